What follows belongs to an exercise in optimizing a design on an open flow for small area; a production flow would make more cautious choices.
RTL that was checked went through simulation tests only; none was proved equivalent to the original.
Runs are listed by start time; runs that overlapped did not see each other's results, and the first one shown may already differ from the original design.
Not every run is shown, and edits may drop behaviour that the tests do not exercise.
Function not checked in runs 3 to 5: the RTL went through the layout flow alone.
Power figures rest on the tool's default switching activity, not on a simulated workload. The flow treats the clock pin as an ideal source, which a real chip does not have.

## config.mk

```make
export PLATFORM = sky130hd
export DESIGN_NAME = ia_loader_top
export DESIGN_NICKNAME = ia_loader_top
export VERILOG_FILES = /design/flow/design.v
export SDC_FILE = /design/flow/constraint.sdc
export NUM_CORES = 4
export LEC_CHECK = 0
export CAP_MARGIN = 20
export CELL_PAD_IN_SITES_DETAIL_PLACEMENT = 2
export CELL_PAD_IN_SITES_GLOBAL_PLACEMENT = 2
export CORE_MARGIN = 2
export CORE_UTILIZATION = 25
export PLACE_DENSITY = 0.45
export SLEW_MARGIN = 20
```

## constraint.sdc

```tcl
create_clock -name core_clock -period 12.0 [get_ports {clk}]
set_input_delay 2.4000 -clock core_clock [delete_from_list [all_inputs] [get_ports {clk}]]
set_output_delay 2.4000 -clock core_clock [all_outputs]
set_load 0.01 [all_outputs]
```

## design.v

```verilog
module ia_loader #(
    parameter int unsigned DATA_WIDTH = 16,
    parameter int unsigned SIZE = 16,
    parameter int unsigned BUS_WIDTH = 32,
    parameter int unsigned REG_WIDTH = 32
) (
    input  logic                        clk,
    input  logic                        rst_n,
    input  logic                        init_cfg,
    output logic                        load_ia_req,
    input  logic                        load_ia_granted,
    input  logic                        send_ia_trigger,
    input  logic [REG_WIDTH-1:0]        k,
    input  logic [REG_WIDTH-1:0]        n,
    input  logic [REG_WIDTH-1:0]        m,
    input  logic signed [REG_WIDTH-1:0] lhs_zp,
    input  logic [REG_WIDTH-1:0]        lhs_row_stride_b,
    input  logic [REG_WIDTH-1:0]        lhs_base,
    input  logic                        use_16bits,
    output logic                        icb_cmd_valid,
    input  logic                        icb_cmd_ready,
    output logic                        icb_cmd_read,
    output logic [REG_WIDTH-1:0]        icb_cmd_addr,
    output logic [3:0]                  icb_cmd_len,
    input  logic                        icb_rsp_valid,
    output logic                        icb_rsp_ready,
    input  logic [BUS_WIDTH-1:0]        icb_rsp_rdata,
    input  logic                        icb_rsp_err,
    output logic                        ia_sending_done,
    output logic                        ia_row_valid,
    output logic                        ia_is_init_data,
    output logic                        ia_calc_done,
    output logic [SIZE-1:0][DATA_WIDTH-1:0] ia_out,
    output logic                        ia_data_valid
);
    localparam logic [1:0] IDLE = 2'b00, INIT = 2'b11, LOAD = 2'b01, SEND = 2'b10;
    logic [1:0] state;
    logic [15:0] cfg_zp;
    logic [31:0] cfg_stride;
    logic        cfg_16;
    logic [5:0]  k_hi, n_hi, m_hi;    
    logic [3:0]  k_lo;                
    logic [3:1]  n_lo;                
    logic [5:0]  tc, tr, lp;
    logic [31:0] row_base;
    logic [4:0]  rd_row;
    logic [31:0] cmd_addr;
    logic [2:0]  bc;
    logic [3:0]  rc;
    logic [4:0]  idx;
    wire [9:0] km1 = k[9:0] - 10'd1;
    wire [9:0] nm1 = n[9:0] - 10'd1;
    wire [9:0] mm1 = m[9:0] - 10'd1;
    wire last_col  = (tc == n_hi);
    wire last_row  = (tr == k_hi);
    wire last_loop = (lp == m_hi);
    wire last_tile = last_col & last_loop & last_row;
    wire [3:0] rows_m1  = last_row ? k_lo : 4'd15;
    wire [2:0] beats_m1 = cfg_16 ? (last_col ? n_lo[3:1] : 3'd7)
                                 : (last_col ? {1'b0, n_lo[3:2]} : 3'd3);
    wire cmd_hs = icb_cmd_valid & icb_cmd_ready;
    wire rsp_hs = icb_rsp_valid & icb_rsp_ready & (state == LOAD);
    wire beat_last = (bc == beats_m1);
    wire row_last  = (rc == rows_m1);
    wire all_issued = (rd_row == {1'b0, rows_m1} + 5'd1);
    always_ff @(posedge clk or negedge rst_n) begin
        if (!rst_n) begin
            state <= IDLE;
        end else begin
            case (state)
                IDLE: if (init_cfg) state <= INIT;
                INIT: if (load_ia_granted) state <= LOAD;
                LOAD: if (ia_data_valid) state <= SEND;
                default: begin
                    if (ia_sending_done && last_tile) state <= IDLE;
                    else if (load_ia_granted) state <= LOAD;
                end
            endcase
        end
    end
    always_ff @(posedge clk) begin
        if (state == IDLE && init_cfg) begin
            cfg_zp     <= lhs_zp[15:0];
            cfg_stride <= lhs_row_stride_b;
            cfg_16     <= use_16bits;
            k_hi       <= km1[9:4];
            k_lo       <= km1[3:0];
            n_hi       <= nm1[9:4];
            n_lo       <= nm1[3:1];
            m_hi       <= mm1[9:4];
        end
    end
    always_ff @(posedge clk) begin
        if (state == IDLE && init_cfg) begin
            tc <= '0;
            tr <= '0;
            lp <= '0;
            row_base <= lhs_base;
        end else if (state == SEND && ia_sending_done) begin
            if (last_col) begin
                tc <= '0;
                if (last_loop) begin
                    lp <= '0;
                    tr <= tr + 6'd1;
                    row_base <= row_base + {cfg_stride[27:0], 4'b0};
                end else begin
                    lp <= lp + 6'd1;
                end
            end else begin
                tc <= tc + 6'd1;
            end
        end
    end
    always_ff @(posedge clk or negedge rst_n) begin
        if (!rst_n)
            load_ia_req <= 1'b0;
        else if (load_ia_granted)
            load_ia_req <= 1'b0;
        else if (state == INIT || (state == SEND && ia_sending_done && !last_tile))
            load_ia_req <= 1'b1;
    end
    wire [31:0] tile_addr = row_base + (cfg_16 ? {21'b0, tc, 5'b0} : {22'b0, tc, 4'b0});
    always_ff @(posedge clk or negedge rst_n) begin
        if (!rst_n) begin
            rd_row <= '0;
            icb_cmd_valid <= 1'b0;
        end else if (state == LOAD) begin
            if (!all_issued) begin
                if (!icb_cmd_valid || icb_cmd_ready) begin
                    icb_cmd_valid <= 1'b1;
                    rd_row <= rd_row + 5'd1;
                end
            end else begin
                icb_cmd_valid <= 1'b0;
            end
        end else begin
            rd_row <= '0;
            icb_cmd_valid <= 1'b0;
        end
    end
    always_ff @(posedge clk) begin
        if (state == LOAD && !all_issued && (!icb_cmd_valid || icb_cmd_ready))
            cmd_addr <= (rd_row == 5'd0) ? tile_addr : cmd_addr + cfg_stride;
    end
    assign icb_cmd_addr = cmd_addr;
    assign icb_cmd_read = icb_cmd_valid;
    assign icb_cmd_len  = {1'b0, beats_m1};
    always_ff @(posedge clk or negedge rst_n) begin
        if (!rst_n) begin
            icb_rsp_ready <= 1'b0;
            bc <= '0;
            rc <= '0;
        end else begin
            icb_rsp_ready <= (state == LOAD);
            if (state != LOAD) begin
                bc <= '0;
                rc <= '0;
            end else if (rsp_hs) begin
                if (beat_last) begin
                    bc <= '0;
                    rc <= row_last ? 4'd0 : rc + 4'd1;
                end else begin
                    bc <= bc + 3'd1;
                end
            end
        end
    end
    always_ff @(posedge clk or negedge rst_n) begin
        if (!rst_n)
            ia_data_valid <= 1'b0;
        else if (state == LOAD) begin
            if (rsp_hs && beat_last && row_last)
                ia_data_valid <= 1'b1;
        end else if (state == SEND) begin
            if (send_ia_trigger || idx != 5'd0)
                ia_data_valid <= 1'b0;
        end else
            ia_data_valid <= 1'b0;
    end
    always_ff @(posedge clk or negedge rst_n) begin
        if (!rst_n) begin
            idx <= '0;
            ia_sending_done <= 1'b0;
        end else if (state == SEND) begin
            if (send_ia_trigger || idx != 5'd0) begin
                if (idx == {1'b0, rows_m1} + 5'd1) begin
                    ia_sending_done <= 1'b1;
                    idx <= '0;
                end else begin
                    idx <= idx + 5'd1;
                    ia_sending_done <= 1'b0;
                end
            end else begin
                ia_sending_done <= 1'b0;
            end
        end else begin
            idx <= '0;
            ia_sending_done <= 1'b0;
        end
    end
    assign ia_row_valid    = (idx != 5'd0);
    assign ia_is_init_data = (tc == 6'd0);
    assign ia_calc_done    = last_col & last_loop;
    wire [3:0] gap = 4'd15 - rows_m1;
    logic [1:0] align;
    logic [5:0] psel;
    always_comb begin
        case (gap)
            4'd0:  begin align = 2'd0; psel = 6'b000001; end
            4'd1:  begin align = 2'd1; psel = 6'b000001; end
            4'd2:  begin align = 2'd2; psel = 6'b000001; end
            4'd3:  begin align = 2'd0; psel = 6'b000010; end
            4'd4:  begin align = 2'd1; psel = 6'b000010; end
            4'd5:  begin align = 2'd2; psel = 6'b000010; end
            4'd6:  begin align = 2'd0; psel = 6'b000100; end
            4'd7:  begin align = 2'd1; psel = 6'b000100; end
            4'd8:  begin align = 2'd2; psel = 6'b000100; end
            4'd9:  begin align = 2'd0; psel = 6'b001000; end
            4'd10: begin align = 2'd1; psel = 6'b001000; end
            4'd11: begin align = 2'd2; psel = 6'b001000; end
            4'd12: begin align = 2'd0; psel = 6'b010000; end
            4'd13: begin align = 2'd1; psel = 6'b010000; end
            4'd14: begin align = 2'd2; psel = 6'b010000; end
            default: begin align = 2'd0; psel = 6'b100000; end
        endcase
    end
    wire shift = (rsp_hs && bc == 3'd0 && rc != 4'd0)
               || (state == LOAD && ia_data_valid && align != 2'd0)
               || (state == SEND && icb_rsp_ready && align == 2'd2)
               || (state == SEND && idx != 5'd0);
    wire [15:0] lane0 = (cfg_16 ? icb_rsp_rdata[15:0]  : {{8{icb_rsp_rdata[7]}},  icb_rsp_rdata[7:0]})   + cfg_zp;
    wire [15:0] lane1 = (cfg_16 ? icb_rsp_rdata[31:16] : {{8{icb_rsp_rdata[15]}}, icb_rsp_rdata[15:8]})  + cfg_zp;
    wire [15:0] lane2 = {{8{icb_rsp_rdata[23]}}, icb_rsp_rdata[23:16]} + cfg_zp;
    wire [15:0] lane3 = {{8{icb_rsp_rdata[31]}}, icb_rsp_rdata[31:24]} + cfg_zp;
    wire [15:0] wd [4];
    assign wd[0] = lane0;
    assign wd[1] = lane1;
    assign wd[2] = cfg_16 ? lane0 : lane2;
    assign wd[3] = cfg_16 ? lane1 : lane3;
    logic [15:0] fifo [16][16];    
    always_ff @(posedge clk) begin
        if (shift) begin
            for (int p = 0; p < 15; p++)
                for (int c = 0; c < 16; c++)
                    fifo[p][c] <= fifo[p+1][c];
        end
    end
    always_ff @(posedge clk) begin
        for (int c = 0; c < 16; c++) begin
            if (rsp_hs && (cfg_16 ? (bc == 3'(c >> 1)) : (bc[1:0] == 2'(c >> 2))))
                fifo[15][c] <= wd[c % 4];
        end
    end
    generate
        for (genvar c = 0; c < 16; c++) begin : gen_out
            assign ia_out[c] = ({16{psel[0]}} & fifo[0][c])
                             | ({16{psel[1]}} & fifo[3][c])
                             | ({16{psel[2]}} & fifo[6][c])
                             | ({16{psel[3]}} & fifo[9][c])
                             | ({16{psel[4]}} & fifo[12][c])
                             | ({16{psel[5]}} & fifo[15][c]);
        end
    endgenerate
endmodule
module ia_loader_top (
    input  wire         clk,
    input  wire         rst_n,
    input  wire         init_cfg,
    output wire         load_ia_req,
    input  wire         load_ia_granted,
    input  wire         send_ia_trigger,
    input  wire [31:0]  k,
    input  wire [31:0]  n,
    input  wire [31:0]  m,
    input  wire [31:0]  lhs_zp,
    input  wire [31:0]  lhs_row_stride_b,
    input  wire [31:0]  lhs_base,
    input  wire         use_16bits,
    output wire         icb_cmd_valid,
    input  wire         icb_cmd_ready,
    output wire         icb_cmd_read,
    output wire [31:0]  icb_cmd_addr,
    output wire [3:0]   icb_cmd_len,
    input  wire         icb_rsp_valid,
    output wire         icb_rsp_ready,
    input  wire [31:0]  icb_rsp_rdata,
    input  wire         icb_rsp_err,
    output wire         ia_sending_done,
    output wire         ia_row_valid,
    output wire         ia_is_init_data,
    output wire         ia_calc_done,
    output wire [255:0] ia_out_flat,
    output wire         ia_data_valid
);
    ia_loader #(
        .DATA_WIDTH(16),
        .SIZE(16),
        .BUS_WIDTH(32),
        .REG_WIDTH(32)
    ) u_ia_loader (
        .clk              (clk),
        .rst_n            (rst_n),
        .init_cfg         (init_cfg),
        .load_ia_req      (load_ia_req),
        .load_ia_granted  (load_ia_granted),
        .send_ia_trigger  (send_ia_trigger),
        .k                (k),
        .n                (n),
        .m                (m),
        .lhs_zp           (lhs_zp),
        .lhs_row_stride_b (lhs_row_stride_b),
        .lhs_base         (lhs_base),
        .use_16bits       (use_16bits),
        .icb_cmd_valid    (icb_cmd_valid),
        .icb_cmd_ready    (icb_cmd_ready),
        .icb_cmd_read     (icb_cmd_read),
        .icb_cmd_addr     (icb_cmd_addr),
        .icb_cmd_len      (icb_cmd_len),
        .icb_rsp_valid    (icb_rsp_valid),
        .icb_rsp_ready    (icb_rsp_ready),
        .icb_rsp_rdata    (icb_rsp_rdata),
        .icb_rsp_err      (icb_rsp_err),
        .ia_sending_done  (ia_sending_done),
        .ia_row_valid     (ia_row_valid),
        .ia_is_init_data  (ia_is_init_data),
        .ia_calc_done     (ia_calc_done),
        .ia_out           (ia_out_flat),
        .ia_data_valid    (ia_data_valid)
    );
endmodule
```

## run.sh

```bash
#!/bin/bash
# synth_recipe.tcl (not shown) runs the flow's synth.tcl, then flattens the netlist and writes it again
# the make line also repeats each setting of config.mk as NAME=value (left out here)
make -C /OpenROAD-flow-scripts/flow DESIGN_CONFIG=/design/flow/config.mk WORK_HOME=/design/flow/orfs CLKGATE_MAP_FILE= SYNTH_SCRIPT=/design/flow/synth_recipe.tcl finish
```

==> impl_results.md, run 1 <==
* Status: no timing/DRC/antenna violations
* Crit path time final at 8.286 ns
* Reg2reg start: u_ia_loader.cfg_16$_DFFE_PP_
* Internal cell power at 0.02676 W
* Slowest CP cell: buf_4
* Row count at 279
* Max H-tree Level at 5
* Setup TNS at 0 ns
* Tot GR Track Use at 12.84%
* Worst Path Required at 9.60 ns
* Reg-to-Reg End: u_ia_loader.fifo[243][15]$_DFFE_PP_
* Final Setup Violations at 0
* Routed vias at 68550
* Startpoint types: flop
* Clock buffer depth at 4
* Syn avg cell area at 20.99 sq um
* P_leak at 54.33 nW
* Layout cells sized above 1 at 10.43%
* Fin. max-slew vios at 0
* Maximum number of pins on one net before global-route repair at 214
* Leading area contributor after synthesis: edfxtp_1
* Area share of the largest cell type after synthesis at 87.56%
* Maximum VDD drop at 0.0001387 V
* CTS Buf Count at 467
* Crit path cell chain: xnor2_1 -> nand2_1 -> or2_1 -> nor2_1 -> inv_1 -> ha_1 -> mux2i_1 -> nor2_4 -> buf_4 -> buf_4 -> a222oi_1 -> nand3_1 -> clkdlybuf4s50_1
* Clock skew at 0.1287 ns
* Reg2Reg Depth at 11
* Total gr overflow at 0
* Die W at 766.1 um
* Relative slew slack at 22.43%
* Syn Nets at 7308
* Clock transition at the registers of the reported paths at 0.06 ns
* Synth cell types at 85
* Area contributors post-synth: edfxtp_1 (88%), a222oi_1 (1.8%), a22oi_1 (1.3%), ha_1 (1.3%), nand2_1 (1.1%)
* Post-Syn Area at 145200 sq um
* Hold Path End: u_ia_loader.fifo[98][0]$_DFFE_PP_
* Worst hold start: u_ia_loader.fifo[114][0]$_DFFE_PP_
* Sink Count at 4276
* Max-Cap Viols at 0
* Final nets at 8134
* Initial antenna violation count at 86
* CP peak stage delay at 0.78 ns
* Met1 GRT Util at 17.46%
* WHS Path Cells at 0
* Post_cts resized at 0
* Switching Power at 0.008963 W
* Most frequent cell on the critical path: buf_4
* GP Congestion at 0.7534
* Post-synth ARST share at 0.5613%
* Drt total wl at 388.1 mm
* Dpl hpwl at 228.2 mm
* Min-delay worst type: reg2reg
* Skew-Pair Late Insertion Delay at 1.03 ns
* Synth Register Bits at 4276
* GRT Max-Usage Layer: met2
* Post-CTS Setup Inserts at 0
* Buffers & Inverters on Critical Path at 4
* Drt drc at 0
* Antenna-violating nets left at 0
* WP data arrival at 5.89 ns
* Number of buffers added on ports at 449
* Worst-path fanout max at 40
* Synth-to-Final Area Change at 20.57%
* Ys flop type: edfxtp_1
* First-pass GRT wire length at 558.7 mm
* Grt met2 use at 20.74%
* Power per cell area at 204.1 nW/um^2
* Upper clock frequency limit at 120.7 MHz
* Ports at 534
* Power Total at 0.03573 W
* Sw Share at 25.09%
* Worst reg-to-reg setup slack at 7.04 ns
* CORE AREA at 578100 sq um
* Synth Instances at 6919
* Worst Setup End Kind: output port
* Wire per inst at 24.47 um
* Post-synth EDFFs at 4234
* Worst-Margin Slew at 1.158 ns
* Clock Power Share at 39.1%
* Final period utilization at 69.05%
* CTS tree: built
* Drt via density at 4.321
* Final count of hold timing violations at 0
* Top Family by Delay on Critical Path: buffers and inverters
* 1st-iter DRT viols at 6664
* RSZ-0062 raised after global routing: no
* Pre-antenna DRT Iters at 6
* Combinational Power Share at 9.9%
* YS warnings at 2
* Initial cell density of the core at 25.12%
* Sequential fraction of the synthesis area at 88.22%
* Critical path depth in cells at 13
* Flop pwr share at 50.9%
* WS Path Type: reg2out
* Die area at 586900 sq um
* Number of hold buffers added after cts at 0
* Root Driver: clkbuf_16
* Vias in the first global route at 73893
* Met3 usage in global routing at 2.789%
* DIE HEIGHT at 766.1 um
-- sequential cells by signal, summed over array words and instances (netlist names), 6 cells and up --
| name | cells |
|---|---|
| u_ia_loader.row_base | 32 |
| u_ia_loader.tc | 6 |
| u_ia_loader.fifo | 4096 |
| u_ia_loader.tr | 6 |
| u_ia_loader.cmd_addr | 32 |
| u_ia_loader.n_hi | 6 |
| u_ia_loader.lp | 6 |
| u_ia_loader.cfg_stride | 32 |
| u_ia_loader.cfg_zp | 16 |
| u_ia_loader.m_hi | 6 |
| u_ia_loader.k_hi | 6 |
-- metrics by stage --
stage                     area, sq um  hold WS, ns  util [%]  worst slack (ns)  cells
after floorplan                145200       0.4003         -            -17.77   6919
after global placement         160000       0.4002     27.69             4.548  14997
after detailed placement       160100       0.4051     27.70             4.541  15000
after CTS                      174900       0.3379     30.26             3.433  15837
after global routing           175000       0.3524     30.28             3.290  15847
final                          175100       0.3464     30.29             3.714  15865
-- area by class of cell --
cell class | instances | area (sq um)
Tap cell | 7727 | 9668
Sequential cell | 4276 | 128100
Clock inverter | 249 | 2609
Fill cell | 58191 | 403000
Clock buffer | 588 | 12190
Antenna cell | 25 | 62.56
Inverter | 75 | 286.5
Multi-Input combinational cell | 2352 | 16310
Timing Repair Buffer | 573 | 5853
-- power groups by stage --
stage	logic, W	clock network, W	registers (W)
6_report	0.00355	0.0140	0.0182
5_1_grt	0.00393	0.0151	0.0183
2_1_floorplan	0.00181	0	0.0194
3_3_place_gp	0.00361	0	0.0184
4_1_cts	0.00373	0.0146	0.0182
3_5_place_dp	0.00371	0	0.0185
-- cell usage after synthesis (all sizes together) (17+ instances only) --
library cell	count
a21o	37
a21oi	136
a222oi	257
a22oi	261
and3	27
buf	57
clkbuf	159
dfrtp	24
dfxtp	18
edfxtp	4234
ha	149
inv	75
mux2	19
nand2	429
nand2b	22
nand3	298
nand4	17
nor2	139
nor3	34
o21ai	99
xnor2	94
xor2	103
-- layer usage --
layer,vias up,share of wire (%)
met1,36744,45
met2,1505,47
met3,574,5.2
li1,29701,-
met4,26,2.6
met5,-,0.045
-- kinds of logic (layout without fill, tap and decap cells) --
group,Yosys count,count (layout),synth area share [%]
other,1,26,0.002582
buffers and inverters,291,1485,0.7996
AOI/OAI and AO/OA,918,918,4.862
xor gates and xnor gates,197,197,1.188
and+or+nand+nor,1045,1045,3.290
DFF,4276,4276,88.22
adders and majority gates,156,156,1.380
muxes,35,35,0.2576
-- how the worst max path moves through the flow --
| stage | startpoint | end | slack, ns |
|---|---|---|---|
| 6_report | u_ia_loader.k_hi[3]$_DFFE_PP_ | ia_out_flat[206] | 3.71 |
| 3_5_place_dp | u_ia_loader.k_hi[3]$_DFFE_PP_ | ia_out_flat[206] | 4.54 |
| 5_1_grt | u_ia_loader.tr[3]$_SDFFE_PP0P_ | ia_out_flat[206] | 3.29 |
| 2_1_floorplan | icb_rsp_valid | u_ia_loader.fifo[0][0]$_DFFE_PP_ | -17.77 |
| 3_3_place_gp | u_ia_loader.k_hi[1]$_DFFE_PP_ | ia_out_flat[86] | 4.55 |
| 4_1_cts | u_ia_loader.k_hi[1]$_DFFE_PP_ | ia_out_flat[83] | 3.43 |
-- placed cells by master (no fill, tap or decap), drive strengths merged, types with 94 or more instances in the layout --
cell,netlist,layout
a21oi,136,136
a222oi,257,257
a22oi,261,261
buf,57,124
clkbuf,159,588
clkdlybuf4s50,0,449
clkinv,0,203
edfxtp,4234,4234
ha,149,149
nand2,429,429
nand3,298,298
nor2,139,139
o21ai,99,99
xnor2,94,94
xor2,103,103
==> run 2, diff against run 1 <==
--- a/config.mk
+++ b/config.mk
@@ -9,6 +9,6 @@
 export CELL_PAD_IN_SITES_DETAIL_PLACEMENT = 2
 export CELL_PAD_IN_SITES_GLOBAL_PLACEMENT = 2
 export CORE_MARGIN = 2
-export CORE_UTILIZATION = 25
-export PLACE_DENSITY = 0.45
+export CORE_UTILIZATION = 60
+export PLACE_DENSITY = 0.7
 export SLEW_MARGIN = 20
==> impl_results.md, run 2 <==
* Ys flop type: edfxtp_1
* Synth Register Bits at 4276
* Syn Nets at 7308
* YS warnings at 2
* Synth cell types at 85
* Stop err: [ERROR DPL-0033] detailed placement checks failed during check placement.
* Most frequent cell after synthesis: edfxtp_1
* Number of buffers added on ports at 449
* Sequential fraction of the synthesis area at 88.22%
* Initial cell density of the core at 60.37%
* GP Congestion at 0.8073
* Row count at 180
* Syn avg cell area at 20.99 sq um
* Leading area contributor after synthesis: edfxtp_1
* Die W at 496.0 um
* Ports at 534
* Synth Instances at 6919
* Post-synth EDFFs at 4234
* Status: did not finish
* Post-Syn Area at 145200 sq um
* Dpl hpwl at 396.3 mm
* Post-synth top cells: edfxtp_1 (4234), nand2_1 (429), nand3_1 (298), a22oi_1 (261), a222oi_1 (257)
* Area share of the largest cell type after synthesis at 87.56%
* Post-synth ARST share at 0.5613%
* Area contributors post-synth: edfxtp_1 (88%), a222oi_1 (1.8%), a22oi_1 (1.3%), ha_1 (1.3%), nand2_1 (1.1%)
* DIE HEIGHT at 496.0 um
* Failed at: detailed placement (3_5_place_dp)
## run 2: through the flow
stage | instance area (sq um) | total power (W) | setup slack, ns | hold slack (ns) | cells
after global placement | 154000 | 0.02158 | 4.467 | 0.4003 | 10430
after floorplan | 145200 | 0.02122 | -17.77 | 0.4003 | 6919
## run 2: cell families after synthesis
family | Yosys count | synth area share (%)
DFF | 4276 | 88.22
and+or+nand+nor | 1045 | 3.290
AOI/OAI and AO/OA | 918 | 4.862
buffers and inverters | 291 | 0.7996
xor gates and xnor gates | 197 | 1.188
adders and majority gates | 156 | 1.380
muxes | 35 | 0.2576
other | 1 | 0.002582
## run 2: how the worst min path moves through the flow
stage / startpoint / endpoint / slack [ns] / cells past startpoint
after floorplan: u_ia_loader.fifo[16][0]$_DFFE_PP_ / u_ia_loader.fifo[0][0]$_DFFE_PP_ / 0.40 / 0
after global placement: u_ia_loader.fifo[30][3]$_DFFE_PP_ / u_ia_loader.fifo[14][3]$_DFFE_PP_ / 0.40 / 0
## run 2: power by group through the flow
stage	logic, W	registers [W]	clock network, W
floorplan	0.00181	0.0194	0
global placement	0.00319	0.0184	0
==> run 3, diff against run 2 <==
--- a/design.v
+++ b/design.v
@@ -201,33 +201,69 @@
     assign ia_row_valid    = (idx != 5'd0);
     assign ia_is_init_data = (tc == 6'd0);
     assign ia_calc_done    = last_col & last_loop;
-    wire [3:0] gap = 4'd15 - rows_m1;
-    logic [1:0] align;
-    logic [5:0] psel;
+    logic [1:0] b1;
+    logic [2:0] b2;
     always_comb begin
-        case (gap)
-            4'd0:  begin align = 2'd0; psel = 6'b000001; end
-            4'd1:  begin align = 2'd1; psel = 6'b000001; end
-            4'd2:  begin align = 2'd2; psel = 6'b000001; end
-            4'd3:  begin align = 2'd0; psel = 6'b000010; end
-            4'd4:  begin align = 2'd1; psel = 6'b000010; end
-            4'd5:  begin align = 2'd2; psel = 6'b000010; end
-            4'd6:  begin align = 2'd0; psel = 6'b000100; end
-            4'd7:  begin align = 2'd1; psel = 6'b000100; end
-            4'd8:  begin align = 2'd2; psel = 6'b000100; end
-            4'd9:  begin align = 2'd0; psel = 6'b001000; end
-            4'd10: begin align = 2'd1; psel = 6'b001000; end
-            4'd11: begin align = 2'd2; psel = 6'b001000; end
-            4'd12: begin align = 2'd0; psel = 6'b010000; end
-            4'd13: begin align = 2'd1; psel = 6'b010000; end
-            4'd14: begin align = 2'd2; psel = 6'b010000; end
-            default: begin align = 2'd0; psel = 6'b100000; end
+        case (rows_m1)
+            4'd0:  begin b1 = 2'd1; b2 = 3'd1; end
+            4'd1:  begin b1 = 2'd2; b2 = 3'd2; end
+            4'd2:  begin b1 = 2'd0; b2 = 3'd3; end
+            4'd3:  begin b1 = 2'd0; b2 = 3'd4; end
+            4'd4:  begin b1 = 2'd0; b2 = 3'd5; end
+            4'd5:  begin b1 = 2'd1; b2 = 3'd6; end
+            4'd6:  begin b1 = 2'd0; b2 = 3'd0; end
+            4'd7:  begin b1 = 2'd0; b2 = 3'd0; end
+            4'd8:  begin b1 = 2'd0; b2 = 3'd0; end
+            4'd9:  begin b1 = 2'd0; b2 = 3'd1; end
+            4'd10: begin b1 = 2'd0; b2 = 3'd2; end
+            4'd11: begin b1 = 2'd0; b2 = 3'd3; end
+            4'd12: begin b1 = 2'd0; b2 = 3'd4; end
+            4'd13: begin b1 = 2'd0; b2 = 3'd5; end
+            4'd14: begin b1 = 2'd1; b2 = 3'd6; end
+            default: begin b1 = 2'd2; b2 = 3'd7; end
         endcase
     end
-    wire shift = (rsp_hs && bc == 3'd0 && rc != 4'd0)
-               || (state == LOAD && ia_data_valid && align != 2'd0)
-               || (state == SEND && icb_rsp_ready && align == 2'd2)
-               || (state == SEND && idx != 5'd0);
+    wire wA = ({2'b0, rc} < {4'b0, b1});
+    wire wB = !wA && ({1'b0, rc} < {2'b0, b2});
+    wire wC = !wA && !wB;
+    wire first_beat = rsp_hs && bc == 3'd0;
+    wire pushA = first_beat && wA && rc != 4'd0;
+    wire pushB = first_beat && wB && rc != {2'b0, b1};
+    wire pushC = first_beat && wC && rc != {1'b0, b2};
+    wire sending = (idx != 5'd0);
+    wire loaded = ia_data_valid || sending;
+    wire doneA = loaded || (state == LOAD && !wA);
+    wire doneB = loaded || (state == LOAD && wC);
+    wire doneC = loaded;
+    wire [4:0] idx_d = (state == SEND && (send_ia_trigger || idx != 5'd0) && idx != {1'b0, rows_m1} + 5'd1)
+                       ? idx + 5'd1 : 5'd0;
+    logic sA, sB, sC;
+    always_ff @(posedge clk) begin
+        sA <= (idx_d <= {3'b0, b1});
+        sB <= (idx_d > {3'b0, b1}) && (idx_d <= {2'b0, b2});
+        sC <= (idx_d > {2'b0, b2});
+    end
+    logic [0:0] cntA;
+    logic [2:0] cntB;
+    logic [3:0] cntC;
+    wire alA = doneA && cntA != 1'd0;
+    wire alB = doneB && cntB != 3'd0;
+    wire alC = doneC && cntC != 4'd0;
+    wire tile_start = state == INIT || (state == SEND && ia_sending_done);
+    always_ff @(posedge clk) begin
+        if (tile_start) begin
+            cntA <= 1'd1;
+            cntB <= 3'd4;
+            cntC <= 4'd8;
+        end else begin
+            if (pushA || alA) cntA <= cntA - 1'd1;
+            if (pushB || alB) cntB <= cntB - 3'd1;
+            if (pushC || alC) cntC <= cntC - 4'd1;
+        end
+    end
+    wire shA = pushA || alA || (sending && sA);
+    wire shB = pushB || alB || (sending && sB);
+    wire shC = pushC || alC || (sending && sC);
     wire [15:0] lane0 = (cfg_16 ? icb_rsp_rdata[15:0]  : {{8{icb_rsp_rdata[7]}},  icb_rsp_rdata[7:0]})   + cfg_zp;
     wire [15:0] lane1 = (cfg_16 ? icb_rsp_rdata[31:16] : {{8{icb_rsp_rdata[15]}}, icb_rsp_rdata[15:8]})  + cfg_zp;
     wire [15:0] lane2 = {{8{icb_rsp_rdata[23]}}, icb_rsp_rdata[23:16]} + cfg_zp;
@@ -237,28 +273,30 @@
     assign wd[1] = lane1;
     assign wd[2] = cfg_16 ? lane0 : lane2;
     assign wd[3] = cfg_16 ? lane1 : lane3;
-    logic [15:0] fifo [16][16];    
+    logic [15:0] col_we;
+    always_comb
+        for (int c = 0; c < 16; c++)
+            col_we[c] = rsp_hs && (cfg_16 ? (bc == 3'(c >> 1)) : (bc[1:0] == 2'(c >> 2)));
+    logic [15:0] segA [2][16];
+    logic [15:0] segB [5][16];
+    logic [15:0] segC [9][16];
     always_ff @(posedge clk) begin
-        if (shift) begin
-            for (int p = 0; p < 15; p++)
-                for (int c = 0; c < 16; c++)
-                    fifo[p][c] <= fifo[p+1][c];
-        end
+        if (shA) for (int p = 0; p < 1; p++) for (int c = 0; c < 16; c++) segA[p][c] <= segA[p+1][c];
+        if (shB) for (int p = 0; p < 4; p++) for (int c = 0; c < 16; c++) segB[p][c] <= segB[p+1][c];
+        if (shC) for (int p = 0; p < 8; p++) for (int c = 0; c < 16; c++) segC[p][c] <= segC[p+1][c];
     end
     always_ff @(posedge clk) begin
         for (int c = 0; c < 16; c++) begin
-            if (rsp_hs && (cfg_16 ? (bc == 3'(c >> 1)) : (bc[1:0] == 2'(c >> 2))))
-                fifo[15][c] <= wd[c % 4];
+            if (col_we[c] && wA) segA[1][c] <= ~wd[c % 4];
+            if (col_we[c] && wB) segB[4][c] <= ~wd[c % 4];
+            if (col_we[c] && wC) segC[8][c] <= ~wd[c % 4];
         end
     end
     generate
         for (genvar c = 0; c < 16; c++) begin : gen_out
-            assign ia_out[c] = ({16{psel[0]}} & fifo[0][c])
-                             | ({16{psel[1]}} & fifo[3][c])
-                             | ({16{psel[2]}} & fifo[6][c])
-                             | ({16{psel[3]}} & fifo[9][c])
-                             | ({16{psel[4]}} & fifo[12][c])
-                             | ({16{psel[5]}} & fifo[15][c]);
+            assign ia_out[c] = ~(({16{sA}} & segA[0][c])
+                               | ({16{sB}} & segB[0][c])
+                               | ({16{sC}} & segC[0][c]));
         end
     endgenerate
 endmodule
--- a/config.mk
+++ b/config.mk
@@ -9,6 +9,8 @@
 export CELL_PAD_IN_SITES_DETAIL_PLACEMENT = 2
 export CELL_PAD_IN_SITES_GLOBAL_PLACEMENT = 2
 export CORE_MARGIN = 2
-export CORE_UTILIZATION = 60
-export PLACE_DENSITY = 0.7
+export CORE_UTILIZATION = 25
+export CTS_CLUSTER_DIAMETER = 80
+export CTS_CLUSTER_SIZE = 30
+export PLACE_DENSITY = 0.45
 export SLEW_MARGIN = 20
==> impl_results.md, run 3 <==
* Status: no timing/DRC/antenna violations
* Fin. max-slew vios at 0
* Final count of hold timing violations at 0
* Worst Setup End Kind: flop
* Post_cts resized at 0
* Max-Cap Viols at 0
* YS warnings at 4
* Drt via density at 4.130
* Final nets at 7261
* Slack of the critical path at 4.824 ns
* Row count at 276
* Skew-Pair Late Insertion Delay at 1.02 ns
* Leading area contributor after synthesis: edfxtp_1
* Layout cells sized above 1 at 10.00%
* CTS Buf Count at 242
* Clock skew at 0.1062 ns
* Sink Count at 4287
* RSZ-0062 raised after global routing: no
* Final Core Density at 29.41%
* 1st-iter DRT viols at 5419
* Initial cell density of the core at 25.06%
* Sequential fraction of the synthesis area at 90.76%
* Synth Instances at 6154
* Top Registers: u_ia_loader.segC x2304, u_ia_loader.segB x1280, u_ia_loader.segA x512
* Syn Nets at 6555
* Initial antenna violation count at 87
* Final period utilization at 59.80%
* Maximum number of pins on one net before global-route repair at 181
* Synth cell types at 84
* Final Setup Violations at 0
* WP data arrival at 7.81 ns
* Reg2reg start: u_ia_loader.tr[1]$_SDFFE_PP0P_
* Root Driver: clkbuf_16
* Synth Register Bits at 4287
* Most common cell after layout, fill and taps aside: edfxtp_1
* Post-synth top cells: edfxtp_1 (4234), a222oi_1 (256), nand2_1 (190), ha_1 (161), nor2_1 (154)
* Top reg by flops: u_ia_loader.segC
* Number of buffers added on ports at 449
* Total gr overflow at 0
* Routed vias at 60250
* Number of hold buffers added after cts at 0
* Max H-tree Level at 4
* Post-Syn Area at 141400 sq um
* CTS tree: built
* CP startpoint: u_ia_loader.tr[1]$_SDFFE_PP0P_
* Power per cell area at 233.8 nW/um^2
* Post-synth EDFFs at 4234
* Most frequent cells in the layout: edfxtp_1 (4234), clkdlybuf4s50_1 (449), a222oi_1 (256)
* Clock transition at the registers of the reported paths at 0.10 ns
* Crit path time final at 7.176 ns
* Relative slew slack at 17.70%
* Die area at 571600 sq um
* Maximum VDD drop at 0.0001689 V
* Ports at 534
* Worst hold start: u_ia_loader.segC[68][0]$_DFFE_PP_
* Startpoint types: flop
* Wire per inst at 25.39 um
* Upper clock frequency limit at 139.4 MHz
* Drt drc at 0
* Post-synth ARST share at 0.5598%
* Drt total wl at 370.4 mm
* CORE AREA at 564300 sq um
* Antenna-violating nets left at 0
* Power Total at 0.03880 W
* Synth-to-Final Area Change at 17.40%
* Dpl hpwl at 224.3 mm
* Clock buffer depth at 4
* Post-CTS Setup Inserts at 0
* Tot GR Track Use at 12.58%
* Worst-Margin Slew at 1.235 ns
* Most frequent cell after synthesis: edfxtp_1
* Min-delay worst type: reg2reg
* WS Path Type: reg2reg
* P_leak at 51.32 nW
* Largest register FFs at 2304
* Worst-path fanout max at 166
* Pre-antenna DRT Iters at 10
* First-pass GRT wire length at 512.6 mm
* GP Congestion at 0.7592
* Area share of the largest cell type after synthesis at 89.93%
* Syn avg cell area at 22.97 sq um
* Die W at 756.0 um
* Placement Setup Slack at 4.500 ns
* Vias in the first global route at 65790
* Worst Path Required at 12.63 ns
* Area contributors post-synth: edfxtp_1 (90%), a222oi_1 (1.8%), ha_1 (1.4%), xnor2_1 (0.66%), xor2_1 (0.55%)
* Setup TNS at 0 ns
* DIE HEIGHT at 756.0 um
* Ys flop type: edfxtp_1
run 3: per-stage QoR:
stage	hold slack (ns)	std cells	cell area [sq um]
6_report	0.3346	14587	166000
5_1_grt	0.3353	14570	165900
4_1_cts	0.3195	14565	165900
3_5_place_dp	0.4051	14121	156800
3_3_place_gp	0.4000	14111	156700
2_1_floorplan	0.4003	6154	141400
run 3: final timing paths:
kind | end | slack [ns] | depth (start not counted)
max in group asynchronous | u_ia_loader.rd_row[4]$_DFFE_PN0P_ | 9.84 | 2
setup / recovery | u_ia_loader.segC[23][4]$_DFFE_PP_ | 4.82 | 15
hold / removal | u_ia_loader.segC[52][0]$_DFFE_PP_ | 0.33 | 0
min in group asynchronous | u_ia_loader.idx[2]$_DFFE_PN0P_ | 1.81 | 2
setup reg to reg | u_ia_loader.segC[23][4]$_DFFE_PP_ | 4.82 | 15
hold reg to reg | u_ia_loader.segC[52][0]$_DFFE_PP_ | 0.33 | 0
run 3: per-layer routing:
metal / up-vias / wire length [um] / global-route usage [%]
met5: - / 241 / 0
met4: 40 / 9248 / 3.053
met3: 410 / 23900 / 2.991
met2: 1273 / 179700 / 21.36
met1: 32151 / 157300 / 16.21
li1: 26376 / - / -
run 3: area by class of cell:
cell class	instances	area, sq um
fillers	57181	398300
flip-flops and latches	4287	128300
multi-input cells	1659	12850
well taps	7506	9392
clock buffers	254	6121
repair buffers	598	5946
clock inverters	190	3004
inverters	72	272.8
diodes	21	52.55
run 3: report_power, final:
group / internal [W] / switching (W) / total, W
registers: 0.0208 / 0.000892 / 0.0217
logic: 0.00205 / 0.00504 / 0.00709
clock network: 0.00438 / 0.00568 / 0.0101
total: 0.0272 / 0.0116 / 0.0388
run 3: kinds of logic (layout without fill, tap and decap cells):
group / Yosys count / count (layout) / share of synthesized area (%)
DFF: 4287 / 4287 / 90.76
AOI/OAI and AO/OA: 691 / 691 / 3.774
and+or+nand+nor: 572 / 572 / 1.917
buffers and inverters: 208 / 1114 / 0.5708
xor gates and xnor gates: 196 / 196 / 1.214
adders and majority gates: 168 / 168 / 1.524
muxes: 31 / 31 / 0.2345
other: 1 / 22 / 0.002652
run 3: worst max-delay path: stages (launching register included):
cell and delay [ns]:
dfxtp_1 0.46, xnor2_1 0.15, nand4_1 0.23, nor2_1 0.47, nand2_1 0.18, ha_1 0.22, mux2i_1 0.28, ha_1 0.22
inv_1 0.07, o21ai_4 0.68, nand2_1 0.81, inv_1 0.27, a32oi_1 0.35, nand2_8 0.67, buf_4 0.83, buf_12 0.64
==> run 4, diff against run 3 <==
==> config.mk (replaced) <==
export PLATFORM = sky130hd
export DESIGN_NAME = ia_loader_top
export DESIGN_NICKNAME = ia_loader_top
export VERILOG_FILES = /design/flow/design.v
export SDC_FILE = /design/flow/constraint.sdc
export NUM_CORES = 4
export LEC_CHECK = 0
export CAP_MARGIN = 20
export CELL_PAD_IN_SITES_DETAIL_PLACEMENT = 1
export CELL_PAD_IN_SITES_GLOBAL_PLACEMENT = 1
export CORE_MARGIN = 2
export CORE_UTILIZATION = 45
export CTS_CLUSTER_DIAMETER = 60
export CTS_CLUSTER_SIZE = 30
export PLACE_DENSITY = 0.6
export SLEW_MARGIN = 20
==> impl_results.md, run 4 <==
* CTS tree: built
* Synth Register Bits at 4287
* Total gr overflow at 0
* Pre-antenna DRT Iters at 10
* Clock transition at the registers of the reported paths at 0.10 ns
* Power per cell area at 237.0 nW/um^2
* WHS Path Cells at 0
* Synth Instances at 6154
* Final Setup Violations at 0
* Area contributors post-synth: edfxtp_1 (90%), a222oi_1 (1.8%), ha_1 (1.4%), xnor2_1 (0.66%), xor2_1 (0.55%)
* Post-synth ARST share at 0.5598%
* Synth-to-Final Area Change at 14.63%
* WS Path Type: reg2out
* Final nets at 7271
* Top Registers: u_ia_loader.segC x2304, u_ia_loader.segB x1280, u_ia_loader.segA x512
* P_leak at 51.54 nW
* Most frequent cells in the layout: edfxtp_1 (4234), clkdlybuf4s50_1 (448), clkbuf_16 (277)
* Most frequent cell after synthesis: edfxtp_1
* Final instance area at 162100 sq um
* Antenna-violating nets left at 0
* Maximum number of pins on one net before global-route repair at 183
* Initial antenna violation count at 57
* Worst Path Required at 9.60 ns
* Skew-Pair Late Insertion Delay at 0.92 ns
* Row count at 205
* 1st-iter DRT viols at 6232
* Sequential fraction of the synthesis area at 90.76%
* DIE HEIGHT at 564.5 um
* Drt drc at 0
* Post-CTS Setup Inserts at 0
* Syn Nets at 6555
* Top reg by flops: u_ia_loader.segC
* WP data arrival at 4.44 ns
* Initial cell density of the core at 45.29%
* Max H-tree Level at 5
* Tot GR Track Use at 18.28%
* Dpl hpwl at 174.5 mm
* Reg2reg start: u_ia_loader.tr[0]$_SDFFE_PP0P_
* Number of hold buffers added after cts at 0
* Clock buffer depth at 4
* Final period utilization at 57.04%
* Worst-Margin Slew at 1.264 ns
* Hold Path End: u_ia_loader.segC[0][12]$_DFFE_PP_
* Root Driver: clkbuf_16
* Worst-path fanout max at 56
* Drt via density at 5.284
* Clock skew at 0.05262 ns
* Relative slew slack at 15.73%
* Drt total wl at 296.2 mm
* Final count of hold timing violations at 0
* Post-Syn Area at 141400 sq um
* Leading area contributor after synthesis: edfxtp_1
* Number of buffers added on ports at 449
* RSZ-0062 raised after global routing: no
* First-pass GRT wire length at 421.5 mm
* Largest register FFs at 2304
* Sink Count at 4287
* Upper clock frequency limit at 146.1 MHz
* Max-Cap Viols at 0
* Wire per inst at 26.36 um
* Routed vias at 59383
* Crit path time final at 6.845 ns
* Min-delay worst type: reg2reg
* Reg2Reg Depth at 16
* Min Hold Slack at 0.3892 ns
* Post-synth EDFFs at 4234
* Placement Setup Slack at 4.465 ns
* GP Congestion at 0.8020
* Worst Setup End Kind: output port
* Maximum VDD drop at 0.0001832 V
* Worst hold start: u_ia_loader.segC[16][12]$_DFFE_PP_
* Fin. max-slew vios at 0
* CORE AREA at 312200 sq um
* Die area at 318700 sq um
* Synth cell types at 84
* Power Total at 0.03841 W
* Vias in the first global route at 61371
* Syn avg cell area at 22.97 sq um
* Die W at 564.5 um
* Post-synth top cells: edfxtp_1 (4234), a222oi_1 (256), nand2_1 (190), ha_1 (161), nor2_1 (154)
* Ys flop type: edfxtp_1
* Reg-to-Reg End: u_ia_loader.segC[16][12]$_DFFE_PP_
* Placed cell areas at 152200 sq um
* Most common cell after layout, fill and taps aside: edfxtp_1
* Layout cells sized above 1 at 10.28%
* Worst reg-to-reg setup slack at 5.24 ns
* Status: no timing/DRC/antenna violations
* YS warnings at 4
* Ports at 534
* Area share of the largest cell type after synthesis at 89.93%
* Post_cts resized at 0
* Startpoint types: flop
* CTS Buf Count at 270
* Slack of the critical path at 5.155 ns
[run 4: how the worst max path moves through the flow]
stage,cells past startpoint,from,slack [ns],endpoint
after global routing,16,u_ia_loader.tr[0]$_SDFFE_PP0P_,4.58,u_ia_loader.segC[116][12]$_DFFE_PP_
after global placement,13,icb_rsp_rdata[8],4.61,u_ia_loader.segA[31][14]$_DFFE_PP_
after detailed placement,13,icb_rsp_rdata[8],4.47,u_ia_loader.segA[19][14]$_DFFE_PP_
after floorplan,12,u_ia_loader.tr[0]$_SDFFE_PP0P_,-3.26,u_ia_loader.segA[0][0]$_DFFE_PP_
after CTS,4,u_ia_loader.sA$_DFF_P_,5.02,ia_out_flat[86]
final,4,u_ia_loader.sA$_DFF_P_,5.16,ia_out_flat[86]
[run 4: metrics by stage]
stage               util (%)  setup TNS, ns  cells
floorplan                  -        -834.40   6154
global placement       48.74              0  10728
detailed placement     48.75              0  10736
CTS                    51.89              0  11228
global route           51.92              0  11235
finish                 51.92              0  11239
[run 4: critical path, cell delays in order (launching register included)]
cell and delay [ns]:
dfxtp_4 1.02, buf_4 0.70, buf_4 0.67, a222oi_1 0.46, clkdlybuf4s50_1 0.60
[run 4: area by class of cell]
cell class	count	area [sq um]
fillers	26914	150100
flip-flops and latches	4287	128300
multi-input cells	1659	12800
clock buffers	284	6968
repair buffers	580	5648
well taps	4140	5180
clock inverters	208	2848
inverters	72	272.8
diodes	9	22.52
[run 4: cell families after synthesis]
group                      count (synthesis)  share of synthesized area (%)
buffers and inverters                    208                         0.5708
AOI/OAI and AO/OA                        691                          3.774
muxes                                     31                         0.2345
xor gates and xnor gates                 196                          1.214
and+or+nand+nor                          572                          1.917
DFF                                     4287                          90.76
adders and majority gates                168                          1.524
other                                      1                       0.002652
[run 4: routing by layer]
| metal | vias to the layer above | part of all wire, % | track usage [%] | wire length [um] |
|---|---|---|---|---|
| met5 | - | 0.046 | 0 | 136 |
| met3 | 415 | 4.9 | 2.657 | 14430 |
| met1 | 30962 | 43 | 24.70 | 126400 |
| met2 | 1564 | 50 | 31.08 | 147300 |
| li1 | 26422 | - | - | - |
| met4 | 20 | 2.7 | 5.034 | 7994 |
[run 4: report_power, final]
| part | total [W] | switching (W) | internal (W) | leakage, nW |
|---|---|---|---|---|
| logic | 0.00655 | 0.00459 | 0.00197 | 7.69 |
| registers | 0.0216 | 0.000802 | 0.0208 | 39.1 |
| clock network | 0.0103 | 0.00543 | 0.00487 | 4.70 |
==> run 5, diff against run 4 <==
--- a/design.v
+++ b/design.v
@@ -38,21 +38,23 @@
     logic [15:0] cfg_zp;
     logic [31:0] cfg_stride;
     logic        cfg_16;
-    logic [5:0]  k_hi, n_hi, m_hi;    
+    logic [5:0]  n_hi, m_hi;          
     logic [3:0]  k_lo;                
     logic [3:1]  n_lo;                
-    logic [5:0]  tc, tr, lp;
+    logic [5:0]  tc, lp;
+    logic [5:0]  tr_left;             
     logic [31:0] row_base;
-    logic [4:0]  rd_row;
+    logic [3:0]  rd_row;
+    logic        issued;
     logic [31:0] cmd_addr;
     logic [2:0]  bc;
     logic [3:0]  rc;
-    logic [4:0]  idx;
+    logic [3:0]  sr;
     wire [9:0] km1 = k[9:0] - 10'd1;
     wire [9:0] nm1 = n[9:0] - 10'd1;
     wire [9:0] mm1 = m[9:0] - 10'd1;
     wire last_col  = (tc == n_hi);
-    wire last_row  = (tr == k_hi);
+    wire last_row  = (tr_left == 6'd0);
     wire last_loop = (lp == m_hi);
     wire last_tile = last_col & last_loop & last_row;
     wire [3:0] rows_m1  = last_row ? k_lo : 4'd15;
@@ -62,7 +64,6 @@
     wire rsp_hs = icb_rsp_valid & icb_rsp_ready & (state == LOAD);
     wire beat_last = (bc == beats_m1);
     wire row_last  = (rc == rows_m1);
-    wire all_issued = (rd_row == {1'b0, rows_m1} + 5'd1);
     always_ff @(posedge clk or negedge rst_n) begin
         if (!rst_n) begin
             state <= IDLE;
@@ -83,7 +84,6 @@
             cfg_zp     <= lhs_zp[15:0];
             cfg_stride <= lhs_row_stride_b;
             cfg_16     <= use_16bits;
-            k_hi       <= km1[9:4];
             k_lo       <= km1[3:0];
             n_hi       <= nm1[9:4];
             n_lo       <= nm1[3:1];
@@ -93,7 +93,7 @@
     always_ff @(posedge clk) begin
         if (state == IDLE && init_cfg) begin
             tc <= '0;
-            tr <= '0;
+            tr_left <= km1[9:4];
             lp <= '0;
             row_base <= lhs_base;
         end else if (state == SEND && ia_sending_done) begin
@@ -101,8 +101,8 @@
                 tc <= '0;
                 if (last_loop) begin
                     lp <= '0;
-                    tr <= tr + 6'd1;
-                    row_base <= row_base + {cfg_stride[27:0], 4'b0};
+                    tr_left <= tr_left - 6'd1;
+                    row_base <= asum;
                 end else begin
                     lp <= lp + 6'd1;
                 end
@@ -119,39 +119,62 @@
         else if (state == INIT || (state == SEND && ia_sending_done && !last_tile))
             load_ia_req <= 1'b1;
     end
-    wire [31:0] tile_addr = row_base + (cfg_16 ? {21'b0, tc, 5'b0} : {22'b0, tc, 4'b0});
+    wire first_cmd = (state != LOAD) || (rd_row == 4'd0);
+    wire [31:0] aa = first_cmd ? row_base : cmd_addr;
+    wire [31:0] ab = (state != LOAD) ? {cfg_stride[27:0], 4'b0}
+                   : (rd_row != 4'd0) ? cfg_stride
+                   : (cfg_16 ? {21'b0, tc, 5'b0} : {22'b0, tc, 4'b0});
+    logic [31:0] asum;
+    logic [16:0] cl;
+    logic [15:0] h0, h1;
+    logic [16:0] c0, c1;
+    always_comb begin
+        cl[0] = 1'b0;
+        c0[0] = 1'b0;
+        c1[0] = 1'b1;
+        for (int i = 0; i < 16; i++) begin
+            asum[i] = aa[i] ^ ab[i] ^ cl[i];
+            cl[i+1] = (aa[i] & ab[i]) | (cl[i] & (aa[i] ^ ab[i]));
+            h0[i] = aa[i+16] ^ ab[i+16] ^ c0[i];
+            c0[i+1] = (aa[i+16] & ab[i+16]) | (c0[i] & (aa[i+16] ^ ab[i+16]));
+            h1[i] = aa[i+16] ^ ab[i+16] ^ c1[i];
+            c1[i+1] = (aa[i+16] & ab[i+16]) | (c1[i] & (aa[i+16] ^ ab[i+16]));
+        end
+        asum[31:16] = cl[16] ? h1 : h0;
+    end
+    wire issue = state == LOAD && !issued && (!icb_cmd_valid || icb_cmd_ready);
     always_ff @(posedge clk or negedge rst_n) begin
-        if (!rst_n) begin
-            rd_row <= '0;
+        if (!rst_n)
             icb_cmd_valid <= 1'b0;
-        end else if (state == LOAD) begin
-            if (!all_issued) begin
-                if (!icb_cmd_valid || icb_cmd_ready) begin
-                    icb_cmd_valid <= 1'b1;
-                    rd_row <= rd_row + 5'd1;
-                end
-            end else begin
-                icb_cmd_valid <= 1'b0;
-            end
-        end else begin
-            rd_row <= '0;
+        else if (state == LOAD)
+            icb_cmd_valid <= !issued;
+        else
             icb_cmd_valid <= 1'b0;
+    end
+    always_ff @(posedge clk) begin
+        if (state != LOAD) begin
+            rd_row <= '0;
+            issued <= 1'b0;
+        end else if (issue) begin
+            rd_row <= rd_row + 4'd1;
+            issued <= (rd_row == rows_m1);
         end
     end
     always_ff @(posedge clk) begin
-        if (state == LOAD && !all_issued && (!icb_cmd_valid || icb_cmd_ready))
-            cmd_addr <= (rd_row == 5'd0) ? tile_addr : cmd_addr + cfg_stride;
+        if (issue)
+            cmd_addr <= asum;
     end
     assign icb_cmd_addr = cmd_addr;
     assign icb_cmd_read = icb_cmd_valid;
     assign icb_cmd_len  = {1'b0, beats_m1};
     always_ff @(posedge clk or negedge rst_n) begin
-        if (!rst_n) begin
+        if (!rst_n)
             icb_rsp_ready <= 1'b0;
-            bc <= '0;
-            rc <= '0;
-        end else begin
+        else
             icb_rsp_ready <= (state == LOAD);
+    end
+    always_ff @(posedge clk) begin
+        begin
             if (state != LOAD) begin
                 bc <= '0;
                 rc <= '0;
@@ -172,33 +195,26 @@
             if (rsp_hs && beat_last && row_last)
                 ia_data_valid <= 1'b1;
         end else if (state == SEND) begin
-            if (send_ia_trigger || idx != 5'd0)
+            if (send_ia_trigger || ia_row_valid)
                 ia_data_valid <= 1'b0;
         end else
             ia_data_valid <= 1'b0;
     end
     always_ff @(posedge clk or negedge rst_n) begin
         if (!rst_n) begin
-            idx <= '0;
+            ia_row_valid <= 1'b0;
             ia_sending_done <= 1'b0;
-        end else if (state == SEND) begin
-            if (send_ia_trigger || idx != 5'd0) begin
-                if (idx == {1'b0, rows_m1} + 5'd1) begin
-                    ia_sending_done <= 1'b1;
-                    idx <= '0;
-                end else begin
-                    idx <= idx + 5'd1;
-                    ia_sending_done <= 1'b0;
-                end
-            end else begin
-                ia_sending_done <= 1'b0;
-            end
+        end else if (state == SEND && ia_row_valid) begin
+            ia_row_valid <= (sr != rows_m1);
+            ia_sending_done <= (sr == rows_m1);
         end else begin
-            idx <= '0;
+            ia_row_valid <= (state == SEND && send_ia_trigger);
             ia_sending_done <= 1'b0;
         end
     end
-    assign ia_row_valid    = (idx != 5'd0);
+    wire [3:0] sr_d = ia_row_valid ? sr + 4'd1 : 4'd0;
+    always_ff @(posedge clk)
+        sr <= sr_d;
     assign ia_is_init_data = (tc == 6'd0);
     assign ia_calc_done    = last_col & last_loop;
     logic [1:0] b1;
@@ -230,18 +246,16 @@
     wire pushA = first_beat && wA && rc != 4'd0;
     wire pushB = first_beat && wB && rc != {2'b0, b1};
     wire pushC = first_beat && wC && rc != {1'b0, b2};
-    wire sending = (idx != 5'd0);
+    wire sending = ia_row_valid;
     wire loaded = ia_data_valid || sending;
     wire doneA = loaded || (state == LOAD && !wA);
     wire doneB = loaded || (state == LOAD && wC);
     wire doneC = loaded;
-    wire [4:0] idx_d = (state == SEND && (send_ia_trigger || idx != 5'd0) && idx != {1'b0, rows_m1} + 5'd1)
-                       ? idx + 5'd1 : 5'd0;
     logic sA, sB, sC;
     always_ff @(posedge clk) begin
-        sA <= (idx_d <= {3'b0, b1});
-        sB <= (idx_d > {3'b0, b1}) && (idx_d <= {2'b0, b2});
-        sC <= (idx_d > {2'b0, b2});
+        sA <= ({1'b0, sr_d} < {3'b0, b1});
+        sB <= ({1'b0, sr_d} >= {3'b0, b1}) && ({1'b0, sr_d} < {2'b0, b2});
+        sC <= ({1'b0, sr_d} >= {2'b0, b2});
     end
     logic [0:0] cntA;
     logic [2:0] cntB;
==> flow/run.sh (new file) <==
#!/bin/bash
# The standard layout (standard.sh), with two changes:
#  - clock tree synthesis inserts no dummy loads and builds larger sink
#    clusters (fewer, fuller leaf buffers);
#  - port buffers use the smallest buffer cell.
# make's output goes to standard.log; each ORFS step logs under orfs/logs.
export CTS_ARGS="-sink_clustering_enable -repair_clock_nets -dont_use_dummy_load -sink_clustering_size 35 -sink_clustering_max_diameter 60"
export BUFFER_PORTS_ARGS="-buffer_cell sky130_fd_sc_hd__buf_1"
bash standard.sh finish > standard.log 2>&1
==> standard.sh (new file) <==
#!/bin/bash
# synth_recipe.tcl (not shown) runs the flow's synth.tcl, then flattens the netlist and writes it again
# the make line also repeats each setting of config.mk as NAME=value (left out here)
make -C /OpenROAD-flow-scripts/flow DESIGN_CONFIG=/design/flow/config.mk WORK_HOME=/design/flow/orfs CLKGATE_MAP_FILE= SYNTH_SCRIPT=/design/flow/synth_recipe.tcl "${@:-finish}"
--- a/config.mk
+++ b/config.mk
@@ -10,7 +10,5 @@
 export CELL_PAD_IN_SITES_GLOBAL_PLACEMENT = 1
 export CORE_MARGIN = 2
 export CORE_UTILIZATION = 45
-export CTS_CLUSTER_DIAMETER = 60
-export CTS_CLUSTER_SIZE = 30
 export PLACE_DENSITY = 0.6
 export SLEW_MARGIN = 20
removed: run.sh
==> impl_results.md, run 5 <==
* Status: no timing/DRC/antenna violations
* Area contributors post-synth: edfxtp_1 (91%), a222oi_1 (1.8%), ha_1 (0.91%), dfxtp_1 (0.56%), fa_1 (0.47%)
* Relative slew slack at 22.85%
* Dpl hpwl at 169.3 mm
* Die W at 560 um
* WP data arrival at 12.54 ns
* Synth Area in Compound Gates at 3.224%
* Met1 GRT Util at 23.85%
* Max H-tree Level at 5
* Power per cell area at 216.0 nW/um^2
* YS warnings at 4
* Final std cells w/o fill at 10702
* P_leak at 47.96 nW
* Main combinational cell family by area after synthesis: compound AO/OA/AOI/OAI gates
* Slack of the critical path at 0.09564 ns
* Simple-Gate Fraction of Synth Area at 1.403%
* Placement Setup Slack at -1.347 ns
* Leading area contributor after synthesis: edfxtp_1
* Post-Syn Area at 139100 sq um
* Maximum VDD drop at 0.0001235 V
* Drt drc at 0
* Top Registers: u_ia_loader.segC x2304, u_ia_loader.segB x1280, u_ia_loader.segA x512
* CTS Buf Count at 263
* Dpl cells at 10410
* Sequential fraction of the synthesis area at 92.10%
* Total gr overflow at 0
* Placed cell areas at 147300 sq um
* RSZ-0062 raised after global routing: yes
* Met3 usage in global routing at 2.960%
* CP peak stage delay at 0.38 ns
* Root Driver: clkbuf_16
* CORE AREA at 308300 sq um
* Initial antenna violation count at 55
* Adder-Cell Fraction of Synth Area at 1.383%
* Die area at 313600 sq um
* Syn Nets at 6198
* Clock skew at 0.1052 ns
* WS Path Type: reg2reg
* Drt via density at 5.266
* Largest register FFs at 2304
* Slowest CP cell: fa_2
* Worst-path fanout max at 3
* GP Congestion at 0.8009
* 1st-iter DRT viols at 5930
* Setup TNS at 0 ns
* Final count of hold timing violations at 0
* Most common cell after layout, fill and taps aside: edfxtp_1
* Crit path time final at 11.90 ns
* Post-synth EDFFs at 4234
* Synth Instances at 5831
* Multiplexer share of the synthesized area at 0.4830%
* Synth Register Bits at 4281
* Area share of the largest cell type after synthesis at 91.40%
* CTS tree: built
* Top reg by flops: u_ia_loader.segC
* Most frequent cell after synthesis: edfxtp_1
* Grt met2 use at 30.32%
* Most frequent cell on the critical path: fa_2
* Post-synth top cells: edfxtp_1 (4234), a222oi_1 (256), nor2_1 (144), nand2_1 (143), clkbuf_1 (118)
* Worst Setup End Kind: flop
* Final Setup Violations at 0
* DIE HEIGHT at 560 um
* Layout cells sized above 1 at 8.794%
* Synth cell types at 68
* Number of buffers added on ports at 449
* Pre-antenna DRT Iters at 7
* Startpoint types: flop
* Final period utilization at 99.20%
* Sink Count at 4281
* Drt total wl at 286.7 mm
* Tot GR Track Use at 17.90%
* Wire per inst at 26.79 um
* Most frequent cells in the layout: edfxtp_1 (4234), buf_1 (449), clkbuf_16 (263)
* Upper clock frequency limit at 84.00 MHz
* Synth-to-Final Area Change at 10.85%
* Ports at 534
* Buffers & Inverters on Critical Path at 5
* XOR/XNOR Fraction of Synth Area at 0.7708%
* Syn avg cell area at 23.86 sq um
* GRT Max-Usage Layer: met2
* Min-delay worst type: reg2reg
* Worst-Margin Slew at 1.157 ns
* Worst Path Required at 12.64 ns
* Final nets at 6930
* Clock transition at the registers of the reported paths at 0.10 ns
* Final instance area at 154200 sq um
* Post-synth ARST share at 0.1869%
* Routed vias at 56358
* Antenna-violating nets left at 0
* Maximum number of pins on one net before global-route repair at 206
* Fin. max-slew vios at 0
* First-pass GRT wire length at 406.6 mm
* Initial cell density of the core at 45.12%
* Ys flop type: edfxtp_1
* FILL cells at 27022
* Row count at 204
* Skew-Pair Late Insertion Delay at 0.92 ns
* Clock buffer depth at 4
* Top Family by Delay on Critical Path: adder cells
* Vias in the first global route at 58695
* Max-Cap Viols at 0
## run 5: power by group
part / switching [W] / internal [W]
Sequential: 0.000623 / 0.0197
Clock: 0.00430 / 0.00390
Combinational: 0.00358 / 0.00118
Total: 0.00851 / 0.0248
## run 5: worst register-to-register path, delay by kind of cell (launching register included)
| family | cells | cell delay [ns] |
|---|---|---|
| and+or+nand+nor | 2 | 0.15 |
| muxes | 3 | 0.58 |
| adders and majority gates | 31 | 10.23 |
| xor gates and xnor gates | 1 | 0.14 |
| DFF | 1 | 0.34 |
| buffers and inverters | 5 | 0.26 |
## run 5: logic make-up after synthesis
kind of cell	after synthesis
multiplexers	65
adder cells (fa/ha/maj)	134
buffers and inverters	227
AO/OA/AOI/OAI	572
XOR/XNOR	120
AND/OR/NAND/NOR	431
other	1
flip-flops	4281
## run 5: stage by stage
stage / utilization, % / total power, W / hold slack, ns
floorplan: - / 0.02377 / 0.4003
global placement: 47.74 / 0.02518 / 0.4001
detailed placement: 47.77 / 0.02550 / 0.4051
CTS: 49.93 / 0.03374 / 0.3225
global route: 50.01 / 0.03469 / 0.3224
finish: 50.01 / 0.03331 / 0.3297
## run 5: area by class of cell
class / instances / area, sq um / share of cell area, %
timing repair buffer: 607 / 3131 / 2.030
tap: 4120 / 5155 / 3.343
sequential: 4281 / 128100 / 83.09
clock buffer: 263 / 6581 / 4.268
inverter: 87 / 327.8 / 0.2126
multi-input combinational: 1323 / 10820 / 7.018
antenna: 21 / 52.55 / 0.03408
## run 5: repair_timing
item	in CTS	in global routing
hold buffers	0	0
setup buffers	2	2
endpoints found under the setup margin	10	4
pin swaps	1	5
gates resized for setup	33	25
## run 5: per-layer routing
metal	routed length (um)	up-vias
met3	15180	386
met4	7804	16
li1	-	24878
met1	121300	29610
met5	107	-
met2	142300	1468
## run 5: final timing paths
| check | endpoint | depth (start not counted) | slack, ns | startpoint |
|---|---|---|---|---|
| hold / removal | u_ia_loader.segC[12][14]$_DFFE_PP_ | 0 | 0.33 | u_ia_loader.segC[28][14]$_DFFE_PP_ |
| hold reg to reg | u_ia_loader.segC[12][14]$_DFFE_PP_ | 0 | 0.33 | u_ia_loader.segC[28][14]$_DFFE_PP_ |
| min in group asynchronous | u_ia_loader.icb_cmd_valid$_DFF_PN0_ | 1 | 1.50 | rst_n |
| max in group asynchronous | u_ia_loader.icb_rsp_ready$_DFF_PN0_ | 1 | 10.09 | rst_n |
| setup / recovery | u_ia_loader.row_base[31]$_DFFE_PP_ | 42 | 0.1 | u_ia_loader.rd_row[0]$_SDFFE_PN0P_ |
| setup reg to reg | u_ia_loader.row_base[31]$_DFFE_PP_ | 42 | 0.1 | u_ia_loader.rd_row[0]$_SDFFE_PN0P_ |
==> run 6, diff against run 5 <==
--- a/design.v
+++ b/design.v
@@ -125,22 +125,32 @@
                    : (rd_row != 4'd0) ? cfg_stride
                    : (cfg_16 ? {21'b0, tc, 5'b0} : {22'b0, tc, 4'b0});
     logic [31:0] asum;
-    logic [16:0] cl;
-    logic [15:0] h0, h1;
-    logic [16:0] c0, c1;
+    logic [32:0] cy;
+    logic [23:0] pg_g [4];
+    logic [23:0] pg_p [4];
+    logic c8, c16, c24;
     always_comb begin
-        cl[0] = 1'b0;
-        c0[0] = 1'b0;
-        c1[0] = 1'b1;
-        for (int i = 0; i < 16; i++) begin
-            asum[i] = aa[i] ^ ab[i] ^ cl[i];
-            cl[i+1] = (aa[i] & ab[i]) | (cl[i] & (aa[i] ^ ab[i]));
-            h0[i] = aa[i+16] ^ ab[i+16] ^ c0[i];
-            c0[i+1] = (aa[i+16] & ab[i+16]) | (c0[i] & (aa[i+16] ^ ab[i+16]));
-            h1[i] = aa[i+16] ^ ab[i+16] ^ c1[i];
-            c1[i+1] = (aa[i+16] & ab[i+16]) | (c1[i] & (aa[i+16] ^ ab[i+16]));
+        pg_g[0] = aa[23:0] & ab[23:0];
+        pg_p[0] = aa[23:0] ^ ab[23:0];
+        for (int l = 1; l < 4; l++) begin
+            pg_g[l] = '0;
+            pg_p[l] = '0;
+            for (int j = 0; j < (24 >> l); j++) begin
+                pg_g[l][j] = pg_g[l-1][2*j+1] | (pg_p[l-1][2*j+1] & pg_g[l-1][2*j]);
+                pg_p[l][j] = pg_p[l-1][2*j+1] & pg_p[l-1][2*j];
+            end
+        end
+        c8  = pg_g[3][0];
+        c16 = pg_g[3][1] | (pg_p[3][1] & c8);
+        c24 = pg_g[3][2] | (pg_p[3][2] & c16);
+        cy[0] = 1'b0;
+        for (int i = 0; i < 32; i++) begin
+            asum[i] = aa[i] ^ ab[i] ^ cy[i];
+            cy[i+1] = (aa[i] & ab[i]) | (cy[i] & (aa[i] ^ ab[i]));
+            if (i == 7)  cy[i+1] = c8;
+            if (i == 15) cy[i+1] = c16;
+            if (i == 23) cy[i+1] = c24;
         end
-        asum[31:16] = cl[16] ? h1 : h0;
     end
     wire issue = state == LOAD && !issued && (!icb_cmd_valid || icb_cmd_ready);
     always_ff @(posedge clk or negedge rst_n) begin
==> flow/run.sh (replaced) <==
#!/bin/bash
# The standard layout (standard.sh), with two changes:
#  - clock tree synthesis inserts no dummy loads and builds larger sink
#    clusters (fewer, fuller leaf buffers);
#  - port buffers use the smallest buffer cell.
# make's output goes to standard.log; each ORFS step logs under orfs/logs.
export CTS_ARGS="-sink_clustering_enable -repair_clock_nets -dont_use_dummy_load -sink_clustering_size 30 -sink_clustering_max_diameter 80"
export BUFFER_PORTS_ARGS="-buffer_cell sky130_fd_sc_hd__buf_1"
bash standard.sh finish > standard.log 2>&1
==> config.mk (replaced) <==
export PLATFORM = sky130hd
export DESIGN_NAME = ia_loader_top
export DESIGN_NICKNAME = ia_loader_top
export VERILOG_FILES = /design/flow/design.v
export SDC_FILE = /design/flow/constraint.sdc
export NUM_CORES = 4
export LEC_CHECK = 0
export CAP_MARGIN = 20
export CELL_PAD_IN_SITES_DETAIL_PLACEMENT = 2
export CELL_PAD_IN_SITES_GLOBAL_PLACEMENT = 2
export CORE_MARGIN = 2
export CORE_UTILIZATION = 25
export PLACE_DENSITY = 0.45
export SLEW_MARGIN = 20
==> impl_results.md, run 6 <==
* Upper clock frequency limit at 130.4 MHz
* Most frequent cell after synthesis: edfxtp_1
* First-pass GRT wire length at 486.6 mm
* CP endpoint: u_ia_loader.row_base[31]$_DFFE_PP_
* Leading area contributor after synthesis: edfxtp_1
* Final instance area at 157900 sq um
* Worst reg-to-reg setup slack at 4.33 ns
* Area share of the largest cell type after synthesis at 91.09%
* Final period utilization at 63.89%
* Critical path depth in cells at 25
* Skew-Pair Late Insertion Delay at 1.00 ns
* Final Core Density at 28.38%
* Layout cells sized above 1 at 8.197%
* Clock buffer depth at 4
* Status: no timing/DRC/antenna violations
* Max H-tree Level at 4
* Sequential fraction of the synthesis area at 91.79%
* Worst-Margin Slew at 1.332 ns
* Pre-antenna DRT Iters at 10
* WS Path Type: reg2reg
* Syn avg cell area at 23.72 sq um
* Die area at 564300 sq um
* DIE HEIGHT at 751.2 um
* Relative slew slack at 11.18%
* Worst Path Required at 12.74 ns
* Placement Setup Slack at 4.179 ns
* CTS tree: built
* Min Hold Slack at 0.3038 ns
* Final Setup Violations at 0
* Buffers & Inverters on Critical Path at 4
* Most frequent cell on the critical path: fa_1
* Post-synth EDFFs at 4234
* Worst Setup End Kind: flop
* Most frequent cells in the layout: edfxtp_1 (4234), buf_1 (449), a222oi_1 (256)
* Final std cells w/o fill at 14065
* Syn Nets at 6270
* Dpl cells at 13816
* Top Registers: u_ia_loader.segC x2304, u_ia_loader.segB x1280, u_ia_loader.segA x512
* Number of hold buffers added after cts at 0
* Min-delay worst type: reg2reg
* Row count at 274
* Synth cell types at 78
* Wire per inst at 24.95 um
* Reg2Reg Depth at 25
* Drt via density at 4.117
* CORE AREA at 556400 sq um
* CP peak stage delay at 0.59 ns
* GP Congestion at 0.7287
* Clock transition at the registers of the reported paths at 0.09 ns
* Antenna-violating nets left at 0
* Slack of the critical path at 4.333 ns
* Tot GR Track Use at 12.07%
* Post-synth ARST share at 0.1869%
* Reg2reg start: u_ia_loader.rd_row[0]$_SDFFE_PN0P_
* Most common cell after layout, fill and taps aside: edfxtp_1
* Synth Register Bits at 4281
* Final nets at 6975
* FILL cells at 56454
* WP data arrival at 8.41 ns
* Slowest CP cell: nand2_1
* Root Driver: clkbuf_16
* Initial antenna violation count at 89
* 1st-iter DRT viols at 5922
* Synth-to-Final Area Change at 13.13%
* Drt drc at 0
* Die W at 751.2 um
* Placed cell areas at 152300 sq um
* Sink Count at 4281
* Startpoint types: flop
* P_leak at 47.77 nW
* Area contributors post-synth: edfxtp_1 (91%), a222oi_1 (1.8%), ha_1 (1.1%), dfxtp_1 (0.56%), nand2_1 (0.54%)
* Fin. max-slew vios at 0
* Initial cell density of the core at 25.09%
* Largest register FFs at 2304
* Drt total wl at 350.9 mm
* Post-CTS Setup Inserts at 0
* Post_cts resized at 0
* RSZ-0062 raised after global routing: no
* Worst-path fanout max at 31
* Max-Cap Viols at 0
* Dpl hpwl at 210.3 mm
* Post-synth top cells: edfxtp_1 (4234), a222oi_1 (256), nand2_1 (202), nor2_1 (129), ha_1 (121)
* Routed vias at 57906
* Crit path time final at 7.667 ns
* Vias in the first global route at 62808
* CTS Buf Count at 222
* Synth Instances at 5885
* Top reg by flops: u_ia_loader.segC
* Final count of hold timing violations at 0
* Total gr overflow at 0
* Top Family by Delay on Critical Path: adder cells
* YS warnings at 6
* Maximum number of pins on one net before global-route repair at 204
* Number of buffers added on ports at 449
* Clock skew at 0.1577 ns
* Ports at 534
* Reg-to-Reg End: u_ia_loader.row_base[31]$_DFFE_PP_
* Ys flop type: edfxtp_1
* CP startpoint: u_ia_loader.rd_row[0]$_SDFFE_PN0P_
* Post-Syn Area at 139600 sq um
* Power per cell area at 210.7 nW/um^2
* Maximum VDD drop at 0.0001532 V
run 6: area by class of cell:
type | instances | area [sq um] | area share (%)
repair buffers | 619 | 3141 | 1.989
clock buffers | 222 | 5555 | 3.518
diodes | 25 | 62.56 | 0.03962
multi-input cells | 1385 | 11390 | 7.213
well taps | 7452 | 9324 | 5.904
inverters | 81 | 306.5 | 0.1941
flip-flops and latches | 4281 | 128100 | 81.14
run 6: per-layer routing:
metal / wire length, um / GRT usage, %
met1: 152600 / 16.05
met2: 173000 / 20.75
met3: 18370 / 2.114
met4: 6691 / 2.428
met5: 138 / 0
run 6: worst register-to-register path: cells and delay by family (launching register included):
family	cells	cell delay (ns)
fa+ha+maj	9	3.04
compound gates	6	1.31
simple gates	3	1.09
buf+inv	4	0.75
mux	2	0.69
flops	1	0.38
xor+xnor	1	0.16
run 6: kinds of logic (layout without fill, tap and decap cells):
logic type               count (synthesis)  after routing  share of synthesized area [%]
AO/OA/AOI/OAI                          544            544                          3.154
XOR/XNOR                               126            126                         0.7906
adder cells (fa/ha/maj)                152            152                          1.529
buffers and inverters                  219            922                         0.6042
flip-flops                            4281           4281                          91.79
multiplexers                            64             64                         0.5083
other                                    1             26                       0.002687
AND/OR/NAND/NOR                        498            498                          1.619
run 6: worst min path at each step:
stage | startpoint | to | slack, ns | cells after the start
2_1_floorplan | u_ia_loader.segA[16][0]$_DFFE_PP_ | u_ia_loader.segA[0][0]$_DFFE_PP_ | 0.40 | 0
3_3_place_gp | u_ia_loader.segB[43][6]$_DFFE_PP_ | u_ia_loader.segB[27][6]$_DFFE_PP_ | 0.40 | 0
3_5_place_dp | u_ia_loader.segB[42][14]$_DFFE_PP_ | u_ia_loader.segB[26][14]$_DFFE_PP_ | 0.41 | 0
4_1_cts | u_ia_loader.segC[82][6]$_DFFE_PP_ | u_ia_loader.segC[66][6]$_DFFE_PP_ | 0.29 | 0
5_1_grt | u_ia_loader.segC[16][15]$_DFFE_PP_ | u_ia_loader.segC[0][15]$_DFFE_PP_ | 0.31 | 0
6_report | u_ia_loader.segC[82][6]$_DFFE_PP_ | u_ia_loader.segC[66][6]$_DFFE_PP_ | 0.30 | 0
run 6: through the flow:
| stage | setup TNS, ns | power, W |
|---|---|---|
| after floorplan | -743.03 | 0.02391 |
| after global placement | 0 | 0.02589 |
| after detailed placement | 0 | 0.02624 |
| after CTS | 0 | 0.03411 |
| after global routing | 0 | 0.03493 |
| final | 0 | 0.03328 |
run 6: power breakdown:
part	internal [W]	leakage, nW	switching, W	total [W]
sequential	0.0197	38.9	0.000587	0.0203
combinational	0.00120	6.10	0.00407	0.00527
clock	0.00328	2.74	0.00446	0.00774
total	0.0242	47.8	0.00912	0.0333
==> run 7, diff against run 6 <==
==> flow/run.sh (replaced) <==
#!/bin/bash
# The standard layout (standard.sh), with two changes:
#  - clock tree synthesis inserts no dummy loads and builds larger sink
#    clusters (fewer, fuller leaf buffers);
#  - port buffers use the smallest buffer cell.
# make's output goes to standard.log; each ORFS step logs under orfs/logs.
export CTS_ARGS="-sink_clustering_enable -repair_clock_nets -dont_use_dummy_load -sink_clustering_size 40 -sink_clustering_max_diameter 50"
export BUFFER_PORTS_ARGS="-buffer_cell sky130_fd_sc_hd__buf_1"
bash standard.sh finish > standard.log 2>&1
==> config.mk (replaced) <==
export PLATFORM = sky130hd
export DESIGN_NAME = ia_loader_top
export DESIGN_NICKNAME = ia_loader_top
export VERILOG_FILES = /design/flow/design.v
export SDC_FILE = /design/flow/constraint.sdc
export NUM_CORES = 4
export LEC_CHECK = 0
export CAP_MARGIN = 10
export CELL_PAD_IN_SITES_DETAIL_PLACEMENT = 1
export CELL_PAD_IN_SITES_GLOBAL_PLACEMENT = 1
export CORE_MARGIN = 2
export CORE_UTILIZATION = 45
export PLACE_DENSITY = 0.6
export SLEW_MARGIN = 10
==> impl_results.md, run 7 <==
* Post-Syn Area at 139600 sq um
* CTS tree: built
* Initial antenna violation count at 59
* RSZ-0062 raised after global routing: no
* Pre-antenna DRT Iters at 6
* Number of buffers added on ports at 449
* Die area at 314600 sq um
* Final Core Density at 50.92%
* CORE AREA at 308800 sq um
* GP Congestion at 0.7849
* Dpl hpwl at 165.5 mm
* Area contributors post-synth: edfxtp_1 (91%), a222oi_1 (1.8%), ha_1 (1.1%), dfxtp_1 (0.56%), nand2_1 (0.54%)
* Maximum VDD drop at 0.0001562 V
* Post-synth EDFFs at 4234
* Internal cell power at 0.02647 W
* WP data arrival at 8.19 ns
* Top Registers: u_ia_loader.segC x2304, u_ia_loader.segB x1280, u_ia_loader.segA x512
* Fin. max-slew vios at 0
* Slack of the critical path at 4.556 ns
* Synth cell types at 78
* Drt total wl at 292.6 mm
* Row count at 204
* Root Driver: clkbuf_16
* Max-Cap Viols at 0
* Ys flop type: edfxtp_1
* Clock Power Share at 29.1%
* Final period utilization at 62.03%
* Most common cell after layout, fill and taps aside: edfxtp_1
* Clock skew at 0.1177 ns
* Syn Nets at 6270
* Post-synth top cells: edfxtp_1 (4234), a222oi_1 (256), nand2_1 (202), nor2_1 (129), ha_1 (121)
* Placement Setup Slack at 4.559 ns
* Tot GR Track Use at 18.32%
* Power Total at 0.03548 W
* Min Hold Slack at 0.3279 ns
* Worst-path fanout max at 31
* Post-synth ARST share at 0.1869%
* Final count of hold timing violations at 0
* Syn avg cell area at 23.72 sq um
* Worst Setup End Kind: flop
* Number of hold buffers added after cts at 0
* YS warnings at 6
* Flop pwr share at 57.2%
* Maximum number of pins on one net before global-route repair at 189
* CTS Buf Count at 387
* Worst Path Required at 12.74 ns
* Wire per inst at 27.01 um
* Post-CTS Setup Inserts at 0
* Reg2Reg Depth at 24
* Sequential fraction of the synthesis area at 91.79%
* Routed vias at 57462
* Drt drc at 0
* Synth-to-Final Area Change at 12.67%
* Clock transition at the registers of the reported paths at 0.08 ns
* Min-delay worst type: reg2reg
* Switching Power at 0.009004 W
* WS Path Type: reg2reg
* Sink Count at 4281
* Max H-tree Level at 5
* Die W at 560.9 um
* Initial cell density of the core at 45.19%
* Antenna-violating nets left at 0
* Area share of the largest cell type after synthesis at 91.09%
* Startpoint types: flop
* Top reg by flops: u_ia_loader.segC
* Ports at 534
* Status: no timing/DRC/antenna violations
* Synth Register Bits at 4281
* Most frequent cells in the layout: edfxtp_1 (4234), buf_1 (449), clkbuf_16 (387)
* Worst-Margin Slew at 1.257 ns
* Synth Instances at 5885
* 1st-iter DRT viols at 5885
* Leading area contributor after synthesis: edfxtp_1
* Power per cell area at 225.6 nW/um^2
* Largest register FFs at 2304
* Most frequent cell after synthesis: edfxtp_1
* Combinational Power Share at 13.7%
* Relative slew slack at 16.19%
* Final Setup Violations at 0
* WHS Path Cells at 0
* Drt via density at 5.306
* DIE HEIGHT at 560.9 um
* Skew-Pair Late Insertion Delay at 0.96 ns
* Vias in the first global route at 60658
* Upper clock frequency limit at 134.3 MHz
* First-pass GRT wire length at 417.0 mm
* Sw Share at 25.38%
* Clock buffer depth at 4
* Crit path time final at 7.444 ns
* Layout cells sized above 1 at 9.586%
* P_leak at 49.50 nW
* Total gr overflow at 0
* Post_cts resized at 0
* Final nets at 7084
-- run 7: worst paths after layout --
kind	from	endpoint	slack [ns]
max	u_ia_loader.rd_row[0]$_SDFFE_PN0P_	u_ia_loader.row_base[22]$_DFFE_PP_	4.56
min	u_ia_loader.segB[26][11]$_DFFE_PP_	u_ia_loader.segB[10][11]$_DFFE_PP_	0.33
max reg2reg	u_ia_loader.rd_row[0]$_SDFFE_PN0P_	u_ia_loader.row_base[22]$_DFFE_PP_	4.56
min reg2reg	u_ia_loader.segB[26][11]$_DFFE_PP_	u_ia_loader.segB[10][11]$_DFFE_PP_	0.33
max in group asynchronous	rst_n	u_ia_loader.icb_cmd_valid$_DFF_PN0_	10.25
min in group asynchronous	rst_n	u_ia_loader.icb_rsp_ready$_DFF_PN0_	1.40
-- run 7: power by group through the flow --
stage | registers, W | logic [W] | clock network [W]
after global placement | 0.0204 | 0.00488 | 0
after detailed placement | 0.0206 | 0.00502 | 0
after floorplan | 0.0213 | 0.00261 | 0
after global routing | 0.0205 | 0.00536 | 0.0111
final | 0.0203 | 0.00485 | 0.0103
after CTS | 0.0203 | 0.00503 | 0.0106
-- run 7: layout make-up --
type	instances	area, sq um
antenna	13	32.53
clock buffer	387	9684
fill	26766	151600
inverter	81	305.3
multi-input combinational	1385	11190
sequential	4281	128100
tap	4120	5155
timing repair buffer	563	2766
-- run 7: layer usage --
metal	share of wire [%]	up-vias	track usage [%]	wire length [um]
met2	48	1714	30.38	141200
li1	-	25270	-	-
met5	0.027	-	0	80
met4	2.5	12	4.928	7426
met3	5.8	468	3.450	17100
met1	43	29998	25.00	126700
-- run 7: cell families (layout without fill, tap and decap cells) --
logic type / Yosys count / after routing / share of synthesized area [%]
flops: 4281 / 4281 / 91.79
xor+xnor: 126 / 126 / 0.7906
other cells: 1 / 14 / 0.002687
buf+inv: 219 / 1031 / 0.6042
simple gates: 498 / 498 / 1.619
fa+ha+maj: 152 / 152 / 1.529
compound gates: 544 / 544 / 3.154
mux: 64 / 64 / 0.5083
-- run 7: critical path, stage by stage, from the launching register on --
cell and delay [ns]:
dfxtp_1 0.38, inv_1 0.12, ha_1 0.17, nand2_1 0.54, nand2_1 0.26, buf_4 0.46
mux2_2 0.40, ha_1 0.19, fa_1 0.40, a21o_1 0.19, a21o_1 0.18, a21o_1 0.19
a21oi_1 0.14, o21ai_0 0.25, a21oi_1 0.21, o21ai_0 0.13, fa_1 0.40, fa_1 0.39
fa_1 0.39, fa_1 0.40, fa_1 0.41, fa_1 0.38, inv_1 0.08, fa_1 0.44
a21oi_1 0.14
-- run 7: stage by stage --
step | cell area [sq um] | setup TNS (ns) | cells
3_5_place_dp | 147500 | 0 | 10429
6_report | 157300 | 0 | 10830
5_1_grt | 157200 | 0 | 10824
4_1_cts | 157200 | 0 | 10816
3_3_place_gp | 147500 | 0 | 10428
2_1_floorplan | 139600 | -743.03 | 5885
==> run 8, diff against run 7 <==
==> flow/run.sh (replaced) <==
#!/bin/bash
# The standard layout (standard.sh), with two changes:
#  - clock tree synthesis inserts no dummy loads and builds larger sink
#    clusters (fewer, fuller leaf buffers);
#  - port buffers use the smallest buffer cell.
# make's output goes to standard.log; each ORFS step logs under orfs/logs.
export CTS_ARGS="-sink_clustering_enable -repair_clock_nets -dont_use_dummy_load -sink_clustering_size 30 -sink_clustering_max_diameter 80"
export BUFFER_PORTS_ARGS="-buffer_cell sky130_fd_sc_hd__buf_1"
bash standard.sh finish > standard.log 2>&1
--- a/config.mk
+++ b/config.mk
@@ -9,6 +9,6 @@
 export CELL_PAD_IN_SITES_DETAIL_PLACEMENT = 1
 export CELL_PAD_IN_SITES_GLOBAL_PLACEMENT = 1
 export CORE_MARGIN = 2
-export CORE_UTILIZATION = 45
-export PLACE_DENSITY = 0.6
+export CORE_UTILIZATION = 55
+export PLACE_DENSITY = 0.7
 export SLEW_MARGIN = 10
==> impl_results.md, run 8 <==
* YS warnings at 6
* Upper clock frequency limit at 133.7 MHz
* Wire per inst at 28.05 um
* Min-delay worst type: reg2reg
* First-pass GRT wire length at 392.3 mm
* Top reg by flops: u_ia_loader.segC
* Maximum number of pins on one net before global-route repair at 192
* Relative slew slack at 16.06%
* Skew-Pair Late Insertion Delay at 0.88 ns
* Most frequent cells in the layout: edfxtp_1 (4234), buf_1 (449), a222oi_1 (256)
* Final nets at 6870
* Clock transition at the registers of the reported paths at 0.11 ns
* Power per cell area at 209.3 nW/um^2
* GP Congestion at 0.8071
* Worst reg-to-reg setup slack at 4.52 ns
* Crit path cell chain: inv_1 -> ha_1 -> nand2_1 -> nand2_1 -> buf_4 -> mux2_2 -> ha_1 -> fa_1 -> a21o_1 -> a21o_1 -> a21o_1 -> a21oi_1 -> o21ai_0 -> a21oi_1 -> o21ai_0 -> fa_1 -> fa_1 -> fa_1 -> fa_1 -> fa_1 -> fa_1 -> inv_1 -> fa_1 -> a21oi_1
* Worst-path fanout max at 31
* Worst-Margin Slew at 1.259 ns
* Drt via density at 5.701
* Fin. max-slew vios at 0
* Total gr overflow at 0
* Most frequent cell after synthesis: edfxtp_1
* Clock buffer depth at 3
* Startpoint types: flop
* Final Setup Violations at 0
* RSZ-0062 raised after global routing: no
* Clock skew at 0.1242 ns
* Most common cell after layout, fill and taps aside: edfxtp_1
* Post-synth ARST share at 0.1869%
* Vias in the first global route at 57726
* CORE AREA at 251900 sq um
* Met1 GRT Util at 29.22%
* Die area at 257800 sq um
* Sequential fraction of the synthesis area at 91.79%
* Placed cell areas at 146500 sq um
* Met3 usage in global routing at 3.267%
* Synth Register Bits at 4281
* Antenna-violating nets left at 0
* Placement Setup Slack at 4.580 ns
* WP data arrival at 8.15 ns
* Ys flop type: edfxtp_1
* Number of buffers added on ports at 449
* Row count at 184
* Maximum VDD drop at 0.0001367 V
* Internal cell power at 0.02339 W
* Root Driver: clkbuf_16
* Drt drc at 0
* Sink Count at 4281
* Post_cts resized at 0
* CP peak stage delay at 0.53 ns
* Syn Nets at 6270
* Drt total wl at 276.3 mm
* Multi-input gate area at 11110 sq um
* Worst Setup End Kind: flop
* Max-Cap Viols at 0
* Slowest CP cell: nand2_1
* Pre-antenna DRT Iters at 9
* Max H-tree Level at 4
* Post-synth EDFFs at 4234
* Final instance area at 150800 sq um
* Dpl hpwl at 164.1 mm
* Top Registers: u_ia_loader.segC x2304, u_ia_loader.segB x1280, u_ia_loader.segA x512
* Most frequent cell on the critical path: fa_1
* Leading area contributor after synthesis: edfxtp_1
* Post-synth top cells: edfxtp_1 (4234), a222oi_1 (256), nand2_1 (202), nor2_1 (129), ha_1 (121)
* Number of hold buffers added after cts at 0
* Combinational Power Share at 15.1%
* Flop pwr share at 64.3%
* Reg2Reg Depth at 24
* Area contributors post-synth: edfxtp_1 (91%), a222oi_1 (1.8%), ha_1 (1.1%), dfxtp_1 (0.56%), nand2_1 (0.54%)
* CTS tree: built
* Area share of the largest cell type after synthesis at 91.09%
* Grt met2 use at 35.68%
* WHS Path Cells at 0
* Largest register FFs at 2304
* Crit path time final at 7.479 ns
* Routed vias at 56173
* CTS Buf Count at 172
* P_leak at 46.83 nW
* Post-CTS Setup Inserts at 0
* Sw Share at 25.94%
* Final count of hold timing violations at 0
* DIE HEIGHT at 507.8 um
* Synth cell types at 78
* Initial cell density of the core at 55.42%
* GRT Max-Usage Layer: met2
* WS Path Type: reg2reg
* Slack of the critical path at 4.521 ns
* Clock Power Share at 20.6%
* Syn avg cell area at 23.72 sq um
* Ports at 534
* Register area at 128100 sq um
* FILL cells at 20755
* Layout cells sized above 1 at 6.556%
* Worst Path Required at 12.67 ns
* 1st-iter DRT viols at 6089
* Die W at 507.8 um
* Synth-to-Final Area Change at 8.071%
* Status: no timing/DRC/antenna violations
* Final period utilization at 62.33%
* Initial antenna violation count at 48
* Switching Power at 0.008192 W
* Post-Syn Area at 139600 sq um
* Tot GR Track Use at 21.25%
* Synth Instances at 5885
[run 8: cell counts after synthesis]
No cell type changed its count.
[run 8: final cells by class]
type	count	share of cell area, %
clock buffer	172	2.853
timing repair buffer	564	1.822
sequential	4281	84.94
tap	3348	2.777
antenna	22	0.03650
multi-input combinational	1385	7.364
inverter	81	0.2024
[run 8: cell families after synthesis]
| family | after synthesis | share of synthesized area [%] |
|---|---|---|
| other | 1 | 0.002687 |
| AND/OR/NAND/NOR | 498 | 1.619 |
| AO/OA/AOI/OAI | 544 | 3.154 |
| buffers and inverters | 219 | 0.6042 |
| multiplexers | 64 | 0.5083 |
| XOR/XNOR | 126 | 0.7906 |
| flip-flops | 4281 | 91.79 |
| adder cells (fa/ha/maj) | 152 | 1.529 |
[run 8: routing by layer]
metal  part of all wire (%)  vias to the layer above
li1                       -                    24783
met1                     42                    29397
met2                     50                     1678
met3                    5.6                      305
met5                  0.028                        -
met4                    2.5                       10
[run 8: critical path, delay by kind of cell, from the launching register on]
family	cells	cell delay (ns)
adders and majority gates	10	3.62
AOI/OAI and AO/OA	8	1.45
and+or+nand+nor	2	0.77
DFF	1	0.39
muxes	1	0.40
buffers and inverters	3	0.66
[run 8: metrics by stage]
step	cells	total power [W]	TNS, ns	hold slack (ns)	util [%]
after floorplan	5885	0.02391	-743.03	0.4003	-
after global routing	9852	0.03277	0	0.3534	59.89
after detailed placement	9659	0.02554	0	0.4051	58.16
after global placement	9659	0.02515	0	0.4000	58.16
after CTS	9831	0.03189	0	0.3569	59.87
final	9853	0.03158	0	0.3634	59.89
[run 8: path summary, 6_finish.rpt]
kind,start,endpoint
setup / recovery,u_ia_loader.rd_row[0]$_SDFFE_PN0P_,u_ia_loader.row_base[22]$_DFFE_PP_
hold / removal,u_ia_loader.segB[65][15]$_DFFE_PP_,u_ia_loader.segB[49][15]$_DFFE_PP_
setup reg to reg,u_ia_loader.rd_row[0]$_SDFFE_PN0P_,u_ia_loader.row_base[22]$_DFFE_PP_
hold reg to reg,u_ia_loader.segB[65][15]$_DFFE_PP_,u_ia_loader.segB[49][15]$_DFFE_PP_
max in group asynchronous,rst_n,u_ia_loader.ia_data_valid$_DFFE_PN0P_
min in group asynchronous,rst_n,u_ia_loader.icb_rsp_ready$_DFF_PN0_
[run 8: power groups by stage]
stage          clock (W)  combinational, W  sequential [W]
2_1_floorplan          0           0.00261          0.0213
3_3_place_gp           0           0.00471          0.0204
3_5_place_dp           0           0.00488          0.0207
4_1_cts          0.00666           0.00490          0.0203
5_1_grt          0.00705           0.00525          0.0205
6_report         0.00649           0.00478          0.0203
==> run 9, diff against run 8 <==
--- a/design.v
+++ b/design.v
@@ -288,15 +288,27 @@
     wire shA = pushA || alA || (sending && sA);
     wire shB = pushB || alB || (sending && sB);
     wire shC = pushC || alC || (sending && sC);
-    wire [15:0] lane0 = (cfg_16 ? icb_rsp_rdata[15:0]  : {{8{icb_rsp_rdata[7]}},  icb_rsp_rdata[7:0]})   + cfg_zp;
-    wire [15:0] lane1 = (cfg_16 ? icb_rsp_rdata[31:16] : {{8{icb_rsp_rdata[15]}}, icb_rsp_rdata[15:8]})  + cfg_zp;
-    wire [15:0] lane2 = {{8{icb_rsp_rdata[23]}}, icb_rsp_rdata[23:16]} + cfg_zp;
-    wire [15:0] lane3 = {{8{icb_rsp_rdata[31]}}, icb_rsp_rdata[31:24]} + cfg_zp;
+    logic [15:0] lin [4];
+    assign lin[0] = cfg_16 ? icb_rsp_rdata[15:0]  : {{8{icb_rsp_rdata[7]}},  icb_rsp_rdata[7:0]};
+    assign lin[1] = cfg_16 ? icb_rsp_rdata[31:16] : {{8{icb_rsp_rdata[15]}}, icb_rsp_rdata[15:8]};
+    assign lin[2] = {{8{icb_rsp_rdata[23]}}, icb_rsp_rdata[23:16]};
+    assign lin[3] = {{8{icb_rsp_rdata[31]}}, icb_rsp_rdata[31:24]};
+    logic [15:0] lane [4];
+    logic [16:0] lcy [4];
+    always_comb begin
+        for (int l = 0; l < 4; l++) begin
+            lcy[l][0] = 1'b0;
+            for (int i = 0; i < 16; i++) begin
+                lane[l][i] = lin[l][i] ^ cfg_zp[i] ^ lcy[l][i];
+                lcy[l][i+1] = (lin[l][i] & cfg_zp[i]) | (lcy[l][i] & (lin[l][i] ^ cfg_zp[i]));
+            end
+        end
+    end
     wire [15:0] wd [4];
-    assign wd[0] = lane0;
-    assign wd[1] = lane1;
-    assign wd[2] = cfg_16 ? lane0 : lane2;
-    assign wd[3] = cfg_16 ? lane1 : lane3;
+    assign wd[0] = lane[0];
+    assign wd[1] = lane[1];
+    assign wd[2] = cfg_16 ? lane[0] : lane[2];
+    assign wd[3] = cfg_16 ? lane[1] : lane[3];
     logic [15:0] col_we;
     always_comb
         for (int c = 0; c < 16; c++)
==> impl_results.md, run 9 <==
* Status: no timing/DRC/antenna violations
* Maximum VDD drop at 0.0001670 V
* Worst Path Required at 12.54 ns
* Root Driver: clkbuf_16
* Reg-to-Reg End: u_ia_loader.segB[77][15]$_DFFE_PP_
* Pre-antenna DRT Iters at 8
* Adder-Cell Fraction of Synth Area at 1.788%
* Clock transition at the registers of the reported paths at 0.10 ns
* Most common cell after layout, fill and taps aside: edfxtp_1
* Relative slew slack at 12.23%
* Initial antenna violation count at 27
* Buffers & Inverters on Critical Path at 4
* First-pass GRT wire length at 381.4 mm
* Fin. max-slew vios at 0
* Min-delay worst type: reg2reg
* Ports at 534
* Power Total at 0.03151 W
* Final count of hold timing violations at 0
* Leading area contributor after synthesis: edfxtp_1
* Dpl cells at 9373
* RSZ-0062 raised after global routing: no
* Worst reg-to-reg setup slack at 3.35 ns
* Top Family by Delay on Critical Path: adder cells
* Post-synth EDFFs at 4234
* XOR/XNOR Fraction of Synth Area at 0.4592%
* Placed cell areas at 145000 sq um
* Top reg by flops: u_ia_loader.segC
* CP peak stage delay at 0.63 ns
* Post-synth top cells: edfxtp_1 (4234), a222oi_1 (256), inv_1 (129), nand2_1 (116), clkbuf_1 (111)
* Row count at 184
* Routed vias at 53837
* Die W at 505.7 um
* Max H-tree Level at 4
* Die area at 255700 sq um
* Power per cell area at 211.0 nW/um^2
* Area share of the largest cell type after synthesis at 91.85%
* Area contributors post-synth: edfxtp_1 (92%), a222oi_1 (1.9%), fa_1 (1.2%), ha_1 (0.59%), dfxtp_1 (0.56%)
* Slowest CP cell: xnor2_2
* Number of buffers added on ports at 449
* Max-Cap Viols at 0
* Synth cell types at 76
* Post_cts resized at 0
* Most frequent cells in the layout: edfxtp_1 (4234), buf_1 (449), a222oi_1 (256)
* Worst hold start: u_ia_loader.segC[67][13]$_DFFE_PP_
* YS warnings at 9
* Sink Count at 4281
* DIE HEIGHT at 505.7 um
* Syn avg cell area at 24.65 sq um
* Crit path time final at 9.723 ns
* Most frequent cell after synthesis: edfxtp_1
* Drt drc at 0
* Critical path depth in cells at 22
* Sequential fraction of the synthesis area at 92.55%
* Upper clock frequency limit at 102.8 MHz
* Simple-Gate Fraction of Synth Area at 1.133%
* WHS Path Cells at 0
* Final std cells w/o fill at 9555
* Skew-Pair Late Insertion Delay at 0.86 ns
* Startpoint types: input port
* Post-synth ARST share at 0.1869%
* 1st-iter DRT viols at 6122
* Antenna-violating nets left at 0
* Synth Register Bits at 4281
* Clock buffer depth at 3
* Post-CTS Setup Inserts at 0
* Synth-to-Final Area Change at 7.881%
* Worst-path fanout max at 13
* Top Registers: u_ia_loader.segC x2304, u_ia_loader.segB x1280, u_ia_loader.segA x512
* Synth Area in Compound Gates at 2.627%
* CTS Buf Count at 171
* Initial cell density of the core at 55.21%
* Maximum number of pins on one net before global-route repair at 195
* Layout cells sized above 1 at 6.245%
* CTS tree: built
* Worst Setup End Kind: flop
* Post-Syn Area at 138400 sq um
* Number of hold buffers added after cts at 0
* WP data arrival at 10.27 ns
* Drt total wl at 270.1 mm
* Dpl hpwl at 159.9 mm
* Final nets at 6580
* Final period utilization at 81.03%
* Largest register FFs at 2304
* Multiplexer share of the synthesized area at 0.6878%
* Reg2Reg Depth at 22
* Crit path cell chain: buf_1 -> inv_1 -> fa_1 -> fa_1 -> fa_1 -> fa_1 -> fa_1 -> fa_1 -> fa_1 -> fa_1 -> fa_1 -> fa_1 -> fa_1 -> fa_1 -> inv_1 -> fa_1 -> inv_1 -> fa_1 -> xor2_1 -> xnor2_2 -> nand2_1 -> o21ai_2
* Main combinational cell family by area after synthesis: compound AO/OA/AOI/OAI gates
* Synth Instances at 5616
* Min Hold Slack at 0.3755 ns
* Final instance area at 149300 sq um
* P_leak at 46.06 nW
* Worst-Margin Slew at 1.317 ns
* Final Setup Violations at 0
* Drt via density at 5.634
* Hold Path End: u_ia_loader.segC[51][13]$_DFFE_PP_
* Clock skew at 0.06867 ns
* GP Congestion at 0.8401
* Most frequent cell on the critical path: fa_1
* Ys flop type: edfxtp_1
* Wire per inst at 28.27 um
* Vias in the first global route at 55675
* Tot GR Track Use at 20.86%
* Reg2reg start: u_ia_loader.cfg_16$_DFFE_PP_
* Total gr overflow at 0
* CORE AREA at 250700 sq um
* WS Path Type: in2reg
* Syn Nets at 5997
[run 9: changes by cell type after synthesis, moves of 22 or more]
cell     delta
a21oi_1    -24
fa_1       +52
ha_1       -56
inv_1      +50
nand2_1    -86
nor2_1     -38
o21ai_0    -33
xnor2_1    -22
xor2_1     -37
[run 9: cell type report]
| cell class | instances | area (sq um) |
|---|---|---|
| tap | 3348 | 4189 |
| clock buffer | 171 | 4279 |
| sequential | 4281 | 128100 |
| timing repair buffer | 548 | 2641 |
| inverter | 130 | 489.2 |
| antenna | 10 | 25.02 |
| fill | 20377 | 101400 |
| multi-input combinational | 1067 | 9582 |
[run 9: report_power, final]
| group | leakage [nW] | total, W | switching [W] | internal, W |
|---|---|---|---|---|
| Clock | 2.11 | 0.00649 | 0.00393 | 0.00256 |
| Sequential | 39.0 | 0.0205 | 0.000661 | 0.0199 |
| Combinational | 4.99 | 0.00449 | 0.00349 | 0.00100 |
[run 9: worst reg2reg max path: stages, from the launching register on]
cell and delay [ns]:
edfxtp_1 0.39, buf_12 0.31, mux2_2 0.50, ha_1 0.14
inv_1 0.05, fa_1 0.41, fa_1 0.43, fa_1 0.43
fa_1 0.44, fa_1 0.43, fa_1 0.46, fa_1 0.44
fa_1 0.43, fa_1 0.46, fa_1 0.44, fa_1 0.43
fa_1 0.41, inv_1 0.11, fa_1 0.17, inv_1 0.06
fa_1 0.43, xor2_1 0.19, xnor2_2 0.74
[run 9: logic make-up (layout without fill, tap and decap cells)]
logic type                 Yosys count  in the layout
muxes                               88             88
AOI/OAI and AO/OA                  427            427
buffers and inverters              268            849
other                                1             11
xor gates and xnor gates            70             70
adders and majority gates          148            148
and+or+nand+nor                    333            333
DFF                               4281           4281
[run 9: worst max-delay path by stage]
| stage | slack (ns) | end | startpoint |
|---|---|---|---|
| after floorplan | -3.38 | u_ia_loader.segA[0][0]$_DFFE_PP_ | u_ia_loader.tr_left[0]$_DFFE_PP_ |
| after global placement | 1.66 | u_ia_loader.segC[138][15]$_DFFE_PP_ | icb_rsp_rdata[1] |
| after detailed placement | 1.40 | u_ia_loader.segC[142][15]$_DFFE_PP_ | icb_rsp_rdata[1] |
| after CTS | 2.28 | u_ia_loader.segA[30][15]$_DFFE_PP_ | icb_rsp_rdata[1] |
| after global routing | 2.01 | u_ia_loader.segA[22][15]$_DFFE_PP_ | icb_rsp_rdata[1] |
| final | 2.28 | u_ia_loader.segA[18][15]$_DFFE_PP_ | icb_rsp_rdata[1] |
[run 9: routing by layer]
| layer | track usage [%] | share of wire [%] | vias up |
|---|---|---|---|
| met4 | 7.111 | 3.5 | 28 |
| met5 | 0 | 0.070 | - |
| met3 | 3.066 | 5.6 | 334 |
| met2 | 35.53 | 50 | 1659 |
| li1 | - | - | 23659 |
| met1 | 27.83 | 41 | 28157 |
[run 9: metrics by stage]
stage | utilization [%] | setup slack [ns] | setup TNS [ns]
after floorplan | - | -3.385 | -989.12
after global placement | 57.85 | 1.660 | 0
after detailed placement | 57.85 | 1.404 | 0
after CTS | 59.55 | 2.284 | 0
after global routing | 59.56 | 2.008 | 0
final | 59.57 | 2.277 | 0
==> run 10, diff against run 9 <==
==> flow/run.sh (replaced) <==
#!/bin/bash
# The standard layout (standard.sh), with two changes:
#  - clock tree synthesis inserts no dummy loads and builds larger sink
#    clusters (fewer, fuller leaf buffers);
#  - port buffers use the smallest buffer cell.
# make's output goes to standard.log; each ORFS step logs under orfs/logs.
export CTS_ARGS="-sink_clustering_enable -repair_clock_nets -dont_use_dummy_load -sink_clustering_size 30 -sink_clustering_max_diameter 100"
export BUFFER_PORTS_ARGS="-buffer_cell sky130_fd_sc_hd__buf_1"
bash standard.sh finish > standard.log 2>&1
==> config.mk (replaced) <==
export PLATFORM = sky130hd
export DESIGN_NAME = ia_loader_top
export DESIGN_NICKNAME = ia_loader_top
export VERILOG_FILES = /design/flow/design.v
export SDC_FILE = /design/flow/constraint.sdc
export NUM_CORES = 4
export LEC_CHECK = 0
export CAP_MARGIN = 5
export CELL_PAD_IN_SITES_DETAIL_PLACEMENT = 1
export CELL_PAD_IN_SITES_GLOBAL_PLACEMENT = 1
export CORE_MARGIN = 2
export CORE_UTILIZATION = 65
export PLACE_DENSITY = 0.8
export SLEW_MARGIN = 5
==> impl_results.md, run 10 <==
* Status: no timing/DRC/antenna violations
* Leading area contributor after synthesis: edfxtp_1
* Synth cell types at 76
* Final nets at 6567
* 1st-iter DRT viols at 7446
* CTS tree: built
* Total gr overflow at 0
* Initial cell density of the core at 65.34%
* Maximum VDD drop at 0.0001938 V
* Clock buffer depth at 3
* Synth Area in Compound Gates at 2.627%
* Routed vias at 56602
* WP data arrival at 10.98 ns
* Most frequent cell after synthesis: edfxtp_1
* Largest register FFs at 2304
* Most frequent cells in the layout: edfxtp_1 (4234), buf_1 (449), a222oi_1 (256)
* First-pass GRT wire length at 421.0 mm
* Tot GR Track Use at 27.96%
* Most common cell after layout, fill and taps aside: edfxtp_1
* CTS Buf Count at 162
* Post-synth EDFFs at 4234
* Clock transition at the registers of the reported paths at 0.10 ns
* Ports at 534
* Maximum number of pins on one net before global-route repair at 186
* Power per cell area at 214.1 nW/um^2
* Worst reg-to-reg setup slack at 2.29 ns
* Syn avg cell area at 24.65 sq um
* Area contributors post-synth: edfxtp_1 (92%), a222oi_1 (1.9%), fa_1 (1.2%), ha_1 (0.59%), dfxtp_1 (0.56%)
* Synth Register Bits at 4281
* Final period utilization at 86.83%
* Combinational Power Share at 14.4%
* Pre-antenna DRT Iters at 9
* Worst Setup End Kind: flop
* Sink Count at 4281
* Upper clock frequency limit at 95.97 MHz
* Post-Syn Area at 138400 sq um
* Syn Nets at 5997
* Wire per inst at 33.56 um
* Die area at 216700 sq um
* WS Path Type: in2reg
* Final Setup Violations at 0
* CORE AREA at 211900 sq um
* Register area at 128100 sq um
* Synth-to-Final Area Change at 7.195%
* Placed cell areas at 144300 sq um
* Top Registers: u_ia_loader.segC x2304, u_ia_loader.segB x1280, u_ia_loader.segA x512
* GP Congestion at 0.8673
* Clock Power Share at 20.5%
* YS warnings at 9
* Ys flop type: edfxtp_1
* Final count of hold timing violations at 0
* Main combinational cell family by area after synthesis: compound AO/OA/AOI/OAI gates
* Sequential fraction of the synthesis area at 92.55%
* Drt drc at 0
* Worst-Margin Slew at 1.387 ns
* XOR/XNOR Fraction of Synth Area at 0.4592%
* FILL cells at 15985
* Min Hold Slack at 0.3678 ns
* Relative slew slack at 7.435%
* Flop pwr share at 65.1%
* Max H-tree Level at 4
* Antenna-violating nets left at 0
* Layout cells sized above 1 at 6.064%
* Sw Share at 26.56%
* Clock skew at 0.06584 ns
* Initial antenna violation count at 24
* Post-synth ARST share at 0.1869%
* Post_cts resized at 0
* Multiplexer share of the synthesized area at 0.6878%
* Top reg by flops: u_ia_loader.segC
* Multi-input gate area at 9585 sq um
* P_leak at 45.92 nW
* Root Driver: clkbuf_16
* Drt via density at 6.279
* Max-Cap Viols at 0
* Final instance area at 148400 sq um
* Die W at 465.5 um
* Vias in the first global route at 58912
* Min-delay worst type: reg2reg
* Area share of the largest cell type after synthesis at 91.85%
* Dpl hpwl at 165.8 mm
* Skew-Pair Late Insertion Delay at 0.88 ns
* Number of buffers added on ports at 449
* Crit path time final at 10.42 ns
* Post-CTS Setup Inserts at 0
* Worst Path Required at 12.56 ns
* DIE HEIGHT at 465.5 um
* Simple-Gate Fraction of Synth Area at 1.133%
* Synth Instances at 5616
* Worst-path fanout max at 13
* Number of hold buffers added after cts at 0
* Row count at 169
* Internal cell power at 0.02333 W
* Drt total wl at 302.5 mm
* Adder-Cell Fraction of Synth Area at 1.788%
* Fin. max-slew vios at 0
* Switching Power at 0.008436 W
* Startpoint types: input port
* RSZ-0062 raised after global routing: no
* Post-synth top cells: edfxtp_1 (4234), a222oi_1 (256), inv_1 (129), nand2_1 (116), clkbuf_1 (111)
-- run 10: critical path, cell delays in order --
cell and delay [ns]:
buf_1 0.08, ha_1 0.16, inv_1 0.08, fa_1 0.45, fa_1 0.53, fa_1 0.70, fa_1 0.55, fa_1 0.49
fa_1 0.49, fa_1 0.48, fa_1 0.50, fa_1 0.46, fa_1 0.44, fa_1 0.46, fa_1 0.42, inv_1 0.10
fa_1 0.17, inv_1 0.07, fa_1 0.44, xor2_1 0.21, xnor2_2 0.78, nand2_1 0.21, o21ai_2 0.28
-- run 10: logic make-up after synthesis --
kind of cell             after synthesis
flip-flops                          4281
AO/OA/AOI/OAI                        427
AND/OR/NAND/NOR                      333
buffers and inverters                268
adder cells (fa/ha/maj)              148
multiplexers                          88
XOR/XNOR                              70
other                                  1
-- run 10: routing by layer --
metal	vias up	global-route usage, %	part of all wire (%)
met5	-	0	0.049
met4	20	12.69	4.9
met3	515	3.959	7.1
met2	3105	47.79	51
met1	29352	36.25	37
li1	23610	-	-
-- run 10: path summary, 6_finish.rpt --
path	from	endpoint	cells past startpoint
setup / recovery	icb_rsp_rdata[0]	u_ia_loader.segA[18][15]$_DFFE_PP_	23
hold / removal	u_ia_loader.segB[64][6]$_DFFE_PP_	u_ia_loader.segB[48][6]$_DFFE_PP_	0
setup reg to reg	u_ia_loader.cfg_zp[0]$_DFFE_PP_	u_ia_loader.segA[18][15]$_DFFE_PP_	22
hold reg to reg	u_ia_loader.segB[64][6]$_DFFE_PP_	u_ia_loader.segB[48][6]$_DFFE_PP_	0
max in group asynchronous	rst_n	u_ia_loader.ia_sending_done$_DFF_PN0_	1
min in group asynchronous	rst_n	u_ia_loader.icb_rsp_ready$_DFF_PN0_	1
-- run 10: final cells by class --
class	instances	share of cell area [%]
inverters	130	0.3297
repair buffers	544	1.734
diodes	9	0.01518
well taps	2821	2.379
multi-input cells	1067	6.460
clock buffers	162	2.732
flip-flops and latches	4281	86.35
-- run 10: through the flow --
| step | total power (W) | std cells | setup TNS, ns | util (%) | setup WS (ns) |
|---|---|---|---|---|---|
| after detailed placement | 0.02544 | 8842 | 0 | 68.11 | 1.162 |
| final | 0.03177 | 9014 | 0 | 70.04 | 1.581 |
| after floorplan | 0.02401 | 5616 | -989.12 | - | -3.385 |
| after CTS | 0.03190 | 9004 | 0 | 70.02 | 1.744 |
| after global routing | 0.03269 | 9008 | 0 | 70.03 | 1.453 |
| after global placement | 0.02497 | 8842 | 0 | 68.11 | 1.530 |
-- run 10: power groups by stage --
| stage | Combinational, W | Clock, W | Sequential, W |
|---|---|---|---|
| CTS | 0.00462 | 0.00658 | 0.0207 |
| global placement | 0.00435 | 0 | 0.0206 |
| global route | 0.00495 | 0.00691 | 0.0208 |
| finish | 0.00459 | 0.00650 | 0.0207 |
| floorplan | 0.00248 | 0 | 0.0215 |
| detailed placement | 0.00454 | 0 | 0.0209 |
==> run 11, diff against run 10 <==
==> flow/run.sh (replaced) <==
#!/bin/bash
# The standard layout (standard.sh), with two changes:
#  - clock tree synthesis inserts no dummy loads, builds larger sink
#    clusters (fewer, fuller leaf buffers) and uses a smaller buffer for
#    the levels above the leaves;
#  - port buffers use the smallest buffer cell.
# make's output goes to standard.log; each ORFS step logs under orfs/logs.
export CTS_ARGS="-sink_clustering_enable -repair_clock_nets -dont_use_dummy_load -sink_clustering_size 30 -sink_clustering_max_diameter 80 -tree_buf sky130_fd_sc_hd__clkbuf_4"
export BUFFER_PORTS_ARGS="-buffer_cell sky130_fd_sc_hd__buf_1"
bash standard.sh finish > standard.log 2>&1
==> impl_results.md, run 11 <==
* Status: no timing/DRC/antenna violations
* Area share of the largest cell type after synthesis at 91.85%
* Sequential fraction of the synthesis area at 92.55%
* Post-synth ARST share at 0.1869%
* Largest register FFs at 2304
* CTS Buf Count at 167
* Post-synth EDFFs at 4234
* Top reg by flops: u_ia_loader.segC
* Vias in the first global route at 58809
* Total gr overflow at 0
* Die area at 216700 sq um
* Max layer used: met5
* Slack of the critical path at 1.835 ns
* Synth cell types at 76
* Root Driver: clkbuf_16
* Power per cell area at 212.7 nW/um^2
* Number of buffers added on ports at 449
* Ports at 534
* Maximum VDD drop at 0.0001585 V
* Leading area contributor after synthesis: edfxtp_1
* Most frequent cell after synthesis: edfxtp_1
* Top Registers: u_ia_loader.segC x2304, u_ia_loader.segB x1280, u_ia_loader.segA x512
* Met1 wire length at 110.8 mm
* Tot GR Track Use at 27.75%
* Pre-antenna DRT Iters at 11
* Final nets at 6573
* Layout cells sized above 1 at 6.155%
* Sink Count at 4281
* CTS tree: built
* Met3 WL at 20.95 mm
* Synth-to-Final Area Change at 7.093%
* CORE AREA at 211900 sq um
* Startpoint types: input port
* Final period utilization at 84.71%
* Dpl hpwl at 165.8 mm
* Max H-tree Level at 4
* Wire per inst at 33.21 um
* Number of hold buffers added after cts at 0
* Clock buffer depth at 3
* Synth Instances at 5616
* Worst hold start: u_ia_loader.segB[34][9]$_DFFE_PP_
* P_leak at 45.86 nW
* Final Setup Violations at 0
* Area contributors post-synth: edfxtp_1 (92%), a222oi_1 (1.9%), fa_1 (1.2%), ha_1 (0.59%), dfxtp_1 (0.56%)
* 1st-iter DRT viols at 7533
* Worst-Margin Slew at 1.462 ns
* Reg2reg start: u_ia_loader.cfg_zp[0]$_DFFE_PP_
* Die W at 465.5 um
* First-pass GRT wire length at 418.8 mm
* Drt total wl at 299.6 mm
* Post-synth top cells: edfxtp_1 (4234), a222oi_1 (256), inv_1 (129), nand2_1 (116), clkbuf_1 (111)
* Min Hold Slack at 0.3444 ns
* Drt drc at 0
* Initial cell density of the core at 65.34%
* Min-delay worst type: reg2reg
* Final count of hold timing violations at 0
* Fin. max-slew vios at 0
* GP Congestion at 0.8673
* Worst Setup End Kind: flop
* Syn avg cell area at 24.65 sq um
* Drt via density at 6.249
* WP data arrival at 10.86 ns
* Max-Cap Viols at 0
* Syn Nets at 5997
* Placement Setup Slack at 1.162 ns
* WS Path Type: in2reg
* Worst-path fanout max at 13
* Post-CTS Setup Inserts at 0
* Upper clock frequency limit at 98.38 MHz
* Row count at 169
* DIE HEIGHT at 465.5 um
* Initial antenna violation count at 21
* Post_cts resized at 0
* CP startpoint: icb_rsp_rdata[0]
* Relative slew slack at 2.529%
* Ys flop type: edfxtp_1
* Metal2 WL at 153.5 mm
* Maximum number of pins on one net before global-route repair at 186
* Most frequent cells in the layout: edfxtp_1 (4234), buf_1 (449), a222oi_1 (256)
* Clock transition at the registers of the reported paths at 0.11 ns
* Crit path time final at 10.16 ns
* Synth Register Bits at 4281
* Routed vias at 56381
* Skew-Pair Late Insertion Delay at 1.07 ns
* Clock skew at 0.1301 ns
* Most common cell after layout, fill and taps aside: edfxtp_1
* RSZ-0062 raised after global routing: no
* Antenna-violating nets left at 0
* YS warnings at 9
* Post-Syn Area at 138400 sq um
* Worst Path Required at 12.70 ns
-- run 11: changes by cell type in the layout (fill, tap and decap cells not counted) --
cell,change
clkbuf_16,-11
diode_2,+3
buf_4,+1
clkbuf_4,+16
-- run 11: where the power goes --
group | leakage (nW) | switching (W) | total (W) | internal, W
combinational | 4.97 | 0.00357 | 0.00456 | 0.000998
sequential | 39.0 | 0.000788 | 0.0207 | 0.0199
clock | 1.93 | 0.00402 | 0.00630 | 0.00228
total | 45.9 | 0.00837 | 0.0315 | 0.0232
-- run 11: final cells by class --
| class | instances | area [sq um] |
|---|---|---|
| sequential | 4281 | 128100 |
| fill | 16052 | 63630 |
| multi-input combinational | 1067 | 9585 |
| clock buffer | 167 | 3899 |
| tap | 2821 | 3530 |
| timing repair buffer | 545 | 2581 |
| inverter | 130 | 489.2 |
| antenna | 12 | 30.03 |
-- run 11: logic make-up (layout without fill, tap and decap cells) --
logic type / count (synthesis) / count (layout) / share of synthesized area [%]
xor gates and xnor gates: 70 / 70 / 0.4592
and+or+nand+nor: 333 / 333 / 1.133
adders and majority gates: 148 / 148 / 1.788
other: 1 / 13 / 0.002709
AOI/OAI and AO/OA: 427 / 427 / 2.627
muxes: 88 / 88 / 0.6878
buffers and inverters: 268 / 842 / 0.7475
DFF: 4281 / 4281 / 92.55
-- run 11: per-stage QoR --
stage	setup TNS (ns)	std cells	power (W)	area [sq um]	utilization (%)
5_1_grt	0	9016	0.03249	148200	69.96
6_report	0	9023	0.03154	148200	69.97
2_1_floorplan	-989.12	5616	0.02401	138500	-
3_5_place_dp	0	8842	0.02544	144300	68.11
3_3_place_gp	0	8842	0.02497	144300	68.11
4_1_cts	0	9009	0.03169	148200	69.95
-- run 11: critical path, stage by stage --
cell	delay (ns)
buf_1	0.09
ha_1	0.16
inv_1	0.07
fa_1	0.45
fa_1	0.49
fa_1	0.71
fa_1	0.56
fa_1	0.46
fa_1	0.45
fa_1	0.47
fa_1	0.52
fa_1	0.46
fa_1	0.45
fa_1	0.44
fa_1	0.42
inv_1	0.09
fa_1	0.17
inv_1	0.07
fa_1	0.45
xor2_1	0.20
xnor2_2	0.79
nand2_1	0.20
o21ai_2	0.27
-- run 11: worst paths after layout --
| kind | cells after the start | end | slack [ns] |
|---|---|---|---|
| setup reg to reg | 22 | u_ia_loader.segC[142][15]$_DFFE_PP_ | 2.46 |
| hold / removal | 0 | u_ia_loader.segB[18][9]$_DFFE_PP_ | 0.34 |
| min in group asynchronous | 1 | u_ia_loader.icb_cmd_valid$_DFF_PN0_ | 1.40 |
| hold reg to reg | 0 | u_ia_loader.segB[18][9]$_DFFE_PP_ | 0.34 |
| setup / recovery | 23 | u_ia_loader.segC[142][15]$_DFFE_PP_ | 1.84 |
| max in group asynchronous | 1 | u_ia_loader.ia_data_valid$_DFFE_PN0P_ | 10.20 |
-- run 11: metal layers --
layer	vias up	track usage, %
met3	470	3.953
met4	16	11.83
met2	2859	47.79
met5	-	0
li1	23644	-
met1	29392	35.94
==> run 12, diff against run 11 <==
--- a/design.v
+++ b/design.v
@@ -49,7 +49,6 @@
     logic [31:0] cmd_addr;
     logic [2:0]  bc;
     logic [3:0]  rc;
-    logic [3:0]  sr;
     wire [9:0] km1 = k[9:0] - 10'd1;
     wire [9:0] nm1 = n[9:0] - 10'd1;
     wire [9:0] mm1 = m[9:0] - 10'd1;
@@ -184,19 +183,18 @@
             icb_rsp_ready <= (state == LOAD);
     end
     always_ff @(posedge clk) begin
-        begin
-            if (state != LOAD) begin
-                bc <= '0;
-                rc <= '0;
-            end else if (rsp_hs) begin
-                if (beat_last) begin
-                    bc <= '0;
-                    rc <= row_last ? 4'd0 : rc + 4'd1;
-                end else begin
-                    bc <= bc + 3'd1;
-                end
-            end
-        end
+        if (state != LOAD || (rsp_hs && beat_last))
+            bc <= '0;
+        else if (rsp_hs)
+            bc <= bc + 3'd1;
+    end
+    wire [3:0] rc_inc = rc + 4'd1;
+    wire [3:0] sr_d = ia_row_valid ? rc_inc : 4'd0;
+    always_ff @(posedge clk) begin
+        if (state != LOAD)
+            rc <= sr_d;
+        else if (rsp_hs && beat_last)
+            rc <= row_last ? 4'd0 : rc_inc;
     end
     always_ff @(posedge clk or negedge rst_n) begin
         if (!rst_n)
@@ -215,47 +213,22 @@
             ia_row_valid <= 1'b0;
             ia_sending_done <= 1'b0;
         end else if (state == SEND && ia_row_valid) begin
-            ia_row_valid <= (sr != rows_m1);
-            ia_sending_done <= (sr == rows_m1);
+            ia_row_valid <= !row_last;
+            ia_sending_done <= row_last;
         end else begin
             ia_row_valid <= (state == SEND && send_ia_trigger);
             ia_sending_done <= 1'b0;
         end
     end
-    wire [3:0] sr_d = ia_row_valid ? sr + 4'd1 : 4'd0;
-    always_ff @(posedge clk)
-        sr <= sr_d;
     assign ia_is_init_data = (tc == 6'd0);
     assign ia_calc_done    = last_col & last_loop;
-    logic [1:0] b1;
-    logic [2:0] b2;
-    always_comb begin
-        case (rows_m1)
-            4'd0:  begin b1 = 2'd1; b2 = 3'd1; end
-            4'd1:  begin b1 = 2'd2; b2 = 3'd2; end
-            4'd2:  begin b1 = 2'd0; b2 = 3'd3; end
-            4'd3:  begin b1 = 2'd0; b2 = 3'd4; end
-            4'd4:  begin b1 = 2'd0; b2 = 3'd5; end
-            4'd5:  begin b1 = 2'd1; b2 = 3'd6; end
-            4'd6:  begin b1 = 2'd0; b2 = 3'd0; end
-            4'd7:  begin b1 = 2'd0; b2 = 3'd0; end
-            4'd8:  begin b1 = 2'd0; b2 = 3'd0; end
-            4'd9:  begin b1 = 2'd0; b2 = 3'd1; end
-            4'd10: begin b1 = 2'd0; b2 = 3'd2; end
-            4'd11: begin b1 = 2'd0; b2 = 3'd3; end
-            4'd12: begin b1 = 2'd0; b2 = 3'd4; end
-            4'd13: begin b1 = 2'd0; b2 = 3'd5; end
-            4'd14: begin b1 = 2'd1; b2 = 3'd6; end
-            default: begin b1 = 2'd2; b2 = 3'd7; end
-        endcase
-    end
-    wire wA = ({2'b0, rc} < {4'b0, b1});
-    wire wB = !wA && ({1'b0, rc} < {2'b0, b2});
+    wire wA = (rc < 4'd2);
+    wire wB = !wA && (rc < 4'd7);
     wire wC = !wA && !wB;
     wire first_beat = rsp_hs && bc == 3'd0;
-    wire pushA = first_beat && wA && rc != 4'd0;
-    wire pushB = first_beat && wB && rc != {2'b0, b1};
-    wire pushC = first_beat && wC && rc != {1'b0, b2};
+    wire pushA = first_beat && rc == 4'd1;
+    wire pushB = first_beat && wB && rc != 4'd2;
+    wire pushC = first_beat && wC && rc != 4'd7;
     wire sending = ia_row_valid;
     wire loaded = ia_data_valid || sending;
     wire doneA = loaded || (state == LOAD && !wA);
@@ -263,9 +236,9 @@
     wire doneC = loaded;
     logic sA, sB, sC;
     always_ff @(posedge clk) begin
-        sA <= ({1'b0, sr_d} < {3'b0, b1});
-        sB <= ({1'b0, sr_d} >= {3'b0, b1}) && ({1'b0, sr_d} < {2'b0, b2});
-        sC <= ({1'b0, sr_d} >= {2'b0, b2});
+        sA <= (sr_d < 4'd2);
+        sB <= (sr_d >= 4'd2) && (sr_d < 4'd7);
+        sC <= (sr_d >= 4'd7);
     end
     logic [0:0] cntA;
     logic [2:0] cntB;
==> flow/run.sh (replaced) <==
#!/bin/bash
# The standard layout (standard.sh), with two changes:
#  - clock tree synthesis inserts no dummy loads and builds larger sink
#    clusters (fewer, fuller leaf buffers);
#  - port buffers use the smallest buffer cell.
# make's output goes to standard.log; each ORFS step logs under orfs/logs.
export CTS_ARGS="-sink_clustering_enable -repair_clock_nets -dont_use_dummy_load -sink_clustering_size 30 -sink_clustering_max_diameter 80"
export BUFFER_PORTS_ARGS="-buffer_cell sky130_fd_sc_hd__buf_1"
bash standard.sh finish > standard.log 2>&1
==> config.mk (replaced) <==
export PLATFORM = sky130hd
export DESIGN_NAME = ia_loader_top
export DESIGN_NICKNAME = ia_loader_top
export VERILOG_FILES = /design/flow/design.v
export SDC_FILE = /design/flow/constraint.sdc
export NUM_CORES = 4
export LEC_CHECK = 0
export CAP_MARGIN = 10
export CELL_PAD_IN_SITES_DETAIL_PLACEMENT = 1
export CELL_PAD_IN_SITES_GLOBAL_PLACEMENT = 1
export CORE_MARGIN = 2
export CORE_UTILIZATION = 55
export PLACE_DENSITY = 0.7
export SLEW_MARGIN = 10
==> impl_results.md, run 12 <==
* Die area at 254800 sq um
* Post-Syn Area at 137900 sq um
* Layout cells sized above 1 at 6.372%
* Most frequent cells in the layout: edfxtp_1 (4238), buf_1 (449), a222oi_1 (256)
* Skew-Pair Late Insertion Delay at 0.86 ns
* Reg-to-Reg End: u_ia_loader.segC[134][15]$_DFFE_PP_
* FILL cells at 20342
* Vias in the first global route at 55622
* Worst Path Required at 12.55 ns
* CTS Buf Count at 172
* Row count at 183
* Worst-path fanout max at 13
* CTS tree: built
* Largest register FFs at 2304
* GP Congestion at 0.8104
* Upper clock frequency limit at 106.0 MHz
* Clock Power Share at 17.5%
* Switching Power at 0.01048 W
* CORE AREA at 248900 sq um
* Final Core Density at 59.81%
* Post_cts resized at 0
* WS Path Type: in2reg
* Worst hold start: u_ia_loader.segB[22][4]$_DFFE_PP_
* Drt total wl at 273.8 mm
* Synth cell types at 63
* Clock buffer depth at 3
* Status: no timing/DRC/antenna violations
* Min-delay worst type: reg2reg
* Reg2reg start: u_ia_loader.cfg_zp[0]$_DFFE_PP_
* Startpoint types: input port
* Dpl hpwl at 160.8 mm
* Crit path time final at 9.432 ns
* Final count of hold timing violations at 0
* Sink Count at 4277
* Ports at 534
* Initial cell density of the core at 55.41%
* Final nets at 6491
* Syn Nets at 5901
* Number of hold buffers added after cts at 0
* Worst reg-to-reg setup slack at 3.71 ns
* Number of buffers added on ports at 449
* Leading area contributor after synthesis: edfxtp_1
* Relative slew slack at 12.24%
* Die W at 504.8 um
* WP data arrival at 9.98 ns
* Routed vias at 53824
* Flop pwr share at 63.7%
* Clock transition at the registers of the reported paths at 0.10 ns
* YS warnings at 9
* Top Registers: u_ia_loader.segC x2304, u_ia_loader.segB x1280, u_ia_loader.segA x512
* Tot GR Track Use at 21.29%
* Initial antenna violation count at 43
* Most common cell after layout, fill and taps aside: edfxtp_1
* Final period utilization at 78.60%
* Combinational Power Share at 18.7%
* Syn avg cell area at 24.93 sq um
* 1st-iter DRT viols at 5885
* Post-synth ARST share at 0.1870%
* Synth-to-Final Area Change at 7.932%
* Maximum number of pins on one net before global-route repair at 192
* P_leak at 46.26 nW
* Wire per inst at 28.93 um
* Final Setup Violations at 0
* Top reg by flops: u_ia_loader.segC
* Drt via density at 5.687
* Sw Share at 28.41%
* Post-synth top cells: edfxtp_1 (4238), a222oi_1 (256), inv_1 (123), clkbuf_1 (109)
* Synth Register Bits at 4277
* Antenna-violating nets left at 0
* Reg2Reg Depth at 22
* WHS Path Cells at 0
* Max H-tree Level at 4
* Post-synth EDFFs at 4238
* Power Total at 0.03689 W
* Placed cell areas at 144500 sq um
* Maximum VDD drop at 0.0002672 V
* Total gr overflow at 0
* Sequential fraction of the synthesis area at 92.87%
* Synth Instances at 5533
* Final instance area at 148900 sq um
* Setup TNS at 0 ns
* Drt drc at 0
* Worst Setup End Kind: flop
* DIE HEIGHT at 504.8 um
* Clock skew at 0.1047 ns
* Internal cell power at 0.02641 W
* First-pass GRT wire length at 385.9 mm
* Ys flop type: edfxtp_1
* Worst-Margin Slew at 1.316 ns
* Root Driver: clkbuf_16
* Post-CTS Setup Inserts at 0
* Most frequent cell after synthesis: edfxtp_1
* Area contributors post-synth: edfxtp_1 (92%), a222oi_1 (1.9%), fa_1 (1.2%), ha_1 (0.47%), dfxtp_1 (0.45%)
* Pre-antenna DRT Iters at 10
* RSZ-0062 raised after global routing: no
* Max-Cap Viols at 0
* Hold Path End: u_ia_loader.segB[6][4]$_DFFE_PP_
* Fin. max-slew vios at 0
* Area share of the largest cell type after synthesis at 92.27%
* Power per cell area at 247.8 nW/um^2
-- run 12: changes by cell type after synthesis, moves of 7 or more --
cell / delta
ha_1: -13
nor2_1: +13
nand2_1: -12
o21ai_0: -11
a21o_1: +10
nor3_1: -9
dfxtp_1: -8
nand4_1: -7
-- run 12: worst max-delay path by stage --
stage                                 from                             endpoint  cells after the start
after detailed placement  icb_rsp_rdata[0]  u_ia_loader.segC[138][15]$_DFFE_PP_                     23
after global routing      icb_rsp_rdata[0]  u_ia_loader.segC[134][15]$_DFFE_PP_                     23
after global placement    icb_rsp_rdata[0]  u_ia_loader.segC[130][15]$_DFFE_PP_                     23
final                     icb_rsp_rdata[0]  u_ia_loader.segC[134][15]$_DFFE_PP_                     23
after CTS                 icb_rsp_rdata[0]  u_ia_loader.segC[134][15]$_DFFE_PP_                     23
after floorplan              icb_rsp_valid     u_ia_loader.segC[0][0]$_DFFE_PP_                      4
-- run 12: final cells by class --
cell class	instances	area [sq um]	area share, %
repair buffers	549	2649	1.779
diodes	14	35.03	0.02353
clock buffers	172	4304	2.891
well taps	3330	4167	2.799
flip-flops and latches	4277	128100	86.05
multi-input cells	1000	9146	6.144
inverters	123	464.2	0.3118
-- run 12: logic make-up after synthesis --
group	after synthesis	synth area share [%]
compound gates	402	2.543
mux	83	0.6523
buf+inv	256	0.7140
fa+ha+maj	135	1.676
other cells	1	0.002719
xor+xnor	77	0.5353
simple gates	302	1.009
flops	4277	92.87
-- run 12: metal layers --
| metal | global-route usage, % | part of all wire (%) | vias to the layer above |
|---|---|---|---|
| met5 | 0 | 0.082 | - |
| met4 | 7.416 | 3.8 | 36 |
| met3 | 3.207 | 5.6 | 376 |
| met2 | 36.21 | 50 | 1722 |
| met1 | 28.37 | 41 | 28349 |
| li1 | - | - | 23341 |
-- run 12: power groups by stage --
stage	clock [W]	sequential, W	combinational [W]
2_1_floorplan	0	0.0249	0.00355
3_3_place_gp	0	0.0234	0.00692
3_5_place_dp	0	0.0239	0.00712
4_1_cts	0.00664	0.0235	0.00714
5_1_grt	0.00701	0.0238	0.00754
6_report	0.00647	0.0235	0.00691
-- run 12: stage by stage --
step	hold WS, ns	std cells	setup slack (ns)
2_1_floorplan	0.4003	5533	-4.667
3_3_place_gp	0.4001	9279	1.766
3_5_place_dp	0.4051	9279	1.614
5_1_grt	0.3592	9459	2.217
4_1_cts	0.3549	9451	2.487
6_report	0.3544	9465	2.568
-- run 12: worst max-delay path: stages --
cell and delay (ns):
buf_1 0.08, ha_1 0.14, inv_1 0.05, fa_1 0.42
fa_1 0.43, fa_1 0.44, fa_1 0.43, fa_1 0.43
fa_1 0.54, fa_1 0.48, fa_1 0.46, fa_1 0.45
fa_1 0.45, fa_1 0.43, fa_1 0.41, inv_1 0.09
fa_1 0.17, inv_1 0.05, fa_1 0.40, xor2_1 0.18
xnor2_2 0.60, nand2_1 0.16, o21ai_2 0.29
==> run 13, diff against run 12 <==
==> flow/run.sh (replaced) <==
#!/bin/bash
# The standard layout (standard.sh), with two changes:
#  - clock tree synthesis inserts no dummy loads and builds larger sink
#    clusters (fewer, fuller leaf buffers);
#  - port buffers use the smallest buffer cell.
# make's output goes to standard.log; each ORFS step logs under orfs/logs.
export CTS_ARGS="-sink_clustering_enable -repair_clock_nets -dont_use_dummy_load -sink_clustering_size 33 -sink_clustering_max_diameter 80"
export BUFFER_PORTS_ARGS="-buffer_cell sky130_fd_sc_hd__buf_1"
bash standard.sh finish > standard.log 2>&1
==> impl_results.md, run 13 <==
* Most frequent cell after synthesis: edfxtp_1
* Max H-tree Level at 4
* 1st-iter DRT viols at 6351
* CTS Buf Count at 161
* Crit path cell chain: buf_1 -> ha_1 -> inv_1 -> fa_1 -> fa_1 -> fa_1 -> fa_1 -> fa_1 -> fa_1 -> fa_1 -> fa_1 -> fa_1 -> fa_1 -> fa_1 -> fa_1 -> inv_1 -> fa_1 -> inv_1 -> fa_1 -> xor2_1 -> xnor2_2 -> nand2_1 -> o21ai_2
* Placement Setup Slack at 1.614 ns
* Clock transition at the registers of the reported paths at 0.10 ns
* Main combinational cell family by area after synthesis: compound AO/OA/AOI/OAI gates
* Post-CTS Setup Inserts at 0
* Synth Area in Compound Gates at 2.543%
* Root Driver: clkbuf_16
* Multiplexer share of the synthesized area at 0.6523%
* Row count at 183
* Synth Instances at 5533
* CP peak stage delay at 0.67 ns
* YS warnings at 9
* Final Setup Violations at 0
* Most frequent cell on the critical path: fa_1
* CTS tree: built
* Max-Cap Viols at 0
* Syn Nets at 5901
* Register area at 128100 sq um
* Wire per inst at 28.98 um
* Drt via density at 5.680
* Post_cts resized at 0
* Number of buffers added on ports at 449
* Syn avg cell area at 24.93 sq um
* DIE HEIGHT at 504.8 um
* Top Registers: u_ia_loader.segC x2304, u_ia_loader.segB x1280, u_ia_loader.segA x512
* Status: no timing/DRC/antenna violations
* FILL cells at 20348
* First-pass GRT wire length at 385.8 mm
* Worst-Margin Slew at 1.284 ns
* CP startpoint: icb_rsp_rdata[0]
* Layout cells sized above 1 at 6.203%
* Final period utilization at 79.05%
* Die W at 504.8 um
* Area share of the largest cell type after synthesis at 92.27%
* Crit path time final at 9.486 ns
* Drt total wl at 273.9 mm
* Sequential fraction of the synthesis area at 92.87%
* Final count of hold timing violations at 0
* Clock buffer depth at 3
* Power per cell area at 247.1 nW/um^2
* Final std cells w/o fill at 9452
* Buffers & Inverters on Critical Path at 4
* Simple-Gate Fraction of Synth Area at 1.009%
* Top reg by flops: u_ia_loader.segC
* Post-synth ARST share at 0.1870%
* Maximum VDD drop at 0.0002690 V
* Maximum number of pins on one net before global-route repair at 192
* Ports at 534
* Startpoint types: input port
* Setup TNS at 0 ns
* WS Path Type: in2reg
* Slowest CP cell: xnor2_2
* Die area at 254800 sq um
* Upper clock frequency limit at 105.4 MHz
* Post-synth top cells: edfxtp_1 (4238), a222oi_1 (256), inv_1 (123), clkbuf_1 (109)
* Top Family by Delay on Critical Path: adder cells
* Routed vias at 53691
* Skew-Pair Late Insertion Delay at 0.86 ns
* Fin. max-slew vios at 0
* Most common cell after layout, fill and taps aside: edfxtp_1
* Post-Syn Area at 137900 sq um
* Final nets at 6480
* Worst hold start: u_ia_loader.segC[84][6]$_DFFE_PP_
* Min-delay worst type: reg2reg
* Initial antenna violation count at 43
* Reg2reg start: u_ia_loader.cfg_zp[0]$_DFFE_PP_
* Dpl cells at 9279
* P_leak at 46.12 nW
* Tot GR Track Use at 21.24%
* Vias in the first global route at 55585
* Area contributors post-synth: edfxtp_1 (92%), a222oi_1 (1.9%), fa_1 (1.2%), ha_1 (0.47%), dfxtp_1 (0.45%)
* GP Congestion at 0.8104
* Adder-Cell Fraction of Synth Area at 1.676%
* Synth-to-Final Area Change at 7.729%
* Clock skew at 0.1118 ns
* RSZ-0062 raised after global routing: no
* CORE AREA at 248900 sq um
* Post-synth EDFFs at 4238
* Synth cell types at 63
* Dpl hpwl at 160.8 mm
* Total gr overflow at 0
* Worst Path Required at 12.56 ns
* Placed cell areas at 144500 sq um
* Drt drc at 0
* Sink Count at 4277
* Ys flop type: edfxtp_1
* Worst-path fanout max at 13
* Antenna-violating nets left at 0
* Multi-input gate area at 9146 sq um
* Power Total at 0.03671 W
* Slack of the critical path at 2.514 ns
* Final instance area at 148600 sq um
* Relative slew slack at 14.38%
* Pre-antenna DRT Iters at 9
* XOR/XNOR Fraction of Synth Area at 0.5352%
* Synth Register Bits at 4277
* Number of hold buffers added after cts at 0
* Initial cell density of the core at 55.41%
* Most frequent cells in the layout: edfxtp_1 (4238), buf_1 (449), a222oi_1 (256)
* Leading area contributor after synthesis: edfxtp_1
* Largest register FFs at 2304
* WP data arrival at 10.05 ns
* Worst Setup End Kind: flop
[run 13: cell counts after synthesis]
Identical to the previous run, type by type.
[run 13: final cells by class]
class,instances,share of cell area (%)
Multi-Input combinational cell,1000,6.156
Inverter,123,0.3124
Tap cell,3330,2.804
Clock buffer,161,2.712
Antenna cell,12,0.02021
Timing Repair Buffer,549,1.783
Sequential cell,4277,86.21
[run 13: worst register-to-register path: stages (launching register included)]
cell and delay (ns):
edfxtp_1 0.45, ha_1 0.18, inv_1 0.05, fa_1 0.42
fa_1 0.43, fa_1 0.44, fa_1 0.43, fa_1 0.43
fa_1 0.55, fa_1 0.48, fa_1 0.47, fa_1 0.45
fa_1 0.45, fa_1 0.43, fa_1 0.41, inv_1 0.09
fa_1 0.17, inv_1 0.05, fa_1 0.40, xor2_1 0.18
xnor2_2 0.67, nand2_1 0.16, o21ai_2 0.28
[run 13: final timing paths]
| kind | end | slack [ns] | cells after the start |
|---|---|---|---|
| min reg2reg | u_ia_loader.segC[68][6]$_DFFE_PP_ | 0.35 | 0 |
| min | u_ia_loader.segC[68][6]$_DFFE_PP_ | 0.35 | 0 |
| max reg2reg | u_ia_loader.segC[138][15]$_DFFE_PP_ | 3.67 | 22 |
| max | u_ia_loader.segC[138][15]$_DFFE_PP_ | 2.51 | 23 |
| min in group asynchronous | u_ia_loader.icb_rsp_ready$_DFF_PN0_ | 1.50 | 1 |
| max in group asynchronous | u_ia_loader.icb_cmd_valid$_DFF_PN0_ | 10.14 | 1 |
[run 13: cells by family (layout without fill, tap and decap cells)]
group,count (synthesis),in the layout
flip-flops,4277,4277
AO/OA/AOI/OAI,402,402
AND/OR/NAND/NOR,302,302
buffers and inverters,256,833
adder cells (fa/ha/maj),135,135
multiplexers,83,83
XOR/XNOR,77,77
other,1,13
[run 13: stage by stage]
step,hold WS [ns],utilization (%)
floorplan,0.4003,-
global placement,0.4001,58.07
detailed placement,0.4051,58.07
CTS,0.3490,59.68
global route,0.3435,59.69
finish,0.3541,59.70
[run 13: per-layer routing]
| metal | vias to the layer above | GRT usage (%) | part of all wire (%) |
|---|---|---|---|
| met5 | - | 0 | 0.087 |
| met4 | 38 | 6.669 | 3.1 |
| met3 | 344 | 3.214 | 5.6 |
| met2 | 1695 | 36.41 | 50 |
| met1 | 28302 | 28.34 | 41 |
| li1 | 23312 | - | - |
[run 13: report_power, final]
group          internal, W  switching (W)
clock network      0.00242        0.00386
registers           0.0224        0.00114
logic              0.00147        0.00544
total               0.0263         0.0105
==> run 14, diff against run 13 <==
==> flow/run.sh (replaced) <==
#!/bin/bash
# The standard layout (standard.sh), with two changes:
#  - clock tree synthesis inserts no dummy loads and builds larger sink
#    clusters (fewer, fuller leaf buffers);
#  - port buffers use the smallest buffer cell.
# make's output goes to standard.log; each ORFS step logs under orfs/logs.
export CTS_ARGS="-sink_clustering_enable -repair_clock_nets -dont_use_dummy_load -sink_clustering_size 30 -sink_clustering_max_diameter 80 -tree_buf sky130_fd_sc_hd__clkbuf_4"
export BUFFER_PORTS_ARGS="-buffer_cell sky130_fd_sc_hd__buf_1"
bash standard.sh finish > standard.log 2>&1
==> impl_results.md, run 14 <==
* FILL cells at 20363
* Number of hold buffers added after cts at 0
* Status: no timing/DRC/antenna violations
* Clock transition at the registers of the reported paths at 0.11 ns
* Worst Setup End Kind: flop
* Dpl hpwl at 160.8 mm
* 1st-iter DRT viols at 5934
* Post_cts resized at 0
* Skew-Pair Late Insertion Delay at 1.05 ns
* Final nets at 6491
* Post-synth ARST share at 0.1870%
* Wire per inst at 28.88 um
* Vias in the first global route at 55660
* Drt total wl at 273.6 mm
* Sequential fraction of the synthesis area at 92.87%
* Final Core Density at 59.71%
* Initial antenna violation count at 47
* Final count of hold timing violations at 0
* Synth cell types at 63
* Routed vias at 53761
* Setup TNS at 0 ns
* P_leak at 46.13 nW
* Area share of the largest cell type after synthesis at 92.27%
* Final Setup Violations at 0
* Pre-antenna DRT Iters at 7
* Final period utilization at 77.49%
* Row count at 183
* Top reg by flops: u_ia_loader.segC
* Post-synth EDFFs at 4238
* Final std cells w/o fill at 9475
* Startpoint types: input port
* Max H-tree Level at 4
* Power Total at 0.03664 W
* Post-CTS Setup Inserts at 0
* Ports at 534
* Clock buffer depth at 3
* Fin. max-slew vios at 0
* Power per cell area at 246.6 nW/um^2
* Maximum number of pins on one net before global-route repair at 192
* Dpl cells at 9279
* Maximum VDD drop at 0.0002664 V
* Most frequent cell after synthesis: edfxtp_1
* Sink Count at 4277
* Worst-Margin Slew at 1.304 ns
* Root Driver: clkbuf_16
* CTS Buf Count at 172
* Tot GR Track Use at 21.28%
* Leading area contributor after synthesis: edfxtp_1
* Relative slew slack at 13.07%
* RSZ-0062 raised after global routing: no
* Number of buffers added on ports at 449
* YS warnings at 9
* Drt drc at 0
* Antenna-violating nets left at 0
* CTS tree: built
* Drt via density at 5.674
* Area contributors post-synth: edfxtp_1 (92%), a222oi_1 (1.9%), fa_1 (1.2%), ha_1 (0.47%), dfxtp_1 (0.45%)
* First-pass GRT wire length at 385.9 mm
* WS Path Type: in2reg
* Post-synth top cells: edfxtp_1 (4238), a222oi_1 (256), inv_1 (123), clkbuf_1 (109)
* Synth Instances at 5533
* Die W at 504.8 um
* Initial cell density of the core at 55.41%
* Min-delay worst type: reg2reg
* Worst Path Required at 12.69 ns
* Most common cell after layout, fill and taps aside: edfxtp_1
* Top Registers: u_ia_loader.segC x2304, u_ia_loader.segB x1280, u_ia_loader.segA x512
* Synth Register Bits at 4277
* Worst-path fanout max at 13
* Post-Syn Area at 137900 sq um
* Syn avg cell area at 24.93 sq um
* DIE HEIGHT at 504.8 um
* CORE AREA at 248900 sq um
* WP data arrival at 9.98 ns
* Ys flop type: edfxtp_1
* Largest register FFs at 2304
* Synth-to-Final Area Change at 7.747%
* Clock skew at 0.2112 ns
* Max-Cap Viols at 0
* Total gr overflow at 0
* GP Congestion at 0.8104
* Most frequent cells in the layout: edfxtp_1 (4238), buf_1 (449), a222oi_1 (256)
* Layout cells sized above 1 at 6.372%
* Upper clock frequency limit at 107.5 MHz
* Syn Nets at 5901
* Crit path time final at 9.298 ns
* Die area at 254800 sq um
[run 14: cell count changes in the layout (fill, tap and decap cells not counted), sizes merged]
cell | previous run | this run
clkbuf | 161 | 172
diode | 12 | 24
[run 14: worst max-delay path: stages]
cell	delay (ns)
buf_1	0.08
ha_1	0.14
inv_1	0.05
fa_1	0.42
fa_1	0.43
fa_1	0.44
fa_1	0.43
fa_1	0.43
fa_1	0.55
fa_1	0.48
fa_1	0.46
fa_1	0.45
fa_1	0.45
fa_1	0.43
fa_1	0.41
inv_1	0.09
fa_1	0.17
inv_1	0.05
fa_1	0.40
xor2_1	0.18
xnor2_2	0.60
nand2_1	0.16
o21ai_2	0.29
[run 14: cell families after synthesis]
| kind of cell | after synthesis | synth area share [%] |
|---|---|---|
| compound gates | 402 | 2.543 |
| mux | 83 | 0.6523 |
| flops | 4277 | 92.87 |
| simple gates | 302 | 1.009 |
| buf+inv | 256 | 0.7140 |
| other cells | 1 | 0.002719 |
| xor+xnor | 77 | 0.5353 |
| fa+ha+maj | 135 | 1.676 |
[run 14: cell type report]
cell class | instances | area [sq um] | share of cell area (%)
flip-flops and latches | 4277 | 128100 | 86.20
multi-input cells | 1000 | 9146 | 6.155
well taps | 3330 | 4167 | 2.804
clock buffers | 172 | 4024 | 2.708
repair buffers | 549 | 2649 | 1.782
inverters | 123 | 464.2 | 0.3124
diodes | 24 | 60.06 | 0.04041
[run 14: metrics by stage]
step | hold slack (ns) | worst slack, ns | cell area [sq um]
detailed placement | 0.4051 | 1.614 | 144500
finish | 0.2426 | 2.702 | 148600
global placement | 0.4001 | 1.766 | 144500
global route | 0.2445 | 2.366 | 148600
floorplan | 0.4003 | -4.667 | 137900
CTS | 0.2381 | 2.636 | 148500
[run 14: final timing paths]
| check | from | cells past startpoint | to | slack, ns |
|---|---|---|---|---|
| max | icb_rsp_rdata[0] | 23 | u_ia_loader.segC[134][15]$_DFFE_PP_ | 2.70 |
| min | u_ia_loader.segB[22][4]$_DFFE_PP_ | 0 | u_ia_loader.segB[6][4]$_DFFE_PP_ | 0.24 |
| max reg2reg | u_ia_loader.cfg_zp[0]$_DFFE_PP_ | 22 | u_ia_loader.segC[134][15]$_DFFE_PP_ | 3.65 |
| min reg2reg | u_ia_loader.segB[22][4]$_DFFE_PP_ | 0 | u_ia_loader.segB[6][4]$_DFFE_PP_ | 0.24 |
| max in group asynchronous | rst_n | 1 | u_ia_loader.icb_rsp_ready$_DFF_PN0_ | 10.26 |
| min in group asynchronous | rst_n | 1 | u_ia_loader.load_ia_req$_DFFE_PN0P_ | 1.38 |
[run 14: routing by layer]
metal / wire, um / GRT usage [%] / part of all wire, %
met2: 137000 / 36.23 / 50
met4: 9677 / 7.316 / 3.5
met5: 239 / 0 / 0.087
met1: 111400 / 28.39 / 41
met3: 15330 / 3.159 / 5.6
[run 14: power by group]
part | leakage (nW) | internal, W | switching (W)
clock network | 2.00 | 0.00234 | 0.00387
registers | 39.3 | 0.0224 | 0.00114
logic | 4.87 | 0.00147 | 0.00545

==> static timing again, ports no longer ideal <==
The results above use ideal ports. As a check the final layouts listed here were re-extracted and re-timed, cells and wires unchanged. Step 1: set_driving_cell puts a clkbuf_16 on clk and a buf_2 on each other input, an assumption about the parent block. Step 2 times the ports against the registers' clock, not the clock port: input delays grow and output delays shrink by t, the midpoint of the rising clock arrivals with the driver on. a / b / c = ideal ports / drivers / drivers and shift; a / b = the first two.
run | t, ns | slack for setup (ns) | worst setup path at the end | clock arrival spread, ns | worst slew at a driven data input, ns
run 1 | 1.100 | 3.714 / 3.591 / 4.691 | register to output | 0.157 / 0.156 | 0.33
run 3 | 1.080 | 4.824 / 4.800 / 4.824 | register to register | 0.122 / 0.122 | 0.36
run 4 | 0.986 | 5.155 / 5.057 / 4.800 | input to register | 0.061 / 0.061 | 0.25
run 5 | 0.970 | 0.096 / 0.096 / 0.096 | register to register | 0.122 / 0.122 | 0.34
run 6 | 1.042 | 4.333 / 4.333 / 4.333 | register to register | 0.165 / 0.165 | 0.32
run 7 | 1.000 | 4.556 / 4.556 / 4.556 | register to register | 0.129 / 0.129 | 0.26
run 8 | 0.915 | 4.521 / 4.521 / 4.521 | register to register | 0.126 / 0.126 | 0.27
run 9 | 0.931 | 2.277 / 2.351 / 1.419 | input to register | 0.085 / 0.085 | 0.09
run 10 | 0.943 | 1.581 / 1.588 / 0.645 | input to register | 0.082 / 0.082 | 0.14
run 11 | 1.069 | 1.835 / 1.801 / 0.732 | input to register | 0.175 / 0.175 | 0.13
run 12 | 0.915 | 2.568 / 2.626 / 1.711 | input to register | 0.126 / 0.127 | 0.29
run 13 | 0.891 | 2.514 / 2.553 / 1.662 | input to register | 0.125 / 0.125 | 0.25
run 14 | 1.051 | 2.702 / 2.763 / 1.712 | input to register | 0.230 / 0.230 | 0.30
After both steps setup and hold are still met in every run listed. The setup slack of run 11, which loses most, moves by -0.034 ns with the drivers and by -1.103 ns with both steps.
